This is an optimization exercise on Yosys and OpenROAD, whose aim is small area, not a production implementation. In this exercise RTL edits were held to simulation tests only and were not proved equivalent to the original. Runs are listed by start time; runs that overlapped did not see each other's results, and the first one shown may already differ from the original design. Some runs may be left out. An edit can pass the tests and still lose a function that they never use. No activity file was given, so power comes from the tool's default toggle rates.

===== flow/constraint.sdc =====
create_clock -name core_clock -period 70.0 [get_ports {clk}]
set_input_delay 14.0000 -clock core_clock [delete_from_list [all_inputs] [get_ports {clk}]]
set_output_delay 14.0000 -clock core_clock [all_outputs]
set_load 0.01 [all_outputs]

===== flow/config.mk =====
export PLATFORM = sky130hd
export DESIGN_NAME = top
export DESIGN_NICKNAME = top
export VERILOG_FILES = /design/flow/design.v
export SDC_FILE = /design/flow/constraint.sdc
export NUM_CORES = 4
export LEC_CHECK = 0
export ABC_AREA = 1
export CAP_MARGIN = 20
export CORE_MARGIN = 2
export CORE_UTILIZATION = 40
export SLEW_MARGIN = 20

===== flow/design.v =====
`timescale 1ns / 1ps
module no_fitter(
	input raw, rst_n, clk,
	output reg en 
);
localparam milli = 50000000 / 1000000;
integer cnt;
always@(posedge clk or negedge rst_n)
begin
	if(~rst_n)
		cnt <= 0;
	else if(raw)
		cnt <= 0;
	else if(cnt <= milli)
		cnt <= cnt + 1;
end
always@(*)
begin
	if(cnt == milli)
		en <= 1;
	else
		en <= 0;
end
endmodule
`timescale 1ns / 1ps
module encode(
	input wire [3:0] tmp,
	output reg [6:0] segment
);
always@(*)
begin
	case (tmp)
		0:  segment = 7'b100_0000;
		1:  segment = 7'b111_1001;
		2:  segment = 7'b010_0100;
		3:  segment = 7'b011_0000;
		4:  segment = 7'b001_1001;
		5:  segment = 7'b001_0010;
		6:  segment = 7'b000_0010;
		7:  segment = 7'b111_1000;
		8:  segment = 7'b000_0000;
		9:  segment = 7'b001_0000; 
		10:  segment = 7'b000_1000;
		11:  segment = 7'b000_0011;
		12:  segment = 7'b100_0110;
		13:  segment = 7'b010_0001;
		14:  segment = 7'b000_0110;
		15:  segment = 7'b000_1110;
		default:  segment = 7'b000_0000;
	endcase
end
endmodule
module seg(
	input clk, 
	input rst_n, 
	input [31:0] q_a,
	output reg [2:0] sel,
	output wire [6:0] segment
	);
	localparam mili = 50_000_00 / 1000000;
	reg [15:0] cnt;
	reg en;
	reg [3:0] tmp;
	encode encode1(tmp,segment);
	always@(posedge clk or negedge rst_n)
	begin
		if (~rst_n)
		begin
			cnt <= 16'h0000;
			sel <= 3'b000;
		end
		else if(cnt == mili)
		cnt <= 16'h0000;
		else if (cnt == mili-1)
		begin
			if (sel != 3'b111)
				sel <= sel + 1;
			else
				sel <= 3'b000;
			cnt <= cnt+1;
		end
		else
			cnt <= cnt+1;
	end
	always@(*)
	begin
		case (sel)
			3'b000: tmp = q_a[3:0];
			3'b001: tmp = q_a[7:4];
			3'b010: tmp = q_a[11:8];
			3'b011: tmp = q_a[15:12];
			3'b100: tmp = q_a[19:16];
			3'b101: tmp = q_a[23:20];
			3'b110: tmp = q_a[27:24];
			3'b111: tmp = q_a[31:28];
		endcase
	end
	endmodule
`timescale 1ns / 1ps
module metronome(
		input [7:0] speed,
		input	clk,
		input	rst_n,
		input [15:0] SW,
		output reg bell,
		output reg [15:0] LED
    );
		localparam freq = 2500;
		localparam beat = 25000 / freq;
		localparam delta = 60 * freq / 256 / 16;
		wire[31:0] blank;
	 	assign blank = 60 * freq / (speed == 8'd0 ? 8'd1 : speed) / 16;
		integer i;
		integer j;
		reg [3:0] k;
		reg sign;
		wire tick;
		assign tick = (SW != 16'h0000) && (j >= beat) && !sign;
		always@(posedge clk or negedge rst_n)
		begin
			if (~rst_n)
			begin
				j <= 0;
				sign <= 0;
			end
			else if(SW == 16'h0000)
				j <= j;
			else if(j >= beat)
			begin
				sign <= ~sign;
				j <= 0;
			end
			else
				j <= j+1;
		end
		always@(posedge clk or negedge rst_n)
		begin
			if (~rst_n)
			begin
				i <= 0;
				bell <= 0;
				k <= 0;
				LED <= 0;
			end
			else if(!tick)
				i <= i;
			else if(i >= blank)
			begin
				i <= 0;
				LED[k] <= 1;
				LED[k == 0 ? 15 : k-1] <= 0;
				k <= k+1;
			end
			else if(SW[k] === 0)
				i <= i+1;
			else if(i >= blank - delta)
			begin
				bell <= ~bell;
				i <= i+1;
			end
			else
				i <= i+1;
		end
endmodule
module band(
		input clk, left, right, up, down, rst_n,
		output reg [7:0] speed
		);
		always@(posedge clk or negedge rst_n)
		begin
			if(~rst_n)
				speed <= 60;
			else if(left)
				speed <= speed - 1;
			else if(right)
				speed <= speed + 1;
			else if(down)
				speed <= speed - 10;
			else if(up)
				speed <= speed + 10;
		end
endmodule
`timescale 1ns / 1ps
module top(
		input clk, rst_n, left, right, up, down,
		input [15:0] SW,
		output bell,
		output [2:0] sel,
		output [6:0] segment,
		output [15:0] LED
    );
		wire [7:0] speed;
		wire [31:0] data;
		wire inc, dec, add, min;
		assign data[31:16] = 16'h0000;
		assign data[15:0] = speed / 100 * 256 + speed % 100 /10 * 16 + speed % 100 % 10;
		metronome metronome1(speed, clk, rst_n, SW, bell, LED);
		seg seg1(clk, rst_n, data, sel, segment);
		band band1(clk, dec, inc, add, min, rst_n, speed);
		no_fitter left_fit(left, rst_n, clk, dec);
		no_fitter right_fit(right, rst_n, clk, inc);
		no_fitter up_fit(up, rst_n, clk, add);
		no_fitter down_fit(down, rst_n, clk, min);
		endmodule

===== flow/run.sh =====
#!/bin/bash
# synth_recipe.tcl (not shown) runs the flow's synth.tcl, then flattens the netlist and writes it again
# the make line also repeats each setting of config.mk as NAME=value (left out here)
make -C /OpenROAD-flow-scripts/flow DESIGN_CONFIG=/design/flow/config.mk WORK_HOME=/design/flow/orfs CLKGATE_MAP_FILE= SYNTH_SCRIPT=/design/flow/synth_recipe.tcl finish

==> flow_summary.toml, run 1 <==
[place]
dp_cells = 6802
dp_hpwl_mm = 82.6
gp_congestion = 0.920
dp_slack_ns = 11.63
portBuffers = 48

[sta]
period_needed_ns = 58.77
fin_skew_ns = 0.0203
max_slew.worst_pin.slew_ns = 1.15
rsz0062_at_grt = "false"
relSlewSlack = 0.228
final.period_utilization = 0.840
finalSetupViolCount = 0
hold_violations = 0
setup_tns_ns = 0
fmax_mhz = 17.0
finalMaxSlewViolations = 0
final.setup.worst_slack_ns = 11.23

[floorplanning]
initial_core_util = 0.403
rows = 110
coreArea_mm2 = 0.0900
die_w_um = 305
dieArea_mm2 = 0.0932
ios = 49
chipHeight_um = 305

[min_path]
hp-class = "reg2reg"
min-delay-start = "seg1.cnt[15]"
hold_path_end = "seg1.cnt[15]"
whs_path_depth = 1

[worst_setup_path]
rrSetupSlack_ns = 11.23
end_kind = "flip-flop"
path_max_fanout = 28
critPathBufInv = 54
cp.required_ns = 70.50
r2r_cells = 328
cpMostUsedCell = "inv_1"
worst_setup_path_start_kind = "flip-flop"
worst_path_largest_cell_delay_ns = 0.68
critPathLaunch = "band1.speed[1]"
r2r-start = "band1.speed[1]"
critical_path.slowest_cell = "nor2_1"
path_depth = 328
cp.arrival_ns = 59.27
r2r-end = "metronome1.bell"
path_class = "reg2reg"
cpLargestDelayFamily = "simple AND/OR/NAND/NOR gates"

[cts]
cts_tree = "yes"
postCtsHoldBufs = 0
htreeDepth = 1
ctsResizeCount = 0
clk_pin_slew_worst_paths_ns = 0.06
clkLatencyLatePin_ns = 0.62
cts_buffers = 31
cts.sinks = 241
clk_path_buf_depth = 3
cts_setup_buffers = 0
root_buffer = "clkbuf_16"

[synth]
netlist_area_mm2 = 0.0363
yosys_warnings = 5
ys_ff_latch = 241
yosysSeqAreaShare = 0.166
synth_cell_types = 92
async_reset_ff_frac = 1.00
synth-edff-count = 0
synth_area_leaders = "dfrtp_1, nand2_1, ha_1, inv_1, nor2_1"
synth_top_area_cell = "dfrtp_1"
synth_flop_cell = "dfrtp_1"
netlist_instances = 5643
yosysTopAreaCellShare = 0.163
syn_avg_cell_area_um2 = 6.43

[route]
drt_iter0_drc = 2397
wl_per_cell_um = 15.2
vias = 36000
vias_per_cell = 5.25
drc_errors = 0
drtAntennaViolNets = 0
wirelength_mm = 104
drt-pass1-iter-count = 5

[final_layout]
fillCellCount = 9393
stdcell_count = 6859
utilization = 0.432
area_delta_synth_final_pct = 7.18
fin_nets = 5980
final_layout_size_suffix_gt1_frac = 0.109

[run_status]
status = "no timing/DRC/antenna violations"

[global_routing]
antenna_found_initial = 1
track_usage = 0.219
grt-ovfl-total = 0
grt_pass1_wl_mm = 172
grt_pass1_vias = 34000
grt_max_degree = 120

[job]
maxCapViolations = 0
[through the flow]
stage / hold slack (ns) / area (um2)
floorplan: 0.442 / 36300
global placement: 0.457 / 37800
detailed placement: 0.460 / 37800
CTS: 0.472 / 38900
global route: 0.495 / 38900
finish: 0.469 / 38900
[synth_stat cells, types with 92 or more instances]
cell     instances
a21oi_1        324
dfrtp_1        237
ha_1           295
inv_1          810
nand2_1       1129
nand2_2        114
nand3_1        373
nand3_2         92
nand4_1        149
nor2_1         614
nor3_1         144
o21ai_0        332
xor2_1         157
[metal layers]
| layer | track usage | vias up | part of all wire |
|---|---|---|---|
| met4 | 0.0449 | 0 | 0.020 |
| met1 | 0.299 | 16400 | 0.48 |
| met5 | 0 | - | 0 |
| li1 | - | 18700 | - |
| met2 | 0.374 | 763 | 0.46 |
| met3 | 0.0200 | 117 | 0.041 |
[worst max-delay path by stage]
stage | end | slack [ns]
3_3_place_gp | metronome1.bell | 13.06
3_5_place_dp | metronome1.bell | 11.63
6_report | metronome1.bell | 11.23
2_1_floorplan | metronome1.bell | 19.35
4_1_cts | metronome1.bell | 11.49
5_1_grt | metronome1.bell | 4.77
[logic make-up after synthesis]
kind of cell | synth area share
flops | 0.166
fa+ha+maj | 0.104
buf+inv | 0.116
other cells | 0.000207
xor+xnor | 0.0516
simple gates | 0.413
compound gates | 0.149
[worst register-to-register path, delay by kind of cell, from the launching register on]
kind	cells	cell delay, ns
buffers and inverters	54	7.94
XOR/XNOR	1	0.19
AND/OR/NAND/NOR	148	21.93
adder cells (fa/ha/maj)	29	9.87
flip-flops	1	0.54
AO/OA/AOI/OAI	96	18.13
[sequential cells by signal, indices dropped and copies added (netlist names)]
signal,count
right_fit.cnt,32
up_fit.cnt,32
metronome1.i,32
left_fit.cnt,32
seg1.cnt,16
band1.speed,8
metronome1.j,32
metronome1.LED,16
seg1.sel,3
down_fit.cnt,32
metronome1.bell,1
metronome1.sign,1
metronome1.k,4
[layout make-up]
class	instances	area, um2	area share
multi-input cells	4407	26100	0.670
clock inverters	19	327	0.00839
repair buffers	67	628	0.0161
flip-flops and latches	241	6040	0.155
inverters	911	3520	0.0906
well taps	1176	1470	0.0378
clock buffers	37	838	0.0215
diodes	1	2.50	0.0000643
[cell usage in the layout, fill, tap and decap left out, types with 31 or more instances in the layout]
cell             netlist  layout
nand2_1             1129    1129
inv_1                810     810
nor2_1               614     614
nand3_1              373     373
o21ai_0              332     332
a21oi_1              324     324
ha_1                 295     295
dfrtp_1              237     237
xor2_1               157     157
nand4_1              149     149
nor3_1               144     144
nand2_2              114     114
nand3_2               92      92
xnor2_1               55      55
inv_2                 52      52
nor2_2                51      51
nor4_1                51      51
nand2_4               50      50
clkdlybuf4s50_1        0      47
nand3b_1              42      42
o21bai_1              39      39
o21ai_2               33      33
clkbuf_16              0      31
Power of run 1 is not shown: default switching activity piles up to over one toggle a cycle in this logic, so the estimate is an artifact.
==> run 2: changes to the inputs <==
==> flow/design.v (replaced) <==
module no_fitter(
	input raw, rst_n, clk,
	output en
);
reg [5:0] cnt;
always @(posedge clk or negedge rst_n)
	if (~rst_n)
		cnt <= 6'd0;
	else if (raw)
		cnt <= 6'd0;
	else if (!(cnt[5] & cnt[4] & cnt[1] & cnt[0]))    
		cnt <= cnt + 6'd1;
assign en = cnt[5] & cnt[4] & cnt[1] & ~cnt[0];      
endmodule
module seg(
	input clk,
	input rst_n,
	input [7:0] speed,
	output reg [2:0] sel,
	output reg [6:0] segment
	);
	reg [2:0] cnt;
	always @(posedge clk or negedge rst_n)
		if (~rst_n) begin
			cnt <= 3'd0;
			sel <= 3'd0;
		end else if (cnt == 3'd5)
			cnt <= 3'd0;
		else begin
			if (cnt == 3'd4)
				sel <= sel + 3'd1;
			cnt <= cnt + 3'd1;
		end
	reg [3:0] d;
	always @(*) begin
		case (sel)
			3'd0: d = speed % 10;
			3'd1: d = (speed / 10) % 10;
			3'd2: d = speed / 100;
			default: d = 4'd0;
		endcase
		case (d)
			4'd0: segment = 7'b100_0000;
			4'd1: segment = 7'b111_1001;
			4'd2: segment = 7'b010_0100;
			4'd3: segment = 7'b011_0000;
			4'd4: segment = 7'b001_1001;
			4'd5: segment = 7'b001_0010;
			4'd6: segment = 7'b000_0010;
			4'd7: segment = 7'b111_1000;
			4'd8: segment = 7'b000_0000;
			default: segment = 7'b001_0000;
		endcase
	end
endmodule
module metronome(
	input [7:0] speed,
	input clk,
	input rst_n,
	input [15:0] SW,
	output reg bell,
	output [15:0] LED
	);
	reg [3:0] j;
	reg sign;
	wire swnz = |SW;
	wire jt = j[3] & j[1];                  
	wire tick = swnz & jt & ~sign;
	always @(posedge clk or negedge rst_n)
		if (~rst_n) begin
			j <= 4'd0;
			sign <= 1'b0;
		end else if (swnz) begin
			if (jt) begin
				j <= 4'd0;
				sign <= ~sign;
			end else
				j <= j + 4'd1;
		end
	reg [13:0] blank;
	always @(*)
		case (speed)
			8'd0: blank = 14'd9375;
			8'd1: blank = 14'd9375;
			8'd2: blank = 14'd4687;
			8'd3: blank = 14'd3125;
			8'd4: blank = 14'd2343;
			8'd5: blank = 14'd1875;
			8'd6: blank = 14'd1562;
			8'd7: blank = 14'd1339;
			8'd8: blank = 14'd1171;
			8'd9: blank = 14'd1041;
			8'd10: blank = 14'd937;
			8'd11: blank = 14'd852;
			8'd12: blank = 14'd781;
			8'd13: blank = 14'd721;
			8'd14: blank = 14'd669;
			8'd15: blank = 14'd625;
			8'd16: blank = 14'd585;
			8'd17: blank = 14'd551;
			8'd18: blank = 14'd520;
			8'd19: blank = 14'd493;
			8'd20: blank = 14'd468;
			8'd21: blank = 14'd446;
			8'd22: blank = 14'd426;
			8'd23: blank = 14'd407;
			8'd24: blank = 14'd390;
			8'd25: blank = 14'd375;
			8'd26: blank = 14'd360;
			8'd27: blank = 14'd347;
			8'd28: blank = 14'd334;
			8'd29: blank = 14'd323;
			8'd30: blank = 14'd312;
			8'd31: blank = 14'd302;
			8'd32: blank = 14'd292;
			8'd33: blank = 14'd284;
			8'd34: blank = 14'd275;
			8'd35: blank = 14'd267;
			8'd36: blank = 14'd260;
			8'd37: blank = 14'd253;
			8'd38: blank = 14'd246;
			8'd39: blank = 14'd240;
			8'd40: blank = 14'd234;
			8'd41: blank = 14'd228;
			8'd42: blank = 14'd223;
			8'd43: blank = 14'd218;
			8'd44: blank = 14'd213;
			8'd45: blank = 14'd208;
			8'd46: blank = 14'd203;
			8'd47: blank = 14'd199;
			8'd48: blank = 14'd195;
			8'd49: blank = 14'd191;
			8'd50: blank = 14'd187;
			8'd51: blank = 14'd183;
			8'd52: blank = 14'd180;
			8'd53: blank = 14'd176;
			8'd54: blank = 14'd173;
			8'd55: blank = 14'd170;
			8'd56: blank = 14'd167;
			8'd57: blank = 14'd164;
			8'd58: blank = 14'd161;
			8'd59: blank = 14'd158;
			8'd60: blank = 14'd156;
			8'd61: blank = 14'd153;
			8'd62: blank = 14'd151;
			8'd63: blank = 14'd148;
			8'd64: blank = 14'd146;
			8'd65: blank = 14'd144;
			8'd66: blank = 14'd142;
			8'd67: blank = 14'd139;
			8'd68: blank = 14'd137;
			8'd69: blank = 14'd135;
			8'd70: blank = 14'd133;
			8'd71: blank = 14'd132;
			8'd72: blank = 14'd130;
			8'd73: blank = 14'd128;
			8'd74: blank = 14'd126;
			8'd75: blank = 14'd125;
			8'd76: blank = 14'd123;
			8'd77: blank = 14'd121;
			8'd78: blank = 14'd120;
			8'd79: blank = 14'd118;
			8'd80: blank = 14'd117;
			8'd81: blank = 14'd115;
			8'd82: blank = 14'd114;
			8'd83: blank = 14'd112;
			8'd84: blank = 14'd111;
			8'd85: blank = 14'd110;
			8'd86: blank = 14'd109;
			8'd87: blank = 14'd107;
			8'd88: blank = 14'd106;
			8'd89: blank = 14'd105;
			8'd90: blank = 14'd104;
			8'd91: blank = 14'd103;
			8'd92: blank = 14'd101;
			8'd93: blank = 14'd100;
			8'd94: blank = 14'd99;
			8'd95: blank = 14'd98;
			8'd96: blank = 14'd97;
			8'd97: blank = 14'd96;
			8'd98: blank = 14'd95;
			8'd99: blank = 14'd94;
			8'd100: blank = 14'd93;
			8'd101: blank = 14'd92;
			8'd102: blank = 14'd91;
			8'd103: blank = 14'd91;
			8'd104: blank = 14'd90;
			8'd105: blank = 14'd89;
			8'd106: blank = 14'd88;
			8'd107: blank = 14'd87;
			8'd108: blank = 14'd86;
			8'd109: blank = 14'd86;
			8'd110: blank = 14'd85;
			8'd111: blank = 14'd84;
			8'd112: blank = 14'd83;
			8'd113: blank = 14'd82;
			8'd114: blank = 14'd82;
			8'd115: blank = 14'd81;
			8'd116: blank = 14'd80;
			8'd117: blank = 14'd80;
			8'd118: blank = 14'd79;
			8'd119: blank = 14'd78;
			8'd120: blank = 14'd78;
			8'd121: blank = 14'd77;
			8'd122: blank = 14'd76;
			8'd123: blank = 14'd76;
			8'd124: blank = 14'd75;
			8'd125: blank = 14'd75;
			8'd126: blank = 14'd74;
			8'd127: blank = 14'd73;
			8'd128: blank = 14'd73;
			8'd129: blank = 14'd72;
			8'd130: blank = 14'd72;
			8'd131: blank = 14'd71;
			8'd132: blank = 14'd71;
			8'd133: blank = 14'd70;
			8'd134: blank = 14'd69;
			8'd135: blank = 14'd69;
			8'd136: blank = 14'd68;
			8'd137: blank = 14'd68;
			8'd138: blank = 14'd67;
			8'd139: blank = 14'd67;
			8'd140: blank = 14'd66;
			8'd141: blank = 14'd66;
			8'd142: blank = 14'd66;
			8'd143: blank = 14'd65;
			8'd144: blank = 14'd65;
			8'd145: blank = 14'd64;
			8'd146: blank = 14'd64;
			8'd147: blank = 14'd63;
			8'd148: blank = 14'd63;
			8'd149: blank = 14'd62;
			8'd150: blank = 14'd62;
			8'd151: blank = 14'd62;
			8'd152: blank = 14'd61;
			8'd153: blank = 14'd61;
			8'd154: blank = 14'd60;
			8'd155: blank = 14'd60;
			8'd156: blank = 14'd60;
			8'd157: blank = 14'd59;
			8'd158: blank = 14'd59;
			8'd159: blank = 14'd58;
			8'd160: blank = 14'd58;
			8'd161: blank = 14'd58;
			8'd162: blank = 14'd57;
			8'd163: blank = 14'd57;
			8'd164: blank = 14'd57;
			8'd165: blank = 14'd56;
			8'd166: blank = 14'd56;
			8'd167: blank = 14'd56;
			8'd168: blank = 14'd55;
			8'd169: blank = 14'd55;
			8'd170: blank = 14'd55;
			8'd171: blank = 14'd54;
			8'd172: blank = 14'd54;
			8'd173: blank = 14'd54;
			8'd174: blank = 14'd53;
			8'd175: blank = 14'd53;
			8'd176: blank = 14'd53;
			8'd177: blank = 14'd52;
			8'd178: blank = 14'd52;
			8'd179: blank = 14'd52;
			8'd180: blank = 14'd52;
			8'd181: blank = 14'd51;
			8'd182: blank = 14'd51;
			8'd183: blank = 14'd51;
			8'd184: blank = 14'd50;
			8'd185: blank = 14'd50;
			8'd186: blank = 14'd50;
			8'd187: blank = 14'd50;
			8'd188: blank = 14'd49;
			8'd189: blank = 14'd49;
			8'd190: blank = 14'd49;
			8'd191: blank = 14'd49;
			8'd192: blank = 14'd48;
			8'd193: blank = 14'd48;
			8'd194: blank = 14'd48;
			8'd195: blank = 14'd48;
			8'd196: blank = 14'd47;
			8'd197: blank = 14'd47;
			8'd198: blank = 14'd47;
			8'd199: blank = 14'd47;
			8'd200: blank = 14'd46;
			8'd201: blank = 14'd46;
			8'd202: blank = 14'd46;
			8'd203: blank = 14'd46;
			8'd204: blank = 14'd45;
			8'd205: blank = 14'd45;
			8'd206: blank = 14'd45;
			8'd207: blank = 14'd45;
			8'd208: blank = 14'd45;
			8'd209: blank = 14'd44;
			8'd210: blank = 14'd44;
			8'd211: blank = 14'd44;
			8'd212: blank = 14'd44;
			8'd213: blank = 14'd44;
			8'd214: blank = 14'd43;
			8'd215: blank = 14'd43;
			8'd216: blank = 14'd43;
			8'd217: blank = 14'd43;
			8'd218: blank = 14'd43;
			8'd219: blank = 14'd42;
			8'd220: blank = 14'd42;
			8'd221: blank = 14'd42;
			8'd222: blank = 14'd42;
			8'd223: blank = 14'd42;
			8'd224: blank = 14'd41;
			8'd225: blank = 14'd41;
			8'd226: blank = 14'd41;
			8'd227: blank = 14'd41;
			8'd228: blank = 14'd41;
			8'd229: blank = 14'd40;
			8'd230: blank = 14'd40;
			8'd231: blank = 14'd40;
			8'd232: blank = 14'd40;
			8'd233: blank = 14'd40;
			8'd234: blank = 14'd40;
			8'd235: blank = 14'd39;
			8'd236: blank = 14'd39;
			8'd237: blank = 14'd39;
			8'd238: blank = 14'd39;
			8'd239: blank = 14'd39;
			8'd240: blank = 14'd39;
			8'd241: blank = 14'd38;
			8'd242: blank = 14'd38;
			8'd243: blank = 14'd38;
			8'd244: blank = 14'd38;
			8'd245: blank = 14'd38;
			8'd246: blank = 14'd38;
			8'd247: blank = 14'd37;
			8'd248: blank = 14'd37;
			8'd249: blank = 14'd37;
			8'd250: blank = 14'd37;
			8'd251: blank = 14'd37;
			8'd252: blank = 14'd37;
			8'd253: blank = 14'd37;
			8'd254: blank = 14'd36;
			8'd255: blank = 14'd36;
		endcase
	reg [13:0] i;
	reg [3:0] k;
	reg started;
	wire step = i >= blank;
	wire near = i + 14'd36 >= blank;       
	always @(posedge clk or negedge rst_n)
		if (~rst_n) begin
			i <= 14'd0;
			k <= 4'd0;
			started <= 1'b0;
			bell <= 1'b0;
		end else if (tick) begin
			if (step) begin
				i <= 14'd0;
				k <= k + 4'd1;
				started <= 1'b1;
			end else begin
				i <= i + 14'd1;
				if (SW[k] & near)
					bell <= ~bell;
			end
		end
	genvar m;
	generate for (m = 0; m < 16; m = m + 1) begin : g_led
		assign LED[m] = started & (k == ((m + 1) % 16));
	end endgenerate
endmodule
module band(
	input clk, left, right, up, down, rst_n,
	output reg [7:0] speed
	);
	always @(posedge clk or negedge rst_n)
		if (~rst_n)
			speed <= 8'd60;
		else if (left)
			speed <= speed - 8'd1;
		else if (right)
			speed <= speed + 8'd1;
		else if (down)
			speed <= speed - 8'd10;
		else if (up)
			speed <= speed + 8'd10;
endmodule
module top(
	input clk,
	input rst_n,
	input left,
	input right,
	input up,
	input down,
	input [15:0] SW,
	output bell,
	output [2:0] sel,
	output [6:0] segment,
	output [15:0] LED
	);
	wire [7:0] speed;
	wire dec, inc, add, min;
	metronome metronome1(speed, clk, rst_n, SW, bell, LED);
	seg seg1(clk, rst_n, speed, sel, segment);
	band band1(clk, dec, inc, add, min, rst_n, speed);
	no_fitter left_fit(left, rst_n, clk, dec);
	no_fitter right_fit(right, rst_n, clk, inc);
	no_fitter up_fit(up, rst_n, clk, add);
	no_fitter down_fit(down, rst_n, clk, min);
endmodule
==> run 2 against run 1 <==
Compared with the run above:
- die area is 76% lower
- wire length is 76% lower
- first-iteration DRC count is 65% lower
- critical path depth is 284 lower
- synthesized cell count is 77% lower
- global-route usage is 0.75 points higher
- critical path type is now reg2out
- hold slack better by 0.013 ns
- via count is 75% lower
==> flow_summary.toml, run 2 <==
[sta]
finalSetupViolCount = 0
period_needed_ns = 22.01
setup_tns_ns = 0
hold_violations = 0
final.period_utilization = 0.314
relSlewSlack = 0.333
fmax_mhz = 45.4
finalMaxSlewViolations = 0
fin_skew_ns = 0.00895
max_slew.worst_pin.slew_ns = 0.997
rsz0062_at_grt = "false"

[worst_setup_path]
cpLargestDelayFamily = "simple AND/OR/NAND/NOR gates"
worst_path_largest_cell_delay_ns = 0.97
path_class = "reg2out"
critical_path.slowest_cell = "dfstp_2"
cp.required_ns = 56.00
end_kind = "primary output"
critPathBufInv = 7
path_max_fanout = 35
cpMostUsedCell = "nand2_1"
cp.arrival_ns = 8.01
worst_setup_path_start_kind = "flip-flop"

[final_layout]
fillCellCount = 2203
final_layout_size_suffix_gt1_frac = 0.0666
max_flop_register = "metronome1.i"
largest_reg_flops = 14
regArea_mm2 = 0.00158
diodes = 0
final_cell_mix = "nand2_1, nor2_1, inv_1"
layout_commonest_cell = "nand2_1"
fin_nets = 1459
top_regs = "metronome1.i (14), band1.speed (8)"
area_delta_synth_final_pct = 11.8
multiInputGateArea_mm2 = 0.00614

[synth]
yosys-top-cells-count = "nand2_1, nor2_1, inv_1, nand3_1, ha_1"
synth_compound_area_frac = 0.186
yosys_warnings = 4
synth_cell_types = 67
yosys.area_share.adder = 0.135
yosys.cell_count.top_type = "nand2_1"
async_reset_ff_frac = 1.00
synth-edff-count = 0
ys_ff_latch = 63
synth_top_area_cell = "dfrtp_1"
netlist_area_mm2 = 0.00852
yosysSeqAreaShare = 0.186
synth_mux_area_frac = 0
synth_flop_cell = "dfrtp_1"
synth-xor-area-share = 0.0473
synth_area_leaders = "dfrtp_1, ha_1, nand2_1, nor2_1, inv_1"
yosysTopAreaCellShare = 0.173
syn_avg_cell_area_um2 = 6.46
netlist_instances = 1319
synth_top_family_by_area = "simple AND/OR/NAND/NOR gates"
synthSimpleGateAreaFrac = 0.352

[pwr]
pwr_density_cell_mw_per_mm2 = 16.5
ir_drop_mv = 0.0129
p_int_w = 0.0000966
finalPower_w = 0.000157
p_sw_w = 0.0000607
netSwitchingFraction = 0.386
p_leak_nw = 4.58
p_comb_frac = 0.379
p_clk_frac = 0.316
seqPwrFrac = 0.305

[floorplanning]
chipHeight_um = 150
coreArea_mm2 = 0.0210
ios = 49
dieArea_mm2 = 0.0225
die_w_um = 150
rows = 53
initial_core_util = 0.407

[cts]
clk_path_buf_depth = 2
postCtsHoldBufs = 0
clkLatencyLatePin_ns = 0.34
root_buffer = "clkbuf_16"
cts_tree = "yes"
htreeDepth = 3
cts_setup_buffers = 0
cts_buffers = 9
cts.sinks = 63
ctsResizeCount = 0
clk_pin_slew_worst_paths_ns = 0.06

[global_routing]
grt-ovfl-total = 0
grt_busiest_layer = "met2"
gr-usage-met1 = 0.325
grt_max_degree = 64
antenna_found_initial = 0
grt_pass1_wl_mm = 41.5
track_usage = 0.226
grt_pass1_vias = 8362
met3_usage = 0.0396
grt_use_met2 = 0.338

[place]
gp_congestion = 0.997
portBuffers = 48
dp_hpwl_mm = 19.2

[route]
drt_iter0_drc = 843
vias_per_cell = 5.53
drc_errors = 0
wl_per_cell_um = 15.4
wirelength_mm = 25.0
drt-pass1-iter-count = 7
vias = 8999
drtAntennaViolNets = 0

[run_status]
status = "no timing/DRC/antenna violations"

[job]
maxCapViolations = 0

[min_path]
hp-class = "reg2reg"
run 2: kinds of logic after synthesis:
group / count (synthesis)
xor+xnor: 46
compound gates: 262
buf+inv: 200
simple gates: 657
flops: 63
fa+ha+maj: 91
run 2: stage by stage:
| step | hold slack [ns] | worst slack, ns | cell area (um2) | cells | utilization |
|---|---|---|---|---|---|
| floorplan | 0.451 | 49.78 | 8520 | 1319 | - |
| global placement | 0.463 | 48.63 | 9190 | 1610 | 0.439 |
| detailed placement | 0.471 | 48.41 | 9190 | 1610 | 0.439 |
| CTS | 0.487 | 48.05 | 9520 | 1626 | 0.454 |
| global route | 0.527 | 47.07 | 9520 | 1626 | 0.454 |
| finish | 0.482 | 47.99 | 9520 | 1626 | 0.454 |
run 2: power groups by stage:
stage	logic, W	registers (W)	clock network (W)
floorplan	0.0000434	0.0000462	0
global placement	0.0000591	0.0000485	0
detailed placement	0.0000593	0.0000484	0
CTS	0.0000597	0.0000480	0.0000509
global route	0.0000685	0.0000489	0.0000528
finish	0.0000596	0.0000480	0.0000497
run 2: final cells by class:
type	count	area share
clock buffers	9	0.0236
flip-flops and latches	63	0.166
repair buffers	53	0.0539
inverters	163	0.0649
multi-input cells	1056	0.644
well taps	275	0.0361
clock inverters	7	0.0109
run 2: worst reg2reg max path: cells and delay by family (launching register included):
family,cells,cell delay [ns]
and+or+nand+nor,4,0.96
adders and majority gates,2,0.82
AOI/OAI and AO/OA,9,2.08
buffers and inverters,3,0.78
DFF,1,0.71
run 2: final timing paths:
path / startpoint / to / slack [ns] / cells past startpoint
worst max-delay path: band1.speed[2] / segment[3] / 47.99 / 44
worst min register to register: metronome1.sign / metronome1.sign / 0.48 / 2
worst min-delay path: metronome1.sign / metronome1.sign / 0.48 / 2
worst max register to register: band1.speed[1] / metronome1.started / 64.54 / 18
max in group asynchronous: rst_n / band1.speed[6] / 55.62 / 2
min in group asynchronous: rst_n / metronome1.i[9] / 13.83 / 2
run 2: metal layers:
metal,vias up,routed length (um)
met5,-,0
met4,0,763
met3,71,1880
met2,372,10500
met1,4036,11900
li1,4520,-
==> run 3: changes to the inputs <==
==> flow/design.v (replaced) <==
module no_fitter(
	input raw, rst_n, clk,
	output en
);
reg [5:0] q;
wire [15:0] ft = 16'b0000001011111100;
wire f = ft[q[5:2]];
always @(posedge clk or negedge rst_n)
	if (~rst_n)
		q <= 6'b001010;
	else if (raw)
		q <= 6'b001010;
	else
		q <= {q[4:0], f};
assign en = q[5] & ~q[4] & ~q[3] & ~q[2] & ~q[0];
endmodule
module seg(
	input clk,
	input rst_n,
	input [7:0] speed,
	output reg [2:0] sel,
	output [6:0] segment
	);
	reg [2:0] cnt;
	always @(posedge clk or negedge rst_n)
		if (~rst_n) begin
			cnt <= 3'b000;
			sel <= 3'd0;
		end else begin
			cnt <= {cnt[1:0], ~cnt[2]};
			if (cnt[1] & ~cnt[0])
				sel <= sel + 3'd1;
		end
	seg_fn seg_fn1(sel, speed, segment);
endmodule
module seg_fn(
  input [2:0] sel,
  input [7:0] speed,
  output [6:0] segment
);
  wire new_n100, new_n101, new_n102, new_n103, new_n104, new_n105, new_n106, new_n108, new_n109, new_n110, new_n111, new_n112, new_n115, new_n117, new_n119, new_n19, new_n20, new_n21, new_n22, new_n23, new_n24, new_n25, new_n26, new_n27, new_n28, new_n29, new_n30, new_n31, new_n32, new_n33, new_n34, new_n35, new_n36, new_n37, new_n38, new_n39, new_n40, new_n41, new_n42, new_n43, new_n44, new_n45, new_n46, new_n47, new_n48, new_n49, new_n50, new_n51, new_n52, new_n53, new_n54, new_n55, new_n56, new_n57, new_n58, new_n59, new_n60, new_n61, new_n62, new_n63, new_n64, new_n65, new_n66, new_n67, new_n68, new_n69, new_n70, new_n71, new_n72, new_n73, new_n74, new_n75, new_n76, new_n77, new_n78, new_n79, new_n80, new_n81, new_n82, new_n83, new_n84, new_n85, new_n86, new_n87, new_n88, new_n89, new_n90, new_n91, new_n92, new_n93, new_n94, new_n95, new_n96, new_n97, new_n98, new_n99;
  assign new_n19 = (~sel[1]);
  assign new_n20 = (~speed[7]);
  assign new_n21 = (~speed[3]);
  assign new_n22 = (~speed[4]);
  assign new_n23 = (~speed[5]);
  assign new_n24 = (~speed[6]);
  assign new_n25 = (~new_n21&~new_n24) | (~new_n22&~new_n24) | (~new_n23&~new_n24);
  assign new_n26 = (~new_n25);
  assign new_n27 = (~sel[0]&~new_n20&~new_n26);
  assign new_n28 = (~sel[0]);
  assign new_n29 = (~speed[6]&~new_n22);
  assign new_n30 = (~new_n29);
  assign new_n31 = (~speed[5]&~new_n20);
  assign new_n32 = (~speed[4]&~new_n24);
  assign new_n33 = (~new_n23&~speed[7]&~new_n32);
  assign new_n34 = (~new_n30&~new_n33) | (~new_n31&~new_n33);
  assign new_n35 = (~speed[3]&~new_n34);
  assign new_n36 = (~speed[2]);
  assign new_n37 = (~new_n34);
  assign new_n38 = (~new_n21&~new_n37);
  assign new_n39 = (~new_n35&~new_n38);
  assign new_n40 = (~new_n39);
  assign new_n41 = (~new_n36&~new_n40);
  assign new_n42 = (~new_n28&~new_n31);
  assign new_n43 = (~new_n32&~new_n29);
  assign new_n44 = (~new_n43);
  assign new_n45 = (~new_n44) | (~new_n42);
  assign new_n46 = (~new_n32&~new_n42) | (~new_n45);
  assign new_n47 = (~new_n41) | (~new_n46);
  assign new_n48 = (~new_n31);
  assign new_n49 = (~speed[7]&~new_n23);
  assign new_n50 = (~new_n48&~new_n49) | (~speed[4]&~new_n49);
  assign new_n51 = (~new_n50) | (~new_n44);
  assign new_n52 = (~new_n51&~new_n37);
  assign new_n53 = (~new_n38&~new_n52) | (~new_n44&~new_n52);
  assign new_n54 = (~new_n51);
  assign new_n55 = (~new_n33&~new_n54) | (~new_n21) | (~new_n30);
  assign new_n56 = (new_n53&new_n55&sel[0]);
  assign new_n57 = (~new_n47) | (~new_n56);
  assign new_n58 = (~sel[0]&~speed[1]) | (~new_n57);
  assign new_n59 = (~new_n58);
  assign new_n60 = (~sel[0]&~new_n42) | (~speed[6]&~new_n42);
  assign new_n61 = (~new_n24&~new_n50);
  assign new_n62 = (~sel[0]&~new_n38) | (~new_n60&~new_n61);
  assign new_n63 = (~new_n28&~new_n59) | (~new_n28&~new_n62) | (~new_n35&~new_n59) | (~new_n35&~new_n62);
  assign new_n64 = (~new_n43&~sel[0]) | (~new_n48&~sel[0]);
  assign new_n65 = (~new_n20&~new_n60);
  assign new_n66 = (~new_n51&~new_n65) | (~new_n64&~new_n65);
  assign new_n67 = (~new_n55) | (~sel[0]) | (~new_n37);
  assign new_n68 = (~new_n28) | (~speed[2]);
  assign new_n69 = (~new_n52);
  assign new_n70 = (~new_n67) | (~new_n68) | (~new_n69);
  assign new_n71 = (~new_n66&~new_n70);
  assign new_n72 = (~sel[0]&~speed[3]&~new_n34&~new_n58);
  assign new_n73 = (~new_n71&~new_n72);
  assign new_n74 = (~new_n73);
  assign new_n75 = (~new_n63) | (~new_n71);
  assign new_n76 = (~new_n63&~new_n74) | (~new_n75);
  assign new_n77 = (~new_n68&~new_n69);
  assign new_n78 = (~new_n62&~new_n59) | (~new_n77);
  assign new_n79 = (~new_n62&~new_n59);
  assign new_n80 = (~new_n68&~new_n69) | (~new_n79);
  assign new_n81 = (~new_n76) | (~new_n78) | (~new_n80);
  assign new_n82 = (~new_n79&~sel[1]) | (~new_n70&~sel[1]) | (~new_n66&~sel[1]);
  assign new_n83 = (~new_n81) | (~new_n82);
  assign new_n84 = (~new_n19&~new_n27) | (~new_n83);
  assign new_n85 = (~sel[2]&~new_n84);
  assign new_n86 = (~new_n80) | (~new_n78);
  assign new_n87 = (~new_n71&~new_n86);
  assign new_n88 = (~new_n70) | (~new_n66);
  assign new_n89 = (~new_n86&~new_n74);
  assign new_n90 = (new_n88&~new_n89) | (~new_n88&new_n89);
  assign new_n91 = (~new_n87&~new_n76) | (~new_n19) | (~new_n90);
  assign new_n92 = (~sel[2]&~new_n91);
  assign new_n93 = (~new_n92) | (~new_n84);
  assign new_n94 = (~speed[1]&~speed[2]&~new_n39);
  assign new_n95 = (~new_n94&~new_n41) | (~new_n56);
  assign new_n96 = (~new_n49&~new_n26);
  assign new_n97 = (~speed[7]&~new_n25) | (~new_n28);
  assign new_n98 = (new_n38&new_n54) | (speed[1]&speed[2]);
  assign new_n99 = (~new_n53&~new_n98) | (~new_n19);
  assign new_n100 = (~new_n96&~new_n97) | (~new_n99);
  assign new_n101 = (~speed[2]&~new_n46);
  assign new_n102 = (~sel[0]&~sel[1]);
  assign new_n103 = (~new_n39&~new_n102) | (~new_n101&~new_n102);
  assign new_n104 = (new_n95&new_n100&new_n103) | (speed[0]&new_n102);
  assign new_n105 = (~sel[2]);
  assign new_n106 = (~new_n104) | (~new_n105);
  assign segment[4] = (~new_n93) | (~new_n106);
  assign new_n108 = (~new_n92) | (~new_n84) | (~new_n104);
  assign new_n109 = (~new_n89&~new_n76);
  assign new_n110 = (~new_n72&~sel[2]) | (~new_n88&~sel[2]);
  assign new_n111 = (~new_n109) | (~new_n82) | (~new_n110);
  assign new_n112 = (~segment[4]) | (~new_n108) | (~new_n111);
  assign segment[0] = (~new_n85&~new_n112);
  assign segment[1] = (~segment[4]&new_n92) | (~new_n108&new_n92);
  assign new_n115 = (~new_n85) | (~new_n91);
  assign segment[2] = (~new_n104&~new_n115);
  assign new_n117 = (~new_n115);
  assign segment[3] = (~new_n117&~new_n112);
  assign new_n119 = (~new_n93) | (~new_n111);
  assign segment[5] = (~new_n106&~new_n119) | (~new_n115&~new_n119);
  assign segment[6] = (~new_n117&~new_n119&~segment[1]);
endmodule
module metronome(
	input [7:0] speed,
	input clk,
	input rst_n,
	input [15:0] SW,
	output reg bell,
	output [15:0] LED
	);
	reg [3:0] j;
	reg sign;
	wire swnz = |SW;
	wire jt = j[3] & j[1];                  
	wire tick = swnz & jt & ~sign;
	always @(posedge clk or negedge rst_n)
		if (~rst_n) begin
			j <= 4'd0;
			sign <= 1'b0;
		end else if (swnz) begin
			if (jt) begin
				j <= 4'd0;
				sign <= ~sign;
			end else
				j <= j + 4'd1;
		end
	reg [13:0] i;
	reg [3:0] k;
	reg started;
	wire [13:0] blank;
	wire step, near;
	lut_fn lut_fn1(speed, blank);
	cmp_fn cmp_fn1(i, blank, step, near);
	always @(posedge clk or negedge rst_n)
		if (~rst_n) begin
			i <= 14'd0;
			k <= 4'd0;
			started <= 1'b0;
			bell <= 1'b0;
		end else if (tick) begin
			if (step) begin
				i <= 14'd0;
				k <= k + 4'd1;
				started <= 1'b1;
			end else begin
				i <= i + 14'd1;
				if (SW[k] & near)
					bell <= ~bell;
			end
		end
	genvar m;
	generate for (m = 0; m < 16; m = m + 1) begin : g_led
		assign LED[m] = started & (k == ((m + 1) % 16));
	end endgenerate
endmodule
module band(
	input clk, left, right, up, down, rst_n,
	output reg [7:0] speed
	);
	wire [7:0] nxt;
	spd_fn spd_fn1(left, right, down, up, speed, nxt);
	always @(posedge clk or negedge rst_n)
		if (~rst_n)
			speed <= 8'd60;
		else
			speed <= nxt;
endmodule
module lut_fn(
  input [7:0] s,
  output [13:0] blank
);
  wire new_n100, new_n101, new_n102, new_n103, new_n104, new_n105, new_n106, new_n107, new_n108, new_n109, new_n110, new_n111, new_n112, new_n113, new_n114, new_n115, new_n116, new_n117, new_n118, new_n119, new_n120, new_n121, new_n122, new_n123, new_n124, new_n125, new_n126, new_n127, new_n128, new_n129, new_n130, new_n131, new_n132, new_n133, new_n134, new_n135, new_n136, new_n137, new_n138, new_n139, new_n140, new_n141, new_n142, new_n143, new_n144, new_n146, new_n147, new_n148, new_n149, new_n150, new_n151, new_n152, new_n153, new_n154, new_n155, new_n156, new_n157, new_n158, new_n159, new_n160, new_n161, new_n162, new_n163, new_n164, new_n165, new_n166, new_n167, new_n168, new_n169, new_n170, new_n171, new_n172, new_n173, new_n174, new_n175, new_n176, new_n177, new_n178, new_n179, new_n180, new_n181, new_n182, new_n183, new_n184, new_n185, new_n186, new_n187, new_n189, new_n190, new_n191, new_n192, new_n193, new_n194, new_n195, new_n196, new_n197, new_n198, new_n199, new_n200, new_n201, new_n202, new_n203, new_n204, new_n205, new_n206, new_n207, new_n208, new_n209, new_n210, new_n211, new_n212, new_n214, new_n215, new_n216, new_n217, new_n218, new_n219, new_n220, new_n221, new_n222, new_n223, new_n224, new_n225, new_n226, new_n227, new_n228, new_n229, new_n23, new_n230, new_n231, new_n233, new_n234, new_n235, new_n236, new_n237, new_n238, new_n239, new_n24, new_n240, new_n241, new_n242, new_n243, new_n244, new_n245, new_n247, new_n248, new_n249, new_n25, new_n250, new_n251, new_n252, new_n253, new_n254, new_n255, new_n256, new_n258, new_n259, new_n26, new_n260, new_n261, new_n262, new_n263, new_n264, new_n265, new_n266, new_n267, new_n269, new_n27, new_n270, new_n271, new_n273, new_n274, new_n276, new_n28, new_n29, new_n30, new_n31, new_n32, new_n33, new_n34, new_n35, new_n36, new_n37, new_n38, new_n39, new_n40, new_n41, new_n42, new_n43, new_n44, new_n45, new_n46, new_n47, new_n48, new_n49, new_n50, new_n51, new_n52, new_n53, new_n54, new_n55, new_n56, new_n57, new_n58, new_n59, new_n60, new_n61, new_n62, new_n63, new_n64, new_n65, new_n66, new_n67, new_n68, new_n69, new_n70, new_n71, new_n72, new_n73, new_n74, new_n75, new_n76, new_n77, new_n78, new_n79, new_n80, new_n81, new_n82, new_n83, new_n84, new_n85, new_n86, new_n87, new_n88, new_n89, new_n90, new_n91, new_n92, new_n93, new_n94, new_n95, new_n96, new_n97, new_n98, new_n99;
  assign new_n23 = (~s[0]);
  assign new_n24 = (~s[2]&~new_n23);
  assign new_n25 = (~new_n24) | (~s[1]);
  assign new_n26 = (~s[3]);
  assign new_n27 = (~new_n25) | (~new_n26);
  assign new_n28 = (~s[1]);
  assign new_n29 = (~s[0]&~new_n28);
  assign new_n30 = (~new_n29);
  assign new_n31 = (~s[2]&~new_n30);
  assign new_n32 = (~s[2]);
  assign new_n33 = (~s[1]&~new_n23);
  assign new_n34 = (~new_n33);
  assign new_n35 = (~new_n32&~new_n34);
  assign new_n36 = (~new_n27&~new_n31&~new_n35);
  assign new_n37 = (~new_n36);
  assign new_n38 = (~s[0]&~new_n32);
  assign new_n39 = (~new_n24&~new_n38);
  assign new_n40 = (~new_n39);
  assign new_n41 = (~new_n40) | (~s[3]);
  assign new_n42 = (~s[1]&~new_n32);
  assign new_n43 = (~new_n28&~new_n39);
  assign new_n44 = (~s[2]&~s[3]);
  assign new_n45 = (~new_n32&~new_n26);
  assign new_n46 = (~s[4]&~new_n44&~new_n45);
  assign new_n47 = (~new_n43) | (~new_n46);
  assign new_n48 = (~new_n23&~new_n28);
  assign new_n49 = (~s[2]&~new_n48);
  assign new_n50 = (~new_n49);
  assign new_n51 = (~new_n28&~new_n32);
  assign new_n52 = (~s[3]&~new_n51);
  assign new_n53 = (~new_n50) | (~new_n52);
  assign new_n54 = (~s[4]);
  assign new_n55 = (~new_n47) | (~new_n53) | (~new_n54);
  assign new_n56 = (~new_n42&~new_n55);
  assign new_n57 = (~s[4]&~new_n56) | (~new_n37&~new_n56) | (~new_n41&~new_n56);
  assign new_n58 = (~s[6]);
  assign new_n59 = (~s[7]&~new_n58);
  assign new_n60 = (~s[5]&~new_n57) | (~new_n59);
  assign new_n61 = (~s[5]);
  assign new_n62 = (~s[3]&~new_n33);
  assign new_n63 = (~new_n24);
  assign new_n64 = (~new_n62&~s[4]) | (~new_n63&~s[4]);
  assign new_n65 = (~new_n42&~new_n41);
  assign new_n66 = (~new_n65);
  assign new_n67 = (~new_n23&~new_n32);
  assign new_n68 = (~new_n42&~new_n67);
  assign new_n69 = (~new_n68&~new_n26) | (~new_n34&~new_n26);
  assign new_n70 = (~s[0]&~s[1]);
  assign new_n71 = (~new_n44&~new_n54) | (~new_n70&~new_n54);
  assign new_n72 = (~new_n71);
  assign new_n73 = (~new_n72&~new_n43);
  assign new_n74 = (~new_n68) | (~new_n26);
  assign new_n75 = (~new_n74);
  assign new_n76 = (~new_n54&~new_n75);
  assign new_n77 = (~new_n73&~new_n76);
  assign new_n78 = (~new_n69&~new_n77);
  assign new_n79 = (~new_n64&~new_n78) | (~new_n66&~new_n78);
  assign new_n80 = (~new_n61&~new_n79);
  assign new_n81 = (~new_n26&~new_n30);
  assign new_n82 = (~new_n81);
  assign new_n83 = (~new_n26&~new_n51);
  assign new_n84 = (~s[1]&~s[2]);
  assign new_n85 = (~new_n84);
  assign new_n86 = (~new_n85) | (~new_n23);
  assign new_n87 = (~new_n83) | (~new_n86);
  assign new_n88 = (~new_n82) | (~new_n87);
  assign new_n89 = (~new_n88);
  assign new_n90 = (~new_n24&~new_n89);
  assign new_n91 = (~new_n37) | (~new_n87);
  assign new_n92 = (~s[6]&~s[7]);
  assign new_n93 = (~new_n92);
  assign new_n94 = (~new_n61&~new_n93);
  assign new_n95 = (~new_n94);
  assign new_n96 = (~new_n91&~new_n95) | (~new_n54&~new_n95);
  assign new_n97 = (~new_n54&~new_n75&~new_n90) | (~new_n96);
  assign new_n98 = (~new_n83);
  assign new_n99 = (~s[3]&~new_n28);
  assign new_n100 = (~new_n99);
  assign new_n101 = (~new_n38&~new_n100);
  assign new_n102 = (~new_n44&~new_n101);
  assign new_n103 = (~new_n29&~new_n102) | (~new_n23&~new_n98) | (~s[4]);
  assign new_n104 = (~s[5]&~new_n93);
  assign new_n105 = (~new_n103) | (~new_n47) | (~new_n104);
  assign new_n106 = (~new_n62);
  assign new_n107 = (~new_n84&~new_n51);
  assign new_n108 = (~new_n107);
  assign new_n109 = (~new_n106&~new_n108);
  assign new_n110 = (~new_n26&~new_n107);
  assign new_n111 = (~new_n110);
  assign new_n112 = (~new_n111) | (~new_n82);
  assign new_n113 = (~s[0]&~new_n108);
  assign new_n114 = (~s[3]&~new_n24&~new_n113);
  assign new_n115 = (~new_n45);
  assign new_n116 = (~new_n115) | (~s[4]);
  assign new_n117 = (~s[4]&~new_n109&~new_n112) | (~new_n114&~new_n116);
  assign new_n118 = (~new_n52);
  assign new_n119 = (~new_n26&~new_n49);
  assign new_n120 = (~s[4]&~new_n119);
  assign new_n121 = (~new_n118&~new_n67) | (~new_n120);
  assign new_n122 = (~new_n62) | (~new_n86) | (~new_n63);
  assign new_n123 = (~new_n98) | (~new_n122) | (~s[4]);
  assign new_n124 = (~s[5]) | (~s[6]);
  assign new_n125 = (~new_n121&~new_n124) | (~new_n123&~new_n124);
  assign new_n126 = (~s[5]&~new_n58);
  assign new_n127 = (~new_n32&~s[4]) | (~new_n126);
  assign new_n128 = (~s[0]&~new_n85);
  assign new_n129 = (~new_n119);
  assign new_n130 = (~new_n118&~new_n128) | (~new_n129);
  assign new_n131 = (~new_n54&~new_n130);
  assign new_n132 = (~new_n127&~new_n131) | (~s[7]);
  assign new_n133 = (~new_n117&~new_n125&~new_n132) | (~s[5]&~new_n125&~new_n132) | (~new_n58&~new_n125&~new_n132);
  assign new_n134 = (~new_n28&~new_n26);
  assign new_n135 = (~new_n134);
  assign new_n136 = (~new_n106&~new_n31) | (~new_n38&~new_n135);
  assign new_n137 = (~new_n136);
  assign new_n138 = (~new_n44&~s[4]) | (~new_n28&~s[4]);
  assign new_n139 = (~new_n138);
  assign new_n140 = (~new_n51&~new_n106);
  assign new_n141 = (~new_n30&~new_n137) | (~new_n30&~new_n88) | (~new_n140&~new_n137) | (~new_n140&~new_n88);
  assign new_n142 = (~s[5]&~s[6]);
  assign new_n143 = (~new_n64&~new_n141) | (~new_n137&~new_n139) | (~new_n142);
  assign new_n144 = (~new_n133) | (~new_n143);
  assign blank[0] = (~new_n60&~new_n80) | (~new_n97) | (~new_n105) | (~new_n144);
  assign new_n146 = (~new_n33&~new_n42&~new_n95);
  assign new_n147 = (~new_n128);
  assign new_n148 = (~new_n104);
  assign new_n149 = (~new_n147&~new_n148) | (~new_n27&~new_n148);
  assign new_n150 = (~new_n146&~new_n149) | (~new_n122&~new_n149);
  assign new_n151 = (~new_n148&~new_n81&~new_n140);
  assign new_n152 = (~new_n147) | (~new_n83) | (~new_n25);
  assign new_n153 = (~new_n88) | (~new_n152);
  assign new_n154 = (~new_n153&~new_n95) | (~new_n102&~new_n95);
  assign new_n155 = (~new_n151&~new_n154) | (~s[4]);
  assign new_n156 = (~s[3]&~new_n49);
  assign new_n157 = (~new_n70&~new_n115);
  assign new_n158 = (~new_n51) | (~s[0]);
  assign new_n159 = (~new_n26&~new_n84);
  assign new_n160 = (~new_n158) | (~new_n159);
  assign new_n161 = (~new_n53) | (~new_n54) | (~new_n160);
  assign new_n162 = (~new_n54&~new_n156&~new_n157) | (~new_n161);
  assign new_n163 = (~new_n67&~new_n118);
  assign new_n164 = (~new_n54&~new_n163);
  assign new_n165 = (~new_n98&~s[4]) | (~new_n85&~s[4]);
  assign new_n166 = (~new_n164&~new_n61&~new_n165) | (~new_n115&~new_n61&~new_n165);
  assign new_n167 = (~new_n162&~new_n166) | (~new_n61&~new_n166);
  assign new_n168 = (~new_n54&~new_n52);
  assign new_n169 = (~new_n168);
  assign new_n170 = (~new_n61&~new_n120);
  assign new_n171 = (~new_n75&~new_n169) | (~new_n170);
  assign new_n172 = (~new_n58&~new_n46&~new_n168) | (~new_n124);
  assign new_n173 = (~s[7]);
  assign new_n174 = (~new_n171&~new_n173) | (~new_n172&~new_n173);
  assign new_n175 = (~s[6]&~new_n167) | (~new_n174);
  assign new_n176 = (~new_n91) | (~s[2]);
  assign new_n177 = (~new_n33&~s[4]) | (~new_n32&~s[4]);
  assign new_n178 = (~new_n176) | (~new_n66) | (~new_n177);
  assign new_n179 = (~new_n73&~new_n76) | (~new_n152);
  assign new_n180 = (~new_n178) | (~new_n61) | (~new_n179);
  assign new_n181 = (~new_n70&~new_n50);
  assign new_n182 = (~new_n48&~new_n181);
  assign new_n183 = (~new_n26&~new_n182) | (~s[4]) | (~new_n53);
  assign new_n184 = (~new_n98&~new_n181);
  assign new_n185 = (~new_n99&~new_n184) | (~new_n54);
  assign new_n186 = (~new_n183) | (~s[5]) | (~new_n185);
  assign new_n187 = (~new_n180) | (~new_n59) | (~new_n186);
  assign blank[1] = (~s[4]&~new_n150) | (~new_n155) | (~new_n175) | (~new_n187);
  assign new_n189 = (~new_n44);
  assign new_n190 = (~s[4]&~new_n189);
  assign new_n191 = (~new_n190);
  assign new_n192 = (~new_n61&~new_n58&~new_n170) | (~new_n169&~new_n58&~new_n170) | (~new_n191&~new_n58&~new_n170);
  assign new_n193 = (~new_n189&~new_n48) | (~new_n61);
  assign new_n194 = (~new_n193);
  assign new_n195 = (~new_n54&~new_n157) | (~new_n159&~new_n157);
  assign new_n196 = (~s[3]&~s[4]);
  assign new_n197 = (~new_n61&~new_n196&~new_n164) | (~new_n58);
  assign new_n198 = (~new_n194&~new_n197) | (~new_n195&~new_n197);
  assign new_n199 = (~new_n192&~new_n198);
  assign new_n200 = (~new_n173&~new_n199);
  assign new_n201 = (~new_n189&~new_n54) | (~new_n28&~new_n54);
  assign new_n202 = (~new_n23&~new_n54&~new_n83) | (~new_n67&~new_n201);
  assign new_n203 = (~new_n181&~new_n89) | (~new_n38&~new_n100);
  assign new_n204 = (~new_n54&~new_n40&~new_n110) | (~s[5]);
  assign new_n205 = (~new_n203&~new_n204) | (~new_n54&~new_n204);
  assign new_n206 = (~new_n61&~new_n93&~new_n205) | (~new_n121&~new_n93&~new_n205) | (~new_n202&~new_n93&~new_n205);
  assign new_n207 = (~s[0]&~s[1]) | (~new_n177) | (~new_n141);
  assign new_n208 = (~new_n54&~new_n112);
  assign new_n209 = (~s[3]&~new_n182) | (~new_n208);
  assign new_n210 = (~new_n115&~new_n130&~new_n61) | (~new_n115&~new_n138&~new_n61) | (~new_n168&~new_n130&~new_n61) | (~new_n168&~new_n138&~new_n61);
  assign new_n211 = (~new_n207&~new_n210) | (~new_n61&~new_n210) | (~new_n209&~new_n210);
  assign new_n212 = (~new_n58&~s[7]&~new_n211);
  assign blank[2] = (~new_n200&~new_n206&~new_n212);
  assign new_n214 = (~new_n64);
  assign new_n215 = (~new_n118&~new_n181) | (~new_n208);
  assign new_n216 = (~new_n214&~new_n69) | (~new_n58) | (~new_n215);
  assign new_n217 = (~new_n139&~new_n119) | (~s[6]) | (~new_n169);
  assign new_n218 = (~new_n216&~s[7]) | (~s[5]&~s[7]) | (~new_n217&~s[7]);
  assign new_n219 = (~new_n54&~new_n44&~new_n119);
  assign new_n220 = (~new_n159&~new_n109) | (~new_n158&~new_n109);
  assign new_n221 = (~s[4]&~new_n220);
  assign new_n222 = (~new_n219&~new_n221) | (~new_n126);
  assign new_n223 = (~new_n91) | (~new_n73);
  assign new_n224 = (~new_n159&~s[4]) | (~new_n23&~s[4]);
  assign new_n225 = (~new_n42&~new_n27) | (~new_n224);
  assign new_n226 = (~new_n223) | (~new_n142) | (~new_n225);
  assign new_n227 = (~new_n54&~new_n193);
  assign new_n228 = (~s[5]&~new_n191) | (~s[6]);
  assign new_n229 = (~new_n228&~new_n170) | (~s[7]);
  assign new_n230 = (~s[4]&~new_n194&~new_n197);
  assign new_n231 = (~new_n227&~new_n229&~new_n230);
  assign blank[3] = (~new_n218&~new_n231) | (~new_n222&~new_n231) | (~new_n226&~new_n231);
  assign new_n233 = (~new_n159) | (~new_n54);
  assign new_n234 = (~new_n189&~new_n138) | (~new_n233);
  assign new_n235 = (~new_n84&~new_n61) | (~new_n196&~new_n61);
  assign new_n236 = (~new_n61&~new_n169&~new_n58) | (~new_n61&~new_n235&~new_n58) | (~new_n234&~new_n169&~new_n58) | (~new_n234&~new_n235&~new_n58);
  assign new_n237 = (~new_n140) | (~new_n30);
  assign new_n238 = (~new_n237&~s[4]) | (~new_n111&~s[4]);
  assign new_n239 = (~new_n131&~new_n238) | (~s[5]);
  assign new_n240 = (~new_n156&~new_n65) | (~new_n76);
  assign new_n241 = (~s[4]&~new_n113) | (~new_n61) | (~new_n240);
  assign new_n242 = (~new_n239&~s[6]) | (~new_n241&~s[6]);
  assign new_n243 = (~s[5]&~new_n227);
  assign new_n244 = (~new_n243&~new_n173) | (~new_n58&~new_n173);
  assign new_n245 = (~new_n244) | (~new_n228);
  assign blank[4] = (~s[7]&~new_n236&~new_n242) | (~new_n245);
  assign new_n247 = (~new_n106&~new_n43);
  assign new_n248 = (~new_n136) | (~new_n138) | (~new_n47);
  assign new_n249 = (~new_n54&~new_n247&~new_n184) | (~new_n248);
  assign new_n250 = (~s[4]&~new_n159);
  assign new_n251 = (~new_n250);
  assign new_n252 = (~s[5]&~new_n251) | (~s[6]);
  assign new_n253 = (~new_n235&~new_n252);
  assign new_n254 = (~s[3]&~new_n114) | (~new_n250);
  assign new_n255 = (~s[3]&~new_n147) | (~s[4]) | (~new_n129);
  assign new_n256 = (~new_n254&~new_n95) | (~new_n255&~new_n95);
  assign blank[5] = (new_n249&new_n104) | (new_n244) | (new_n253) | (new_n256);
  assign new_n258 = (~new_n163) | (~new_n54);
  assign new_n259 = (~new_n258) | (~s[5]);
  assign new_n260 = (~new_n259);
  assign new_n261 = (~new_n252) | (~new_n173);
  assign new_n262 = (~new_n260&~new_n261) | (~new_n72&~new_n261);
  assign new_n263 = (~new_n31&~new_n35) | (~new_n196);
  assign new_n264 = (~new_n23&~new_n233) | (~new_n263);
  assign new_n265 = (~new_n147) | (~new_n83);
  assign new_n266 = (~new_n237&~new_n54) | (~new_n265&~new_n54);
  assign new_n267 = (~new_n264&~new_n266) | (~new_n142);
  assign blank[6] = (~new_n262&~new_n244) | (~new_n267&~new_n244);
  assign new_n269 = (~s[3]&~new_n54&~new_n156) | (~new_n128&~new_n54&~new_n156);
  assign new_n270 = (~s[5]&~new_n269);
  assign new_n271 = (~new_n139&~new_n90) | (~new_n270);
  assign blank[7] = (~new_n271&~new_n261) | (~new_n58&~new_n261) | (~new_n259&~new_n261);
  assign new_n273 = (~new_n68&~new_n157) | (~new_n135&~new_n157);
  assign new_n274 = (~s[5]&~new_n227&~new_n273);
  assign blank[8] = (~new_n93&~new_n274&~new_n260);
  assign new_n276 = (~new_n29&~new_n35&~new_n251);
  assign blank[9] = (~new_n148&~new_n227&~new_n276);
  assign blank[10] = (~new_n148&~new_n251&~new_n113);
  assign blank[11] = (~new_n49&~new_n148&~new_n258);
  assign blank[12] = (~s[5]&~new_n30&~new_n93&~new_n191);
  assign blank[13] = (~s[3]&~s[4]&~new_n85&~new_n148);
endmodule
module cmp_fn(
  input [13:0] i,
  input [13:0] blank,
  output A,
  output B
);
  wire new_n100, new_n101, new_n102, new_n31, new_n32, new_n33, new_n34, new_n35, new_n36, new_n37, new_n38, new_n39, new_n40, new_n41, new_n42, new_n43, new_n44, new_n45, new_n46, new_n47, new_n48, new_n49, new_n50, new_n51, new_n52, new_n53, new_n54, new_n55, new_n56, new_n57, new_n58, new_n59, new_n60, new_n61, new_n62, new_n63, new_n64, new_n65, new_n66, new_n67, new_n68, new_n69, new_n70, new_n71, new_n72, new_n73, new_n74, new_n75, new_n76, new_n77, new_n78, new_n79, new_n80, new_n81, new_n82, new_n84, new_n85, new_n86, new_n87, new_n88, new_n89, new_n90, new_n91, new_n92, new_n93, new_n94, new_n95, new_n96, new_n97, new_n98, new_n99;
  assign new_n31 = (~blank[13]);
  assign new_n32 = (~i[12]);
  assign new_n33 = (~new_n32) | (~blank[12]);
  assign new_n34 = (~i[13]&~new_n31) | (~new_n33);
  assign new_n35 = (~i[10]);
  assign new_n36 = (~new_n35) | (~blank[10]);
  assign new_n37 = (~i[9]);
  assign new_n38 = (~new_n37) | (~blank[9]);
  assign new_n39 = (~new_n36) | (~new_n38);
  assign new_n40 = (~blank[5]);
  assign new_n41 = (~i[5]&~new_n40);
  assign new_n42 = (~blank[6]);
  assign new_n43 = (~i[6]&~new_n42);
  assign new_n44 = (~blank[1]);
  assign new_n45 = (~new_n44) | (~i[1]);
  assign new_n46 = (~i[0]);
  assign new_n47 = (~i[1]&~new_n44);
  assign new_n48 = (~new_n45&~new_n47) | (~new_n46&~new_n47) | (~blank[0]&~new_n47);
  assign new_n49 = (~blank[3]);
  assign new_n50 = (~i[4]);
  assign new_n51 = (~blank[4]&~new_n50);
  assign new_n52 = (~i[3]&~new_n51) | (~new_n49&~new_n51);
  assign new_n53 = (~blank[2]);
  assign new_n54 = (~new_n53) | (~i[2]);
  assign new_n55 = (~new_n52) | (~new_n54);
  assign new_n56 = (~new_n48&~new_n55);
  assign new_n57 = (~i[3]&~new_n49) | (~i[2]&~new_n53);
  assign new_n58 = (~blank[4]);
  assign new_n59 = (~i[4]&~new_n58);
  assign new_n60 = (~new_n52&~new_n59) | (~new_n57&~new_n59);
  assign new_n61 = (~new_n60);
  assign new_n62 = (~new_n40) | (~i[5]);
  assign new_n63 = (new_n56&new_n62) | (new_n61&new_n62);
  assign new_n64 = (~new_n42) | (~i[6]);
  assign new_n65 = (~blank[7]);
  assign new_n66 = (~new_n65) | (~i[7]);
  assign new_n67 = (~new_n41&~new_n43&~new_n63) | (~new_n64) | (~new_n66);
  assign new_n68 = (i[7]) | (new_n65);
  assign new_n69 = (~i[8]&~blank[8]) | (i[8]&blank[8]);
  assign new_n70 = (~i[8]);
  assign new_n71 = (~blank[8]&~new_n70);
  assign new_n72 = (~blank[9]&~new_n37);
  assign new_n73 = (~new_n67&~new_n71&~new_n72) | (~new_n68&~new_n71&~new_n72) | (~new_n69&~new_n71&~new_n72);
  assign new_n74 = (~blank[10]&~new_n35);
  assign new_n75 = (~new_n74);
  assign new_n76 = (~i[11]);
  assign new_n77 = (blank[11]) | (new_n76);
  assign new_n78 = (~new_n39&~new_n73) | (~new_n75) | (~new_n77);
  assign new_n79 = (~new_n76) | (~blank[11]);
  assign new_n80 = (~blank[12]&~new_n32);
  assign new_n81 = (~new_n78&~new_n80) | (~new_n79&~new_n80);
  assign new_n82 = (~new_n31) | (~i[13]);
  assign A = (~new_n34&~new_n81) | (~new_n82);
  assign new_n84 = (~new_n77&~new_n74) | (~new_n79&~new_n74);
  assign new_n85 = (~i[3]);
  assign new_n86 = (~new_n85&~blank[3]&~new_n54) | (~new_n51&~new_n59);
  assign new_n87 = (~new_n54) | (~new_n85) | (~blank[3]);
  assign new_n88 = (~new_n86) | (~new_n51) | (~new_n48) | (~new_n87);
  assign new_n89 = (~new_n64);
  assign new_n90 = (new_n43) | (new_n89);
  assign new_n91 = (~new_n88&~new_n41) | (~new_n90&~new_n41);
  assign new_n92 = (~new_n48&~new_n60) | (~new_n86&~new_n60) | (~new_n87&~new_n60);
  assign new_n93 = (~new_n62&~new_n92) | (~new_n90&~new_n92);
  assign new_n94 = (~i[13]&~new_n31&~new_n80);
  assign new_n95 = (~new_n77&~new_n94) | (~new_n34);
  assign new_n96 = (~i[7]&~new_n69) | (~new_n65&~new_n69);
  assign new_n97 = (~new_n68&~new_n89) | (~new_n66&~new_n89);
  assign new_n98 = (~new_n72);
  assign new_n99 = (~new_n98&~new_n71) | (~new_n38&~new_n71);
  assign new_n100 = (~new_n75&~new_n72) | (~new_n36&~new_n72);
  assign new_n101 = (~new_n96&~new_n97&~new_n99&~new_n100);
  assign new_n102 = (~new_n91&~new_n93) | (~new_n95) | (~new_n101);
  assign B = (~new_n84&~new_n102) | (A);
endmodule
module spd_fn(
  input l,
  input r,
  input d,
  input u,
  input [7:0] s,
  output [7:0] n
);
  wire new_n21, new_n22, new_n23, new_n25, new_n26, new_n27, new_n28, new_n29, new_n31, new_n32, new_n33, new_n34, new_n35, new_n36, new_n37, new_n39, new_n40, new_n41, new_n42, new_n44, new_n45, new_n46, new_n48, new_n49, new_n50, new_n52, new_n53, new_n55, new_n56, new_n57;
  assign new_n21 = (~l&~r&~s[0]);
  assign new_n22 = (~l&~r) | (~s[0]);
  assign new_n23 = (~new_n22);
  assign n[0] = (~new_n21&~new_n23);
  assign new_n25 = (~r);
  assign new_n26 = (~new_n25&~l) | (~d&~l);
  assign new_n27 = (~new_n26);
  assign new_n28 = (~new_n25&~new_n27) | (~u&~new_n27);
  assign new_n29 = (new_n22&~new_n28) | (~new_n22&new_n28);
  assign n[1] = (s[1]&~new_n29) | (~s[1]&new_n29);
  assign new_n31 = (~s[1]);
  assign new_n32 = (~new_n29) | (~new_n31);
  assign new_n33 = (~new_n28) | (~new_n22);
  assign new_n34 = (~s[1]&~new_n27) | (~new_n33);
  assign new_n35 = (~new_n32&~new_n34) | (~new_n27&~new_n34);
  assign new_n36 = (~s[2]&~new_n35);
  assign new_n37 = (new_n35&s[2]);
  assign n[2] = (~new_n36&~new_n37);
  assign new_n39 = (~l&~r);
  assign new_n40 = (~d&~new_n28) | (~new_n39&~new_n28);
  assign new_n41 = (~s[3]&~new_n40) | (s[3]&new_n40);
  assign new_n42 = (~new_n27&~new_n37) | (~new_n32&~new_n37);
  assign n[3] = (new_n41&~new_n42) | (~new_n41&new_n42);
  assign new_n44 = (~new_n40) | (~s[3]);
  assign new_n45 = (~new_n41&~new_n42) | (~new_n44);
  assign new_n46 = (new_n27&~new_n45) | (~new_n27&new_n45);
  assign n[4] = (s[4]&~new_n46) | (~s[4]&new_n46);
  assign new_n48 = (s[4]) | (new_n26) | (new_n45);
  assign new_n49 = (~new_n45) | (~s[4]) | (~new_n26);
  assign new_n50 = (~new_n48) | (~new_n49);
  assign n[5] = (s[5]&~new_n50) | (~s[5]&new_n50);
  assign new_n52 = (~new_n45) | (~s[4]) | (~s[5]) | (~new_n26);
  assign new_n53 = (~s[5]&~new_n48) | (~new_n52);
  assign n[6] = (s[6]&~new_n53) | (~s[6]&new_n53);
  assign new_n55 = (~s[5]&~new_n48);
  assign new_n56 = (~new_n52) | (~s[6]);
  assign new_n57 = (~s[6]&~new_n55) | (~new_n56);
  assign n[7] = (~s[7]&~new_n57) | (s[7]&new_n57);
endmodule
module top(
	input clk,
	input rst_n,
	input left,
	input right,
	input up,
	input down,
	input [15:0] SW,
	output bell,
	output [2:0] sel,
	output [6:0] segment,
	output [15:0] LED
	);
	wire [7:0] speed;
	wire dec, inc, add, min;
	metronome metronome1(speed, clk, rst_n, SW, bell, LED);
	seg seg1(clk, rst_n, speed, sel, segment);
	band band1(clk, dec, inc, add, min, rst_n, speed);
	no_fitter left_fit(left, rst_n, clk, dec);
	no_fitter right_fit(right, rst_n, clk, inc);
	no_fitter up_fit(up, rst_n, clk, add);
	no_fitter down_fit(down, rst_n, clk, min);
endmodule
==> run 3 against run 2 <==
Compared with the run above:
- still clean
- count of clock-buffer cells in the layout did not move
- sequential share of layout area rose by 7.7 points
- critical path depth fell by 19
- cell area fell by 31%
- setup slack improved by 2.8 ns
- area after synthesis fell by 34%
- utilization rose by 1.9 points
- via count fell by 35%
- maximum frequency rose by 15%
- register-to-register slack improved by 1.1 ns
- wire length fell by 39%
- critical endpoint unchanged
- highest routed layer unchanged
==> flow_summary.toml, run 3 <==
[synth]
netlist_instances = 880
async_reset_ff_frac = 1.00
synth_area_leaders = "dfrtp_1, nand2_1, inv_1, nand3_1, ha_1"
yosys.cell_count.top_type = "nand2_1"
netlist_area_mm2 = 0.00566
synth_flop_cell = "dfrtp_1"
synth-edff-count = 0
synth_top_area_cell = "dfrtp_1"
yosys-top-cells-count = "nand2_1, inv_1, nor2_1, nand3_1"
yosys_warnings = 4
yosysSeqAreaShare = 0.281
ys_ff_latch = 63
yosysTopAreaCellShare = 0.226
syn_avg_cell_area_um2 = 6.43
synth_cell_types = 50

[worst_setup_path]
r2r-start = "band1.speed[4]"
worst_setup_path_start_kind = "flip-flop"
critPathBufInv = 6
worst_path_largest_cell_delay_ns = 0.92
end_kind = "primary output"
critical_path.slowest_cell = "dfstp_2"
cp.required_ns = 56.00
cpMostUsedCell = "nand2_2"
cpLargestDelayFamily = "buffers and inverters"
critPathLaunch = "band1.speed[4]"
cp.arrival_ns = 5.23
path_max_fanout = 34
path_class = "reg2out"

[global_routing]
grt_max_degree = 64
grt_busiest_layer = "met2"
grt_use_met2 = 0.307
antenna_found_initial = 0
track_usage = 0.210
met3_usage = 0.0332
grt-ovfl-total = 0
grt_pass1_vias = 5259
grt_pass1_wl_mm = 25.2
gr-usage-met1 = 0.299

[cts]
root_buffer = "clkbuf_16"
clk_pin_slew_worst_paths_ns = 0.06
cts.sinks = 63
clk_path_buf_depth = 2
postCtsHoldBufs = 0
cts_tree = "yes"
htreeDepth = 3
clkLatencyLatePin_ns = 0.33
cts_buffers = 9
cts_setup_buffers = 0
ctsResizeCount = 0

[final_layout]
max_flop_register = "metronome1.i"
top_regs = "metronome1.i (14), band1.speed (8)"
fin_nets = 971
layout_commonest_cell = "nand2_1"
largest_reg_flops = 14
final_cell_mix = "nand2_1, inv_1, nor2_1"
area_delta_synth_final_pct = 15.7
final_layout_size_suffix_gt1_frac = 0.0889
diodes = 0

[floorplanning]
dieArea_mm2 = 0.0151
ios = 49
coreArea_mm2 = 0.0138
die_w_um = 123
chipHeight_um = 123
initial_core_util = 0.409
rows = 43

[sta]
relSlewSlack = 0.404
fin_skew_ns = 0.00736
rsz0062_at_grt = "false"
finalMaxSlewViolations = 0
hold_violations = 0
final.period_utilization = 0.275
fmax_mhz = 52.0
finalSetupViolCount = 0
max_slew.worst_pin.slew_ns = 0.893
final.setup.worst_slack_ns = 50.77
setup_tns_ns = 0
period_needed_ns = 19.23

[route]
drt-pass1-iter-count = 5
vias_per_cell = 5.27
vias = 5813
wl_per_cell_um = 13.8
drtAntennaViolNets = 0
drt_iter0_drc = 653
wirelength_mm = 15.2
drc_errors = 0

[place]
dp_slack_ns = 51.20
portBuffers = 48
gp_congestion = 1.01
dp_hpwl_mm = 11.4

[min_path]
hp-class = "reg2reg"
min-delay-start = "seg1.cnt[0]"

[run_status]
status = "no timing/DRC/antenna violations"

[job]
maxCapViolations = 0
-- run 3: final timing paths --
path	to	slack, ns	depth (start not counted)
worst max-delay path	segment[3]	50.77	25
worst min-delay path	seg1.cnt[1]	0.37	0
worst max register to register	metronome1.k[0]	65.67	22
worst min register to register	seg1.cnt[1]	0.37	0
max in group asynchronous	metronome1.bell	55.66	2
min in group asynchronous	right_fit.q[5]	13.83	2
-- run 3: cell type report --
cell class	instances	area, um2
fill	1369	7280
sequential	63	1590
inverter	132	495
tap	180	225
clock inverter	7	72.6
multi-input combinational	661	3450
clock buffer	9	225
timing repair buffer	50	490
-- run 3: per-stage QoR --
step                instance area [um2]  hold WS, ns  instances   util
detailed placement                 6250        0.365       1086  0.452
floorplan                          5660        0.354        880      -
finish                             6550        0.372       1102  0.474
CTS                                6550        0.372       1102  0.474
global route                       6550        0.383       1102  0.474
global placement                   6250        0.356       1086  0.452
-- run 3: logic make-up (layout without fill, tap and decap cells) --
kind of cell | count (synthesis) | count (layout) | synth area share
buf+inv | 156 | 198 | 0.110
simple gates | 478 | 478 | 0.367
fa+ha+maj | 32 | 32 | 0.0721
xor+xnor | 14 | 14 | 0.0217
flops | 63 | 63 | 0.281
compound gates | 137 | 137 | 0.149
-- run 3: metal layers --
metal	vias up	wire (um)
met3	53	1110
met5	-	0
li1	2919	-
met4	0	542
met2	276	6390
met1	2565	7210
-- run 3: worst register-to-register path: stages (launching register included) --
cell and delay [ns]:
dfstp_2 0.92, inv_1 0.60, nor2_1 0.36, inv_1 0.12, a221oi_1 0.31, nor2_1 0.06, a32oi_1 0.29, ha_1 0.20
inv_1 0.06, nand3_1 0.09, nand2_1 0.05, nand2_1 0.06, inv_1 0.03, nand3_1 0.07, nand3_1 0.09, nand4_1 0.08
nand4_1 0.09, nand3_1 0.09, nand3_2 0.11, nand2_4 0.25, nand2_2 0.14, nand2_1 0.08, nand2_1 0.06
Power of run 3 is not shown: the default activity estimate is doubtful for this run.
==> run 4: changes to the inputs <==
==> flow/flow/run.sh (new file) <==
#!/bin/bash
# Own layout flow: the standard ORFS flow (standard.sh) with
#  - synthesis through flow/synth_own.tcl (standard synthesis, stronger ABC script),
#  - port buffers of the smallest buffer cell (every port still gets one),
#  - CTS with small clock buffers and no dummy loads.
# Each tool's output goes to logs under orfs/logs (ORFS) and to own_*.log here.
set -euo pipefail
WORK=$(pwd)
sed "s#@WORK@#$WORK#g" flow/synth_own.tcl > own_synth.tcl
# standard.sh with our synthesis script and extra make variables
sed -e "s#SYNTH_SCRIPT=[^ ]*synth_recipe.tcl#SYNTH_SCRIPT=$WORK/own_synth.tcl#" \
    -e 's#"\${@:-finish}"#"BUFFER_PORTS_ARGS=-buffer_cell sky130_fd_sc_hd__buf_1" "CTS_ARGS=-sink_clustering_enable -repair_clock_nets -buf_list sky130_fd_sc_hd__clkbuf_4 -dont_use_dummy_load" "${@:-finish}"#' \
    standard.sh > own.sh
grep -q own_synth.tcl own.sh
grep -q BUFFER_PORTS_ARGS own.sh
bash own.sh > own_make.log 2>&1
==> flow/flow/abc_own.script (new file) <==
strash
dc2
&get -n
&deepsyn -T 60
&nf -R 1000
&put
topo
==> flow/flow/synth_own.tcl (new file) <==
# The standard synthesis (synth_recipe.tcl), with one change: ABC maps the
# logic with flow/abc_own.script (area-oriented) instead of ORFS's script.
# Registers are mapped before ABC runs, so they are the standard synthesis's.
proc abc {args} {
  set i [lsearch -exact $args -script]
  if {$i >= 0} {
    lset args [expr {$i + 1}] "@WORK@/flow/abc_own.script"
  }
  yosys abc {*}$args
}
source @WORK@/synth_recipe.tcl
==> flow/standard.sh (new file) <==
#!/bin/bash
# synth_recipe.tcl (not shown) runs the flow's synth.tcl, then flattens the netlist and writes it again
# the make line also repeats each setting of config.mk as NAME=value (left out here)
make -C /OpenROAD-flow-scripts/flow DESIGN_CONFIG=/design/flow/config.mk WORK_HOME=/design/flow/orfs CLKGATE_MAP_FILE= SYNTH_SCRIPT=/design/flow/synth_recipe.tcl "${@:-finish}"
removed: flow/run.sh
==> run 4 against run 3 <==
Compared with the run above:
- synthesized cell count down 29%
- global-route usage increased by 1.8 points
- cell count fell by 25%
- non-clock buffer count up 1
- still clean
- hold slack better by 0.011 ns
- highest routed layer unchanged
- maximum frequency is 3.8% lower
- setup slack worse by 0.77 ns
- via count down 12%
- sequential share of layout area is 5.4 points higher
- cell area is 18% lower
- wire length down 6.0%
- critical endpoint is now segment[6]
- die area is 13% lower
==> flow_summary.toml, run 4 <==
[synth]
synth_cell_types = 57
yosysSeqAreaShare = 0.325
yosys-top-cells-count = "nor2_1, nand2_1, dfrtp_1, o21ai_0, a21oi_1"
netlist_area_mm2 = 0.00490
synth_top_area_cell = "dfrtp_1"
yosys.cell_count.top_type = "nor2_1"
synth-edff-count = 0
yosysTopAreaCellShare = 0.261
synth_flop_cell = "dfrtp_1"
syn_avg_cell_area_um2 = 7.85
netlist_instances = 624
yosys_warnings = 4
synth_area_leaders = "dfrtp_1, ha_1, nor2_1, dfstp_2, nand2_1"
async_reset_ff_frac = 1.00
ys_ff_latch = 63

[worst_setup_path]
critPathBufInv = 3
critPathLaunch = "band1.speed[4]"
r2r-end = "metronome1.bell"
r2r_cells = 23
critical_path.slowest_cell = "dfstp_2"
worst_path_largest_cell_delay_ns = 1.05
end_kind = "primary output"
setup.worst_path.end = "segment[6]"
rrSetupSlack_ns = 63.88
r2r-start = "band1.speed[1]"
cp.arrival_ns = 5.99
worst_setup_path_start_kind = "flip-flop"
path_depth = 20
path_class = "reg2out"
cpLargestDelayFamily = "simple AND/OR/NAND/NOR gates"
path_max_fanout = 42
cp.required_ns = 56.00
path_cells = "clkinv_1, ha_1, o22a_1, ha_1, clkinv_1, o21ai_0, a311oi_1, a32oi_1, ha_1, nor2b_1, and2_0, o21ai_0, a21oi_1, o211ai_1, nor2b_1, or2_0, nand2_1, nor2b_1, nor4_1, buf_1"

[route]
wl_per_cell_um = 17.2
wirelength_mm = 14.3
vias = 5097
vias_per_cell = 6.13
drc_errors = 0
drt-pass1-iter-count = 7
drt_iter0_drc = 407
drtAntennaViolNets = 0

[sta]
hold_violations = 0
fmax_mhz = 50.0
rsz0062_at_grt = "false"
setup_tns_ns = 0
finalSetupViolCount = 0
relSlewSlack = 0.377
final.setup.worst_slack_ns = 50.01
max_slew.worst_pin.slew_ns = 0.927
finalMaxSlewViolations = 0
period_needed_ns = 19.99
finalHoldWorstSlack_ns = 0.383
fin_skew_ns = 0.0403
final.period_utilization = 0.286

[floorplanning]
coreArea_mm2 = 0.0120
initial_core_util = 0.409
chipHeight_um = 115
rows = 40
die_w_um = 115
ios = 49
dieArea_mm2 = 0.0131

[final_layout]
fillCellCount = 1184
final_layout_size_suffix_gt1_frac = 0.0365
top_regs = "metronome1.i (14), band1.speed (8)"
max_flop_register = "metronome1.i"
fin_nets = 740
final_cell_mix = "nor2_1, nand2_1, dfrtp_1"
diodes = 0
area_delta_synth_final_pct = 9.35
largest_reg_flops = 14
layout_commonest_cell = "nor2_1"

[global_routing]
track_usage = 0.228
grt_pass1_wl_mm = 24.0
grt_max_degree = 64
antenna_found_initial = 0
grt_pass1_vias = 4883
grt-ovfl-total = 0

[job]
maxCapViolations = 0

[place]
dp_slack_ns = 50.69
dp_hpwl_mm = 10.5
gp_congestion = 0.998
portBuffers = 48

[run_status]
status = "no timing/DRC/antenna violations"

[cts]
ctsResizeCount = 0
root_buffer = "clkbuf_4"
htreeDepth = 3
cts_buffers = 9
cts.sinks = 63
cts_tree = "yes"
cts_setup_buffers = 0
postCtsHoldBufs = 0
clkLatencyLatePin_ns = 0.41
clk_path_buf_depth = 2
clk_pin_slew_worst_paths_ns = 0.10

[min_path]
hp-class = "reg2reg"
## run 4: cell count changes in the layout (fill, tap and decap cells not counted), moves of 10 or more
cell	change
a21oi_2	-11
nand2b_1	+11
or2_0	+19
buf_1	+47
nor2b_1	+25
nand2_1	-167
clkdlybuf4s50_1	-47
xnor2_1	+10
a21oi_1	-13
nor3_1	+17
clkinv_1	+25
nand3_1	-62
inv_1	-120
## run 4: per-layer routing
metal | wire, um | vias up | GRT usage | share of wire
met1 | 6130 | 2357 | 0.304 | 0.43
met2 | 6440 | 277 | 0.359 | 0.45
li1 | - | 2412 | - | -
met5 | 0 | - | 0 | 0
met4 | 540 | 0 | 0.115 | 0.038
met3 | 1220 | 51 | 0.0349 | 0.085
## run 4: logic make-up after synthesis
logic type	synth area share
AND/OR/NAND/NOR	0.300
adder cells (fa/ha/maj)	0.0853
XOR/XNOR	0.0322
flip-flops	0.325
AO/OA/AOI/OAI	0.224
multiplexers	0.0105
buffers and inverters	0.0230
## run 4: layout make-up
cell class	count	area, um2	share of cell area
multi-input combinational	531	3200	0.597
sequential	63	1590	0.297
timing repair buffer	51	204	0.0381
clock buffer	9	67.6	0.0126
tap	147	184	0.0343
inverter	30	113	0.0210
## run 4: worst min path at each step
stage	from	endpoint	slack (ns)	cells past startpoint
2_1_floorplan	seg1.cnt[1]	seg1.cnt[2]	0.35	0
3_3_place_gp	seg1.cnt[1]	seg1.cnt[2]	0.36	0
3_5_place_dp	seg1.cnt[1]	seg1.cnt[2]	0.37	0
4_1_cts	seg1.cnt[0]	seg1.cnt[1]	0.39	0
5_1_grt	seg1.cnt[0]	seg1.cnt[1]	0.39	0
6_report	seg1.cnt[0]	seg1.cnt[1]	0.38	0
## run 4: through the flow
| stage | instance area, um2 | cells | util |
|---|---|---|---|
| 3_5_place_dp | 5290 | 822 | 0.442 |
| 2_1_floorplan | 4900 | 624 | - |
| 5_1_grt | 5360 | 831 | 0.448 |
| 6_report | 5360 | 831 | 0.448 |
| 3_3_place_gp | 5290 | 822 | 0.442 |
| 4_1_cts | 5350 | 831 | 0.447 |
## run 4: worst register-to-register path, delay by kind of cell, from the launching register on
family	cells	cell delay [ns]
AOI/OAI and AO/OA	12	2.29
and+or+nand+nor	8	1.76
DFF	1	0.79
buffers and inverters	1	0.52
adders and majority gates	1	0.51
xor gates and xnor gates	1	0.13
Power of run 4 is not shown: the default activity estimate is doubtful for this run.
==> run 5: changes to the inputs <==
==> flow/design.v (replaced) <==
module nxt(
  input left,
  input right,
  input up,
  input down,
  input [15:0] SW,
  input [5:0] ql,
  input [5:0] qr,
  input [5:0] qu,
  input [5:0] qd,
  input [7:0] speed,
  input [2:0] cnt,
  input [2:0] sel,
  input [3:0] j,
  input sign,
  input [13:0] i,
  input [3:0] k,
  input started,
  input bell,
  output [5:0] ql_n,
  output [5:0] qr_n,
  output [5:0] qu_n,
  output [5:0] qd_n,
  output [7:0] speed_n,
  output [2:0] cnt_n,
  output [2:0] sel_n,
  output [3:0] j_n,
  output sign_n,
  output [13:0] i_n,
  output [3:0] k_n,
  output started_n,
  output bell_n,
  output [6:0] segment,
  output [15:0] LED
);
  wire new_n170, new_n171, new_n172, new_n173, new_n175, new_n176, new_n178, new_n180, new_n182, new_n184, new_n186, new_n187, new_n188, new_n189, new_n191, new_n192, new_n194, new_n196, new_n198, new_n200, new_n202, new_n203, new_n204, new_n205, new_n206, new_n207, new_n208, new_n211, new_n216, new_n217, new_n218, new_n219, new_n221, new_n222, new_n224, new_n226, new_n228, new_n230, new_n232, new_n233, new_n234, new_n236, new_n237, new_n238, new_n239, new_n240, new_n241, new_n242, new_n243, new_n244, new_n245, new_n246, new_n248, new_n249, new_n250, new_n251, new_n252, new_n254, new_n255, new_n256, new_n257, new_n258, new_n259, new_n260, new_n261, new_n263, new_n264, new_n265, new_n266, new_n267, new_n269, new_n270, new_n271, new_n272, new_n274, new_n275, new_n276, new_n278, new_n279, new_n280, new_n281, new_n286, new_n287, new_n288, new_n289, new_n291, new_n292, new_n293, new_n296, new_n297, new_n298, new_n299, new_n300, new_n301, new_n302, new_n303, new_n304, new_n306, new_n307, new_n308, new_n310, new_n312, new_n314, new_n315, new_n316, new_n318, new_n319, new_n320, new_n321, new_n322, new_n323, new_n324, new_n325, new_n326, new_n327, new_n328, new_n329, new_n330, new_n331, new_n332, new_n333, new_n334, new_n335, new_n336, new_n337, new_n338, new_n339, new_n340, new_n341, new_n342, new_n343, new_n344, new_n345, new_n346, new_n347, new_n348, new_n349, new_n350, new_n351, new_n352, new_n353, new_n354, new_n355, new_n356, new_n357, new_n358, new_n359, new_n360, new_n361, new_n362, new_n363, new_n364, new_n365, new_n366, new_n367, new_n368, new_n369, new_n370, new_n371, new_n372, new_n373, new_n374, new_n375, new_n376, new_n377, new_n378, new_n379, new_n380, new_n381, new_n382, new_n383, new_n384, new_n385, new_n386, new_n387, new_n388, new_n389, new_n390, new_n391, new_n392, new_n393, new_n394, new_n395, new_n396, new_n397, new_n398, new_n399, new_n400, new_n401, new_n402, new_n403, new_n404, new_n405, new_n406, new_n407, new_n408, new_n409, new_n410, new_n411, new_n412, new_n413, new_n414, new_n415, new_n416, new_n417, new_n418, new_n419, new_n420, new_n421, new_n422, new_n423, new_n424, new_n425, new_n426, new_n427, new_n428, new_n429, new_n430, new_n431, new_n432, new_n433, new_n434, new_n435, new_n436, new_n437, new_n438, new_n439, new_n440, new_n441, new_n442, new_n443, new_n444, new_n445, new_n446, new_n447, new_n448, new_n449, new_n450, new_n451, new_n452, new_n453, new_n454, new_n455, new_n456, new_n457, new_n458, new_n459, new_n460, new_n461, new_n462, new_n463, new_n464, new_n465, new_n466, new_n467, new_n468, new_n469, new_n470, new_n471, new_n472, new_n473, new_n474, new_n475, new_n476, new_n477, new_n478, new_n479, new_n480, new_n481, new_n482, new_n483, new_n484, new_n485, new_n486, new_n487, new_n488, new_n489, new_n490, new_n491, new_n492, new_n493, new_n494, new_n495, new_n496, new_n497, new_n498, new_n499, new_n500, new_n501, new_n502, new_n503, new_n504, new_n505, new_n506, new_n507, new_n508, new_n509, new_n510, new_n511, new_n512, new_n513, new_n514, new_n515, new_n516, new_n517, new_n518, new_n519, new_n520, new_n521, new_n522, new_n523, new_n524, new_n525, new_n526, new_n527, new_n528, new_n529, new_n530, new_n531, new_n532, new_n533, new_n534, new_n535, new_n536, new_n537, new_n538, new_n539, new_n540, new_n541, new_n542, new_n543, new_n544, new_n545, new_n546, new_n547, new_n548, new_n549, new_n550, new_n551, new_n552, new_n553, new_n554, new_n555, new_n556, new_n557, new_n558, new_n559, new_n560, new_n561, new_n562, new_n563, new_n564, new_n565, new_n566, new_n567, new_n568, new_n569, new_n570, new_n571, new_n572, new_n573, new_n574, new_n575, new_n576, new_n577, new_n578, new_n579, new_n580, new_n581, new_n582, new_n583, new_n584, new_n585, new_n586, new_n587, new_n588, new_n589, new_n590, new_n591, new_n592, new_n593, new_n594, new_n595, new_n596, new_n597, new_n598, new_n599, new_n600, new_n601, new_n602, new_n603, new_n604, new_n605, new_n606, new_n607, new_n608, new_n609, new_n610, new_n611, new_n612, new_n613, new_n614, new_n615, new_n616, new_n617, new_n618, new_n619, new_n620, new_n621, new_n622, new_n623, new_n624, new_n625, new_n626, new_n627, new_n629, new_n630, new_n631, new_n632, new_n634, new_n635, new_n637, new_n638, new_n639, new_n641, new_n642, new_n644, new_n645, new_n646, new_n648, new_n649, new_n651, new_n652, new_n653, new_n655, new_n656, new_n657, new_n659, new_n660, new_n662, new_n663, new_n664, new_n666, new_n667, new_n669, new_n671, new_n672, new_n674, new_n675, new_n676, new_n679, new_n680, new_n681, new_n682, new_n684, new_n685, new_n686, new_n688, new_n690, new_n691, new_n692, new_n693, new_n694, new_n695, new_n696, new_n697, new_n698, new_n699, new_n700, new_n701, new_n702, new_n703, new_n704, new_n705, new_n706, new_n707, new_n708, new_n709, new_n710, new_n711, new_n712, new_n713, new_n714, new_n715, new_n716, new_n717, new_n718, new_n719, new_n720, new_n721, new_n722, new_n723, new_n724, new_n725, new_n726, new_n727, new_n728, new_n729, new_n730, new_n731, new_n732, new_n733, new_n734, new_n735, new_n736, new_n738, new_n739, new_n740, new_n741, new_n742, new_n743, new_n744, new_n745, new_n746, new_n747, new_n748, new_n749, new_n750, new_n751, new_n752, new_n753, new_n754, new_n755, new_n756, new_n757, new_n758, new_n759, new_n760, new_n761, new_n762, new_n763, new_n764, new_n765, new_n766, new_n767, new_n768, new_n769, new_n770, new_n771, new_n772, new_n773, new_n774, new_n775, new_n776, new_n777, new_n778, new_n779, new_n780, new_n781, new_n782, new_n783, new_n784, new_n785, new_n786, new_n787, new_n788, new_n789, new_n790, new_n791, new_n792, new_n793, new_n794, new_n795, new_n796, new_n797, new_n798, new_n799, new_n800, new_n801, new_n802, new_n803, new_n804, new_n805, new_n806, new_n807, new_n808, new_n809, new_n810, new_n811, new_n812, new_n813, new_n814, new_n815, new_n816, new_n817, new_n818, new_n819, new_n820, new_n821, new_n823, new_n825, new_n827, new_n830, new_n833, new_n835, new_n837, new_n839, new_n844, new_n849;
  assign new_n170 = (~ql[5]);
  assign new_n171 = (~ql[3]&~ql[4]&~new_n170);
  assign new_n172 = (~new_n171) | (~ql[2]);
  assign new_n173 = (~ql[3]&~ql[4]) | (~new_n170);
  assign ql_n[0] = (~new_n172&~left) | (~new_n173&~left);
  assign new_n175 = (~left);
  assign new_n176 = (~ql[0]);
  assign ql_n[1] = (~new_n175) | (~new_n176);
  assign new_n178 = (~ql[1]);
  assign ql_n[2] = (~left&~new_n178);
  assign new_n180 = (~ql[2]);
  assign ql_n[3] = (~new_n175) | (~new_n180);
  assign new_n182 = (~ql[3]);
  assign ql_n[4] = (~left&~new_n182);
  assign new_n184 = (~ql[4]);
  assign ql_n[5] = (~left&~new_n184);
  assign new_n186 = (~qr[5]);
  assign new_n187 = (~qr[3]&~qr[4]&~new_n186);
  assign new_n188 = (~new_n187) | (~qr[2]);
  assign new_n189 = (~qr[3]&~qr[4]) | (~new_n186);
  assign qr_n[0] = (~new_n188&~right) | (~new_n189&~right);
  assign new_n191 = (~right);
  assign new_n192 = (~qr[0]);
  assign qr_n[1] = (~new_n191) | (~new_n192);
  assign new_n194 = (~qr[1]);
  assign qr_n[2] = (~right&~new_n194);
  assign new_n196 = (~qr[2]);
  assign qr_n[3] = (~new_n191) | (~new_n196);
  assign new_n198 = (~qr[3]);
  assign qr_n[4] = (~right&~new_n198);
  assign new_n200 = (~qr[4]);
  assign qr_n[5] = (~right&~new_n200);
  assign new_n202 = (~qu[3]);
  assign new_n203 = (~qu[4]);
  assign new_n204 = (~new_n202&~qu[5]) | (~new_n203&~qu[5]);
  assign new_n205 = (~qu[2]);
  assign new_n206 = (~new_n202) | (~new_n203) | (~qu[5]);
  assign new_n207 = (~new_n205&~new_n206);
  assign new_n208 = (~new_n204&~new_n207);
  assign qu_n[0] = (~up&~new_n208);
  assign qu_n[1] = (up) | (qu[0]);
  assign new_n211 = (~qu[1]);
  assign qu_n[2] = (~up&~new_n211);
  assign qu_n[3] = (up) | (qu[2]);
  assign qu_n[4] = (~up&~new_n202);
  assign qu_n[5] = (~up&~new_n203);
  assign new_n216 = (~qd[5]);
  assign new_n217 = (~qd[3]&~qd[4]&~new_n216);
  assign new_n218 = (~new_n217) | (~qd[2]);
  assign new_n219 = (~qd[3]&~qd[4]) | (~new_n216);
  assign qd_n[0] = (~new_n218&~down) | (~new_n219&~down);
  assign new_n221 = (~down);
  assign new_n222 = (~qd[0]);
  assign qd_n[1] = (~new_n221) | (~new_n222);
  assign new_n224 = (~qd[1]);
  assign qd_n[2] = (~down&~new_n224);
  assign new_n226 = (~qd[2]);
  assign qd_n[3] = (~new_n221) | (~new_n226);
  assign new_n228 = (~qd[3]);
  assign qd_n[4] = (~down&~new_n228);
  assign new_n230 = (~qd[4]);
  assign qd_n[5] = (~down&~new_n230);
  assign new_n232 = (~new_n171) | (~new_n176) | (~new_n180);
  assign new_n233 = (~new_n187) | (~new_n192) | (~new_n196);
  assign new_n234 = (~new_n232) | (~new_n233);
  assign speed_n[0] = (speed[0]&~new_n234) | (~speed[0]&new_n234);
  assign new_n236 = (~speed[1]);
  assign new_n237 = (~speed[0]);
  assign new_n238 = (~new_n233) | (~new_n222) | (~new_n226) | (~new_n217);
  assign new_n239 = (~new_n238) | (~new_n232);
  assign new_n240 = (~new_n239);
  assign new_n241 = (~new_n234) | (~speed[0]);
  assign new_n242 = (~qu[0]&~qu[2]&~new_n206);
  assign new_n243 = (~new_n217) | (~new_n222) | (~new_n226);
  assign new_n244 = (~new_n242) | (~new_n233) | (~new_n243);
  assign new_n245 = (~new_n240) | (~new_n241) | (~new_n244);
  assign new_n246 = (~new_n237&~new_n232) | (~new_n245);
  assign speed_n[1] = (new_n236&~new_n246) | (~new_n236&new_n246);
  assign new_n248 = (~speed[2]);
  assign new_n249 = (~speed[1]&~new_n246);
  assign new_n250 = (~new_n240&~new_n249);
  assign new_n251 = (~new_n250);
  assign new_n252 = (~speed[1]&~new_n239) | (~new_n245) | (~new_n251);
  assign speed_n[2] = (new_n248&~new_n252) | (~new_n248&new_n252);
  assign new_n254 = (~speed[3]);
  assign new_n255 = (~new_n244&~new_n254) | (~new_n232&~new_n254);
  assign new_n256 = (~new_n255);
  assign new_n257 = (~new_n244) | (~new_n254) | (~new_n232);
  assign new_n258 = (~new_n248&~new_n252) | (~new_n251);
  assign new_n259 = (~new_n256&~new_n258) | (~new_n257&~new_n258);
  assign new_n260 = (~new_n258) | (~new_n256) | (~new_n257);
  assign new_n261 = (~new_n260);
  assign speed_n[3] = (~new_n259&~new_n261);
  assign new_n263 = (~new_n240) | (~speed[4]);
  assign new_n264 = (~speed[4]);
  assign new_n265 = (~new_n239) | (~new_n264);
  assign new_n266 = (~new_n263) | (~new_n265);
  assign new_n267 = (~new_n255&~new_n261);
  assign speed_n[4] = (~new_n266&~new_n267) | (new_n266&new_n267);
  assign new_n269 = (~speed[5]);
  assign new_n270 = (~new_n255&~new_n265&~new_n261);
  assign new_n271 = (~new_n263&~new_n267);
  assign new_n272 = (~new_n270&~new_n271);
  assign speed_n[5] = (new_n269&~new_n272) | (~new_n269&new_n272);
  assign new_n274 = (~speed[6]);
  assign new_n275 = (~new_n263&~new_n267) | (~speed[5]);
  assign new_n276 = (~speed[5]&~new_n270) | (~new_n275);
  assign speed_n[6] = (new_n274&~new_n276) | (~new_n274&new_n276);
  assign new_n278 = (~speed[5]&~speed[6]);
  assign new_n279 = (~new_n269&~new_n274);
  assign new_n280 = (~new_n278&~new_n279);
  assign new_n281 = (~new_n280&~new_n276);
  assign speed_n[7] = (speed[7]&~new_n281) | (~speed[7]&new_n281);
  assign cnt_n[0] = (~cnt[2]);
  assign cnt_n[1] = (cnt[0]);
  assign cnt_n[2] = (cnt[1]);
  assign new_n286 = (~cnt[0]);
  assign new_n287 = (~new_n286&~sel[0]) | (~cnt[1]&~sel[0]);
  assign new_n288 = (~new_n286) | (~cnt[1]) | (~sel[0]);
  assign new_n289 = (~new_n288);
  assign sel_n[0] = (~new_n287&~new_n289);
  assign new_n291 = (~sel[1]);
  assign new_n292 = (~new_n291&~new_n288);
  assign new_n293 = (~sel[1]&~new_n289);
  assign sel_n[1] = (~new_n292&~new_n293);
  assign sel_n[2] = (sel[2]&~new_n292) | (~sel[2]&new_n292);
  assign new_n296 = (~SW[4]&~SW[5]&~SW[6]&~SW[7]);
  assign new_n297 = (~SW[0]&~SW[1]&~SW[2]&~SW[3]);
  assign new_n298 = (~SW[12]&~SW[13]&~SW[14]&~SW[15]);
  assign new_n299 = (~SW[8]&~SW[9]&~SW[10]&~SW[11]);
  assign new_n300 = (~new_n296) | (~new_n297) | (~new_n298) | (~new_n299);
  assign new_n301 = (~new_n300) | (~j[0]);
  assign new_n302 = (~new_n301);
  assign new_n303 = (~new_n300) | (~j[1]) | (~j[3]);
  assign new_n304 = (~j[0]&~new_n300) | (~new_n303);
  assign j_n[0] = (~new_n302&~new_n304);
  assign new_n306 = (~j[1]&~new_n302) | (~new_n303);
  assign new_n307 = (~new_n302) | (~j[1]);
  assign new_n308 = (~new_n307);
  assign j_n[1] = (~new_n306&~new_n308);
  assign new_n310 = (~j[2]&~new_n308) | (~new_n303);
  assign j_n[2] = (~j[2]&~new_n310) | (~new_n308&~new_n310);
  assign new_n312 = (~new_n308&~j[3]) | (~j[2]&~j[3]);
  assign j_n[3] = (~j[1]&~new_n312) | (~j[3]&~new_n312) | (~new_n300&~new_n312);
  assign new_n314 = (~sign&~new_n303);
  assign new_n315 = (~new_n314);
  assign new_n316 = (~new_n303) | (~sign);
  assign sign_n = (~new_n315) | (~new_n316);
  assign new_n318 = (~i[0]);
  assign new_n319 = (~new_n318&~new_n315);
  assign new_n320 = (~i[13]);
  assign new_n321 = (~speed[1]&~speed[2]);
  assign new_n322 = (~speed[3]&~speed[4]);
  assign new_n323 = (~new_n321) | (~new_n322);
  assign new_n324 = (~new_n278);
  assign new_n325 = (~speed[7]&~new_n324);
  assign new_n326 = (~new_n325);
  assign new_n327 = (~new_n323&~new_n326);
  assign new_n328 = (~speed[0]&~new_n236);
  assign new_n329 = (~new_n328);
  assign new_n330 = (~speed[2]&~new_n329);
  assign new_n331 = (~new_n330);
  assign new_n332 = (~new_n321);
  assign new_n333 = (~new_n332) | (~speed[3]);
  assign new_n334 = (~new_n333) | (~new_n264);
  assign new_n335 = (~new_n334);
  assign new_n336 = (~new_n335) | (~new_n325);
  assign new_n337 = (~new_n331&~new_n336);
  assign new_n338 = (~i[12]);
  assign new_n339 = (~new_n320&~new_n337) | (~new_n320&~new_n338) | (~new_n327&~new_n337) | (~new_n327&~new_n338);
  assign new_n340 = (~new_n339);
  assign new_n341 = (~speed[1]&~new_n248);
  assign new_n342 = (~new_n341);
  assign new_n343 = (~new_n237&~new_n342);
  assign new_n344 = (~new_n328&~new_n334&~new_n343);
  assign new_n345 = (~speed[2]&~new_n237);
  assign new_n346 = (~new_n345);
  assign new_n347 = (~new_n236&~new_n346);
  assign new_n348 = (~speed[2]&~new_n347);
  assign new_n349 = (~new_n348&~speed[5]) | (~new_n254&~speed[5]);
  assign new_n350 = (~new_n349);
  assign new_n351 = (~new_n264&~new_n350);
  assign new_n352 = (~new_n326&~new_n344&~new_n351);
  assign new_n353 = (~i[9]);
  assign new_n354 = (~new_n352) | (~new_n353);
  assign new_n355 = (~new_n236&~new_n248);
  assign new_n356 = (~speed[0]&~new_n321);
  assign new_n357 = (~new_n356);
  assign new_n358 = (~new_n355&~new_n357);
  assign new_n359 = (i[10]) | (new_n358) | (new_n336);
  assign new_n360 = (~new_n354) | (~new_n359);
  assign new_n361 = (~new_n237&~new_n248);
  assign new_n362 = (~speed[3]&~new_n355);
  assign new_n363 = (~new_n362);
  assign new_n364 = (~new_n361&~new_n363);
  assign new_n365 = (~new_n364);
  assign new_n366 = (~speed[4]&~new_n365);
  assign new_n367 = (~new_n236&~new_n254);
  assign new_n368 = (~new_n248&~new_n328);
  assign new_n369 = (~new_n248&~new_n254);
  assign new_n370 = (~new_n369);
  assign new_n371 = (~speed[0]&~speed[1]);
  assign new_n372 = (~new_n370&~new_n371) | (~new_n367&~new_n368);
  assign new_n373 = (~new_n372) | (~new_n269);
  assign new_n374 = (~speed[6]&~speed[7]);
  assign new_n375 = (~new_n373&~new_n351) | (~new_n269&~new_n366) | (~new_n374);
  assign new_n376 = (~new_n375) | (~i[8]);
  assign new_n377 = (~new_n376);
  assign new_n378 = (~new_n353&~new_n352);
  assign new_n379 = (~new_n366);
  assign new_n380 = (~new_n264&~new_n362);
  assign new_n381 = (~speed[1]&~new_n237);
  assign new_n382 = (~speed[3]&~new_n381);
  assign new_n383 = (~new_n382) | (~new_n346);
  assign new_n384 = (~new_n356&~new_n383);
  assign new_n385 = (~new_n254&~new_n355);
  assign new_n386 = (~new_n385);
  assign new_n387 = (~new_n386) | (~speed[4]);
  assign new_n388 = (~new_n384&~new_n387);
  assign new_n389 = (~new_n380&~new_n388);
  assign new_n390 = (~new_n335) | (~new_n269);
  assign new_n391 = (~new_n390&~speed[7]) | (~speed[6]&~speed[7]);
  assign new_n392 = (~new_n391);
  assign new_n393 = (~new_n379&~new_n392) | (~speed[5]&~new_n392) | (~new_n389&~new_n392);
  assign new_n394 = (~speed[4]&~new_n333);
  assign new_n395 = (~new_n394);
  assign new_n396 = (~new_n330&~new_n343) | (~new_n322);
  assign new_n397 = (~new_n237&~new_n395) | (~new_n396);
  assign new_n398 = (~speed[0]&~new_n332);
  assign new_n399 = (~new_n398&~new_n386);
  assign new_n400 = (~new_n399);
  assign new_n401 = (~new_n382);
  assign new_n402 = (~new_n355&~new_n401);
  assign new_n403 = (~new_n402) | (~new_n329);
  assign new_n404 = (~new_n400&~new_n264) | (~new_n403&~new_n264);
  assign new_n405 = (~new_n397&~new_n404) | (~new_n278);
  assign new_n406 = (~new_n351);
  assign new_n407 = (~speed[7]);
  assign new_n408 = (~new_n406&~new_n407) | (~new_n278&~new_n407);
  assign new_n409 = (~new_n393&~new_n408) | (~new_n405&~new_n408);
  assign new_n410 = (~new_n409);
  assign new_n411 = (~i[6]&~new_n410);
  assign new_n412 = (~i[3]);
  assign new_n413 = (~speed[3]&~new_n347);
  assign new_n414 = (~new_n413) | (~new_n342);
  assign new_n415 = (~new_n237&~new_n395) | (~new_n334);
  assign new_n416 = (~speed[0]&~new_n248);
  assign new_n417 = (~new_n345&~new_n416);
  assign new_n418 = (~new_n236&~new_n417);
  assign new_n419 = (~new_n418&~new_n389);
  assign new_n420 = (~new_n330&~new_n343);
  assign new_n421 = (~new_n420) | (~new_n413);
  assign new_n422 = (~new_n385) | (~new_n357);
  assign new_n423 = (~new_n421) | (~new_n422);
  assign new_n424 = (new_n419&new_n423) | (new_n414&new_n415) | (new_n324);
  assign new_n425 = (~speed[1]&~new_n333) | (~new_n361&~new_n333);
  assign new_n426 = (~new_n355);
  assign new_n427 = (~new_n426) | (~new_n332);
  assign new_n428 = (~new_n427&~new_n401) | (~new_n264);
  assign new_n429 = (~speed[2]&~speed[3]);
  assign new_n430 = (~new_n254&~new_n348);
  assign new_n431 = (~new_n429&~new_n430) | (~speed[4]);
  assign new_n432 = (~new_n425&~new_n428) | (~new_n269) | (~speed[6]) | (~new_n431);
  assign new_n433 = (~new_n321&~speed[4]) | (~new_n254&~speed[4]);
  assign new_n434 = (~new_n433);
  assign new_n435 = (~speed[7]&~new_n274);
  assign new_n436 = (~new_n434&~new_n430) | (~new_n435);
  assign new_n437 = (~new_n348);
  assign new_n438 = (~new_n371&~new_n437);
  assign new_n439 = (~new_n254&~new_n329);
  assign new_n440 = (~new_n439);
  assign new_n441 = (~new_n427) | (~speed[3]);
  assign new_n442 = (~new_n440) | (~new_n441);
  assign new_n443 = (~new_n264&~new_n442);
  assign new_n444 = (~new_n363&~new_n438) | (~new_n443);
  assign new_n445 = (~new_n383) | (~new_n264);
  assign new_n446 = (~new_n445);
  assign new_n447 = (~new_n381&~new_n368) | (~speed[3]);
  assign new_n448 = (~new_n446) | (~new_n447);
  assign new_n449 = (~new_n444) | (~new_n374) | (~new_n448);
  assign new_n450 = (~new_n380&~new_n436) | (~speed[5]&~speed[7]) | (~new_n449);
  assign new_n451 = (~new_n365) | (~speed[4]);
  assign new_n452 = (~new_n322);
  assign new_n453 = (~new_n451&~speed[6]) | (~speed[5]&~speed[6]) | (~new_n452&~speed[6]);
  assign new_n454 = (~new_n453) | (~new_n264) | (~new_n350);
  assign new_n455 = (~new_n254&~new_n348) | (~new_n264);
  assign new_n456 = (~new_n455) | (~speed[5]);
  assign new_n457 = (~speed[2]&~speed[5]&~new_n452) | (~speed[6]);
  assign new_n458 = (~new_n457);
  assign new_n459 = (~new_n456&~new_n407&~new_n351) | (~new_n458&~new_n407&~new_n351);
  assign new_n460 = (~new_n424&~new_n454) | (~new_n424&~new_n459) | (~new_n432&~new_n454) | (~new_n450&~new_n454) | (~new_n432&~new_n459) | (~new_n450&~new_n459);
  assign new_n461 = (~i[4]);
  assign new_n462 = (~new_n429&~new_n394) | (~new_n434&~new_n394);
  assign new_n463 = (~new_n323) | (~speed[5]);
  assign new_n464 = (~speed[5]&~new_n462) | (~new_n463);
  assign new_n465 = (~new_n380);
  assign new_n466 = (~new_n464&~new_n274) | (~new_n465&~new_n274);
  assign new_n467 = (~new_n403&~speed[4]) | (~new_n441&~speed[4]);
  assign new_n468 = (~new_n398);
  assign new_n469 = (~new_n362&~new_n430) | (~new_n468&~new_n430);
  assign new_n470 = (~new_n469);
  assign new_n471 = (~new_n264&~new_n470);
  assign new_n472 = (~speed[6]&~new_n269);
  assign new_n473 = (~new_n467&~new_n471) | (~new_n472);
  assign new_n474 = (~new_n345&~new_n416) | (~speed[3]);
  assign new_n475 = (~new_n341&~new_n474);
  assign new_n476 = (~speed[3]&~new_n348);
  assign new_n477 = (~new_n368);
  assign new_n478 = (~new_n477&~new_n264) | (~new_n254&~new_n264);
  assign new_n479 = (~new_n475&~new_n476) | (~new_n478);
  assign new_n480 = (~speed[4]&~new_n358) | (~new_n278) | (~new_n479);
  assign new_n481 = (~new_n473) | (~new_n407) | (~new_n480);
  assign new_n482 = (~new_n408) | (~new_n457);
  assign new_n483 = (~new_n466&~new_n481) | (~new_n482);
  assign new_n484 = (~new_n461&~new_n483);
  assign new_n485 = (~new_n484);
  assign new_n486 = (~new_n412&~new_n460) | (~new_n485);
  assign new_n487 = (~new_n416);
  assign new_n488 = (~speed[3]&~new_n236);
  assign new_n489 = (~new_n440) | (~new_n422);
  assign new_n490 = (~new_n489);
  assign new_n491 = (~new_n490&~new_n438);
  assign new_n492 = (~new_n487&~new_n491) | (~new_n488&~new_n491);
  assign new_n493 = (~new_n441&~new_n269) | (~new_n417&~new_n269) | (~speed[4]&~new_n269);
  assign new_n494 = (~speed[4]&~new_n492) | (~new_n493);
  assign new_n495 = (~new_n429);
  assign new_n496 = (~new_n495&~new_n264) | (~new_n236&~new_n264);
  assign new_n497 = (~new_n237&~new_n387) | (~new_n361&~new_n496);
  assign new_n498 = (~new_n364&~new_n455) | (~new_n269) | (~new_n497);
  assign new_n499 = (~new_n371&~new_n416&~new_n341);
  assign new_n500 = (~new_n499) | (~new_n254);
  assign new_n501 = (~new_n345&~speed[4]) | (~new_n236&~speed[4]);
  assign new_n502 = (~new_n501);
  assign new_n503 = (~new_n487) | (~new_n367);
  assign new_n504 = (~new_n330&~new_n401) | (~new_n503);
  assign new_n505 = (~new_n504&~new_n490);
  assign new_n506 = (~new_n402&~new_n505);
  assign new_n507 = (~new_n328&~new_n506) | (~new_n370&~new_n506);
  assign new_n508 = (~new_n371&~new_n502&~new_n507);
  assign new_n509 = (~new_n443&~new_n508) | (~new_n500&~new_n508);
  assign new_n510 = (~new_n434&~new_n469) | (~new_n369&~new_n465);
  assign new_n511 = (~new_n435);
  assign new_n512 = (~new_n510&~new_n511) | (~speed[5]&~new_n511);
  assign new_n513 = (~speed[5]&~new_n509) | (~new_n512);
  assign new_n514 = (~speed[4]&~new_n274);
  assign new_n515 = (~new_n514);
  assign new_n516 = (~speed[5]&~new_n380) | (~speed[6]) | (~new_n456);
  assign new_n517 = (~new_n371&~new_n370);
  assign new_n518 = (~new_n394&~new_n517&~new_n350) | (~new_n453);
  assign new_n519 = (~new_n495&~new_n515) | (~new_n516) | (~new_n518);
  assign new_n520 = (~new_n519) | (~speed[7]);
  assign new_n521 = (~new_n513) | (~new_n520);
  assign new_n522 = (~new_n374&~new_n521) | (~new_n494&~new_n521) | (~new_n498&~new_n521);
  assign new_n523 = (~i[2]);
  assign new_n524 = (new_n460&new_n412);
  assign new_n525 = (~new_n522&~new_n524) | (~new_n523&~new_n524);
  assign new_n526 = (~new_n483) | (~new_n461);
  assign new_n527 = (~new_n486&~new_n525) | (~new_n526);
  assign new_n528 = (~new_n527);
  assign new_n529 = (~new_n523&~new_n522);
  assign new_n530 = (~new_n486&~new_n529);
  assign new_n531 = (~new_n423&~new_n475&~new_n502) | (~speed[2]&~new_n475&~new_n502);
  assign new_n532 = (~new_n347&~new_n400);
  assign new_n533 = (~new_n478&~new_n419);
  assign new_n534 = (~new_n532&~new_n533);
  assign new_n535 = (~new_n386&~new_n438);
  assign new_n536 = (~new_n488&~new_n535) | (~new_n264);
  assign new_n537 = (~new_n437) | (~new_n362);
  assign new_n538 = (~new_n499&~new_n264) | (~speed[3]&~new_n264);
  assign new_n539 = (~new_n537&~new_n269) | (~new_n538&~new_n269);
  assign new_n540 = (~new_n536&~new_n511) | (~new_n539&~new_n511);
  assign new_n541 = (~speed[5]&~new_n531&~new_n534) | (~new_n540);
  assign new_n542 = (~new_n370) | (~new_n264) | (~new_n495);
  assign new_n543 = (~new_n465&~speed[5]) | (~new_n542&~speed[5]);
  assign new_n544 = (~new_n477&~new_n465) | (~new_n254&~new_n465);
  assign new_n545 = (~new_n544&~new_n456);
  assign new_n546 = (~new_n365) | (~speed[4]) | (~new_n370);
  assign new_n547 = (~new_n321&~new_n385) | (~new_n264);
  assign new_n548 = (~new_n546&~new_n407) | (~new_n472&~new_n407) | (~new_n547&~new_n407);
  assign new_n549 = (~speed[3]&~new_n348) | (~speed[4]);
  assign new_n550 = (~new_n537) | (~new_n264);
  assign new_n551 = (~new_n425&~new_n550) | (~new_n517&~new_n549);
  assign new_n552 = (~new_n551) | (~new_n278);
  assign new_n553 = (~new_n274&~new_n543&~new_n545) | (~new_n548) | (~new_n552);
  assign new_n554 = (~new_n488);
  assign new_n555 = (~new_n416&~new_n554) | (~new_n495);
  assign new_n556 = (~new_n490&~new_n532);
  assign new_n557 = (~speed[7]&~new_n269);
  assign new_n558 = (~new_n557);
  assign new_n559 = (~speed[6]&~new_n558);
  assign new_n560 = (~new_n555&~new_n556) | (~new_n559);
  assign new_n561 = (~new_n326&~new_n402&~new_n439) | (~new_n560);
  assign new_n562 = (~new_n381&~new_n341&~new_n384);
  assign new_n563 = (~new_n562) | (~new_n559);
  assign new_n564 = (~new_n398&~new_n413) | (~new_n325);
  assign new_n565 = (~new_n563&~speed[4]) | (~new_n564&~speed[4]);
  assign new_n566 = (~new_n561&~new_n565) | (~speed[4]&~new_n565);
  assign new_n567 = (~new_n541) | (~new_n553) | (~i[1]) | (~new_n566);
  assign new_n568 = (~speed[4]&~new_n248) | (~new_n269) | (~speed[6]);
  assign new_n569 = (~new_n364&~new_n455);
  assign new_n570 = (~new_n388&~new_n569) | (~new_n279);
  assign new_n571 = (~speed[3]&~new_n345&~new_n358);
  assign new_n572 = (~new_n264&~new_n369&~new_n571) | (~new_n428&~new_n442);
  assign new_n573 = (~new_n572&~new_n407) | (~new_n472&~new_n407);
  assign new_n574 = (~new_n568&~new_n471) | (~new_n570) | (~new_n573);
  assign new_n575 = (~new_n433&~new_n507&~new_n324) | (~new_n433&~new_n445&~new_n324) | (~new_n504&~new_n507&~new_n324) | (~new_n504&~new_n445&~new_n324);
  assign new_n576 = (~new_n478&~new_n419) | (~new_n447);
  assign new_n577 = (~new_n341&~new_n474) | (~new_n446);
  assign new_n578 = (~new_n236&~new_n417&~new_n542);
  assign new_n579 = (~new_n341&~new_n578&~new_n550);
  assign new_n580 = (~speed[4]&~speed[5]&~new_n579) | (~new_n421&~speed[5]&~new_n579) | (~new_n474&~speed[5]&~new_n579);
  assign new_n581 = (~speed[5]&~new_n580) | (~new_n576&~new_n580) | (~new_n577&~new_n580);
  assign new_n582 = (~new_n345&~new_n490) | (~new_n478);
  assign new_n583 = (~new_n423) | (~new_n264);
  assign new_n584 = (~new_n326&~new_n578);
  assign new_n585 = (~new_n555&~new_n399) | (~new_n357);
  assign new_n586 = (~new_n585) | (~speed[4]);
  assign new_n587 = (~new_n582&~new_n584) | (~new_n582&~new_n586) | (~new_n559&~new_n584) | (~new_n583&~new_n584) | (~new_n559&~new_n586) | (~new_n583&~new_n586);
  assign new_n588 = (~new_n511&~new_n581) | (~new_n574&~new_n575) | (~new_n587);
  assign new_n589 = (~new_n541&~i[1]) | (~new_n566&~i[1]) | (~new_n553&~i[1]);
  assign new_n590 = (new_n567&new_n318&new_n588) | (new_n589);
  assign new_n591 = (~new_n530) | (~new_n590);
  assign new_n592 = (~speed[3]&~new_n571) | (~new_n335);
  assign new_n593 = (~new_n430&~new_n389) | (~new_n592);
  assign new_n594 = (~new_n264&~new_n326&~new_n535);
  assign new_n595 = (~new_n401&~new_n418) | (~new_n594);
  assign new_n596 = (~new_n390) | (~speed[6]) | (~new_n463);
  assign new_n597 = (~new_n584) | (~new_n433) | (~new_n504);
  assign new_n598 = (~new_n595) | (~new_n596) | (~new_n597);
  assign new_n599 = (new_n559&new_n593) | (new_n408) | (new_n598);
  assign new_n600 = (~i[5]);
  assign new_n601 = (~new_n599) | (~new_n600);
  assign new_n602 = (~new_n600&~new_n599);
  assign new_n603 = (~new_n528&~new_n602) | (~new_n591&~new_n602) | (~new_n601&~new_n602);
  assign new_n604 = (new_n411) | (new_n603);
  assign new_n605 = (~i[6]);
  assign new_n606 = (~new_n605&~new_n409);
  assign new_n607 = (~new_n606);
  assign new_n608 = (~i[7]);
  assign new_n609 = (~new_n254&~new_n468);
  assign new_n610 = (~new_n345&~new_n490) | (~new_n433);
  assign new_n611 = (~new_n549&~new_n609) | (~new_n610);
  assign new_n612 = (~speed[5]&~new_n611&~new_n392) | (~speed[5]&~new_n278&~new_n392) | (~new_n366&~new_n611&~new_n392) | (~new_n366&~new_n278&~new_n392);
  assign new_n613 = (new_n608) | (new_n612);
  assign new_n614 = (~new_n612) | (~new_n608);
  assign new_n615 = (~i[8]&~new_n375) | (~new_n614);
  assign new_n616 = (~new_n604&~new_n615) | (~new_n607&~new_n615) | (~new_n613&~new_n615);
  assign new_n617 = (~new_n377&~new_n378&~new_n616);
  assign new_n618 = (~new_n358&~new_n336) | (~i[10]);
  assign new_n619 = (~new_n360&~new_n617) | (~new_n618);
  assign new_n620 = (~new_n326&~new_n348&~new_n379);
  assign new_n621 = (~i[11]);
  assign new_n622 = (~new_n620) | (~new_n621);
  assign new_n623 = (~new_n621&~new_n620) | (~new_n338&~new_n337);
  assign new_n624 = (~new_n619&~new_n623) | (~new_n622&~new_n623);
  assign new_n625 = (~new_n340&~new_n624) | (~new_n320&~new_n327);
  assign new_n626 = (~new_n315&~new_n625);
  assign new_n627 = (~i[0]&~new_n626);
  assign i_n[0] = (~new_n319&~new_n627);
  assign new_n629 = (~new_n319) | (~i[1]);
  assign new_n630 = (~new_n629);
  assign new_n631 = (~new_n625) | (~new_n314);
  assign new_n632 = (~i[1]&~new_n319) | (~new_n631);
  assign i_n[1] = (~new_n630&~new_n632);
  assign new_n634 = (~new_n523&~new_n629);
  assign new_n635 = (~i[2]&~new_n630) | (~new_n631);
  assign i_n[2] = (~new_n634&~new_n635);
  assign new_n637 = (~new_n634) | (~i[3]);
  assign new_n638 = (~new_n637);
  assign new_n639 = (~i[3]&~new_n634) | (~new_n631);
  assign i_n[3] = (~new_n638&~new_n639);
  assign new_n641 = (~new_n461&~new_n637);
  assign new_n642 = (~i[4]&~new_n638) | (~new_n631);
  assign i_n[4] = (~new_n641&~new_n642);
  assign new_n644 = (~new_n641) | (~i[5]);
  assign new_n645 = (~new_n644);
  assign new_n646 = (~i[5]&~new_n641) | (~new_n631);
  assign i_n[5] = (~new_n645&~new_n646);
  assign new_n648 = (~new_n605&~new_n644);
  assign new_n649 = (~i[6]&~new_n645) | (~new_n631);
  assign i_n[6] = (~new_n648&~new_n649);
  assign new_n651 = (~new_n648) | (~i[7]);
  assign new_n652 = (~new_n651);
  assign new_n653 = (~i[7]&~new_n648) | (~new_n631);
  assign i_n[7] = (~new_n652&~new_n653);
  assign new_n655 = (~new_n652) | (~i[8]);
  assign new_n656 = (~new_n655);
  assign new_n657 = (~i[8]&~new_n652) | (~new_n631);
  assign i_n[8] = (~new_n656&~new_n657);
  assign new_n659 = (~new_n353&~new_n655);
  assign new_n660 = (~i[9]&~new_n656) | (~new_n631);
  assign i_n[9] = (~new_n659&~new_n660);
  assign new_n662 = (~new_n659) | (~i[10]);
  assign new_n663 = (~new_n662);
  assign new_n664 = (~i[10]&~new_n659) | (~new_n631);
  assign i_n[10] = (~new_n663&~new_n664);
  assign new_n666 = (~new_n621&~new_n662);
  assign new_n667 = (~i[11]&~new_n663) | (~new_n631);
  assign i_n[11] = (~new_n666&~new_n667);
  assign new_n669 = (~i[12]&~new_n666) | (~new_n631);
  assign i_n[12] = (~i[12]&~new_n669) | (~new_n666&~new_n669);
  assign new_n671 = (~new_n666) | (~i[12]);
  assign new_n672 = (i[13]&~new_n671) | (~i[13]&new_n671);
  assign i_n[13] = (~new_n625&~new_n672) | (~new_n314&~new_n672);
  assign new_n674 = (~new_n625&~k[0]) | (~new_n314&~k[0]);
  assign new_n675 = (~k[0]);
  assign new_n676 = (~new_n675&~new_n631);
  assign k_n[0] = (~new_n674&~new_n676);
  assign k_n[1] = (k[1]&~new_n676) | (~k[1]&new_n676);
  assign new_n679 = (~new_n676&~k[2]) | (~k[1]&~k[2]);
  assign new_n680 = (~k[2]);
  assign new_n681 = (~new_n676) | (~k[1]);
  assign new_n682 = (~new_n680&~new_n681);
  assign k_n[2] = (~new_n679&~new_n682);
  assign new_n684 = (~k[3]&~new_n680);
  assign new_n685 = (~new_n684);
  assign new_n686 = (~k[3]);
  assign k_n[3] = (~new_n686&~new_n682) | (~new_n681&~new_n685);
  assign new_n688 = (~started);
  assign started_n = (~new_n631) | (~new_n688);
  assign new_n690 = (~new_n606&~new_n411);
  assign new_n691 = (~new_n523&~new_n522) | (~new_n524);
  assign new_n692 = (~new_n691) | (~new_n526);
  assign new_n693 = (~new_n412&~new_n460);
  assign new_n694 = (~new_n529) | (~new_n693);
  assign new_n695 = (~new_n692&~new_n590) | (~new_n694&~new_n590);
  assign new_n696 = (~new_n695&~new_n528) | (~new_n602&~new_n690);
  assign new_n697 = (~new_n590&~new_n485&~new_n694);
  assign new_n698 = (~new_n690&~new_n697) | (~new_n601);
  assign new_n699 = (~new_n613&~new_n606) | (~new_n614&~new_n606);
  assign new_n700 = (~SW[12]&~k[0]&~k[1]);
  assign new_n701 = (~SW[13]&~k[1]&~new_n675);
  assign new_n702 = (~k[1]);
  assign new_n703 = (~SW[14]&~k[0]&~new_n702);
  assign new_n704 = (~SW[15]&~new_n675&~new_n702);
  assign new_n705 = (~new_n680&~new_n686);
  assign new_n706 = (~new_n700&~new_n701&~new_n703&~new_n704) | (~new_n705);
  assign new_n707 = (~SW[8]&~k[0]&~k[1]);
  assign new_n708 = (~SW[9]&~k[1]&~new_n675);
  assign new_n709 = (~SW[10]&~k[0]&~new_n702);
  assign new_n710 = (~SW[11]&~new_n675&~new_n702);
  assign new_n711 = (~k[2]&~new_n686);
  assign new_n712 = (~new_n707&~new_n708&~new_n709&~new_n710) | (~new_n711);
  assign new_n713 = (~SW[4]&~k[0]&~k[1]);
  assign new_n714 = (~SW[5]&~k[1]&~new_n675);
  assign new_n715 = (~SW[6]&~k[0]&~new_n702);
  assign new_n716 = (~SW[7]&~new_n675&~new_n702);
  assign new_n717 = (~new_n713&~new_n714&~new_n715&~new_n716);
  assign new_n718 = (~k[2]&~k[3]);
  assign new_n719 = (~new_n718);
  assign new_n720 = (~SW[0]&~k[0]&~k[1]);
  assign new_n721 = (~SW[1]&~k[1]&~new_n675);
  assign new_n722 = (~SW[2]&~k[0]&~new_n702);
  assign new_n723 = (~SW[3]&~new_n675&~new_n702);
  assign new_n724 = (~new_n720&~new_n721&~new_n722&~new_n723);
  assign new_n725 = (~new_n719&~new_n724) | (~new_n685&~new_n717);
  assign new_n726 = (~new_n725&~new_n340);
  assign new_n727 = (~new_n622) | (~new_n706) | (~new_n712) | (~new_n726);
  assign new_n728 = (~new_n618&~new_n378) | (~new_n359&~new_n378);
  assign new_n729 = (~new_n378);
  assign new_n730 = (~new_n729&~new_n377) | (~new_n354&~new_n377);
  assign new_n731 = (~new_n727&~new_n728&~new_n730);
  assign new_n732 = (~i[8]&~new_n375);
  assign new_n733 = (~new_n732&~new_n377) | (~new_n613);
  assign new_n734 = (~new_n731) | (~new_n733);
  assign new_n735 = (~new_n696&~new_n699&~new_n734) | (~new_n698&~new_n699&~new_n734);
  assign new_n736 = (~new_n626) | (~new_n735);
  assign bell_n = (~bell&~new_n736) | (bell&new_n736);
  assign new_n738 = (~new_n322&~new_n274&~new_n407) | (~new_n269&~new_n274&~new_n407);
  assign new_n739 = (~sel[0]);
  assign new_n740 = (~new_n738&~new_n291) | (~new_n739&~new_n291);
  assign new_n741 = (~speed[6]&~new_n264);
  assign new_n742 = (~new_n741);
  assign new_n743 = (~speed[5]&~new_n407);
  assign new_n744 = (~new_n514&~new_n558);
  assign new_n745 = (~new_n742&~new_n744) | (~new_n743&~new_n744);
  assign new_n746 = (~sel[0]&~new_n554&~new_n745);
  assign new_n747 = (~new_n743&~new_n739) | (~new_n274&~new_n739);
  assign new_n748 = (~new_n741&~new_n514);
  assign new_n749 = (~new_n748);
  assign new_n750 = (~new_n743&~new_n749);
  assign new_n751 = (~new_n558&~new_n743) | (~new_n264&~new_n743);
  assign new_n752 = (~new_n748&~new_n751);
  assign new_n753 = (~sel[0]&~new_n750&~new_n752);
  assign new_n754 = (~speed[7]&~new_n753) | (~new_n747&~new_n753);
  assign new_n755 = (~new_n744&~new_n752) | (~new_n254) | (~new_n742);
  assign new_n756 = (~new_n755) | (~sel[0]);
  assign new_n757 = (~new_n739) | (~speed[2]);
  assign new_n758 = (~new_n745);
  assign new_n759 = (~new_n752);
  assign new_n760 = (~new_n758&~new_n759);
  assign new_n761 = (~new_n760);
  assign new_n762 = (~new_n745&~new_n756) | (~new_n757) | (~new_n761);
  assign new_n763 = (~new_n754&~new_n762);
  assign new_n764 = (~new_n746&~new_n763);
  assign new_n765 = (~new_n254&~new_n758);
  assign new_n766 = (~new_n765&~new_n760) | (~new_n749&~new_n760);
  assign new_n767 = (~new_n766);
  assign new_n768 = (~new_n756&~new_n767);
  assign new_n769 = (~speed[3]&~new_n745);
  assign new_n770 = (~new_n248&~new_n769&~new_n765);
  assign new_n771 = (~new_n739&~new_n743);
  assign new_n772 = (~new_n515&~new_n771);
  assign new_n773 = (~new_n748&~new_n772) | (~new_n771&~new_n772);
  assign new_n774 = (~new_n770) | (~new_n773);
  assign new_n775 = (~new_n768) | (~new_n774);
  assign new_n776 = (~speed[1]&~sel[0]&~new_n769);
  assign new_n777 = (~new_n751) | (~speed[6]);
  assign new_n778 = (~new_n765);
  assign new_n779 = (~new_n747&~new_n778) | (~new_n747&~new_n739) | (~new_n777&~new_n778) | (~new_n777&~new_n739);
  assign new_n780 = (~new_n776&~new_n779);
  assign new_n781 = (~new_n775) | (~new_n780);
  assign new_n782 = (~new_n762&~new_n754) | (~new_n781);
  assign new_n783 = (~new_n764&~new_n781) | (~new_n782);
  assign new_n784 = (~speed[1]&~sel[0]) | (~new_n775);
  assign new_n785 = (~new_n784) | (~new_n779);
  assign new_n786 = (~new_n785);
  assign new_n787 = (~new_n757&~new_n761) | (~new_n786);
  assign new_n788 = (~new_n757&~new_n761);
  assign new_n789 = (~new_n785) | (~new_n788);
  assign new_n790 = (~new_n787) | (~new_n789);
  assign new_n791 = (~new_n762) | (~new_n754);
  assign new_n792 = (~new_n791);
  assign new_n793 = (~new_n786&~sel[1]) | (~new_n792&~sel[1]);
  assign new_n794 = (new_n783&new_n793) | (new_n790&new_n793);
  assign new_n795 = (~new_n740&~new_n794);
  assign new_n796 = (~new_n795);
  assign new_n797 = (~sel[2]&~new_n796);
  assign new_n798 = (~new_n739) | (~new_n291);
  assign new_n799 = (~speed[7]&~new_n279) | (~new_n739);
  assign new_n800 = (~new_n759&~new_n778) | (~new_n426);
  assign new_n801 = (~new_n766&~new_n800) | (~new_n291);
  assign new_n802 = (~new_n738&~new_n799) | (~new_n801);
  assign new_n803 = (~new_n769&~new_n765);
  assign new_n804 = (~new_n332&~new_n803);
  assign new_n805 = (~new_n804&~new_n770) | (~new_n768);
  assign new_n806 = (~speed[2]&~new_n773);
  assign new_n807 = (~new_n803) | (~new_n806);
  assign new_n808 = (~new_n802) | (~new_n798) | (~new_n805) | (~new_n807);
  assign new_n809 = (~new_n237&~new_n798) | (~new_n808);
  assign new_n810 = (~sel[2]);
  assign new_n811 = (~new_n809) | (~new_n810);
  assign new_n812 = (~new_n790);
  assign new_n813 = (~new_n812) | (~new_n764);
  assign new_n814 = (new_n792&~new_n813) | (~new_n792&new_n813);
  assign new_n815 = (~new_n762&~new_n754) | (~new_n812);
  assign new_n816 = (~new_n815&~sel[1]) | (~new_n783&~sel[1]);
  assign new_n817 = (~new_n814) | (~new_n810) | (~new_n816) | (~new_n796);
  assign new_n818 = (~new_n809&~new_n817) | (~new_n811&new_n817);
  assign new_n819 = (~new_n791&~sel[2]) | (~new_n746&~sel[2]);
  assign new_n820 = (~new_n813) | (~new_n783) | (~new_n793) | (~new_n819);
  assign new_n821 = (~new_n818) | (~new_n820);
  assign segment[0] = (~new_n797&~new_n821);
  assign new_n823 = (~new_n814) | (~new_n816);
  assign segment[1] = (~sel[2]&~new_n823&~new_n818);
  assign new_n825 = (~new_n823) | (~new_n797);
  assign segment[2] = (~new_n809&~new_n825);
  assign new_n827 = (~new_n825);
  assign segment[3] = (~new_n827&~new_n821);
  assign segment[4] = (~new_n817) | (~new_n811);
  assign new_n830 = (~new_n817) | (~new_n820);
  assign segment[5] = (~new_n811&~new_n830) | (~new_n825);
  assign segment[6] = (~new_n827&~new_n830&~segment[1]);
  assign new_n833 = (~new_n702) | (~k[0]) | (~started);
  assign LED[0] = (~new_n833&~new_n719);
  assign new_n835 = (~new_n675) | (~k[1]) | (~started);
  assign LED[1] = (~new_n835&~new_n719);
  assign new_n837 = (~k[0]) | (~k[1]) | (~started);
  assign LED[2] = (~new_n837&~new_n719);
  assign new_n839 = (~new_n675) | (~new_n702) | (~started);
  assign LED[3] = (~new_n839&~new_n685);
  assign LED[4] = (~new_n833&~new_n685);
  assign LED[5] = (~new_n835&~new_n685);
  assign LED[6] = (~new_n837&~new_n685);
  assign new_n844 = (~new_n711);
  assign LED[7] = (~new_n839&~new_n844);
  assign LED[8] = (~new_n833&~new_n844);
  assign LED[9] = (~new_n835&~new_n844);
  assign LED[10] = (~new_n837&~new_n844);
  assign new_n849 = (~new_n705);
  assign LED[11] = (~new_n839&~new_n849);
  assign LED[12] = (~new_n833&~new_n849);
  assign LED[13] = (~new_n835&~new_n849);
  assign LED[14] = (~new_n837&~new_n849);
  assign LED[15] = (~new_n839&~new_n719);
endmodule
module top(
	input clk,
	input rst_n,
	input left,
	input right,
	input up,
	input down,
	input [15:0] SW,
	output reg bell,
	output reg [2:0] sel,
	output [6:0] segment,
	output [15:0] LED
	);
	reg [5:0] ql, qr, qu, qd;    
	reg [7:0] speed;             
	reg [2:0] cnt;               
	reg [3:0] j;                 
	reg sign;
	reg [13:0] i;                
	reg [3:0] k;                 
	reg started;                 
	wire [5:0] ql_n, qr_n, qu_n, qd_n;
	wire [7:0] speed_n;
	wire [2:0] cnt_n, sel_n;
	wire [3:0] j_n, k_n;
	wire sign_n, started_n, bell_n;
	wire [13:0] i_n;
	nxt nxt1(
		.left(left), .right(right), .up(up), .down(down), .SW(SW),
		.ql(ql), .qr(qr), .qu(qu), .qd(qd), .speed(speed), .cnt(cnt), .sel(sel),
		.j(j), .sign(sign), .i(i), .k(k), .started(started), .bell(bell),
		.ql_n(ql_n), .qr_n(qr_n), .qu_n(qu_n), .qd_n(qd_n), .speed_n(speed_n),
		.cnt_n(cnt_n), .sel_n(sel_n), .j_n(j_n), .sign_n(sign_n), .i_n(i_n),
		.k_n(k_n), .started_n(started_n), .bell_n(bell_n),
		.segment(segment), .LED(LED));
	always @(posedge clk or negedge rst_n)
		if (~rst_n) begin
			ql <= 6'b001010;
			qr <= 6'b001010;
			qu <= 6'b001010;
			qd <= 6'b001010;
			speed <= 8'd60;
			cnt <= 3'd0;
			sel <= 3'd0;
			j <= 4'd0;
			sign <= 1'b0;
			i <= 14'd0;
			k <= 4'd0;
			started <= 1'b0;
			bell <= 1'b0;
		end else begin
			ql <= ql_n;
			qr <= qr_n;
			qu <= qu_n;
			qd <= qd_n;
			speed <= speed_n;
			cnt <= cnt_n;
			sel <= sel_n;
			j <= j_n;
			sign <= sign_n;
			i <= i_n;
			k <= k_n;
			started <= started_n;
			bell <= bell_n;
		end
endmodule
==> flow/flow/abc_own.script (replaced) <==
strash
&get -n
&dch
&nf -R 1000
&put
topo
==> run 5 against run 4 <==
Compared with the run above:
- register-to-register slack got worse by 0.06 ns
- cell count fell by 0.60%
- cell area down 2.9%
- wire length fell by 0.57%
==> flow_summary.toml, run 5 <==
[synth]
yosys.area_share.adder = 0.0685
yosys.cell_count.top_type = "nor2_1"
yosysSeqAreaShare = 0.335
synth_compound_area_frac = 0.234
yosys-top-cells-count = "nor2_1, a21oi_1, nand2_1, dfrtp_1, o21ai_0"
synth_mux_area_frac = 0.00632
synth_area_leaders = "dfrtp_1, nor2_1, ha_1, a21oi_1, dfstp_2"
synthSimpleGateAreaFrac = 0.310
syn_avg_cell_area_um2 = 7.62
netlist_instances = 623
yosysTopAreaCellShare = 0.269
yosys_warnings = 1
synth_top_area_cell = "dfrtp_1"
synth_flop_cell = "dfrtp_1"
synth-xor-area-share = 0.0277
netlist_area_mm2 = 0.00475
async_reset_ff_frac = 1.00
synth_cell_types = 46
ys_ff_latch = 63
synth_top_family_by_area = "simple AND/OR/NAND/NOR gates"
synth-edff-count = 0

[cts]
htreeDepth = 3
cts_tree = "yes"
cts_buffers = 9
clk_path_buf_depth = 2
root_buffer = "clkbuf_4"
ctsResizeCount = 0
postCtsHoldBufs = 0
clkLatencyLatePin_ns = 0.40
cts_setup_buffers = 0
clk_pin_slew_worst_paths_ns = 0.11
cts.sinks = 63

[global_routing]
grt_use_met2 = 0.362
grt-ovfl-total = 0
grt_busiest_layer = "met2"
met3_usage = 0.0321
grt_pass1_vias = 4877
grt_pass1_wl_mm = 23.9
track_usage = 0.230
antenna_found_initial = 0
grt_max_degree = 64
gr-usage-met1 = 0.313

[final_layout]
final_cell_mix = "nor2_1, a21oi_1, nand2_1"
multiInputGateArea_mm2 = 0.00307
fin_area_mm2 = 0.00520
top_regs = "i (14), speed (8)"
fin_nets = 733
diodes = 0
regArea_mm2 = 0.00159
area_delta_synth_final_pct = 9.48
layout_commonest_cell = "nor2_1"
largest_reg_flops = 14
final_layout_size_suffix_gt1_frac = 0.0366
max_flop_register = "i"
fillCellCount = 1195

[worst_setup_path]
path_max_fanout = 15
critical_path.slowest_cell = "dfrtp_1"
critPathBufInv = 3
r2r-start = "speed[1]"
cp.arrival_ns = 4.78
worst_path_largest_cell_delay_ns = 0.69
end_kind = "primary output"
cpLargestDelayFamily = "compound AO/OA/AOI/OAI gates"
r2r_cells = 25
rrSetupSlack_ns = 63.82
cp.required_ns = 56.00
r2r-end = "k[3]"
path_cells = "clkinv_1, ha_1, o22ai_1, clkinv_1, ha_1, nor2b_1, a21oi_1, nand2_1, a21o_1, a21oi_1, xnor2_1, o21ai_0, a21oi_1, nand2_1, nor2_1, nand2_1, nand2_1, nand2_1, and2_0, nor3_1, buf_1"
cpMostUsedCell = "nand2_1"
worst_setup_path_start_kind = "flip-flop"
path_class = "reg2out"

[sta]
fmax_mhz = 53.3
period_needed_ns = 18.78
relSlewSlack = 0.481
finalSetupViolCount = 0
final.period_utilization = 0.268
hold_violations = 0
setup_tns_ns = 0
max_slew.worst_pin.slew_ns = 0.779
finalMaxSlewViolations = 0
rsz0062_at_grt = "false"
fin_skew_ns = 0.0479
final.setup.worst_slack_ns = 51.22

[floorplanning]
initial_core_util = 0.412
chipHeight_um = 113
coreArea_mm2 = 0.0115
ios = 49
rows = 39
dieArea_mm2 = 0.0128
die_w_um = 113

[job]
maxCapViolations = 0

[min_path]
min-delay-start = "cnt[0]"
hp-class = "reg2reg"
whs_path_depth = 0
hold_path_end = "cnt[1]"

[place]
gp_congestion = 0.984
portBuffers = 48
dp_hpwl_mm = 10.6
dpl_cell_area_mm2 = 0.00513
dp_slack_ns = 51.68

[route]
wirelength_mm = 14.2
drc_errors = 0
vias = 5008
drt-pass1-iter-count = 5
drtAntennaViolNets = 0
drt_iter0_drc = 401
vias_per_cell = 6.06
wl_per_cell_um = 17.2

[run_status]
status = "no timing/DRC/antenna violations"
run 5: changes by cell type after synthesis, moves of 5 or more:
cell	delta
nand2_1	-7
clkinv_1	-6
ha_1	-5
nor3_1	+9
o21ai_0	+7
a21oi_1	+26
a21o_1	+6
nor2b_1	-7
nand2b_1	+6
o22ai_1	+5
run 5: layer usage:
metal | share of wire | wire length, um | vias to the layer above
met5 | 0 | 0 | -
met4 | 0.038 | 548 | 0
met3 | 0.067 | 954 | 44
met2 | 0.47 | 6630 | 227
met1 | 0.43 | 6120 | 2354
li1 | - | - | 2383
run 5: cell type report:
cell class	instances	share of cell area
flip-flops and latches	63	0.306
repair buffers	51	0.0392
well taps	143	0.0344
multi-input cells	536	0.590
clock buffers	9	0.0130
inverters	24	0.0173
run 5: worst reg2reg max path, delay by kind of cell (launching register included):
| family | cells | cell delay [ns] |
|---|---|---|
| compound gates | 12 | 2.53 |
| xor+xnor | 1 | 0.14 |
| fa+ha+maj | 2 | 0.75 |
| buf+inv | 2 | 0.71 |
| flops | 1 | 0.76 |
| simple gates | 8 | 1.20 |
run 5: worst max-delay path by stage:
stage               startpoint          to  slack, ns  depth (start not counted)
finish                speed[6]  segment[6]      51.22                         21
global route          speed[6]  segment[6]      50.79                         21
CTS                   speed[6]  segment[6]      51.24                         21
detailed placement    speed[6]  segment[6]      51.68                         21
global placement      speed[4]  segment[6]      51.92                         21
floorplan             speed[4]  segment[6]      51.73                         20
run 5: kinds of logic (layout without fill, tap and decap cells):
family	after synthesis	after routing
simple gates	307	307
buf+inv	24	84
xor+xnor	15	15
compound gates	185	185
mux	3	3
flops	63	63
fa+ha+maj	26	26
run 5: stage by stage:
stage                     hold slack, ns  std cells  utilization
after detailed placement           0.365        817        0.446
final                              0.362        826        0.452
after global routing               0.396        826        0.452
after CTS                          0.367        826        0.452
after global placement             0.368        817        0.446
after floorplan                    0.361        623            -
Power of run 5 is not shown: the default activity estimate is doubtful for this run.
==> run 6: changes to the inputs <==
--- a/flow/flow/run.sh
+++ b/flow/flow/run.sh
@@ -11,3 +11,3 @@
 sed -e "s#SYNTH_SCRIPT=[^ ]*synth_recipe.tcl#SYNTH_SCRIPT=$WORK/own_synth.tcl#" \
-    -e 's#"\${@:-finish}"#"BUFFER_PORTS_ARGS=-buffer_cell sky130_fd_sc_hd__buf_1" "CTS_ARGS=-sink_clustering_enable -repair_clock_nets -buf_list sky130_fd_sc_hd__clkbuf_4 -dont_use_dummy_load" "${@:-finish}"#' \
+    -e 's#"\${@:-finish}"#"BUFFER_PORTS_ARGS=-buffer_cell sky130_fd_sc_hd__buf_1" "CTS_ARGS=-sink_clustering_enable -repair_clock_nets -buf_list sky130_fd_sc_hd__clkbuf_4 -sink_clustering_size 22 -sink_clustering_max_diameter 200 -dont_use_dummy_load" "${@:-finish}"#' \
     standard.sh > own.sh
==> run 6 against run 5 <==
Compared with the run above:
- still clean
- first-iteration DRC count stayed put
- wire length is the same
- cell count unchanged
- critical path depth unchanged
- non-clock buffer count unchanged
- critical endpoint unchanged
==> flow_summary.toml, run 6 <==
[sta]
finalMaxSlewViolations = 0
rsz0062_at_grt = "false"
relSlewSlack = 0.481
hold_violations = 0
setup_tns_ns = 0
finalSetupViolCount = 0
max_slew.worst_pin.slew_ns = 0.779
fmax_mhz = 53.3
fin_skew_ns = 0.0479
period_needed_ns = 18.78
final.period_utilization = 0.268

[cts]
clk_path_buf_depth = 2
clkLatencyLatePin_ns = 0.40
htreeDepth = 3
cts.sinks = 63
cts_setup_buffers = 0
ctsResizeCount = 0
cts_buffers = 9
cts_tree = "yes"
postCtsHoldBufs = 0
clk_pin_slew_worst_paths_ns = 0.11
root_buffer = "clkbuf_4"

[worst_setup_path]
cp.required_ns = 56.00
path_cells = "clkinv_1, ha_1, o22ai_1, clkinv_1, ha_1, nor2b_1, a21oi_1, nand2_1, a21o_1, a21oi_1, xnor2_1, o21ai_0, a21oi_1, nand2_1, nor2_1, nand2_1, nand2_1, nand2_1, and2_0, nor3_1, buf_1"
critPathBufInv = 3
r2r-end = "k[3]"
cpMostUsedCell = "nand2_1"
cp.arrival_ns = 4.78
critical_path.slowest_cell = "dfrtp_1"
worst_path_largest_cell_delay_ns = 0.69
path_class = "reg2out"
path_max_fanout = 15
cpLargestDelayFamily = "compound AO/OA/AOI/OAI gates"
r2r_cells = 25
end_kind = "primary output"
rrSetupSlack_ns = 63.82
worst_setup_path_start_kind = "flip-flop"
r2r-start = "speed[1]"

[final_layout]
diodes = 0
fin_nets = 733
max_flop_register = "i"
area_delta_synth_final_pct = 9.48
final_layout_size_suffix_gt1_frac = 0.0366
largest_reg_flops = 14
layout_commonest_cell = "nor2_1"
final_cell_mix = "nor2_1, a21oi_1, nand2_1"
top_regs = "i (14), speed (8)"

[place]
gp_congestion = 0.984
portBuffers = 48
dp_hpwl_mm = 10.6

[synth]
syn_avg_cell_area_um2 = 7.62
yosysTopAreaCellShare = 0.269
netlist_area_mm2 = 0.00475
netlist_instances = 623
yosys.cell_count.top_type = "nor2_1"
synth-edff-count = 0
synth_top_area_cell = "dfrtp_1"
yosysSeqAreaShare = 0.335
async_reset_ff_frac = 1.00
synth_area_leaders = "dfrtp_1, nor2_1, ha_1, a21oi_1, dfstp_2"
synth_cell_types = 46
yosys-top-cells-count = "nor2_1, a21oi_1, nand2_1, dfrtp_1, o21ai_0"
synth_flop_cell = "dfrtp_1"
yosys_warnings = 1
ys_ff_latch = 63

[floorplanning]
die_w_um = 113
rows = 39
ios = 49
dieArea_mm2 = 0.0128
chipHeight_um = 113
coreArea_mm2 = 0.0115
initial_core_util = 0.412

[job]
maxCapViolations = 0

[global_routing]
track_usage = 0.230
grt_pass1_wl_mm = 23.9
grt_max_degree = 64
antenna_found_initial = 0
grt-ovfl-total = 0
grt_pass1_vias = 4877

[route]
vias_per_cell = 6.06
drt-pass1-iter-count = 5
drt_iter0_drc = 401
drtAntennaViolNets = 0
wirelength_mm = 14.2
wl_per_cell_um = 17.2
vias = 5008
drc_errors = 0

[min_path]
hold_path_end = "cnt[1]"
hp-class = "reg2reg"
whs_path_depth = 0
min-delay-start = "cnt[0]"

[run_status]
status = "no timing/DRC/antenna violations"
## run 6: cell families after synthesis
family / share of synthesized area
DFF: 0.335
muxes: 0.00632
AOI/OAI and AO/OA: 0.234
and+or+nand+nor: 0.310
xor gates and xnor gates: 0.0277
adders and majority gates: 0.0685
buffers and inverters: 0.0190
## run 6: routing by layer
layer  part of all wire  vias up  GRT usage
met5                  0        -          0
met4              0.038        0      0.108
met3              0.067       44     0.0321
met2               0.47      227      0.362
met1               0.43     2354      0.313
li1                   -     2383          -
## run 6: area by class of cell
cell class | count | area (um2)
flip-flops and latches | 63 | 1590
clock buffers | 9 | 67.6
multi-input cells | 536 | 3070
well taps | 143 | 179
inverters | 24 | 90.1
repair buffers | 51 | 204
fillers | 1195 | 6320
## run 6: worst reg2reg max path, stage by stage (launching register included)
cell and delay [ns]:
dfrtp_1 0.76, clkinv_1 0.50, ha_1 0.55, nor2_1 0.25, nor3_1 0.14, o21ai_0 0.63
a31oi_1 0.22, a31oi_1 0.19, o21ai_0 0.16, o21ai_0 0.21, nand2_1 0.13, o21ai_0 0.12
o21ai_0 0.16, o21ai_0 0.17, a211oi_1 0.09, nor3_1 0.16, nor3_1 0.08, o31a_1 0.29
o21ai_0 0.14, a22oi_1 0.15, nor2b_1 0.14, buf_4 0.21, and2_0 0.23, ha_1 0.20
nand2_1 0.07, xnor2_1 0.14
## run 6: how the worst max path moves through the flow
stage,from,end,slack [ns],depth (start not counted)
2_1_floorplan,speed[4],segment[6],51.73,20
3_3_place_gp,speed[4],segment[6],51.92,21
3_5_place_dp,speed[6],segment[6],51.68,21
4_1_cts,speed[6],segment[6],51.24,21
5_1_grt,speed[6],segment[6],50.79,21
6_report,speed[6],segment[6],51.22,21
## run 6: per-stage QoR
step           area, um2   util  instances  hold WS [ns]  setup slack, ns
2_1_floorplan       4750      -        623         0.361            51.73
3_3_place_gp        5130  0.446        817         0.368            51.92
3_5_place_dp        5130  0.446        817         0.365            51.68
4_1_cts             5200  0.452        826         0.367            51.24
5_1_grt             5200  0.452        826         0.396            50.79
6_report            5200  0.452        826         0.362            51.22
Power of run 6 is not shown: the default activity estimate is doubtful for this run.
==> run 7: changes to the inputs <==
==> flow/design.v (replaced) <==
module nxt(
  input left,
  input right,
  input up,
  input down,
  input [15:0] SW,
  input [5:0] pl,
  input [5:0] pr,
  input [5:0] pu,
  input [5:0] pd,
  input [7:0] sp,
  input [2:0] cnt,
  input [2:0] sel,
  input [3:0] j,
  input sign,
  input [13:0] i,
  input [3:0] k,
  input started,
  input bell,
  output [5:0] pl_n,
  output [5:0] pr_n,
  output [5:0] pu_n,
  output [5:0] pd_n,
  output [7:0] sp_n,
  output [2:0] cnt_n,
  output [2:0] sel_n,
  output [3:0] j_n,
  output sign_n,
  output [13:0] i_n,
  output [3:0] k_n,
  output started_n,
  output bell_n,
  output [6:0] segment,
  output [15:0] LED
);
  wire new_n170, new_n171, new_n172, new_n173, new_n174, new_n180, new_n182, new_n183, new_n184, new_n185, new_n186, new_n192, new_n194, new_n195, new_n196, new_n197, new_n198, new_n204, new_n206, new_n207, new_n208, new_n209, new_n210, new_n216, new_n218, new_n219, new_n220, new_n221, new_n222, new_n224, new_n225, new_n226, new_n227, new_n228, new_n229, new_n230, new_n231, new_n232, new_n233, new_n234, new_n235, new_n237, new_n238, new_n239, new_n240, new_n241, new_n242, new_n243, new_n245, new_n246, new_n247, new_n248, new_n250, new_n251, new_n252, new_n253, new_n254, new_n255, new_n256, new_n257, new_n259, new_n260, new_n261, new_n262, new_n264, new_n265, new_n266, new_n268, new_n269, new_n270, new_n271, new_n272, new_n277, new_n278, new_n279, new_n280, new_n282, new_n283, new_n284, new_n287, new_n288, new_n289, new_n290, new_n291, new_n292, new_n293, new_n294, new_n295, new_n297, new_n298, new_n299, new_n301, new_n303, new_n305, new_n306, new_n307, new_n309, new_n310, new_n311, new_n312, new_n313, new_n314, new_n315, new_n316, new_n317, new_n318, new_n319, new_n320, new_n321, new_n322, new_n323, new_n324, new_n325, new_n326, new_n327, new_n328, new_n329, new_n330, new_n331, new_n332, new_n333, new_n334, new_n335, new_n336, new_n337, new_n338, new_n339, new_n340, new_n341, new_n342, new_n343, new_n344, new_n345, new_n346, new_n347, new_n348, new_n349, new_n350, new_n351, new_n352, new_n353, new_n354, new_n355, new_n356, new_n357, new_n358, new_n359, new_n360, new_n361, new_n362, new_n363, new_n364, new_n365, new_n366, new_n367, new_n368, new_n369, new_n370, new_n371, new_n372, new_n373, new_n374, new_n375, new_n376, new_n377, new_n378, new_n379, new_n380, new_n381, new_n382, new_n383, new_n384, new_n385, new_n386, new_n387, new_n388, new_n389, new_n390, new_n391, new_n392, new_n393, new_n394, new_n395, new_n396, new_n397, new_n398, new_n399, new_n400, new_n401, new_n402, new_n403, new_n404, new_n405, new_n406, new_n407, new_n408, new_n409, new_n410, new_n411, new_n412, new_n413, new_n414, new_n415, new_n416, new_n417, new_n418, new_n419, new_n420, new_n421, new_n422, new_n423, new_n424, new_n425, new_n426, new_n427, new_n428, new_n429, new_n430, new_n431, new_n432, new_n433, new_n434, new_n435, new_n436, new_n437, new_n438, new_n439, new_n440, new_n441, new_n442, new_n443, new_n444, new_n445, new_n446, new_n447, new_n448, new_n449, new_n450, new_n451, new_n452, new_n453, new_n454, new_n455, new_n456, new_n457, new_n458, new_n459, new_n460, new_n461, new_n462, new_n463, new_n464, new_n465, new_n466, new_n467, new_n468, new_n469, new_n470, new_n471, new_n472, new_n473, new_n474, new_n475, new_n476, new_n477, new_n478, new_n479, new_n480, new_n481, new_n482, new_n483, new_n484, new_n485, new_n486, new_n487, new_n488, new_n489, new_n490, new_n491, new_n492, new_n493, new_n494, new_n495, new_n496, new_n497, new_n498, new_n499, new_n500, new_n501, new_n502, new_n503, new_n504, new_n505, new_n506, new_n507, new_n508, new_n509, new_n510, new_n511, new_n512, new_n513, new_n514, new_n515, new_n516, new_n517, new_n518, new_n519, new_n520, new_n521, new_n522, new_n523, new_n524, new_n525, new_n526, new_n527, new_n528, new_n529, new_n530, new_n531, new_n532, new_n533, new_n534, new_n535, new_n536, new_n537, new_n538, new_n539, new_n540, new_n541, new_n542, new_n543, new_n544, new_n545, new_n546, new_n547, new_n548, new_n549, new_n550, new_n551, new_n552, new_n553, new_n554, new_n555, new_n556, new_n557, new_n558, new_n559, new_n560, new_n561, new_n562, new_n563, new_n564, new_n565, new_n566, new_n567, new_n568, new_n569, new_n570, new_n571, new_n572, new_n573, new_n574, new_n575, new_n576, new_n577, new_n578, new_n579, new_n580, new_n581, new_n582, new_n583, new_n584, new_n585, new_n586, new_n587, new_n588, new_n589, new_n590, new_n591, new_n592, new_n593, new_n594, new_n595, new_n596, new_n597, new_n598, new_n599, new_n600, new_n601, new_n602, new_n603, new_n604, new_n605, new_n606, new_n607, new_n608, new_n609, new_n610, new_n611, new_n612, new_n613, new_n614, new_n615, new_n616, new_n617, new_n618, new_n619, new_n621, new_n622, new_n623, new_n624, new_n626, new_n627, new_n629, new_n630, new_n631, new_n633, new_n634, new_n635, new_n637, new_n638, new_n640, new_n641, new_n642, new_n644, new_n645, new_n647, new_n648, new_n649, new_n651, new_n652, new_n653, new_n655, new_n656, new_n658, new_n659, new_n660, new_n662, new_n663, new_n665, new_n666, new_n668, new_n669, new_n670, new_n672, new_n673, new_n674, new_n675, new_n676, new_n678, new_n679, new_n680, new_n681, new_n683, new_n684, new_n685, new_n688, new_n689, new_n690, new_n691, new_n692, new_n693, new_n694, new_n695, new_n696, new_n697, new_n698, new_n699, new_n700, new_n701, new_n702, new_n703, new_n704, new_n705, new_n706, new_n707, new_n708, new_n709, new_n710, new_n711, new_n712, new_n713, new_n714, new_n715, new_n716, new_n717, new_n718, new_n719, new_n720, new_n721, new_n722, new_n723, new_n724, new_n725, new_n726, new_n727, new_n728, new_n730, new_n731, new_n732, new_n733, new_n734, new_n735, new_n736, new_n737, new_n738, new_n739, new_n740, new_n741, new_n742, new_n743, new_n744, new_n745, new_n746, new_n747, new_n748, new_n749, new_n750, new_n751, new_n752, new_n753, new_n754, new_n755, new_n756, new_n757, new_n758, new_n759, new_n760, new_n761, new_n762, new_n763, new_n764, new_n765, new_n766, new_n767, new_n768, new_n769, new_n770, new_n771, new_n772, new_n773, new_n774, new_n775, new_n776, new_n777, new_n778, new_n779, new_n780, new_n781, new_n782, new_n783, new_n784, new_n785, new_n786, new_n787, new_n788, new_n789, new_n790, new_n791, new_n792, new_n793, new_n794, new_n795, new_n796, new_n797, new_n798, new_n799, new_n800, new_n801, new_n802, new_n803, new_n804, new_n805, new_n806, new_n807, new_n809, new_n810, new_n811, new_n812, new_n813, new_n816, new_n818, new_n820, new_n823, new_n824, new_n826, new_n828, new_n830, new_n835, new_n840;
  assign new_n170 = (~pl[3]);
  assign new_n171 = (~pl[5]);
  assign new_n172 = (~pl[4]&~new_n170&~new_n171);
  assign new_n173 = (~new_n172) | (~pl[2]);
  assign new_n174 = (~pl[4]&~new_n170) | (~new_n171);
  assign pl_n[0] = (~new_n173&~left) | (~new_n174&~left);
  assign pl_n[1] = (~left&~pl[0]);
  assign pl_n[2] = (~left&~pl[1]);
  assign pl_n[3] = (~left&~pl[2]);
  assign pl_n[4] = (~left&~pl[3]);
  assign new_n180 = (~pl[4]);
  assign pl_n[5] = (~left&~new_n180);
  assign new_n182 = (~pr[3]);
  assign new_n183 = (~pr[5]);
  assign new_n184 = (~pr[4]&~new_n182&~new_n183);
  assign new_n185 = (~new_n184) | (~pr[2]);
  assign new_n186 = (~pr[4]&~new_n182) | (~new_n183);
  assign pr_n[0] = (~new_n185&~right) | (~new_n186&~right);
  assign pr_n[1] = (~right&~pr[0]);
  assign pr_n[2] = (~right&~pr[1]);
  assign pr_n[3] = (~right&~pr[2]);
  assign pr_n[4] = (~right&~pr[3]);
  assign new_n192 = (~pr[4]);
  assign pr_n[5] = (~right&~new_n192);
  assign new_n194 = (~pu[3]);
  assign new_n195 = (~pu[5]);
  assign new_n196 = (~pu[4]&~new_n194&~new_n195);
  assign new_n197 = (~new_n196) | (~pu[2]);
  assign new_n198 = (~pu[4]&~new_n194) | (~new_n195);
  assign pu_n[0] = (~new_n197&~up) | (~new_n198&~up);
  assign pu_n[1] = (~up&~pu[0]);
  assign pu_n[2] = (~up&~pu[1]);
  assign pu_n[3] = (~up&~pu[2]);
  assign pu_n[4] = (~up&~pu[3]);
  assign new_n204 = (~pu[4]);
  assign pu_n[5] = (~up&~new_n204);
  assign new_n206 = (~pd[3]);
  assign new_n207 = (~pd[5]);
  assign new_n208 = (~pd[4]&~new_n206&~new_n207);
  assign new_n209 = (~new_n208) | (~pd[2]);
  assign new_n210 = (~pd[4]&~new_n206) | (~new_n207);
  assign pd_n[0] = (~new_n209&~down) | (~new_n210&~down);
  assign pd_n[1] = (~down&~pd[0]);
  assign pd_n[2] = (~down&~pd[1]);
  assign pd_n[3] = (~down&~pd[2]);
  assign pd_n[4] = (~down&~pd[3]);
  assign new_n216 = (~pd[4]);
  assign pd_n[5] = (~down&~new_n216);
  assign new_n218 = (~pl[0]&~pl[2]);
  assign new_n219 = (~new_n172) | (~new_n218);
  assign new_n220 = (~pr[0]&~pr[2]);
  assign new_n221 = (~new_n184) | (~new_n220);
  assign new_n222 = (~new_n219) | (~new_n221);
  assign sp_n[0] = (sp[0]&~new_n222) | (~sp[0]&new_n222);
  assign new_n224 = (~sp[1]);
  assign new_n225 = (~sp[0]);
  assign new_n226 = (~pd[0]&~pd[2]);
  assign new_n227 = (~new_n221) | (~new_n208) | (~new_n226);
  assign new_n228 = (~new_n227) | (~new_n219);
  assign new_n229 = (~new_n228);
  assign new_n230 = (~new_n222) | (~sp[0]);
  assign new_n231 = (~new_n208) | (~new_n226);
  assign new_n232 = (~pu[0]&~pu[2]);
  assign new_n233 = (~new_n221) | (~new_n231) | (~new_n196) | (~new_n232);
  assign new_n234 = (~new_n229) | (~new_n230) | (~new_n233);
  assign new_n235 = (~new_n225&~new_n219) | (~new_n234);
  assign sp_n[1] = (new_n224&~new_n235) | (~new_n224&new_n235);
  assign new_n237 = (~sp[1]&~new_n228) | (~new_n234);
  assign new_n238 = (~sp[1]&~new_n235);
  assign new_n239 = (~new_n229&~new_n238);
  assign new_n240 = (~new_n237&~new_n239);
  assign new_n241 = (~sp[2]);
  assign new_n242 = (~new_n240) | (~new_n241);
  assign new_n243 = (~new_n237&~new_n239) | (~sp[2]);
  assign sp_n[2] = (~new_n242) | (~new_n243);
  assign new_n245 = (~sp[3]);
  assign new_n246 = (~new_n233) | (~new_n219);
  assign new_n247 = (new_n245&~new_n246) | (~new_n245&new_n246);
  assign new_n248 = (~new_n229&~new_n238) | (~new_n242);
  assign sp_n[3] = (~new_n247&~new_n248) | (new_n247&new_n248);
  assign new_n250 = (~sp[4]);
  assign new_n251 = (~new_n250&~new_n229);
  assign new_n252 = (~new_n251);
  assign new_n253 = (~new_n229) | (~new_n250);
  assign new_n254 = (~new_n252) | (~new_n253);
  assign new_n255 = (~new_n248) | (~new_n247);
  assign new_n256 = (~new_n246) | (~new_n245);
  assign new_n257 = (~new_n255) | (~new_n256);
  assign sp_n[4] = (~new_n254&~new_n257) | (new_n254&new_n257);
  assign new_n259 = (~sp[5]);
  assign new_n260 = (~new_n255&~new_n253) | (~new_n256&~new_n253);
  assign new_n261 = (~new_n252&~new_n257);
  assign new_n262 = (~new_n260&~new_n261);
  assign sp_n[5] = (new_n259&~new_n262) | (~new_n259&new_n262);
  assign new_n264 = (~new_n261) | (~sp[5]);
  assign new_n265 = (~new_n260) | (~new_n259);
  assign new_n266 = (~new_n264) | (~new_n265);
  assign sp_n[6] = (sp[6]&~new_n266) | (~sp[6]&new_n266);
  assign new_n268 = (~sp[7]);
  assign new_n269 = (~sp[6]&~new_n259);
  assign new_n270 = (~sp[6]);
  assign new_n271 = (~sp[5]&~new_n270);
  assign new_n272 = (~new_n269&~new_n271) | (~new_n266);
  assign sp_n[7] = (new_n268&~new_n272) | (~new_n268&new_n272);
  assign cnt_n[0] = (~cnt[2]);
  assign cnt_n[1] = (cnt[0]);
  assign cnt_n[2] = (cnt[1]);
  assign new_n277 = (~cnt[0]);
  assign new_n278 = (~new_n277&~sel[0]) | (~cnt[1]&~sel[0]);
  assign new_n279 = (~new_n277) | (~cnt[1]) | (~sel[0]);
  assign new_n280 = (~new_n279);
  assign sel_n[0] = (~new_n278&~new_n280);
  assign new_n282 = (~sel[1]);
  assign new_n283 = (~new_n282&~new_n279);
  assign new_n284 = (~sel[1]&~new_n280);
  assign sel_n[1] = (~new_n283&~new_n284);
  assign sel_n[2] = (sel[2]&~new_n283) | (~sel[2]&new_n283);
  assign new_n287 = (~SW[4]&~SW[5]&~SW[6]&~SW[7]);
  assign new_n288 = (~SW[0]&~SW[1]&~SW[2]&~SW[3]);
  assign new_n289 = (~SW[12]&~SW[13]&~SW[14]&~SW[15]);
  assign new_n290 = (~SW[8]&~SW[9]&~SW[10]&~SW[11]);
  assign new_n291 = (~new_n287) | (~new_n288) | (~new_n289) | (~new_n290);
  assign new_n292 = (~new_n291) | (~j[0]);
  assign new_n293 = (~new_n292);
  assign new_n294 = (~new_n291) | (~j[1]) | (~j[3]);
  assign new_n295 = (~j[0]&~new_n291) | (~new_n294);
  assign j_n[0] = (~new_n293&~new_n295);
  assign new_n297 = (~j[1]&~new_n293) | (~new_n294);
  assign new_n298 = (~new_n293) | (~j[1]);
  assign new_n299 = (~new_n298);
  assign j_n[1] = (~new_n297&~new_n299);
  assign new_n301 = (~j[2]&~new_n299) | (~new_n294);
  assign j_n[2] = (~j[2]&~new_n301) | (~new_n299&~new_n301);
  assign new_n303 = (~new_n299&~j[3]) | (~j[2]&~j[3]);
  assign j_n[3] = (~j[1]&~new_n303) | (~j[3]&~new_n303) | (~new_n291&~new_n303);
  assign new_n305 = (~sign&~new_n294);
  assign new_n306 = (~new_n305);
  assign new_n307 = (~new_n294) | (~sign);
  assign sign_n = (~new_n306) | (~new_n307);
  assign new_n309 = (~i[0]);
  assign new_n310 = (~new_n309&~new_n306);
  assign new_n311 = (~i[13]);
  assign new_n312 = (~new_n269);
  assign new_n313 = (~sp[7]&~new_n312);
  assign new_n314 = (~new_n313);
  assign new_n315 = (~sp[1]&~new_n241);
  assign new_n316 = (~new_n315);
  assign new_n317 = (~new_n245&~new_n250);
  assign new_n318 = (~new_n317);
  assign new_n319 = (~new_n316&~new_n318);
  assign new_n320 = (~new_n319);
  assign new_n321 = (~new_n314&~new_n320);
  assign new_n322 = (~new_n250&~new_n314);
  assign new_n323 = (~i[12]);
  assign new_n324 = (~sp[0]&~new_n224);
  assign new_n325 = (~new_n324);
  assign new_n326 = (~new_n241&~new_n245);
  assign new_n327 = (~new_n326);
  assign new_n328 = (~new_n325&~new_n327);
  assign new_n329 = (new_n322&new_n323&new_n328) | (new_n311&new_n321);
  assign new_n330 = (~sp[2]&~new_n225);
  assign new_n331 = (~sp[2]&~new_n224);
  assign new_n332 = (~new_n245&~new_n331);
  assign new_n333 = (~new_n332);
  assign new_n334 = (~new_n330&~new_n333);
  assign new_n335 = (~new_n334);
  assign new_n336 = (~new_n250&~new_n335);
  assign new_n337 = (~new_n225&~new_n224);
  assign new_n338 = (~new_n241&~new_n337);
  assign new_n339 = (~new_n338&~new_n314);
  assign new_n340 = (~i[11]);
  assign new_n341 = (~new_n336&~new_n340) | (~new_n339&~new_n340);
  assign new_n342 = (~new_n322&~new_n323) | (~new_n328&~new_n323);
  assign new_n343 = (~new_n322);
  assign new_n344 = (~i[11]&~new_n335&~new_n338&~new_n343);
  assign new_n345 = (~sp[5]&~new_n336);
  assign new_n346 = (~new_n345);
  assign new_n347 = (~sp[6]&~sp[7]);
  assign new_n348 = (~sp[0]&~sp[1]);
  assign new_n349 = (~sp[2]&~sp[3]&~new_n348);
  assign new_n350 = (~sp[1]&~sp[2]);
  assign new_n351 = (~new_n245&~new_n350&~new_n330);
  assign new_n352 = (~new_n337&~new_n327) | (~sp[5]);
  assign new_n353 = (~sp[4]&~new_n352);
  assign new_n354 = (~new_n353);
  assign new_n355 = (~new_n315&~new_n349&~new_n351) | (~sp[5]) | (~new_n354);
  assign new_n356 = (~new_n346) | (~new_n347) | (~new_n355);
  assign new_n357 = (~i[8]&~new_n356);
  assign new_n358 = (~new_n357);
  assign new_n359 = (~new_n225&~new_n241);
  assign new_n360 = (~sp[3]&~new_n325);
  assign new_n361 = (~new_n360);
  assign new_n362 = (~sp[3]&~new_n331);
  assign new_n363 = (~sp[0]&~sp[2]);
  assign new_n364 = (~new_n363&~new_n324);
  assign new_n365 = (~new_n362) | (~new_n364);
  assign new_n366 = (~new_n361) | (~new_n365);
  assign new_n367 = (~new_n366);
  assign new_n368 = (~new_n250&~new_n319);
  assign new_n369 = (~new_n359&~new_n367) | (~new_n368);
  assign new_n370 = (~new_n348);
  assign new_n371 = (~new_n241&~new_n370);
  assign new_n372 = (~new_n371);
  assign new_n373 = (~new_n245&~new_n338);
  assign new_n374 = (~sp[4]&~new_n373);
  assign new_n375 = (~sp[3]&~new_n372) | (~new_n374);
  assign new_n376 = (~new_n369) | (~sp[5]) | (~new_n375);
  assign new_n377 = (~sp[3]&~new_n315);
  assign new_n378 = (~new_n250&~new_n377);
  assign new_n379 = (~sp[7]&~new_n259);
  assign new_n380 = (~new_n378&~new_n347) | (~new_n379&~new_n347);
  assign new_n381 = (~new_n346&~new_n380) | (~new_n376&~new_n380) | (~new_n270&~new_n380);
  assign new_n382 = (~i[7]);
  assign new_n383 = (~new_n381) | (~new_n382);
  assign new_n384 = (~new_n358) | (~new_n383);
  assign new_n385 = (~i[2]);
  assign new_n386 = (~sp[1]&~new_n225);
  assign new_n387 = (~new_n386);
  assign new_n388 = (~new_n241&~new_n387) | (~sp[4]);
  assign new_n389 = (~new_n331);
  assign new_n390 = (~new_n386&~new_n333);
  assign new_n391 = (~new_n390) | (~new_n325);
  assign new_n392 = (~new_n316&~sp[3]) | (~new_n389&~sp[3]);
  assign new_n393 = (~new_n392);
  assign new_n394 = (~new_n391) | (~new_n393);
  assign new_n395 = (~new_n349&~new_n394) | (~new_n225&~new_n389);
  assign new_n396 = (~new_n395) | (~new_n370);
  assign new_n397 = (~new_n224&~new_n363);
  assign new_n398 = (~new_n359&~new_n397);
  assign new_n399 = (~new_n393) | (~new_n361);
  assign new_n400 = (~sp[4]&~new_n399);
  assign new_n401 = (~new_n245&~new_n398) | (~new_n400);
  assign new_n402 = (~new_n388&~new_n396) | (~new_n401);
  assign new_n403 = (~sp[2]&~sp[3]);
  assign new_n404 = (~sp[4]&~new_n403);
  assign new_n405 = (~sp[3]&~new_n338);
  assign new_n406 = (~new_n405);
  assign new_n407 = (~new_n333&~new_n371) | (~new_n406);
  assign new_n408 = (~new_n333&~new_n407) | (~new_n333&~new_n368) | (~new_n404&~new_n407) | (~new_n404&~new_n368);
  assign new_n409 = (~sp[7]&~new_n270);
  assign new_n410 = (~sp[5]&~new_n408) | (~new_n409);
  assign new_n411 = (~new_n402&~new_n410) | (~sp[5]&~new_n410);
  assign new_n412 = (~new_n397);
  assign new_n413 = (~new_n241&~new_n348&~new_n337);
  assign new_n414 = (~new_n413&~new_n367) | (~new_n245&~new_n412);
  assign new_n415 = (~new_n363&~new_n359);
  assign new_n416 = (~new_n415);
  assign new_n417 = (~sp[4]&~new_n416&~new_n392) | (~new_n259);
  assign new_n418 = (~new_n414&~new_n417) | (~sp[4]&~new_n417);
  assign new_n419 = (~new_n250&~new_n405);
  assign new_n420 = (~new_n335) | (~new_n419);
  assign new_n421 = (~new_n327&~sp[4]) | (~new_n224&~sp[4]);
  assign new_n422 = (~new_n362);
  assign new_n423 = (~new_n422) | (~new_n250);
  assign new_n424 = (~new_n225&~new_n423) | (~new_n330&~new_n421);
  assign new_n425 = (~new_n420) | (~sp[5]) | (~new_n424);
  assign new_n426 = (~new_n425) | (~new_n347);
  assign new_n427 = (~new_n377);
  assign new_n428 = (~new_n250&~new_n427);
  assign new_n429 = (~sp[4]&~new_n334);
  assign new_n430 = (~sp[5]&~new_n317&~new_n429);
  assign new_n431 = (~sp[6]&~new_n430);
  assign new_n432 = (~new_n352&~new_n428&~new_n349) | (~new_n431);
  assign new_n433 = (~sp[4]&~new_n332);
  assign new_n434 = (~new_n433);
  assign new_n435 = (~new_n270&~new_n434);
  assign new_n436 = (~sp[5]&~new_n419);
  assign new_n437 = (~new_n436);
  assign new_n438 = (~new_n271&~new_n435) | (~new_n437);
  assign new_n439 = (~new_n241&~new_n318);
  assign new_n440 = (~new_n439) | (~sp[6]);
  assign new_n441 = (~new_n432) | (~new_n438) | (~new_n440);
  assign new_n442 = (~new_n441) | (~sp[7]);
  assign new_n443 = (~new_n418&~new_n426) | (~new_n442);
  assign new_n444 = (~new_n411&~new_n443);
  assign new_n445 = (~new_n385&~new_n444);
  assign new_n446 = (~sp[3]&~new_n398);
  assign new_n447 = (~new_n338&~new_n333);
  assign new_n448 = (~sp[4]&~new_n446&~new_n447);
  assign new_n449 = (~new_n250&~new_n413&~new_n422);
  assign new_n450 = (~new_n224&~new_n318) | (~new_n259);
  assign new_n451 = (~new_n416) | (~new_n245);
  assign new_n452 = (~new_n350&~new_n451);
  assign new_n453 = (~sp[2]&~new_n387);
  assign new_n454 = (~sp[2]&~new_n453) | (~new_n324&~new_n453);
  assign new_n455 = (~new_n359) | (~sp[1]);
  assign new_n456 = (~new_n454) | (~sp[3]) | (~new_n455);
  assign new_n457 = (~new_n456) | (~new_n365);
  assign new_n458 = (~new_n457);
  assign new_n459 = (~sp[2]&~new_n458);
  assign new_n460 = (~new_n429);
  assign new_n461 = (~new_n331&~new_n364);
  assign new_n462 = (~new_n245&~new_n359&~new_n461) | (~new_n404);
  assign new_n463 = (~new_n460) | (~new_n462);
  assign new_n464 = (~new_n224&~new_n415) | (~new_n463);
  assign new_n465 = (~sp[4]&~new_n351);
  assign new_n466 = (~new_n465);
  assign new_n467 = (~new_n464) | (~new_n466);
  assign new_n468 = (~new_n372) | (~new_n362) | (~new_n455);
  assign new_n469 = (~new_n467) | (~new_n468);
  assign new_n470 = (~new_n452&~new_n388&~new_n459) | (~sp[5]) | (~new_n469);
  assign new_n471 = (~new_n448&~new_n449&~new_n450) | (~new_n409) | (~new_n470);
  assign new_n472 = (~sp[0]&~new_n427) | (~new_n331&~new_n427);
  assign new_n473 = (~new_n374);
  assign new_n474 = (~new_n250&~new_n447&~new_n472) | (~new_n349&~new_n473);
  assign new_n475 = (~new_n474) | (~new_n269);
  assign new_n476 = (~new_n335) | (~new_n404);
  assign new_n477 = (~new_n315&~new_n362) | (~sp[4]);
  assign new_n478 = (~sp[5]&~sp[6]);
  assign new_n479 = (~new_n476&~new_n268) | (~new_n477&~new_n268) | (~new_n478&~new_n268);
  assign new_n480 = (~new_n351&~new_n434) | (~new_n436);
  assign new_n481 = (~new_n250&~new_n403&~new_n326);
  assign new_n482 = (~new_n481&~new_n433) | (~sp[5]);
  assign new_n483 = (~new_n480) | (~sp[6]) | (~new_n482);
  assign new_n484 = (~new_n475) | (~new_n479) | (~new_n483);
  assign new_n485 = (~new_n245&~new_n386);
  assign new_n486 = (~new_n485);
  assign new_n487 = (~new_n324&~new_n363&~new_n359&~new_n486);
  assign new_n488 = (~new_n250&~new_n386&~new_n350&~new_n487);
  assign new_n489 = (~new_n366) | (~new_n468);
  assign new_n490 = (~sp[2]&~new_n397) | (~sp[3]);
  assign new_n491 = (~new_n489&~sp[4]) | (~new_n490&~sp[4]);
  assign new_n492 = (~new_n259) | (~new_n268);
  assign new_n493 = (~sp[6]&~new_n492);
  assign new_n494 = (~new_n488&~new_n491) | (~new_n493);
  assign new_n495 = (~sp[4]&~new_n314);
  assign new_n496 = (~new_n360&~new_n390);
  assign new_n497 = (~new_n455) | (~sp[3]);
  assign new_n498 = (~new_n497&~new_n343) | (~new_n372&~new_n343);
  assign new_n499 = (~new_n495&~new_n498) | (~new_n496&~new_n498);
  assign new_n500 = (~new_n471) | (~new_n484) | (~new_n494) | (~new_n499);
  assign new_n501 = (~new_n224&~new_n415);
  assign new_n502 = (~new_n501) | (~new_n481);
  assign new_n503 = (~new_n502);
  assign new_n504 = (~new_n250&~new_n350&~new_n447&~new_n503);
  assign new_n505 = (new_n456&new_n250&new_n451);
  assign new_n506 = (~new_n359);
  assign new_n507 = (~new_n506&~new_n250) | (~new_n485&~new_n250);
  assign new_n508 = (~new_n507);
  assign new_n509 = (~new_n508&~new_n452) | (~new_n259);
  assign new_n510 = (~new_n350&~new_n330);
  assign new_n511 = (~new_n510&~sp[3]) | (~new_n387&~sp[3]);
  assign new_n512 = (~new_n464&~new_n511) | (~new_n466&~new_n511);
  assign new_n513 = (~new_n259&~new_n504&~new_n505) | (~new_n509&~new_n512);
  assign new_n514 = (~new_n513) | (~new_n409);
  assign new_n515 = (~sp[4]&~new_n407);
  assign new_n516 = (~new_n259&~new_n270);
  assign new_n517 = (~sp[2]&~new_n250) | (~new_n516);
  assign new_n518 = (~new_n423&~new_n487) | (~new_n420);
  assign new_n519 = (~new_n518&~new_n268) | (~new_n271&~new_n268);
  assign new_n520 = (~new_n390&~new_n250) | (~new_n316&~new_n250);
  assign new_n521 = (~new_n520);
  assign new_n522 = (~new_n399&~new_n521) | (~new_n462);
  assign new_n523 = (~new_n522) | (~new_n478);
  assign new_n524 = (~new_n368);
  assign new_n525 = (~new_n486&~new_n328&~new_n524) | (~new_n412&~new_n328&~new_n524);
  assign new_n526 = (~new_n312&~new_n525);
  assign new_n527 = (~new_n507&~new_n395) | (~new_n526);
  assign new_n528 = (~new_n515&~new_n517) | (~new_n519) | (~new_n523) | (~new_n527);
  assign new_n529 = (~new_n359&~new_n367) | (~new_n465);
  assign new_n530 = (~new_n457) | (~sp[4]);
  assign new_n531 = (~new_n314&~new_n503);
  assign new_n532 = (new_n324&~sp[0]) | (new_n324&~new_n362) | (new_n490&~sp[0]) | (new_n490&~new_n362);
  assign new_n533 = (~new_n532) | (~new_n250);
  assign new_n534 = (~new_n529&~new_n531) | (~new_n529&~new_n533) | (~new_n493&~new_n531) | (~new_n530&~new_n531) | (~new_n493&~new_n533) | (~new_n530&~new_n533);
  assign new_n535 = (~new_n514&~i[0]) | (~new_n528&~i[0]) | (~new_n534&~i[0]);
  assign new_n536 = (~i[1]);
  assign new_n537 = (new_n500&new_n535) | (new_n500&new_n536) | (new_n535&new_n536);
  assign new_n538 = (~new_n516);
  assign new_n539 = (~new_n524&~new_n538) | (~new_n326&~new_n538);
  assign new_n540 = (~new_n428);
  assign new_n541 = (~new_n271);
  assign new_n542 = (~new_n541&~new_n320);
  assign new_n543 = (~new_n539&~sp[7]&~new_n542&~new_n435) | (~new_n540&~sp[7]&~new_n542&~new_n435);
  assign new_n544 = (~new_n373&~new_n452) | (~new_n465);
  assign new_n545 = (~new_n250&~new_n461) | (~new_n269) | (~new_n544);
  assign new_n546 = (~new_n391&~new_n250) | (~new_n393&~new_n250);
  assign new_n547 = (~new_n515&~new_n546) | (~new_n478);
  assign new_n548 = (~new_n270&~new_n439) | (~new_n541);
  assign new_n549 = (~new_n312&~new_n353) | (~sp[7]);
  assign new_n550 = (~new_n548&~new_n549);
  assign new_n551 = (~new_n543&~new_n550) | (~new_n545&~new_n550) | (~new_n547&~new_n550);
  assign new_n552 = (new_n551&i[4]);
  assign new_n553 = (~i[3]);
  assign new_n554 = (~new_n431) | (~sp[4]) | (~new_n352);
  assign new_n555 = (~new_n437&~new_n268) | (~new_n548&~new_n268);
  assign new_n556 = (~new_n458&~new_n464);
  assign new_n557 = (~new_n312&~new_n556);
  assign new_n558 = (~sp[0]&~new_n427) | (~new_n350&~new_n497) | (~sp[4]);
  assign new_n559 = (~new_n406&~sp[4]) | (~new_n327&~sp[4]);
  assign new_n560 = (~new_n472&~new_n521);
  assign new_n561 = (~new_n538&~new_n559&~new_n560);
  assign new_n562 = (~new_n557&~new_n561) | (~new_n558&~new_n561);
  assign new_n563 = (~new_n405&~new_n524) | (~new_n409);
  assign new_n564 = (~new_n333&~new_n413) | (~new_n400);
  assign new_n565 = (~new_n511&~new_n508) | (~new_n347) | (~new_n564);
  assign new_n566 = (~new_n433&~new_n563) | (~new_n259&~sp[7]) | (~new_n565);
  assign new_n567 = (~new_n354&~new_n562) | (~new_n354&~new_n566) | (~new_n554&~new_n562) | (~new_n555&~new_n562) | (~new_n554&~new_n566) | (~new_n555&~new_n566);
  assign new_n568 = (~new_n553&~new_n567);
  assign new_n569 = (~new_n552&~new_n568);
  assign new_n570 = (~new_n537) | (~new_n569);
  assign new_n571 = (~new_n567) | (~new_n553);
  assign new_n572 = (~new_n444) | (~new_n385);
  assign new_n573 = (~new_n571) | (~new_n572);
  assign new_n574 = (~i[4]&~new_n551);
  assign new_n575 = (~new_n569&~new_n574) | (~new_n573&~new_n574);
  assign new_n576 = (~new_n445&~new_n570) | (~new_n575);
  assign new_n577 = (~i[5]);
  assign new_n578 = (~new_n378);
  assign new_n579 = (~new_n461);
  assign new_n580 = (~new_n579&~new_n245) | (~new_n506&~new_n245);
  assign new_n581 = (~new_n463) | (~new_n406);
  assign new_n582 = (~new_n578&~new_n580) | (~new_n581);
  assign new_n583 = (~new_n516&~new_n542) | (~new_n578&~new_n542);
  assign new_n584 = (~new_n422&~new_n413) | (~new_n501&~new_n486) | (~new_n495);
  assign new_n585 = (~new_n583) | (~new_n584) | (~new_n549);
  assign new_n586 = (~new_n531&~new_n582&~new_n585) | (~new_n531&~new_n493&~new_n585) | (~new_n525&~new_n582&~new_n585) | (~new_n525&~new_n493&~new_n585);
  assign new_n587 = (~new_n586);
  assign new_n588 = (~new_n577&~new_n587);
  assign new_n589 = (~new_n588);
  assign new_n590 = (~new_n576) | (~new_n589);
  assign new_n591 = (~new_n587) | (~new_n577);
  assign new_n592 = (~new_n345&~new_n380) | (~new_n462&~new_n380) | (~new_n460&~new_n380);
  assign new_n593 = (~new_n372) | (~new_n362);
  assign new_n594 = (~new_n391&~sp[4]) | (~new_n593&~sp[4]);
  assign new_n595 = (~new_n225&~new_n540) | (~new_n318&~new_n454);
  assign new_n596 = (~new_n594&~new_n595) | (~new_n269);
  assign new_n597 = (~new_n592) | (~new_n596);
  assign new_n598 = (~new_n597) | (~new_n549);
  assign new_n599 = (~new_n598);
  assign new_n600 = (~i[6]);
  assign new_n601 = (~new_n599) | (~new_n600);
  assign new_n602 = (~new_n382&~new_n381);
  assign new_n603 = (~new_n600&~new_n599);
  assign new_n604 = (~new_n590&~new_n602&~new_n603) | (~new_n591&~new_n602&~new_n603) | (~new_n601&~new_n602&~new_n603);
  assign new_n605 = (~new_n356) | (~i[8]);
  assign new_n606 = (~new_n324&~new_n453&~new_n578) | (~new_n313) | (~new_n354);
  assign new_n607 = (~new_n606) | (~i[9]);
  assign new_n608 = (~new_n384&~new_n604) | (~new_n605) | (~new_n607);
  assign new_n609 = (~i[10]&~new_n461&~new_n314&~new_n578);
  assign new_n610 = (~i[9]&~new_n606);
  assign new_n611 = (~new_n609&~new_n610);
  assign new_n612 = (~i[10]);
  assign new_n613 = (~new_n579&~new_n612) | (~new_n313&~new_n612) | (~new_n378&~new_n612);
  assign new_n614 = (~new_n608&~new_n613) | (~new_n611&~new_n613);
  assign new_n615 = (~new_n344&~new_n614);
  assign new_n616 = (~new_n341&~new_n342&~new_n615);
  assign new_n617 = (~new_n329&~new_n616) | (~new_n311&~new_n321);
  assign new_n618 = (~new_n306&~new_n617);
  assign new_n619 = (~i[0]&~new_n618);
  assign i_n[0] = (~new_n310&~new_n619);
  assign new_n621 = (~new_n310) | (~i[1]);
  assign new_n622 = (~new_n621);
  assign new_n623 = (~new_n617) | (~new_n305);
  assign new_n624 = (~i[1]&~new_n310) | (~new_n623);
  assign i_n[1] = (~new_n622&~new_n624);
  assign new_n626 = (~new_n385&~new_n621);
  assign new_n627 = (~i[2]&~new_n622) | (~new_n623);
  assign i_n[2] = (~new_n626&~new_n627);
  assign new_n629 = (~new_n626) | (~i[3]);
  assign new_n630 = (~new_n629);
  assign new_n631 = (~i[3]&~new_n626) | (~new_n623);
  assign i_n[3] = (~new_n630&~new_n631);
  assign new_n633 = (~new_n630) | (~i[4]);
  assign new_n634 = (~new_n633);
  assign new_n635 = (~i[4]&~new_n630) | (~new_n623);
  assign i_n[4] = (~new_n634&~new_n635);
  assign new_n637 = (~new_n577&~new_n633);
  assign new_n638 = (~i[5]&~new_n634) | (~new_n623);
  assign i_n[5] = (~new_n637&~new_n638);
  assign new_n640 = (~new_n637) | (~i[6]);
  assign new_n641 = (~new_n640);
  assign new_n642 = (~i[6]&~new_n637) | (~new_n623);
  assign i_n[6] = (~new_n641&~new_n642);
  assign new_n644 = (~new_n382&~new_n640);
  assign new_n645 = (~i[7]&~new_n641) | (~new_n623);
  assign i_n[7] = (~new_n644&~new_n645);
  assign new_n647 = (~new_n644) | (~i[8]);
  assign new_n648 = (~new_n647);
  assign new_n649 = (~i[8]&~new_n644) | (~new_n623);
  assign i_n[8] = (~new_n648&~new_n649);
  assign new_n651 = (~new_n648) | (~i[9]);
  assign new_n652 = (~new_n651);
  assign new_n653 = (~i[9]&~new_n648) | (~new_n623);
  assign i_n[9] = (~new_n652&~new_n653);
  assign new_n655 = (~new_n612&~new_n651);
  assign new_n656 = (~i[10]&~new_n652) | (~new_n623);
  assign i_n[10] = (~new_n655&~new_n656);
  assign new_n658 = (~new_n655) | (~i[11]);
  assign new_n659 = (~new_n658);
  assign new_n660 = (~i[11]&~new_n655) | (~new_n623);
  assign i_n[11] = (~new_n659&~new_n660);
  assign new_n662 = (~new_n323&~new_n658);
  assign new_n663 = (~i[12]&~new_n659) | (~new_n623);
  assign i_n[12] = (~new_n662&~new_n663);
  assign new_n665 = (new_n311&~new_n662) | (~new_n311&new_n662);
  assign new_n666 = (~new_n623);
  assign i_n[13] = (~new_n665&~new_n666);
  assign new_n668 = (~k[0]);
  assign new_n669 = (~new_n668&~new_n623);
  assign new_n670 = (~k[0]&~new_n666);
  assign k_n[0] = (~new_n669&~new_n670);
  assign new_n672 = (~k[1]);
  assign new_n673 = (~new_n668&~new_n672);
  assign new_n674 = (~new_n673);
  assign new_n675 = (~new_n674&~new_n623);
  assign new_n676 = (~k[1]&~new_n669);
  assign k_n[1] = (~new_n675&~new_n676);
  assign new_n678 = (~k[2]&~new_n675);
  assign new_n679 = (~k[2]);
  assign new_n680 = (~new_n675);
  assign new_n681 = (~new_n679&~new_n680);
  assign k_n[2] = (~new_n678&~new_n681);
  assign new_n683 = (~k[3]&~new_n679);
  assign new_n684 = (~new_n683);
  assign new_n685 = (~k[3]);
  assign k_n[3] = (~new_n685&~new_n681) | (~new_n680&~new_n684);
  assign started_n = (started) | (new_n666);
  assign new_n688 = (~new_n602);
  assign new_n689 = (~new_n688&~new_n603) | (~new_n383&~new_n603);
  assign new_n690 = (~new_n358&~new_n602) | (~new_n605&~new_n602);
  assign new_n691 = (~new_n607);
  assign new_n692 = (~new_n610&~new_n691) | (~new_n605);
  assign new_n693 = (~new_n609&~new_n613) | (~new_n607);
  assign new_n694 = (~SW[5]&~k[1]&~new_n668);
  assign new_n695 = (~SW[4]&~k[0]&~k[1]);
  assign new_n696 = (~k[0]&~new_n672);
  assign new_n697 = (~new_n696);
  assign new_n698 = (~SW[7]&~new_n674) | (~SW[6]&~new_n697);
  assign new_n699 = (~new_n694&~new_n695&~new_n698);
  assign new_n700 = (~SW[9]&~k[1]&~new_n668);
  assign new_n701 = (~SW[8]&~k[0]&~k[1]);
  assign new_n702 = (~SW[11]&~new_n674) | (~SW[10]&~new_n697);
  assign new_n703 = (~k[2]&~new_n685);
  assign new_n704 = (~new_n700&~new_n701&~new_n702) | (~new_n703);
  assign new_n705 = (~SW[1]&~k[1]&~new_n668);
  assign new_n706 = (~SW[0]&~k[0]&~k[1]);
  assign new_n707 = (~SW[3]&~new_n674) | (~SW[2]&~new_n697);
  assign new_n708 = (~k[2]&~k[3]);
  assign new_n709 = (~new_n705&~new_n706&~new_n707) | (~new_n708);
  assign new_n710 = (~SW[13]&~k[1]&~new_n668);
  assign new_n711 = (~SW[12]&~k[0]&~k[1]);
  assign new_n712 = (~SW[15]&~new_n674) | (~SW[14]&~new_n697);
  assign new_n713 = (~new_n679&~new_n685);
  assign new_n714 = (~new_n710&~new_n711&~new_n712) | (~new_n713);
  assign new_n715 = (~new_n684&~new_n699) | (~new_n704) | (~new_n709) | (~new_n714);
  assign new_n716 = (~new_n715&~new_n329&~new_n341&~new_n344);
  assign new_n717 = (~new_n692) | (~new_n693) | (~new_n716);
  assign new_n718 = (~new_n568) | (~new_n552) | (~new_n445);
  assign new_n719 = (~new_n603);
  assign new_n720 = (~new_n719) | (~new_n601);
  assign new_n721 = (~new_n718&~new_n537) | (~new_n720);
  assign new_n722 = (~new_n445&~new_n571);
  assign new_n723 = (~new_n537&~new_n722) | (new_n575);
  assign new_n724 = (~new_n568) | (~new_n445);
  assign new_n725 = (~new_n720&~new_n724) | (~new_n720&~new_n574) | (~new_n589&~new_n724) | (~new_n589&~new_n574);
  assign new_n726 = (~new_n591&~new_n723) | (~new_n591&~new_n725) | (~new_n721&~new_n723) | (~new_n721&~new_n725);
  assign new_n727 = (~new_n689&~new_n690&~new_n717&~new_n726);
  assign new_n728 = (~new_n618) | (~new_n727);
  assign bell_n = (~bell&~new_n728) | (bell&new_n728);
  assign new_n730 = (~sp[5]) | (~sp[7]);
  assign new_n731 = (~new_n730) | (~sp[6]);
  assign new_n732 = (~new_n492&~new_n731) | (~sp[4]&~new_n731);
  assign new_n733 = (~sp[6]&~new_n730);
  assign new_n734 = (~new_n733&~new_n271&~new_n409);
  assign new_n735 = (~new_n732&~new_n734);
  assign new_n736 = (~new_n733&~new_n732);
  assign new_n737 = (~new_n250&~new_n736);
  assign new_n738 = (~new_n250&~new_n737) | (~new_n734&~new_n737);
  assign new_n739 = (~new_n738) | (~sp[3]);
  assign new_n740 = (~sp[4]&~sp[6]);
  assign new_n741 = (~new_n492&~new_n737) | (~new_n740&~new_n730);
  assign new_n742 = (~new_n739) | (~new_n741);
  assign new_n743 = (~new_n742);
  assign new_n744 = (~new_n735&~new_n743);
  assign new_n745 = (~new_n245&~new_n744);
  assign new_n746 = (~new_n744);
  assign new_n747 = (~sp[3]&~new_n746);
  assign new_n748 = (~new_n745&~new_n747);
  assign new_n749 = (~new_n748);
  assign new_n750 = (~new_n735);
  assign new_n751 = (~new_n738&~new_n745) | (~new_n739&~new_n750);
  assign new_n752 = (~new_n241&~new_n749) | (~new_n751);
  assign new_n753 = (~new_n738&~new_n750) | (~sp[3]&~new_n750);
  assign new_n754 = (~new_n741&~new_n753) | (~new_n742);
  assign new_n755 = (~new_n752) | (~new_n754);
  assign new_n756 = (~new_n755);
  assign new_n757 = (~new_n756) | (~new_n241);
  assign new_n758 = (~new_n755) | (~sp[2]);
  assign new_n759 = (~new_n757) | (~new_n758);
  assign new_n760 = (~new_n241&~new_n749);
  assign new_n761 = (~new_n754);
  assign new_n762 = (new_n758&new_n749) | (new_n760&new_n761);
  assign new_n763 = (~sp[1]&~new_n759) | (~new_n762);
  assign new_n764 = (~new_n760&~new_n761) | (~new_n751&~new_n761);
  assign new_n765 = (~new_n763) | (~new_n764);
  assign new_n766 = (~new_n765);
  assign new_n767 = (~new_n766) | (~sp[1]);
  assign new_n768 = (~new_n765) | (~new_n224);
  assign new_n769 = (~new_n767) | (~new_n768);
  assign new_n770 = (~sel[0]&~sel[1]&~sel[2]);
  assign new_n771 = (~new_n312) | (~sp[7]);
  assign new_n772 = (~new_n742&~new_n771) | (~new_n734&~new_n771);
  assign new_n773 = (~new_n772);
  assign new_n774 = (~sel[0]&~sel[2]);
  assign new_n775 = (~new_n774) | (~sel[1]);
  assign new_n776 = (~new_n742) | (~sp[7]) | (~new_n734);
  assign new_n777 = (~new_n733&~new_n732) | (~new_n773);
  assign new_n778 = (~new_n776&~new_n756) | (~new_n777);
  assign new_n779 = (~new_n756&~new_n778);
  assign new_n780 = (~new_n776);
  assign new_n781 = (~sp[7]&~new_n746) | (~new_n732&~new_n771);
  assign new_n782 = (~new_n756&~new_n777) | (~new_n781&~new_n777);
  assign new_n783 = (~new_n780&~new_n782);
  assign new_n784 = (~new_n755&~new_n783);
  assign new_n785 = (~sel[0]);
  assign new_n786 = (~sel[1]&~sel[2]&~new_n785);
  assign new_n787 = (~new_n779&~new_n784) | (~new_n786);
  assign new_n788 = (~new_n773&~new_n775) | (~new_n787);
  assign new_n789 = (~new_n769&~new_n788) | (~new_n770&~new_n788);
  assign new_n790 = (~new_n789);
  assign new_n791 = (~new_n770);
  assign new_n792 = (~new_n775&~new_n783) | (~new_n225&~new_n791);
  assign new_n793 = (~new_n786);
  assign new_n794 = (~new_n793&~new_n766);
  assign new_n795 = (~new_n792&~new_n794);
  assign new_n796 = (~new_n795);
  assign new_n797 = (~new_n796&~new_n790);
  assign new_n798 = (~new_n768) | (~new_n759);
  assign new_n799 = (~new_n764);
  assign new_n800 = (~new_n757) | (~new_n224) | (~new_n758) | (~new_n799);
  assign new_n801 = (~new_n798) | (~new_n800);
  assign new_n802 = (~new_n781&~new_n784);
  assign new_n803 = (~new_n756&~new_n802) | (~new_n780&~new_n802);
  assign new_n804 = (~new_n793&~new_n803);
  assign new_n805 = (~new_n770&~new_n804) | (~new_n801&~new_n804);
  assign new_n806 = (~new_n790&~new_n805) | (~new_n796&~new_n805);
  assign new_n807 = (~new_n806);
  assign segment[4] = (~new_n805&~new_n790) | (~new_n795);
  assign new_n809 = (~new_n793&~new_n782);
  assign new_n810 = (~sp[1]&~new_n762) | (~new_n799&~new_n762);
  assign new_n811 = (~new_n791&~new_n810);
  assign new_n812 = (~new_n778&~new_n811) | (~new_n778&~new_n763) | (~new_n809&~new_n811) | (~new_n809&~new_n763);
  assign new_n813 = (~new_n797&~new_n807) | (~segment[4]) | (~new_n812);
  assign segment[0] = (~new_n790&~new_n813);
  assign segment[1] = (~new_n797&~new_n807);
  assign new_n816 = (~new_n790) | (~new_n805);
  assign segment[2] = (~new_n796&~new_n816);
  assign new_n818 = (~new_n816);
  assign segment[3] = (~new_n818&~new_n813);
  assign new_n820 = (~new_n807) | (~new_n812);
  assign segment[5] = (~new_n797&~new_n820);
  assign segment[6] = (~new_n818&~new_n820);
  assign new_n823 = (~new_n672) | (~k[0]) | (~started);
  assign new_n824 = (~new_n708);
  assign LED[0] = (~new_n823&~new_n824);
  assign new_n826 = (~new_n696) | (~started);
  assign LED[1] = (~new_n824&~new_n826);
  assign new_n828 = (~new_n673) | (~started);
  assign LED[2] = (~new_n824&~new_n828);
  assign new_n830 = (~new_n668) | (~new_n672) | (~started);
  assign LED[3] = (~new_n830&~new_n684);
  assign LED[4] = (~new_n823&~new_n684);
  assign LED[5] = (~new_n826&~new_n684);
  assign LED[6] = (~new_n684&~new_n828);
  assign new_n835 = (~new_n703);
  assign LED[7] = (~new_n830&~new_n835);
  assign LED[8] = (~new_n823&~new_n835);
  assign LED[9] = (~new_n826&~new_n835);
  assign LED[10] = (~new_n835&~new_n828);
  assign new_n840 = (~new_n713);
  assign LED[11] = (~new_n830&~new_n840);
  assign LED[12] = (~new_n823&~new_n840);
  assign LED[13] = (~new_n826&~new_n840);
  assign LED[14] = (~new_n828&~new_n840);
  assign LED[15] = (~new_n830&~new_n824);
endmodule
module top(
	input clk,
	input rst_n,
	input left,
	input right,
	input up,
	input down,
	input [15:0] SW,
	output reg bell,
	output reg [2:0] sel,
	output [6:0] segment,
	output [15:0] LED
	);
	reg [5:0] pl, pr, pu, pd;    
	reg [7:0] sp;                
	reg [2:0] cnt;               
	reg [3:0] j;                 
	reg sign;
	reg [13:0] i;                
	reg [3:0] k;                 
	reg started;                 
	wire [5:0] pl_n, pr_n, pu_n, pd_n;
	wire [7:0] sp_n;
	wire [2:0] cnt_n, sel_n;
	wire [3:0] j_n, k_n;
	wire sign_n, started_n, bell_n;
	wire [13:0] i_n;
	nxt nxt1(
		.left(left), .right(right), .up(up), .down(down), .SW(SW),
		.pl(pl), .pr(pr), .pu(pu), .pd(pd), .sp(sp), .cnt(cnt), .sel(sel),
		.j(j), .sign(sign), .i(i), .k(k), .started(started), .bell(bell),
		.pl_n(pl_n), .pr_n(pr_n), .pu_n(pu_n), .pd_n(pd_n), .sp_n(sp_n),
		.cnt_n(cnt_n), .sel_n(sel_n), .j_n(j_n), .sign_n(sign_n), .i_n(i_n),
		.k_n(k_n), .started_n(started_n), .bell_n(bell_n),
		.segment(segment), .LED(LED));
	always @(posedge clk or negedge rst_n)
		if (~rst_n) begin
			pl <= 6'd0;
			pr <= 6'd0;
			pu <= 6'd0;
			pd <= 6'd0;
			sp <= 8'd0;
			cnt <= 3'd0;
			sel <= 3'd0;
			j <= 4'd0;
			sign <= 1'b0;
			i <= 14'd0;
			k <= 4'd0;
			started <= 1'b0;
			bell <= 1'b0;
		end else begin
			pl <= pl_n;
			pr <= pr_n;
			pu <= pu_n;
			pd <= pd_n;
			sp <= sp_n;
			cnt <= cnt_n;
			sel <= sel_n;
			j <= j_n;
			sign <= sign_n;
			i <= i_n;
			k <= k_n;
			started <= started_n;
			bell <= bell_n;
		end
endmodule
--- a/flow/flow/run.sh
+++ b/flow/flow/run.sh
@@ -11,3 +11,3 @@
 sed -e "s#SYNTH_SCRIPT=[^ ]*synth_recipe.tcl#SYNTH_SCRIPT=$WORK/own_synth.tcl#" \
-    -e 's#"\${@:-finish}"#"BUFFER_PORTS_ARGS=-buffer_cell sky130_fd_sc_hd__buf_1" "CTS_ARGS=-sink_clustering_enable -repair_clock_nets -buf_list sky130_fd_sc_hd__clkbuf_4 -sink_clustering_size 22 -sink_clustering_max_diameter 200 -dont_use_dummy_load" "${@:-finish}"#' \
+    -e 's#"\${@:-finish}"#"BUFFER_PORTS_ARGS=-buffer_cell sky130_fd_sc_hd__buf_1" "CTS_ARGS=-sink_clustering_enable -repair_clock_nets -buf_list sky130_fd_sc_hd__clkbuf_4 -dont_use_dummy_load" "${@:-finish}"#' \
     standard.sh > own.sh
==> run 7 against run 6 <==
Compared with the run above:
- still clean
- hold slack improved by 0.032 ns
- critical path type unchanged
- cell count up 0.24%
- count of clock-buffer cells in the layout unchanged
- die area is 1.9% lower
- clock skew fell by 0.022 ns
- register-to-register slack improved by 0.13 ns
- setup slack got worse by 0.71 ns
- area after synthesis fell by 1.9%
- critical path depth up 2
- cell area is 1.5% lower
==> flow_summary.toml, run 7 <==
[run_status]
status = "no timing/DRC/antenna violations"

[job]
maxCapViolations = 0

[synth]
yosys.cell_count.top_type = "nor2_1"
yosysTopAreaCellShare = 0.338
netlist_instances = 623
synth-edff-count = 0
yosys-top-cells-count = "nor2_1, nand2_1, dfrtp_1, a21oi_1, o21ai_0"
synth_top_area_cell = "dfrtp_1"
synth_area_leaders = "dfrtp_1, nor2_1, ha_1, a21oi_1, nand2_1"
yosysSeqAreaShare = 0.338
netlist_area_mm2 = 0.00466
yosys_warnings = 1
syn_avg_cell_area_um2 = 7.48
synth_cell_types = 47
ys_ff_latch = 63
async_reset_ff_frac = 1.00
synth_flop_cell = "dfrtp_1"

[floorplanning]
rows = 39
chipHeight_um = 112
initial_core_util = 0.410
dieArea_mm2 = 0.0125
ios = 49
die_w_um = 112
coreArea_mm2 = 0.0114

[route]
vias = 5089
wl_per_cell_um = 17.7
drt-pass1-iter-count = 6
vias_per_cell = 6.15
drc_errors = 0
drt_iter0_drc = 382
drtAntennaViolNets = 0
wirelength_mm = 14.6

[place]
gp_congestion = 1.00
dp_hpwl_mm = 10.9
dpl_cell_area_mm2 = 0.00506
portBuffers = 48

[sta]
max_slew.worst_pin.slew_ns = 0.883
relSlewSlack = 0.409
setup_tns_ns = 0
rsz0062_at_grt = "false"
fin_skew_ns = 0.0261
final.period_utilization = 0.278
fmax_mhz = 51.3
period_needed_ns = 19.49
hold_violations = 0
finalMaxSlewViolations = 0
finalSetupViolCount = 0

[worst_setup_path]
critical_path.slowest_cell = "dfrtp_1"
cp.required_ns = 56.00
r2r-start = "sp[2]"
cp.arrival_ns = 5.49
worst_path_largest_cell_delay_ns = 0.89
end_kind = "primary output"
critPathLaunch = "sp[5]"
cpMostUsedCell = "nand2_1"
path_max_fanout = 25
r2r_cells = 26
path_cells = "nand2_1, and3_1, o31ai_1, nand2_1, nand2_1, nand2_1, ha_1, nand2_1, a21oi_1, clkinv_1, ha_1, o22ai_1, o21ai_0, nand2_1, ha_1, o32ai_1, nor2_1, nand2_1, nand2_1, a21boi_0, nand3b_1, nor2_1, buf_1"
worst_setup_path_start_kind = "flip-flop"
r2r-end = "k[0]"
rrSetupSlack_ns = 63.95
setup.worst_path.end = "segment[3]"
path_class = "reg2out"

[final_layout]
regArea_mm2 = 0.00158
multiInputGateArea_mm2 = 0.00295
fin_area_mm2 = 0.00512
top_regs = "i (14), sp (8)"
area_delta_synth_final_pct = 9.99
final_layout_size_suffix_gt1_frac = 0.0219
final_cell_mix = "nor2_1, nand2_1, dfrtp_1"
max_flop_register = "i"
largest_reg_flops = 14
fin_nets = 735
layout_commonest_cell = "nor2_1"
diodes = 0
fillCellCount = 1189

[cts]
ctsResizeCount = 0
cts_buffers = 9
root_buffer = "clkbuf_4"
postCtsHoldBufs = 0
cts_tree = "yes"
clk_pin_slew_worst_paths_ns = 0.09
clk_path_buf_depth = 2
cts.sinks = 63
htreeDepth = 3
cts_setup_buffers = 0
clkLatencyLatePin_ns = 0.41

[min_path]
hp-class = "reg2reg"

[global_routing]
antenna_found_initial = 0
grt_pass1_vias = 4890
grt_max_degree = 64
grt-ovfl-total = 0
grt_pass1_wl_mm = 24.3
track_usage = 0.239
## run 7: changes by cell type after synthesis, moves of 5 or more
cell and delta:
clkinv_1 +12, o31ai_1 +5, nor3_1 -6, o21ai_0 -12
nor2b_1 -16, nand2b_1 -8, nor2_1 +17, a21oi_1 -8
nand2_1 +17, dfrtp_1 +12, or2_0 -13, dfstp_2 -12
## run 7: cell families after synthesis
group	after synthesis	share of synthesized area
and+or+nand+nor	300	0.288
AOI/OAI and AO/OA	185	0.248
adders and majority gates	26	0.0714
muxes	1	0.00215
DFF	63	0.338
xor gates and xnor gates	12	0.0226
buffers and inverters	36	0.0290
## run 7: layout make-up
cell class,instances,share of cell area
Clock buffer,9,0.0132
Inverter,36,0.0264
Multi-Input combinational cell,524,0.575
Sequential cell,63,0.308
Tap cell,143,0.0349
Timing Repair Buffer,53,0.0427
## run 7: how the worst min path moves through the flow
stage	cells past startpoint	slack (ns)	endpoint	from
floorplan	0	0.36	cnt[1]	cnt[0]
detailed placement	0	0.37	cnt[1]	cnt[0]
CTS	0	0.40	cnt[1]	cnt[0]
finish	0	0.39	cnt[1]	cnt[0]
global route	1	0.41	pr[2]	pr[1]
global placement	0	0.37	cnt[1]	cnt[0]
## run 7: through the flow
| step | std cells | hold WS [ns] | util | setup WS, ns |
|---|---|---|---|---|
| CTS | 828 | 0.397 | 0.451 | 50.58 |
| floorplan | 623 | 0.361 | - | 51.28 |
| global placement | 819 | 0.368 | 0.445 | 51.26 |
| detailed placement | 819 | 0.373 | 0.445 | 51.05 |
| finish | 828 | 0.394 | 0.451 | 50.51 |
| global route | 828 | 0.413 | 0.451 | 50.04 |
## run 7: worst max-delay path, delay by kind of cell, from the launching register on
| kind | cells | cell delay [ns] |
|---|---|---|
| AO/OA/AOI/OAI | 6 | 1.43 |
| adder cells (fa/ha/maj) | 3 | 0.78 |
| buffers and inverters | 2 | 0.36 |
| flip-flops | 1 | 0.89 |
| AND/OR/NAND/NOR | 12 | 1.61 |
## run 7: layer usage
metal,global-route usage,share of wire,wire length [um],vias up
met4,0.102,0.038,561,0
met5,0,0,0,-
li1,-,-,-,2390
met2,0.380,0.45,6620,256
met1,0.325,0.43,6280,2385
met3,0.0370,0.080,1170,58
Power of run 7 is not shown: the default activity estimate is doubtful for this run.
==> run 8: changes to the inputs <==
--- a/flow/flow/run.sh
+++ b/flow/flow/run.sh
@@ -11,3 +11,3 @@
 sed -e "s#SYNTH_SCRIPT=[^ ]*synth_recipe.tcl#SYNTH_SCRIPT=$WORK/own_synth.tcl#" \
-    -e 's#"\${@:-finish}"#"BUFFER_PORTS_ARGS=-buffer_cell sky130_fd_sc_hd__buf_1" "CTS_ARGS=-sink_clustering_enable -repair_clock_nets -buf_list sky130_fd_sc_hd__clkbuf_4 -dont_use_dummy_load" "${@:-finish}"#' \
+    -e 's#"\${@:-finish}"#"BUFFER_PORTS_ARGS=-buffer_cell sky130_fd_sc_hd__buf_1" "CTS_ARGS=-sink_clustering_enable -repair_clock_nets -buf_list sky130_fd_sc_hd__clkbuf_8 -dont_use_dummy_load" "${@:-finish}"#' \
     standard.sh > own.sh
==> run 8 against run 7 <==
Compared with the run above:
- flip-flop and latch count did not move
- first-iteration DRC count grew 4.2%
- wire length is 0.55% lower
- hold slack got worse by 0.0076 ns
- critical endpoint unchanged
- maximum frequency increased by 0.29%
- clock skew fell by 0.012 ns
==> flow_summary.toml, run 8 <==
[route]
wl_per_cell_um = 17.6
vias = 5025
drc_errors = 0
vias_per_cell = 6.07
drt_iter0_drc = 398
drt-pass1-iter-count = 5
drtAntennaViolNets = 0
wirelength_mm = 14.5

[worst_setup_path]
r2r-start = "sp[2]"
critPathLaunch = "sp[5]"
path_class = "reg2out"
cp.required_ns = 56.00
critical_path.slowest_cell = "dfrtp_1"
r2r_cells = 26
worst_setup_path_start_kind = "flip-flop"
path_max_fanout = 25
r2r-end = "k[0]"
end_kind = "primary output"
worst_path_largest_cell_delay_ns = 0.89
path_cells = "nand2_1, and3_1, o31ai_1, nand2_1, nand2_1, nand2_1, ha_1, nand2_1, a21oi_1, clkinv_1, ha_1, o22ai_1, o21ai_0, nand2_1, ha_1, o32ai_1, nor2_1, nand2_1, nand2_1, a21boi_0, nand3b_1, nor2_1, buf_1"
cp.arrival_ns = 5.43
rrSetupSlack_ns = 63.93
cpMostUsedCell = "nand2_1"
setup.worst_path.end = "segment[3]"

[cts]
ctsResizeCount = 0
clk_pin_slew_worst_paths_ns = 0.06
cts.sinks = 63
cts_tree = "yes"
cts_setup_buffers = 0
htreeDepth = 3
postCtsHoldBufs = 0
clk_path_buf_depth = 2
root_buffer = "clkbuf_8"
cts_buffers = 9
clkLatencyLatePin_ns = 0.34

[synth]
synth_top_area_cell = "dfrtp_1"
yosysSeqAreaShare = 0.338
ys_ff_latch = 63
synth_flop_cell = "dfrtp_1"
yosys-top-cells-count = "nor2_1, nand2_1, dfrtp_1, a21oi_1, o21ai_0"
async_reset_ff_frac = 1.00
netlist_area_mm2 = 0.00466
yosysTopAreaCellShare = 0.338
yosys_warnings = 1
synth_cell_types = 47
syn_avg_cell_area_um2 = 7.48
synth_area_leaders = "dfrtp_1, nor2_1, ha_1, a21oi_1, nand2_1"
yosys.cell_count.top_type = "nor2_1"
synth-edff-count = 0
netlist_instances = 623

[job]
maxCapViolations = 0

[floorplanning]
coreArea_mm2 = 0.0114
rows = 39
dieArea_mm2 = 0.0125
die_w_um = 112
chipHeight_um = 112
initial_core_util = 0.410
ios = 49

[place]
dp_hpwl_mm = 10.9
gp_congestion = 1.00
portBuffers = 48
dpl_cell_area_mm2 = 0.00506

[global_routing]
grt_use_met2 = 0.380
grt-ovfl-total = 0
grt_busiest_layer = "met2"
grt_max_degree = 64
grt_pass1_wl_mm = 24.2
grt_pass1_vias = 4888
track_usage = 0.239
gr-usage-met1 = 0.325
met3_usage = 0.0289
antenna_found_initial = 0

[sta]
relSlewSlack = 0.418
fmax_mhz = 51.5
period_needed_ns = 19.43
finalSetupViolCount = 0
finalHoldWorstSlack_ns = 0.387
max_slew.worst_pin.slew_ns = 0.870
rsz0062_at_grt = "false"
hold_violations = 0
setup_tns_ns = 0
finalMaxSlewViolations = 0
final.period_utilization = 0.278
fin_skew_ns = 0.0144

[final_layout]
fillCellCount = 1184
final_cell_mix = "nor2_1, nand2_1, dfrtp_1"
area_delta_synth_final_pct = 11.2
fin_nets = 735
layout_commonest_cell = "nor2_1"
final_layout_size_suffix_gt1_frac = 0.0219
diodes = 0
max_flop_register = "i"
top_regs = "i (14), sp (8)"
largest_reg_flops = 14
fin_area_mm2 = 0.00518

[min_path]
hp-class = "reg2reg"

[run_status]
status = "no timing/DRC/antenna violations"
-- run 8: routing by layer --
| metal | share of wire | up-vias |
|---|---|---|
| met3 | 0.073 | 59 |
| met1 | 0.43 | 2336 |
| met5 | 0 | - |
| li1 | - | 2389 |
| met4 | 0.042 | 0 |
| met2 | 0.45 | 241 |
-- run 8: cells by family after synthesis --
| family | share of synthesized area |
|---|---|
| simple gates | 0.288 |
| compound gates | 0.248 |
| flops | 0.338 |
| buf+inv | 0.0290 |
| fa+ha+maj | 0.0714 |
| xor+xnor | 0.0226 |
| mux | 0.00215 |
-- run 8: final cells by class --
type                       instances  area [um2]  area share
multi-input combinational        524        2950       0.569
sequential                        63        1580       0.304
timing repair buffer              53         219      0.0423
tap                              143         179      0.0345
clock buffer                       9         124      0.0239
inverter                          36         135      0.0261
-- run 8: worst min path at each step --
stage	cells past startpoint	endpoint	from	slack (ns)
after floorplan	0	cnt[1]	cnt[0]	0.36
after global placement	0	cnt[1]	cnt[0]	0.37
after detailed placement	0	cnt[1]	cnt[0]	0.37
after CTS	0	cnt[1]	cnt[0]	0.39
after global routing	1	pr[2]	pr[1]	0.41
final	0	cnt[1]	cnt[0]	0.39
-- run 8: metrics by stage --
step           setup WS, ns  instances  utilization
6_report              50.57        828        0.456
5_1_grt               50.14        828        0.456
4_1_cts               50.66        828        0.456
3_5_place_dp          51.05        819        0.445
3_3_place_gp          51.26        819        0.445
2_1_floorplan         51.28        623            -
-- run 8: worst max-delay path, delay by kind of cell (launching register included) --
kind,cells,cell delay [ns]
flip-flops,1,0.89
buffers and inverters,2,0.37
AO/OA/AOI/OAI,6,1.44
adder cells (fa/ha/maj),3,0.79
AND/OR/NAND/NOR,12,1.62
Power of run 8 is not shown: the default activity estimate is doubtful for this run.
==> run 9: changes to the inputs <==
--- a/flow/flow/run.sh
+++ b/flow/flow/run.sh
@@ -11,3 +11,3 @@
 sed -e "s#SYNTH_SCRIPT=[^ ]*synth_recipe.tcl#SYNTH_SCRIPT=$WORK/own_synth.tcl#" \
-    -e 's#"\${@:-finish}"#"BUFFER_PORTS_ARGS=-buffer_cell sky130_fd_sc_hd__buf_1" "CTS_ARGS=-sink_clustering_enable -repair_clock_nets -buf_list sky130_fd_sc_hd__clkbuf_8 -dont_use_dummy_load" "${@:-finish}"#' \
+    -e 's#"\${@:-finish}"#"BUFFER_PORTS_ARGS=-buffer_cell sky130_fd_sc_hd__buf_1" "CTS_ARGS=-sink_clustering_enable -repair_clock_nets -buf_list sky130_fd_sc_hd__clkbuf_4 -dont_use_dummy_load" "${@:-finish}"#' \
     standard.sh > own.sh
==> flow/flow/abc_own.script (replaced) <==
strash
&get -n
&dch
&nf -R 1000
&put
strash
&get -n
&dch
&nf -R 1000
&put
strash
&get -n
&dch
&nf -R 1000
&put
topo
==> run 9 against run 8 <==
Compared with the run above:
- still clean on timing, DRC and antenna
- global-route usage about the same
- sequential share of layout area increased by 0.42 points
- hold slack worse by 0.018 ns
- first-iteration DRC count is 87% higher
- via count down 0.16%
- register-to-register slack got worse by 1.2 ns
- wire length increased by 1.1%
- synthesized cell count decreased by 1.9%
==> flow_summary.toml, run 9 <==
[synth]
yosys-top-cells-count = "nor2_1, nand2_1, dfrtp_1, a21oi_1, o21ai_0"
syn_avg_cell_area_um2 = 7.58
netlist_instances = 611
yosysTopAreaCellShare = 0.340
synth-edff-count = 0
yosys_warnings = 1
synth_area_leaders = "dfrtp_1, nor2_1, ha_1, nand2_1, a21oi_1"
synth_cell_types = 51
synth_top_area_cell = "dfrtp_1"
netlist_area_mm2 = 0.00463
synth_flop_cell = "dfrtp_1"
yosys.cell_count.top_type = "nor2_1"
async_reset_ff_frac = 1.00
ys_ff_latch = 63
yosysSeqAreaShare = 0.340

[final_layout]
top_regs = "i (14), sp (8)"
max_flop_register = "i"
final_layout_size_suffix_gt1_frac = 0.0237
final_cell_mix = "nor2_1, nand2_1, dfrtp_1"
fin_area_mm2 = 0.00511
fin_nets = 724
area_delta_synth_final_pct = 10.3
fillCellCount = 1149
multiInputGateArea_mm2 = 0.00295
largest_reg_flops = 14
regArea_mm2 = 0.00158
layout_commonest_cell = "nor2_1"

[worst_setup_path]
end_kind = "primary output"
cp.arrival_ns = 5.54
critical_path.slowest_cell = "dfrtp_1"
critPathBufInv = 3
critPathLaunch = "sp[7]"
path_class = "reg2out"
worst_path_largest_cell_delay_ns = 0.77
cp.required_ns = 56.00
rrSetupSlack_ns = 62.69
worst_setup_path_start_kind = "flip-flop"
r2r_cells = 29
setup.worst_path.end = "segment[3]"
path_max_fanout = 20
r2r-end = "k[3]"
cpLargestDelayFamily = "compound AO/OA/AOI/OAI gates"
path_cells = "nand2_1, nand3_1, o21ai_0, o21ai_0, a22oi_1, nand2b_1, ha_1, o22ai_1, a21o_1, clkinv_1, ha_1, clkinv_1, o21ai_0, nand2b_1, ha_1, o41ai_1, a21o_1, o211ai_1, nor2_1, buf_1"
path_depth = 20
r2r-start = "sp[2]"

[cts]
htreeDepth = 3
cts_setup_buffers = 0
postCtsHoldBufs = 0
root_buffer = "clkbuf_4"
cts_tree = "yes"
clk_path_buf_depth = 2
cts.sinks = 63
clk_pin_slew_worst_paths_ns = 0.12
clkLatencyLatePin_ns = 0.47
cts_buffers = 9
ctsResizeCount = 0

[place]
gp_congestion = 0.988
dpl_cell_area_mm2 = 0.00504
dp_hpwl_mm = 10.6
portBuffers = 48
dp_slack_ns = 51.07

[route]
drt-pass1-iter-count = 6
drtAntennaViolNets = 0
drt_iter0_drc = 746
wl_per_cell_um = 17.9
wirelength_mm = 14.7
drc_errors = 0
vias_per_cell = 6.13
vias = 5017

[sta]
finalSetupViolCount = 0
fin_skew_ns = 0.0304
fmax_mhz = 51.2
period_needed_ns = 19.54
relSlewSlack = 0.413
max_slew.worst_pin.slew_ns = 0.881
setup_tns_ns = 0
finalMaxSlewViolations = 0
final.setup.worst_slack_ns = 50.46
finalHoldWorstSlack_ns = 0.369
hold_violations = 0
final.period_utilization = 0.279
rsz0062_at_grt = "false"

[min_path]
whs_path_depth = 1
hp-class = "reg2reg"

[floorplanning]
coreArea_mm2 = 0.0114
chipHeight_um = 112
initial_core_util = 0.407
dieArea_mm2 = 0.0125
die_w_um = 112
ios = 49
rows = 39

[global_routing]
grt-ovfl-total = 0
grt_pass1_vias = 4760
grt_max_degree = 64
grt_pass1_wl_mm = 23.8
track_usage = 0.239
antenna_found_initial = 2

[run_status]
status = "no timing/DRC/antenna violations"

[job]
maxCapViolations = 0
run 9: cell count changes in the layout (fill, tap and decap cells not counted), sizes merged, moves of 4 or more:
cell,delta
nand4,-4
clkinv,-9
nor2,-5
o21ai,+8
nor2b,+6
nand3,+5
and2,-4
a21oi,-5
or2,+4
run 9: cells by family after synthesis:
kind of cell,synth area share
AOI/OAI and AO/OA,0.242
xor gates and xnor gates,0.0246
adders and majority gates,0.0740
buffers and inverters,0.0219
DFF,0.340
and+or+nand+nor,0.297
run 9: metal layers:
| metal | wire, um | track usage | part of all wire | vias to the layer above |
|---|---|---|---|---|
| met5 | 0 | 0 | 0 | - |
| met1 | 6500 | 0.322 | 0.44 | 2311 |
| met3 | 1190 | 0.0512 | 0.081 | 60 |
| met2 | 6290 | 0.354 | 0.43 | 273 |
| li1 | - | - | - | 2373 |
| met4 | 716 | 0.142 | 0.049 | 0 |
run 9: worst min path at each step:
stage	startpoint	end	slack (ns)
after CTS	pd[1]	pd[2]	0.38
final	pd[1]	pd[2]	0.37
after floorplan	cnt[0]	cnt[1]	0.36
after global placement	pr[1]	pr[2]	0.37
after global routing	pd[1]	pd[2]	0.39
after detailed placement	cnt[0]	cnt[1]	0.37
run 9: worst register-to-register path, delay by kind of cell, from the launching register on:
family,cells,cell delay (ns)
and+or+nand+nor,14,2.85
AOI/OAI and AO/OA,12,2.13
DFF,1,0.86
adders and majority gates,2,0.73
buffers and inverters,1,0.62
run 9: per-stage QoR:
step,instances,util
finish,819,0.449
global route,819,0.449
CTS,817,0.449
detailed placement,808,0.443
global placement,808,0.443
floorplan,611,-
run 9: layout make-up:
type	count	share of cell area
Antenna cell	2	0.000980
Sequential cell	63	0.309
Tap cell	143	0.0350
Clock buffer	9	0.0132
Inverter	27	0.0198
Timing Repair Buffer	54	0.0443
Multi-Input combinational cell	521	0.578
Power of run 9 is not shown: the default activity estimate is doubtful for this run.

## port drivers added, routing unchanged
Ports are ideal in the flow. The routed layouts listed here were re-timed in OpenROAD. Step 1, drivers: a clkbuf_16 drives clk and a buf_2 each remaining input, both assumed. Step 2, shift: input delay + t, output delay - t, t = (earliest + latest rising clock arrival at the registers) / 2. This alone moves slack from input paths to output paths. Slacks: ideal / step 1 / step 2; pairs: ideal / step 1.
run	t (ns)	slack for setup (ns)	hold WS [ns]	worst register clock-pin slew, ns	cell pins on the clock port's net
run 1	0.673	11.226 / 11.226 / 11.226	0.469 / 0.469 / 0.469	0.07 / 0.07	1
run 2	0.386	47.986 / 47.939 / 48.324	0.482 / 0.482 / 0.482	0.06 / 0.06	1
run 3	0.364	50.774 / 50.733 / 51.098	0.372 / 0.372 / 0.372	0.06 / 0.06	1
run 4	0.420	50.008 / 49.976 / 50.396	0.383 / 0.383 / 0.383	0.11 / 0.11	1
run 5	0.401	51.223 / 51.195 / 51.596	0.362 / 0.362 / 0.362	0.12 / 0.12	1
run 6	0.401	51.223 / 51.195 / 51.596	0.362 / 0.362 / 0.362	0.12 / 0.12	1
run 7	0.419	50.512 / 50.483 / 50.903	0.394 / 0.394 / 0.394	0.11 / 0.11	1
run 8	0.363	50.569 / 50.538 / 50.901	0.387 / 0.387 / 0.387	0.07 / 0.07	1
run 9	0.488	50.457 / 50.422 / 50.911	0.369 / 0.369 / 0.369	0.12 / 0.12	1
After both steps every run listed still meets setup and hold.
